This is an optimization exercise on Yosys and OpenROAD, whose aim is small area, not a production implementation. At most, simulation tests tie the RTL to the original design; equivalence was not proved. Order is by start time. A run may have started before the one above it ended, and the first run may already hold edits. The series may have gaps, and a smaller design here may also do less where the tests do not look. No functional check of the RTL was part of runs 5 and 13. In runs 11 and 13 to 15 the design's own scripts or RTL, not TritonCTS, make the clock network. No driver is modelled on the clock port, so clock power and skew are understated where the tree is cut down; a real chip needs a root buffer or a tree. Power and IR drop assume default switching activity.

**flow/design.v**
```verilog
module AppAlarmClockForFPGA (
	clk,
	pushBtn,
	switches,
	led,
	buzzer,
	ps,
	seg0, seg1,
	seg2, seg3,
	seg4, seg5
);
input [9:0] switches;
input [1:0] pushBtn;
input clk;
output [9:0] led;
output reg buzzer;
output [3:0] ps;
output reg [7:0] seg0;
output reg [7:0] seg1;
output reg [7:0] seg2;
output reg [7:0] seg3;
output [6:0] seg4;
output [7:0] seg5;
localparam [9:0] SEC_CYCLES = 10'd1000;
localparam [9:0] HALF_SEC   = 10'd500;
localparam [5:0] HOLD       = 6'd40;
reg [8:0] cnt;
reg [1:0] currentState;
reg [5:0] counter_pressed, counter_not_pressed;
reg button_state;
reg alarmflag;
reg timerFlag;
reg buzzerFlag;
reg [5:0] led_flash;
reg [2:0] led_mode;
assign led = {led_flash, 1'b0, led_mode};
assign ps = {2'b00, currentState};
reg [9:0] count;
reg [7:0] hours;
reg [7:0] seconds;
reg [7:0] minutes;
reg [7:0] alarm_hours;
reg [7:0] alarm_minutes;
reg [7:0] timer_hours;
reg [7:0] timer_minutes;
reg [7:0] timer_seconds;
reg [7:0] stopwatch_hours;
reg [7:0] stopwatch_minutes;
reg [7:0] stopwatch_seconds;
reg [7:0] display_hours;
reg [7:0] display_seconds;
reg [7:0] display_minutes;
reg switch_old;
always @ (posedge clk) begin
if(!pushBtn[1]) begin
	hours <= 0;
	minutes <= 0;
	seconds <= 0;
	alarm_hours <= 0;
	alarm_minutes <= 0;
	timer_hours <= 0;
	timer_minutes <= 0;
	timer_seconds <= 8'd2;
	stopwatch_hours <= 0;
	stopwatch_minutes <= 0;
	stopwatch_seconds <= 0;
	alarmflag <= 0;
	timerFlag <= 0;
	count <= 0;
	buzzer <= 0;
end
else begin
	if((switches[9] == 1'b0)) begin  
		if(count == (SEC_CYCLES - 1'b1)) begin
			count <= 0;  
			if(seconds == 6'd59) begin
				seconds <= 0;
				if(minutes == 6'd59) begin
					minutes <= 0;
					if(hours == 6'd23) begin
						hours <= 0;
					end
					else begin
						hours <= hours + 1;
					end
				end
				else begin
					minutes <= minutes + 1;
				end
			end
			else begin
				seconds <= seconds + 1;
			end
			if(timer_seconds == 6'd00 && (timer_minutes != 0 ||timer_hours != 0)) begin
				timer_seconds <= 6'd59;
				if(timer_minutes == 6'd00) begin
					timer_minutes <= 6'd59;
					if(timer_hours == 6'd00) begin
						timer_hours <= 0;
					end
					else begin
						timer_hours <= timer_hours - 1;
					end
				end
				else begin
					timer_minutes <= timer_minutes - 1;
				end
			end
			else begin
			if (timer_seconds != 0) begin
				timer_seconds <= timer_seconds - 1;
				end
			end
			if (currentState ==3 && switches[0] == 1) begin
				if(stopwatch_seconds == 6'd59) begin
					stopwatch_seconds <= 0;
					if(stopwatch_minutes == 6'd59) begin
						stopwatch_minutes <= 0;
						if(stopwatch_hours == 6'd23) begin
							stopwatch_hours <= 0;
						end
						else begin
							stopwatch_hours <= stopwatch_hours + 1;
						end
					end
					else begin
						stopwatch_minutes <= stopwatch_minutes + 1;
					end
				end
				else begin
					stopwatch_seconds <= stopwatch_seconds + 1;
				end
			end
		end
		else begin
			count <= count + 1;
			if(count > HALF_SEC) begin
				if ((buzzerFlag && alarmflag) || (buzzerFlag && timerFlag)) begin
					buzzer <= 1;
				end
				end
			else begin
				buzzer <= 0;
			end
		end
	end
    if(currentState == 0 && switch_old != pushBtn[0] && !pushBtn[0]) begin
        if(switches[9] == 1'b1)
            if(switches[0] == 0 && switches[1] == 1) begin
                if(hours == 6'd23) begin
						hours <= 0;
					end
					else begin
						hours <= hours + 1;
					end
            end
            else if(switches[0] == 1 && switches[1] == 0) begin
                if(minutes == 6'd59) begin
						minutes <= 0;
					end
					else begin
						minutes <= minutes + 1;
					end
            end
    end
    else if(currentState == 1 && switch_old != pushBtn[0] && !pushBtn[0]) begin
			if(switches[9] == 1'b1)
            if(switches[0] == 0 && switches[1] == 1) begin
                if(alarm_hours == 6'd23) begin
						alarm_hours <= 0;
					end
					else begin
						alarm_hours <= alarm_hours + 1;
						alarmflag <=1;
					end
            end
            else if(switches[0] == 1 && switches[1] == 0) begin
                if(alarm_minutes == 6'd59) begin
						alarm_minutes <= 0;
					end
					else begin
						alarm_minutes <= alarm_minutes + 1;
						alarmflag <=1;
					end
            end
    end
	 else if(currentState == 2 && switch_old != pushBtn[0] && !pushBtn[0]) begin
        if(switches[9] == 1'b1)
            if(switches[0] == 0 && switches[1] == 1) begin
                if(timer_hours == 6'd23) begin
						timer_hours <= 0;
					end
					else begin
						timer_hours <= timer_hours + 1;
						timerFlag <= 1;
					end
            end
            else if(switches[0] == 1 && switches[1] == 0) begin
                if(timer_minutes == 6'd59) begin
						timer_minutes <= 0;
					end
					else begin
						timer_minutes <= timer_minutes + 1;
						timerFlag <= 1;
					end
            end
    end
end
switch_old  <= pushBtn[0];
end
wire button_state_mid = (counter_pressed == HOLD) ? 1'b1 : button_state;
always @ (posedge clk)
begin
	if(!pushBtn[1])
		begin
		currentState <= 2'b0;
		counter_pressed <= 6'b0;
		counter_not_pressed <= 6'b0;
		button_state <= 1'b1;
		end
	else
		begin
		if(!pushBtn[0] & !button_state)
			counter_pressed <= counter_pressed + 1'b1;
		else
			counter_pressed <= 6'b0;
		if(counter_pressed == HOLD)
			begin
			if (switches[9] == 1'b0)
				currentState <= currentState + 1'b1;
			counter_pressed <= 6'b0;
			end
		if(pushBtn[0] & button_state_mid)
			counter_not_pressed <= counter_not_pressed + 1'b1;
		else
			counter_not_pressed <= 6'b0;
		if(counter_not_pressed == HOLD)
			begin
			counter_not_pressed <= 6'b0;
			button_state <= 1'b0;
			end
		else
			button_state <= button_state_mid;
		end
end
always @ (posedge clk) begin
	if(!pushBtn[1])
		cnt <= 0;
	else
		cnt <= cnt + 1;
	if((hours == alarm_hours) && (minutes == alarm_minutes) && (alarmflag == 1)
	|| (0 == timer_minutes) && (0 == timer_seconds) && (timerFlag == 1) && (0 == timer_hours))
	begin
		led_flash <= {6{cnt[8]}};
		buzzerFlag <= 1;
	end
	else begin
		led_flash <= 6'b000000;
		buzzerFlag <= 0;
	end
end
always @ (*) begin
	case(currentState)
		0: begin
			display_hours = hours;
			display_minutes = minutes;
			display_seconds = seconds;
			led_mode = 3'b000;
			end
		1: begin
			display_hours = alarm_hours;
			display_minutes = alarm_minutes;
			display_seconds = 0;
			led_mode = 3'b001;
			end
		2: begin
			display_hours = timer_hours;
			display_minutes = timer_minutes;
			display_seconds = timer_seconds;
			led_mode = 3'b011;
			end
		default: begin
			display_hours = stopwatch_hours;
			display_seconds = stopwatch_seconds;
			display_minutes = stopwatch_minutes;
			led_mode = 3'b111;
			end
	endcase
end
reg [7:0] seg5_full, seg4_full;
assign seg5 = seg5_full;
assign seg4 = seg4_full[6:0];
always @ (*) begin
  case(display_hours)
		0: {seg5_full,seg4_full} =  {8'b11_00_00_00,8'b11_00_00_00};
		1: {seg5_full,seg4_full} =  {8'b11_00_00_00,8'b11_11_10_01};
		2: {seg5_full,seg4_full} =  {8'b11_00_00_00,8'b10_10_01_00};
		3: {seg5_full,seg4_full} =  {8'b11_00_00_00,8'b10_11_00_00};
		4: {seg5_full,seg4_full} =  {8'b11_00_00_00,8'b10_01_10_01};
		5: {seg5_full,seg4_full} =  {8'b11_00_00_00,8'b10_01_00_10};
		6: {seg5_full,seg4_full} =  {8'b11_00_00_00,8'b10_00_00_10};
		7: {seg5_full,seg4_full} =  {8'b11_00_00_00,8'b11_11_10_00};
		8: {seg5_full,seg4_full} =  {8'b11_00_00_00,8'b10_00_00_00};
		9: {seg5_full,seg4_full} =  {8'b11_00_00_00,8'b10_01_00_00};
		10: {seg5_full,seg4_full} = {8'b11_11_10_01,8'b11_00_00_00};
		11: {seg5_full,seg4_full} = {8'b11_11_10_01,8'b11_11_10_01};
		12: {seg5_full,seg4_full} = {8'b11_11_10_01,8'b10_10_01_00};
		13: {seg5_full,seg4_full} = {8'b11_11_10_01,8'b10_11_00_00};
		14: {seg5_full,seg4_full} = {8'b11_11_10_01,8'b10_01_10_01};
		15: {seg5_full,seg4_full} = {8'b11_11_10_01,8'b10_01_00_10};
		16: {seg5_full,seg4_full} = {8'b11_11_10_01,8'b10_00_00_10};
		17: {seg5_full,seg4_full} = {8'b11_11_10_01,8'b11_11_10_00};
		18: {seg5_full,seg4_full} = {8'b11_11_10_01,8'b10_00_00_00};
		19: {seg5_full,seg4_full} = {8'b11_11_10_01,8'b10_01_00_00};
		20: {seg5_full,seg4_full} = {8'b10_10_01_00,8'b11_00_00_00};
		21: {seg5_full,seg4_full} = {8'b10_10_01_00,8'b11_11_10_01};
		22: {seg5_full,seg4_full} = {8'b10_10_01_00,8'b10_10_01_00};
		23: {seg5_full,seg4_full} = {8'b10_10_01_00,8'b10_11_00_00};
		24: {seg5_full,seg4_full} = {8'b10_10_01_00,8'b10_01_10_01};
		default: {seg5_full,seg4_full} = {8'b11_11_11_11,8'b11_11_11_11};
  endcase
  case(display_minutes)
		0: {seg3,seg2} =  {8'b11_00_00_00,8'b11_00_00_00};
		1: {seg3,seg2} =  {8'b11_00_00_00,8'b11_11_10_01};
		2: {seg3,seg2} =  {8'b11_00_00_00,8'b10_10_01_00};
		3: {seg3,seg2} =  {8'b11_00_00_00,8'b10_11_00_00};
		4: {seg3,seg2} =  {8'b11_00_00_00,8'b10_01_10_01};
		5: {seg3,seg2} =  {8'b11_00_00_00,8'b10_01_00_10};
		6: {seg3,seg2} =  {8'b11_00_00_00,8'b10_00_00_10};
		7: {seg3,seg2} =  {8'b11_00_00_00,8'b11_11_10_00};
		8: {seg3,seg2} =  {8'b11_00_00_00,8'b10_00_00_00};
		9: {seg3,seg2} =  {8'b11_00_00_00,8'b10_01_00_00};
		10: {seg3,seg2} = {8'b11_11_10_01,8'b11_00_00_00};
		11: {seg3,seg2} = {8'b11_11_10_01,8'b11_11_10_01};
		12: {seg3,seg2} = {8'b11_11_10_01,8'b10_10_01_00};
		13: {seg3,seg2} = {8'b11_11_10_01,8'b10_11_00_00};
		14: {seg3,seg2} = {8'b11_11_10_01,8'b10_01_10_01};
		15: {seg3,seg2} = {8'b11_11_10_01,8'b10_01_00_10};
		16: {seg3,seg2} = {8'b11_11_10_01,8'b10_00_00_10};
		17: {seg3,seg2} = {8'b11_11_10_01,8'b11_11_10_00};
		18: {seg3,seg2} = {8'b11_11_10_01,8'b10_00_00_00};
		19: {seg3,seg2} = {8'b11_11_10_01,8'b10_01_00_00};
		20: {seg3,seg2} = {8'b10_10_01_00,8'b11_00_00_00};
		21: {seg3,seg2} = {8'b10_10_01_00,8'b11_11_10_01};
		22: {seg3,seg2} = {8'b10_10_01_00,8'b10_10_01_00};
		23: {seg3,seg2} = {8'b10_10_01_00,8'b10_11_00_00};
		24: {seg3,seg2} = {8'b10_10_01_00,8'b10_01_10_01};
		25: {seg3,seg2} = {8'b10_10_01_00,8'b10_01_00_10};
		26: {seg3,seg2} = {8'b10_10_01_00,8'b10_00_00_10};
		27: {seg3,seg2} = {8'b10_10_01_00,8'b11_11_10_00};
		28: {seg3,seg2} = {8'b10_10_01_00,8'b10_00_00_00};
		29: {seg3,seg2} = {8'b10_10_01_00,8'b10_01_00_00};
		30: {seg3,seg2} = {8'b10_11_00_00,8'b11_00_00_00};
		31: {seg3,seg2} = {8'b10_11_00_00,8'b11_11_10_01};
		32: {seg3,seg2} = {8'b10_11_00_00,8'b10_10_01_00};
		33: {seg3,seg2} = {8'b10_11_00_00,8'b10_11_00_00};
		34: {seg3,seg2} = {8'b10_11_00_00,8'b10_01_10_01};
		35: {seg3,seg2} = {8'b10_11_00_00,8'b10_01_00_10};
		36: {seg3,seg2} = {8'b10_11_00_00,8'b10_00_00_10};
		37: {seg3,seg2} = {8'b10_11_00_00,8'b11_11_10_00};
		38: {seg3,seg2} = {8'b10_11_00_00,8'b10_00_00_00};
		39: {seg3,seg2} = {8'b10_11_00_00,8'b10_01_00_00};
		40: {seg3,seg2} = {8'b10_01_10_01,8'b11_00_00_00};
		41: {seg3,seg2} = {8'b10_01_10_01,8'b11_11_10_01};
		42: {seg3,seg2} = {8'b10_01_10_01,8'b10_10_01_00};
		43: {seg3,seg2} = {8'b10_01_10_01,8'b10_11_00_00};
		44: {seg3,seg2} = {8'b10_01_10_01,8'b10_01_10_01};
		45: {seg3,seg2} = {8'b10_01_10_01,8'b10_01_00_10};
		46: {seg3,seg2} = {8'b10_01_10_01,8'b10_00_00_10};
		47: {seg3,seg2} = {8'b10_01_10_01,8'b11_11_10_00};
		48: {seg3,seg2} = {8'b10_01_10_01,8'b10_00_00_00};
		49: {seg3,seg2} = {8'b10_01_10_01,8'b10_01_00_00};
		50: {seg3,seg2} = {8'b10_01_00_10,8'b11_00_00_00};
		51: {seg3,seg2} = {8'b10_01_00_10,8'b11_11_10_01};
		52: {seg3,seg2} = {8'b10_01_00_10,8'b10_10_01_00};
		53: {seg3,seg2} = {8'b10_01_00_10,8'b10_11_00_00};
		54: {seg3,seg2} = {8'b10_01_00_10,8'b10_01_10_01};
		55: {seg3,seg2} = {8'b10_01_00_10,8'b10_01_00_10};
		56: {seg3,seg2} = {8'b10_01_00_10,8'b10_00_00_10};
		57: {seg3,seg2} = {8'b10_01_00_10,8'b11_11_10_00};
		58: {seg3,seg2} = {8'b10_01_00_10,8'b10_00_00_00};
		59: {seg3,seg2} = {8'b10_01_00_10,8'b10_01_00_00};
		60: {seg3,seg2} = {8'b10_00_00_10,8'b11_00_00_00};
		default: {seg3,seg2} = {8'b11_11_11_11,8'b11_11_11_11};
  endcase
  case(display_seconds)
		0: {seg1,seg0} =  {8'b11_00_00_00,8'b11_00_00_00};
		1: {seg1,seg0} =  {8'b11_00_00_00,8'b11_11_10_01};
		2: {seg1,seg0} =  {8'b11_00_00_00,8'b10_10_01_00};
		3: {seg1,seg0} =  {8'b11_00_00_00,8'b10_11_00_00};
		4: {seg1,seg0} =  {8'b11_00_00_00,8'b10_01_10_01};
		5: {seg1,seg0} =  {8'b11_00_00_00,8'b10_01_00_10};
		6: {seg1,seg0} =  {8'b11_00_00_00,8'b10_00_00_10};
		7: {seg1,seg0} =  {8'b11_00_00_00,8'b11_11_10_00};
		8: {seg1,seg0} =  {8'b11_00_00_00,8'b10_00_00_00};
		9: {seg1,seg0} =  {8'b11_00_00_00,8'b10_01_00_00};
		10: {seg1,seg0} = {8'b11_11_10_01,8'b11_00_00_00};
		11: {seg1,seg0} = {8'b11_11_10_01,8'b11_11_10_01};
		12: {seg1,seg0} = {8'b11_11_10_01,8'b10_10_01_00};
		13: {seg1,seg0} = {8'b11_11_10_01,8'b10_11_00_00};
		14: {seg1,seg0} = {8'b11_11_10_01,8'b10_01_10_01};
		15: {seg1,seg0} = {8'b11_11_10_01,8'b10_01_00_10};
		16: {seg1,seg0} = {8'b11_11_10_01,8'b10_00_00_10};
		17: {seg1,seg0} = {8'b11_11_10_01,8'b11_11_10_00};
		18: {seg1,seg0} = {8'b11_11_10_01,8'b10_00_00_00};
		19: {seg1,seg0} = {8'b11_11_10_01,8'b10_01_00_00};
		20: {seg1,seg0} = {8'b10_10_01_00,8'b11_00_00_00};
		21: {seg1,seg0} = {8'b10_10_01_00,8'b11_11_10_01};
		22: {seg1,seg0} = {8'b10_10_01_00,8'b10_10_01_00};
		23: {seg1,seg0} = {8'b10_10_01_00,8'b10_11_00_00};
		24: {seg1,seg0} = {8'b10_10_01_00,8'b10_01_10_01};
		25: {seg1,seg0} = {8'b10_10_01_00,8'b10_01_00_10};
		26: {seg1,seg0} = {8'b10_10_01_00,8'b10_00_00_10};
		27: {seg1,seg0} = {8'b10_10_01_00,8'b11_11_10_00};
		28: {seg1,seg0} = {8'b10_10_01_00,8'b10_00_00_00};
		29: {seg1,seg0} = {8'b10_10_01_00,8'b10_01_00_00};
		30: {seg1,seg0} = {8'b10_11_00_00,8'b11_00_00_00};
		31: {seg1,seg0} = {8'b10_11_00_00,8'b11_11_10_01};
		32: {seg1,seg0} = {8'b10_11_00_00,8'b10_10_01_00};
		33: {seg1,seg0} = {8'b10_11_00_00,8'b10_11_00_00};
		34: {seg1,seg0} = {8'b10_11_00_00,8'b10_01_10_01};
		35: {seg1,seg0} = {8'b10_11_00_00,8'b10_01_00_10};
		36: {seg1,seg0} = {8'b10_11_00_00,8'b10_00_00_10};
		37: {seg1,seg0} = {8'b10_11_00_00,8'b11_11_10_00};
		38: {seg1,seg0} = {8'b10_11_00_00,8'b10_00_00_00};
		39: {seg1,seg0} = {8'b10_11_00_00,8'b10_01_00_00};
		40: {seg1,seg0} = {8'b10_01_10_01,8'b11_00_00_00};
		41: {seg1,seg0} = {8'b10_01_10_01,8'b11_11_10_01};
		42: {seg1,seg0} = {8'b10_01_10_01,8'b10_10_01_00};
		43: {seg1,seg0} = {8'b10_01_10_01,8'b10_11_00_00};
		44: {seg1,seg0} = {8'b10_01_10_01,8'b10_01_10_01};
		45: {seg1,seg0} = {8'b10_01_10_01,8'b10_01_00_10};
		46: {seg1,seg0} = {8'b10_01_10_01,8'b10_00_00_10};
		47: {seg1,seg0} = {8'b10_01_10_01,8'b11_11_10_00};
		48: {seg1,seg0} = {8'b10_01_10_01,8'b10_00_00_00};
		49: {seg1,seg0} = {8'b10_01_10_01,8'b10_01_00_00};
		50: {seg1,seg0} = {8'b10_01_00_10,8'b11_00_00_00};
		51: {seg1,seg0} = {8'b10_01_00_10,8'b11_11_10_01};
		52: {seg1,seg0} = {8'b10_01_00_10,8'b10_10_01_00};
		53: {seg1,seg0} = {8'b10_01_00_10,8'b10_11_00_00};
		54: {seg1,seg0} = {8'b10_01_00_10,8'b10_01_10_01};
		55: {seg1,seg0} = {8'b10_01_00_10,8'b10_01_00_10};
		56: {seg1,seg0} = {8'b10_01_00_10,8'b10_00_00_10};
		57: {seg1,seg0} = {8'b10_01_00_10,8'b11_11_10_00};
		58: {seg1,seg0} = {8'b10_01_00_10,8'b10_00_00_00};
		59: {seg1,seg0} = {8'b10_01_00_10,8'b10_01_00_00};
		60: {seg1,seg0} = {8'b10_00_00_10,8'b11_00_00_00};
		default: {seg1,seg0} = {8'b11_11_11_11,8'b11_11_11_11};
  endcase
end
endmodule
```
**flow/run.sh**
```bash
#!/bin/bash
# synth_recipe.tcl (not shown) runs the flow's synth.tcl, then flattens the netlist and writes it again
# the make line also repeats each setting of config.mk as NAME=value (left out here)
make -C /OpenROAD-flow-scripts/flow DESIGN_CONFIG=/design/flow/config.mk WORK_HOME=/design/flow/orfs CLKGATE_MAP_FILE= SYNTH_SCRIPT=/design/flow/synth_recipe.tcl finish
```
**flow/config.mk**
```make
export PLATFORM = sky130hd
export DESIGN_NAME = AppAlarmClockForFPGA
export DESIGN_NICKNAME = AppAlarmClockForFPGA
export VERILOG_FILES = /design/flow/design.v
export SDC_FILE = /design/flow/constraint.sdc
export NUM_CORES = 4
export LEC_CHECK = 0
export CAP_MARGIN = 20
export CORE_MARGIN = 2
export CORE_UTILIZATION = 40
export SLEW_MARGIN = 20
```
**flow/constraint.sdc**
```tcl
create_clock -name core_clock -period 10.0 [get_ports {clk}]
set_input_delay 2.0000 -clock core_clock [delete_from_list [all_inputs] [get_ports {clk}]]
set_output_delay 2.0000 -clock core_clock [all_outputs]
set_load 0.01 [all_outputs]
```
==> impl_results.md, run 1 <==
* Clock Tree Root: clkbuf_16
* Gates resized, CTS repair at 0
* Crit path kind: flip-flop to primary output
* Ys Warns at 1
* Clock Path Buffers at 2
* Hold Crit Class: flip-flop to flip-flop
* Post-CTS Hold Buffers at 0
* Area growth syn-to-layout at 14.07%
* Initial antenna violation count at 0
* Worst hold start: cnt[0]$_SDFF_PN0_
* Worst skew pair latency at 0.42 ns
* Commonest cells in the netlist: 158 x nor2_1, 128 x dfxtp_1, 122 x nand2_1, 73 x o21ai_0, 69 x a21oi_1
* Clock Skew at 0.01051 ns
* Pin count of the biggest net entering global routing at 41
* ANT cells at 0
* Row count at 55
* Final hold violation count at 0
* Most used DFF post-synth: dfxtp_1
* # IOs at 75
* GR Util All Layers at 20.23%
* Setup TNS at 0 ns
* Worst-case vdd ir drop at 0.1009 mV
* FMAX at 0.1499 GHz
* MaxCap Viol Count at 0
* Tmin final at 6.673 ns
* Final #Nets at 1317
* Reg-to-Reg Start: currentState[1]$_SDFFE_PN0P_
* Level count of the clock H-tree at 4
* Max incr delay on CP at 0.72 ns
* Slew @ Worst Pin at 1.009 ns
* Routed Antenna Nets at 0
* Slew Viols, Final at 0
* DRT Pass-1 Iters at 8
* DRT iter0 DRCs at 619
* EDFF count, synth at 0
* Share of cells above drive strength 1 at 5.617%
* Yosys reg bits at 128
* Via count at 8880
* CP Max Fanout at 26
* Leakage at 3.924 nW
* First-pass GRT wire length at 40720 um
* Total Power at 0.001156 W
* # Post-CTS Setup Buffers at 0
* Cell Chain, Critical Path: inv_1, ha_1, buf_4, a221oi_1, nor2_2, clkinv_1, xnor2_1, a31oi_1, a21oi_1, o211a_1, clkdlybuf4s50_1
* Placer Congestion at 0.8728
* Die width at 156.7 um
* Synthesized cell area at 9326 sq um
* Largest register FFs at 10
* Grt total ovfl at 0
* Slowest stage cell, crit path: clkinv_1
* Sequential area share after synthesis at 27.48%
* CTS Buf Count at 17
* Area leader, netlist: dfxtp_1
* Outcome: complete, no violations
* Fin crit share at 66.73%
* Routed length per instance at 15.52 um
* Die span in y at 156.7 um
* Routed wire length at 24470 um
* Post-Place Worst Slack at 3.875 ns
* Min Hold Slack at 0.4477 ns
* Syn Area/Cell at 7.540 sq um
* Core area at 22780 sq um
* Fin util at 46.71%
* DP Wirelength at 17140 um
* P per Cell Area at 108.7 nW/um^2
* CTS tree: yes
* Initial Utilization at 40.94%
* Number of global-route vias before repair at 8050
* Port bufs at 59
* Asr flop ratio synth at 0%
* Mapped Cells at 1237
* DRC Markers at 0
* Setup WS post-layout at 3.327 ns
* Ranking of synthesized cells by area: dfxtp_1 27%, ha_1 7.0%, nor2_1 6.4%
* Sink Count at 128
* Count leader, synth: nor2_1
* Unrepaired setup endpoints after global routing: no
* Most flops, register: count
* Clock transition at path regs at 0.06 ns
* Vias per cell at 5.631
* Crit path DAT at 4.67 ns
* Data required, critical path at 8.00 ns
* Largest registers: count x10, cnt x9
* Setup violators final at 0
* Number of distinct library cells after synthesis at 81
* Synth top area share at 27.48%
* Die ar. at 24550 sq um
* CP endpoint kind: primary output
* Setup crit start kind: flip-flop
* Crit path launch: currentState[0]$_SDFFE_PN0P_
* Worst relative slew slack at 30.80%
==> power breakdown <==
group          switching, W  leakage, nW   total, W  internal [W]
combinational     0.0000212         2.62  0.0000319     0.0000107
clock              0.000235        0.272   0.000609      0.000373
sequential       0.00000286         1.03   0.000516      0.000513
==> kinds of logic (layout without fill, tap and decap cells) <==
group | count (synthesis) | in the layout | synth area share [%]
XOR/XNOR | 107 | 107 | 10.05
AND/OR/NAND/NOR | 505 | 505 | 26.38
buffers and inverters | 133 | 154 | 6.118
other | 2 | 8 | 0.08052
adder cells (fa/ha/maj) | 53 | 53 | 7.083
flip-flops | 128 | 128 | 27.48
multiplexers | 26 | 26 | 2.884
AO/OA/AOI/OAI | 283 | 283 | 19.94
==> per-stage QoR <==
step,area [sq um],cells
6_report,10640,1577
5_1_grt,10640,1577
4_1_cts,10640,1577
3_5_place_dp,10060,1546
3_3_place_gp,10060,1546
2_1_floorplan,9349,1243
==> critical path: cells and delay by family, from the launching register on <==
| family | cells | cell delay (ns) |
|---|---|---|
| AND/OR/NAND/NOR | 1 | 0.68 |
| adder cells (fa/ha/maj) | 1 | 0.15 |
| flip-flops | 1 | 0.35 |
| AO/OA/AOI/OAI | 4 | 0.76 |
| buffers and inverters | 4 | 1.65 |
| XOR/XNOR | 1 | 0.64 |
==> final cells by class <==
type	instances	area [sq um]
Tap cell	313	391.6
Clock inverter	12	135.1
Clock buffer	19	442.9
Inverter	49	183.9
Sequential cell	128	2562
Timing Repair Buffer	74	703.2
Fill cell	2250	12140
Multi-Input combinational cell	982	6220
==> cells in the final DEF, fill, tap and decap left out, types with 15 or more instances in the layout <==
cell,netlist,final
clkdlybuf4s50_1,0,59
nor2_1,158,158
or3_1,18,18
and3_1,17,17
dfxtp_1,128,128
buf_4,17,15
inv_1,46,46
a22oi_1,15,15
clkbuf_16,0,17
nand4_1,32,32
nand2_1,122,122
o21ai_0,73,73
a21oi_1,69,69
nor3_1,27,27
xnor2_1,64,64
ha_1,52,52
nand3_1,51,51
mux2i_1,19,18
xor2_1,43,43
==> metal layers <==
metal / vias to the layer above / track usage, % / share of wire (%)
li1: 4449 / - / -
met2: 237 / 32.93 / 46
met3: 28 / 3.129 / 4.3
met1: 4166 / 27.70 / 48
met4: 0 / 5.767 / 1.5
met5: - / 0 / 0
==> worst paths after layout <==
kind                                       to  slack [ns]  depth (start not counted)
setup / recovery                      seg0[3]        3.33                         11
hold / removal              cnt[0]$_SDFF_PN0_        0.45                          1
setup reg to reg  timer_minutes[6]$_SDFF_PN0_        6.96                          7
hold reg to reg             cnt[0]$_SDFF_PN0_        0.45                          1
==> run 2: changes to the inputs <==
==> flow/design.v (replaced) <==
module AppAlarmClockForFPGA (
	clk,
	pushBtn,
	switches,
	led,
	buzzer,
	ps,
	seg0, seg1,
	seg2, seg3,
	seg4, seg5
);
input [9:0] switches;
input [1:0] pushBtn;
input clk;
output [9:0] led;
output reg buzzer;
output [3:0] ps;
output [7:0] seg0;
output [7:0] seg1;
output [7:0] seg2;
output [7:0] seg3;
output [6:0] seg4;
output [7:0] seg5;
function [3:0] bcd_inc(input [3:0] d);
	bcd_inc = {(d[0] & d[1] & d[2]) | (d[3] & ~d[0]),
	           d[2] ^ (d[0] & d[1]),
	           d[1] ^ (d[0] & ~d[3]),
	           ~d[0]};
endfunction
function [3:0] bcd_dec(input [3:0] d);
	bcd_dec = {(d[3] & d[0]) | ~(d[0] | d[1] | d[2] | d[3]),
	           d[2] ^ (~d[0] & ~d[1] & (d[2] | d[3])),
	           d[1] ^ (~d[0] & (d[1] | d[2] | d[3])),
	           ~d[0]};
endfunction
function [6:0] ms_inc(input [6:0] v);
	ms_inc = {(v[0] & v[3]) ? {v[5], v[4], ~v[6]} : v[6:4], bcd_inc(v[3:0])};
endfunction
function [6:0] ms_dec(input [6:0] v);
	ms_dec = {(v[3:0] == 4'd0) ? {~v[4], v[6], v[5]} : v[6:4], bcd_dec(v[3:0])};
endfunction
function [5:0] h_inc(input [5:0] v);
	if (v[5] & v[1] & v[0])
		h_inc = 6'd0;
	else
		h_inc = {(v[0] & v[3]) ? {v[4], ~v[4]} : v[5:4], bcd_inc(v[3:0])};
endfunction
function [5:0] h_dec(input [5:0] v);
	h_dec = {(v[3:0] == 4'd0) ? {1'b0, v[5]} : v[5:4], bcd_dec(v[3:0])};
endfunction
function ms_is59(input [6:0] v);
	ms_is59 = v[6] & ~v[5] & v[3] & v[0];
endfunction
function h_is23(input [5:0] v);
	h_is23 = v[5] & v[1] & v[0];
endfunction
function ms_is0(input [6:0] v);
	ms_is0 = ~(v[6] | v[4] | v[3] | v[2] | v[1] | v[0]);
endfunction
function h_is0(input [5:0] v);
	h_is0 = ~(v[5] | v[4] | v[3] | v[2] | v[1] | v[0]);
endfunction
function [6:0] seg_bcd(input [3:0] d);
	reg A, B, C, D;
	begin
		A = d[3]; B = d[2]; C = d[1]; D = d[0];
		seg_bcd[0] = ~(A | C | (B & D) | (~B & ~D));
		seg_bcd[1] = ~(~B | (~C & ~D) | (C & D));
		seg_bcd[2] = ~(B | ~C | D);
		seg_bcd[3] = ~(A | (~B & ~D) | (~B & C) | (C & ~D) | (B & ~C & D));
		seg_bcd[4] = ~((~B & ~D) | (C & ~D));
		seg_bcd[5] = ~(A | (~C & ~D) | (B & ~C) | (B & ~D));
		seg_bcd[6] = ~(A | (~B & C) | (B & ~C) | (C & ~D));
	end
endfunction
function [6:0] seg_jt(input [2:0] j);
	seg_jt = {~j[1] & ~j[2], j[0], j[2] | (j[0] & ~j[1]), j[0] ^ j[1],
	          j[1] & ~j[2], j[2] & ~j[1], j[0] ^ j[1]};
endfunction
function [6:0] seg_ht(input [1:0] b);
	seg_ht = {~b[1], b[0] | b[1], b[0], b[0], b[1], 1'b0, b[0]};
endfunction
wire rst = ~pushBtn[1];
wire sw9 = switches[9];
reg [9:0] count;           
reg [8:0] cnt;             
reg [1:0] currentState;
reg [5:0] btn_cnt;
reg button_state;
reg alarmflag, timerFlag, buzzerFlag;
reg led_flash;
reg switch_old;
reg [5:0] hours, alarm_hours, timer_hours, stopwatch_hours;
reg [6:0] minutes, alarm_minutes, timer_minutes, stopwatch_minutes;
reg [6:0] seconds, timer_seconds, stopwatch_seconds;
wire tick = ~sw9 & (&count[9:4]) & count[1];
always @(posedge clk) begin
	if (rst)
		count <= 10'd11;
	else if (~sw9)
		count <= tick ? 10'd11 : count + 1'b1;
end
always @(posedge clk) begin
	if (rst)
		buzzer <= 1'b0;
	else if (~sw9 & ~tick) begin
		if (count[9]) begin
			if (buzzerFlag & (alarmflag | timerFlag))
				buzzer <= 1'b1;
		end
		else
			buzzer <= 1'b0;
	end
end
reg [5:0] disp_h;
reg [6:0] disp_m, disp_s;
always @(*) begin
	case (currentState)
		2'd0: begin disp_h = hours;           disp_m = minutes;           disp_s = seconds; end
		2'd1: begin disp_h = alarm_hours;     disp_m = alarm_minutes;     disp_s = 7'd0; end
		2'd2: begin disp_h = timer_hours;     disp_m = timer_minutes;     disp_s = timer_seconds; end
		default: begin disp_h = stopwatch_hours; disp_m = stopwatch_minutes; disp_s = stopwatch_seconds; end
	endcase
end
wire [5:0] disp_h_inc = h_inc(disp_h);
wire [6:0] disp_m_inc = ms_inc(disp_m);
wire [6:0] disp_s_inc = ms_inc(disp_s);
assign seg0 = {1'b1, seg_bcd(disp_s[3:0])};
assign seg1 = {1'b1, seg_jt(disp_s[6:4])};
assign seg2 = {1'b1, seg_bcd(disp_m[3:0])};
assign seg3 = {1'b1, seg_jt(disp_m[6:4])};
assign seg4 = seg_bcd(disp_h[3:0]);
assign seg5 = {1'b1, seg_ht(disp_h[5:4])};
assign ps = {2'b00, currentState};
assign led = {{6{led_flash}}, 1'b0, currentState[1] & currentState[0],
              currentState[1], currentState[1] | currentState[0]};
wire press = switch_old & ~pushBtn[0];
wire set_h = sw9 & press & ~switches[0] & switches[1];
wire set_m = sw9 & press & switches[0] & ~switches[1];
wire mode0 = currentState == 2'd0;
wire mode1 = currentState == 2'd1;
wire mode2 = currentState == 2'd2;
wire mode3 = currentState == 2'd3;
always @(posedge clk)
	switch_old <= pushBtn[0];
wire s59 = ms_is59(seconds);
wire m59 = ms_is59(minutes);
wire clk_s_en = tick;
wire clk_m_en = (tick & s59) | (set_m & mode0);
wire clk_h_en = (tick & s59 & m59) | (set_h & mode0);
always @(posedge clk) begin
	if (rst) begin
		hours <= 6'd0;
		minutes <= 7'd0;
		seconds <= 7'd0;
	end
	else begin
		if (clk_s_en) seconds <= ms_inc(seconds);
		if (clk_m_en) minutes <= ms_inc(minutes);
		if (clk_h_en) hours <= h_inc(hours);
	end
end
always @(posedge clk) begin
	if (rst) begin
		alarm_hours <= 6'd0;
		alarm_minutes <= 7'd0;
		alarmflag <= 1'b0;
	end
	else begin
		if (set_h & mode1) alarm_hours <= disp_h_inc;
		if (set_m & mode1) alarm_minutes <= disp_m_inc;
		if (mode1 & ((set_h & ~h_is23(disp_h)) | (set_m & ~ms_is59(disp_m))))
			alarmflag <= 1'b1;
	end
end
wire ts0 = ms_is0(timer_seconds);
wire tm0 = ms_is0(timer_minutes);
wire th0 = h_is0(timer_hours);
wire timer_zero = ts0 & tm0 & th0;
wire t_dec = tick & ~timer_zero;
always @(posedge clk) begin
	if (rst) begin
		timer_hours <= 6'd0;
		timer_minutes <= 7'd0;
		timer_seconds <= 7'd2;
		timerFlag <= 1'b0;
	end
	else begin
		if (t_dec) timer_seconds <= ms_dec(timer_seconds);
		if (t_dec & ts0) timer_minutes <= ms_dec(timer_minutes);
		else if (set_m & mode2) timer_minutes <= disp_m_inc;
		if (t_dec & ts0 & tm0) timer_hours <= h_dec(timer_hours);
		else if (set_h & mode2) timer_hours <= disp_h_inc;
		if (mode2 & ((set_h & ~h_is23(disp_h)) | (set_m & ~ms_is59(disp_m))))
			timerFlag <= 1'b1;
	end
end
wire sw_s_en = tick & mode3 & switches[0];
wire sw_m_en = sw_s_en & ms_is59(disp_s);
wire sw_h_en = sw_m_en & ms_is59(disp_m);
always @(posedge clk) begin
	if (rst) begin
		stopwatch_hours <= 6'd0;
		stopwatch_minutes <= 7'd0;
		stopwatch_seconds <= 7'd0;
	end
	else begin
		if (sw_s_en) stopwatch_seconds <= disp_s_inc;
		if (sw_m_en) stopwatch_minutes <= disp_m_inc;
		if (sw_h_en) stopwatch_hours <= disp_h_inc;
	end
end
wire btn_hit = btn_cnt[5] & btn_cnt[3];    
always @(posedge clk) begin
	if (rst) begin
		currentState <= 2'd0;
		btn_cnt <= 6'd0;
		button_state <= 1'b1;
	end
	else if (btn_hit) begin
		btn_cnt <= {5'd0, pushBtn[0] & ~button_state};
		button_state <= ~button_state;
		if (~button_state & ~sw9)
			currentState <= currentState + 1'b1;
	end
	else begin
		btn_cnt <= (pushBtn[0] == button_state) ? btn_cnt + 1'b1 : 6'd0;
	end
end
wire going_off = ((hours == alarm_hours) & (minutes == alarm_minutes) & alarmflag)
               | (timer_zero & timerFlag);
always @(posedge clk) begin
	if (rst)
		cnt <= 9'd0;
	else
		cnt <= cnt + 1'b1;
	led_flash <= going_off & cnt[8];
	buzzerFlag <= going_off;
end
endmodule
==> run 2 against run 1 <==
Compared with the run above: critical path depth down 3; via count decreased by 41%; core utilization is 0.82 points lower; global-route usage is 1.5 points lower; clock power decreased by 41%; sequential share of layout area rose by 7.0 points; register-to-register slack got worse by 0.32 ns; final cell count is 41% lower; die area is 34% lower; worst hold slack gained 0.012 ns.
==> impl_results.md, run 2 <==
* Outcome: complete, no violations
* Syn Area/Cell at 8.473 sq um (+12%)
* Setup violators final at 0 (unchanged)
* Die ar. at 16230 sq um (-34%)
* Final #Nets at 770 (-42%)
* Number of global-route vias before repair at 4892 (-39%)
* Post-Place Worst Slack at 5.020 ns (+1.145 ns)
* Worst relative slew slack at 33.73% (+2.9 points)
* Largest registers: count x10, cnt x9
* Synth top area share at 35.16% (+7.7 points)
* Crit path DAT at 3.38 ns (-1.29 ns)
* MaxCap Viol Count at 0 (unchanged)
* Die width at 127.4 um (-19%)
* Most used DFF post-synth: dfxtp_1
* Routed length per instance at 16.29 um (+5.0%)
* Min Hold Slack at 0.4597 ns (+0.01193 ns)
* Switching power at 0.0001866 W (-28%)
* Seq pwr share at 52.7% (+8.1 points)
* Clock Path Buffers at 2 (unchanged)
* Area growth syn-to-layout at 13.23%
* Clock Skew at 0.007942 ns (-0.002564 ns)
* Clock Tree Root: clkbuf_16
* Number of distinct library cells after synthesis at 81 (unchanged)
* P per Cell Area at 118.9 nW/um^2 (+9.4%)
* Port bufs at 58 (-1.7%)
* Asr flop ratio synth at 0% (unchanged)
* Final non-filler cell total at 933 (-41%)
* Commonest cells in the netlist: 107 x dfxtp_1, 73 x nor2_1, 66 x nand2_1, 48 x a21oi_1
* Level count of the clock H-tree at 3 (-1)
* Area leader, netlist: dfxtp_1
* Core area at 15030 sq um (-34%)
* Fin util at 45.88% (-0.82 points)
* Share of cells above drive strength 1 at 8.188% (+2.6 points)
* Largest register FFs at 10 (unchanged)
* Sequential area share after synthesis at 35.16% (+7.7 points)
* CTS Buf Count at 9 (-8)
* CP endpoint kind: primary output
* Initial Utilization at 40.52% (-0.42 points)
* EDFF count, synth at 0 (unchanged)
* Worst reg-to-reg setup slack at 6.64 ns (-0.32 ns)
* Post-CTS Hold Buffers at 0 (unchanged)
* Most flops, register: count
* Worst-case vdd ir drop at 0.08221 mV (-18%)
* Slew @ Worst Pin at 0.9941 ns (-0.01506 ns)
* Count leader, synth: dfxtp_1
* Pin count of the biggest net entering global routing at 55 (+34%)
* Sink Count at 107 (-16%)
* Logic pwr share at 3.5% (+0.7 points)
* Final hold violation count at 0 (unchanged)
* Data required, critical path at 8.00 ns (about the same)
* Worst skew pair latency at 0.36 ns (-0.06 ns)
* Via count at 5238 (-41%)
* Clock transition at path regs at 0.07 ns (about the same)
* Mapped Cells at 719 (-42%)
* Ys Warns at 1 (unchanged)
* Die span in y at 127.4 um (-19%)
* Net Sw Frac at 22.74% (+0.29 points)
* Number of fill cells at 1455 (-35%)
* CTS tree: yes
* P_int at 0.0006338 W (-29%)
* Leading cell types in the layout, fill and taps excluded: 107 x dfxtp_1, 73 x nor2_1, 66 x nand2_1
* Grt total ovfl at 0 (unchanged)
* Placed insts at 918 (-41%)
* Leakage at 2.594 nW (-34%)
* Yosys reg bits at 107 (-16%)
* GR Util All Layers at 18.72% (-1.5 points)
* Tmin final at 5.381 ns (-1.292 ns)
* Setup TNS at 0 ns (unchanged)
* Setup crit start kind: flip-flop
* Row count at 45 (-18%)
* Synthesized cell area at 6092 sq um (-35%)
* First-pass GRT wire length at 24520 um (-40%)
* Hold Crit Class: flip-flop to flip-flop
* Most common cell after layout, fill and taps aside: dfxtp_1
* # Post-CTS Setup Buffers at 0 (unchanged)
* # IOs at 75 (unchanged)
* DRC Markers at 0 (unchanged)
* Vias per cell at 5.614 (-0.30%)
* Routed Antenna Nets at 0 (unchanged)
* Clk pwr share at 43.8% (-8.8 points)
* Placer Congestion at 0.8207 (-6.0%)
* Initial antenna violation count at 0 (unchanged)
* Routed wire length at 15200 um (-38%)
* Setup WS post-layout at 4.619 ns (+1.292 ns)
* Slew Viols, Final at 0 (unchanged)
* DP Wirelength at 10690 um (-38%)
* DRT iter0 DRCs at 380 (-39%)
* Unrepaired setup endpoints after global routing: no
* FMAX at 0.1859 GHz (+24%)
* DRT Pass-1 Iters at 6 (-2)
* Ranking of synthesized cells by area: dfxtp_1 35%, nor2_1 4.5%, mux2i_1 4.1%
* CP Max Fanout at 17 (-35%)
* Fin crit share at 53.81% (-13 points)
* Crit path kind: flip-flop to primary output
* ANT cells at 0 (unchanged)
* Gates resized, CTS repair at 0 (unchanged)
==> run 2: cell count changes in the layout (fill, tap and decap cells not counted), moves of 17 or more <==
cell	delta
nand3_1	-31
dfxtp_1	-21
inv_1	-21
o21ai_0	-49
ha_1	-36
nor2_1	-85
nor3_1	-17
xnor2_1	-41
nand2_1	-56
xor2_1	-28
nand4_1	-26
a21oi_1	-21
==> run 2: area by class of cell <==
cell class                      instances  area (sq um)  area share, %
Tap cell                              188         235.2          3.410
Timing Repair Buffer                   63         618.1          8.961
Sequential cell                       107          2142          31.05
Clock buffer                           10         229.0          3.319
Inverter                               32         122.6          1.778
Clock inverter                          5         62.56         0.9069
Multi-Input combinational cell        528          3488          50.57
==> run 2: power groups by stage <==
stage | Combinational [W] | Clock (W) | Sequential (W)
2_1_floorplan | 0.0000223 | 0 | 0.000442
3_3_place_gp | 0.0000276 | 0 | 0.000442
3_5_place_dp | 0.0000285 | 0 | 0.000443
4_1_cts | 0.0000285 | 0.000368 | 0.000432
5_1_grt | 0.0000318 | 0.000383 | 0.000433
6_report | 0.0000284 | 0.000359 | 0.000433
==> run 2: kinds of logic (layout without fill, tap and decap cells) <==
kind of cell / after synthesis / in the layout / share of synthesized area [%]
compound gates: 168 / 168 / 19.04
buf+inv: 91 / 110 / 8.010
other cells: 2 / 9 / 0.1233
xor+xnor: 38 / 38 / 5.463
mux: 32 / 32 / 5.689
fa+ha+maj: 18 / 18 / 3.615
flops: 107 / 107 / 35.16
simple gates: 263 / 263 / 22.90
==> run 2: metrics by stage <==
stage	instance area, sq um	power, W
floorplan	6118	0.0004639
global placement	6606	0.0004698
detailed placement	6606	0.0004710
CTS	6898	0.0008288
global route	6898	0.0008483
finish	6898	0.0008204
==> run 2: layer usage <==
metal	track usage, %	vias to the layer above	part of all wire (%)
met5	0	-	0
met3	3.476	21	4.9
met1	24.14	2452	47
met2	31.46	172	47
met4	6.464	0	1.4
li1	-	2593	-
==> run 2: worst paths after layout <==
kind	from	to	depth (start not counted)
min	cnt[0]$_SDFF_PN0_	cnt[0]$_SDFF_PN0_	1
max reg2reg	currentState[1]$_SDFFE_PN0P_	stopwatch_hours[2]$_SDFFE_PN0P_	11
min reg2reg	cnt[0]$_SDFF_PN0_	cnt[0]$_SDFF_PN0_	1
max	currentState[1]$_SDFFE_PN0P_	seg4[6]	8
==> run 2: critical path, cell delays in order, from the launching register on <==
cell             delay, ns
dfxtp_1               0.36
inv_1                 0.09
ha_1                  0.64
a22oi_2               0.12
a22oi_1               0.80
nand2_1               0.21
nand2_1               0.11
and3_1                0.15
clkdlybuf4s50_1       0.53
==> run 3: changes to the inputs <==
==> flow/flow/run.sh (new file) <==
#!/bin/bash
# Layout flow: the standard ORFS flow with three changes
#  - synthesis maps the logic with an area-oriented ABC script (flow/abc_area.script)
#    and without the adder-cell extraction; registers are mapped exactly as in the
#    standard synthesis, which runs first and whose netlist is compared register by register
#  - port buffers are the smallest buffer (buf_1)
#  - CTS without dummy loads
# Each tool's output goes to a log file in the work folder.
set -euo pipefail
WORK=$(pwd)

# standard synthesis, kept for reference (register names and cells)
bash standard.sh SCRIPTS_DIR=$FLOW_HOME/scripts synth > std_synth.log 2>&1
mkdir -p std
cp orfs/results/$FLOW_PLATFORM/AppAlarmClockForFPGA/base/1_2_yosys.v std/1_2_yosys.v
rm -rf orfs

# ORFS scripts with the area ABC script
rm -rf orfs_scripts
cp -r "$FLOW_HOME/scripts" orfs_scripts
cp flow/abc_area.script orfs_scripts/abc_area.script

bash standard.sh SCRIPTS_DIR=$WORK/orfs_scripts ABC_AREA=1 ADDER_MAP_FILE= synth > synth.log 2>&1

python3 flow/regs.py std/1_2_yosys.v orfs/results/$FLOW_PLATFORM/AppAlarmClockForFPGA/base/1_2_yosys.v > regs_check.log 2>&1

export BUFFER_PORTS_ARGS="-buffer_cell sky130_fd_sc_hd__buf_1"
export CTS_ARGS="-sink_clustering_enable -repair_clock_nets -dont_use_dummy_load"
bash standard.sh > layout.log 2>&1
==> flow/flow/abc_area.script (new file) <==
strash
&get -n
&deepsyn -T 30
&put
amap
==> flow/flow/regs.py (new file) <==
# Compare the flip-flops (instance name -> cell type) of two Yosys netlists; exit 1 on a difference.
import re, sys

def regs(path):
    text = open(path).read()
    out = {}
    for m in re.finditer(r'^\s*(sky130_fd_sc_hd__(?:df|edf|sdf|dl)\w*)\s+(\S+)\s*\(', text, re.M):
        out[m.group(2)] = re.sub(r'_\d+$', '', m.group(1))
    return out

a, b = regs(sys.argv[1]), regs(sys.argv[2])
print(f"standard: {len(a)} registers, this flow: {len(b)} registers")
bad = 0
for k in sorted(set(a) | set(b)):
    if a.get(k) != b.get(k):
        print(f"differs: {k}: {a.get(k)} vs {b.get(k)}")
        bad += 1
print("registers match" if bad == 0 else f"{bad} differences")
sys.exit(1 if bad else 0)
==> flow/standard.sh (new file) <==
#!/bin/bash
# synth_recipe.tcl (not shown) runs the flow's synth.tcl, then flattens the netlist and writes it again
# the make line also repeats each setting of config.mk as NAME=value (left out here)
make -C /OpenROAD-flow-scripts/flow DESIGN_CONFIG=/design/flow/config.mk WORK_HOME=/design/flow/orfs CLKGATE_MAP_FILE= SYNTH_SCRIPT=/design/flow/synth_recipe.tcl "${@:-finish}"
removed: flow/run.sh
==> run 3 against run 2 <==
Compared with the run above: still clean on timing, DRC and antenna; sequential power barely moved; die area is 18% lower; count of clock-buffer cells in the layout shrank 1; setup slack better by 0.28 ns; clock power shrank 16%; routed wire length decreased by 14%; global-route usage increased by 1.2 points; critical path type unchanged.
==> impl_results.md, run 3 <==
* Synthesized cell area at 4945 sq um (-19%)
* Logic pwr share at 4.2% (+0.7 points)
* Switching power at 0.0001684 W (-9.7%)
* Vias per cell at 5.460 (-2.7%)
* Worst skew pair latency at 0.35 ns (about the same)
* Initial Utilization at 41.00% (+0.47 points)
* Die span in y at 115.2 um (-9.6%)
* WHS Path Cells at 2 (+1)
* Final hold violation count at 0 (unchanged)
* # Post-CTS Setup Buffers at 0 (unchanged)
* Area growth syn-to-layout at 11.46%
* Hold Crit Endpoint: led_flash$_DFF_P_
* EDFF count, synth at 0 (unchanged)
* Ranking of synthesized cells by area: dfxtp_1 43%, clkinv_1 8.2%, nor2_1 7.8%
* Worst R2R Path Depth at 11 (unchanged)
* Clk pwr share at 39.2% (-4.6 points)
* Setup TNS at 0 ns (unchanged)
* Most flops, register: count
* Reg-to-Reg Start: count[4]$_SDFFE_PN0N_
* # IOs at 75 (unchanged)
* Setup violators final at 0 (unchanged)
* Yosys reg bits at 107 (unchanged)
* Cell Chain, Critical Path: clkinv_1, nand2_1, o22ai_1, a221oi_1, clkinv_1, nor2_1, nor3_1, nor2_1, a31o_1, buf_1
* Count leader, synth: clkinv_1
* Leakage at 1.908 nW (-26%)
* Core area at 12060 sq um (-20%)
* Sequential area share after synthesis at 43.32% (+8.2 points)
* Fin crit share at 50.97% (-2.8 points)
* Setup crit start kind: flip-flop
* Slew @ Worst Pin at 0.8540 ns (-0.1400 ns)
* ANT cells at 0 (unchanged)
* Initial antenna violation count at 0 (unchanged)
* Reg2reg end: timer_hours[4]$_SDFFE_PN0P_
* DRT iter0 DRCs at 277 (-27%)
* MaxCap Viol Count at 0 (unchanged)
* GR Util All Layers at 19.94% (+1.2 points)
* Max incr delay on CP at 0.54 ns (-0.26 ns)
* GR Util met2 at 35.33% (+3.9 points)
* Gates resized, CTS repair at 0 (unchanged)
* Grt total ovfl at 0 (unchanged)
* Number of distinct library cells after synthesis at 42 (-48%)
* Outcome: complete, no violations
* Routed Antenna Nets at 0 (unchanged)
* Crit path kind: flip-flop to primary output
* Slowest stage cell, crit path: a221oi_1
* CTS Buf Count at 9 (unchanged)
* Most common cell after layout, fill and taps aside: clkinv_1
* Syn Area/Cell at 7.690 sq um (-9.2%)
* Hold Crit Class: flip-flop to flip-flop
* Pin count of the biggest net entering global routing at 28 (-49%)
* CP Max Fanout at 14 (-3)
* Tmin final at 5.097 ns (-0.2833 ns)
* Unrepaired setup endpoints after global routing: no
* DP Wirelength at 9815 um (-8.2%)
* Clock transition at path regs at 0.07 ns (about the same)
* CP endpoint kind: primary output
* Final #Nets at 717 (-6.9%)
* Commonest cells in the netlist: 108 x clkinv_1, 107 x dfxtp_1, 103 x nor2_1, 47 x o22ai_1, 42 x o21ai_0
* Sink Count at 107 (unchanged)
* Asr flop ratio synth at 0% (unchanged)
* Clock Path Buffers at 2 (unchanged)
* Clock Skew at 0.01495 ns (+0.007010 ns)
* Mapped Cells at 643 (-11%)
* Slew Viols, Final at 0 (unchanged)
* Placer Congestion at 0.8818 (+7.4%)
* Clock Tree Root: clkbuf_16
* Worst hold start: cnt[8]$_SDFF_PN0_
* Number of global-route vias before repair at 4284 (-12%)
* Via count at 4750 (-9.3%)
* Net Sw Frac at 21.94% (-0.81 points)
* Grt met3 use at 5.535% (+2.1 points)
* Post-CTS Hold Buffers at 0 (unchanged)
* CTS tree: yes
* Ys Warns at 1 (unchanged)
* Largest register FFs at 10 (unchanged)
* Leading cell types in the layout, fill and taps excluded: 108 x clkinv_1, 107 x dfxtp_1, 103 x nor2_1
* Fin util at 45.70% (-0.19 points)
* Met1 usage at 23.94% (-0.21 points)
* Worst-case vdd ir drop at 0.1326 mV (+61%)
* Share of cells above drive strength 1 at 1.994% (-6.2 points)
* FMAX at 0.1962 GHz (+5.6%)
* Synth top area share at 43.32% (+8.2 points)
* P per Cell Area at 139.3 nW/um^2 (+17%)
* Number of fill cells at 1196 (-18%)
* Largest registers: count x10, cnt x9
* Row count at 40 (-11%)
* Level count of the clock H-tree at 3 (unchanged)
* Crit path DAT at 3.10 ns (-0.28 ns)
* Worst reg-to-reg setup slack at 6.79 ns (+0.15 ns)
* Seq pwr share at 56.6% (+3.9 points)
* Routed wire length at 13040 um (-14%)
* Die width at 115.2 um (-9.6%)
* Die ar. at 13270 sq um (-18%)
* First-pass GRT wire length at 20680 um (-16%)
* Most used DFF post-synth: dfxtp_1
* Data required, critical path at 8.00 ns (about the same)
* Area leader, netlist: dfxtp_1
* DRC Markers at 0 (unchanged)
* P_int at 0.0005993 W (-5.4%)
* Routed length per instance at 14.99 um (-8.0%)
* Worst relative slew slack at 43.06% (+9.3 points)
* DRT Pass-1 Iters at 7 (+1)
* Port bufs at 58 (unchanged)
* Top Usage Layer GRT: met2
run 3: changes by cell type after synthesis, moves of 18 or more:
| cell | delta |
|---|---|
| clkinv_1 | +107 |
| inv_1 | -25 |
| nor2_1 | +30 |
| mux2i_1 | -25 |
| nor3_1 | +19 |
| o21ai_0 | +18 |
| xnor2_1 | -23 |
| o22ai_1 | +44 |
| nand2_1 | -28 |
| a21oi_1 | -26 |
run 3: layout make-up:
class                   instances  area [sq um]  area share (%)
inverters                     108         405.4           7.355
repair buffers                 63         255.2           4.631
flip-flops and latches        107          2142           38.86
well taps                     168         210.2           3.814
clock buffers                   9         225.2           4.086
multi-input cells             415          2273           41.25
run 3: cells by family (layout without fill, tap and decap cells):
kind of cell / Yosys count / count (layout) / synth area share (%)
AND/OR/NAND/NOR: 216 / 216 / 19.26
buffers and inverters: 128 / 180 / 11.23
AO/OA/AOI/OAI: 190 / 190 / 26.04
other: 2 / 9 / 0.1519
flip-flops: 107 / 107 / 43.32
run 3: layer usage:
metal	vias up	part of all wire (%)
met4	0	1.2
met3	9	6.5
met5	-	0
met1	2190	44
met2	154	48
li1	2397	-
run 3: stage by stage:
| stage | total power, W | area (sq um) | setup slack (ns) | hold WS [ns] | std cells |
|---|---|---|---|---|---|
| detailed placement | 0.0004762 | 5286 | 4.942 | 0.4299 | 861 |
| finish | 0.0007677 | 5512 | 4.903 | 0.4420 | 870 |
| floorplan | 0.0004671 | 4971 | 5.062 | 0.4146 | 650 |
| global route | 0.0007969 | 5512 | 4.618 | 0.4744 | 870 |
| CTS | 0.0007761 | 5512 | 4.926 | 0.4432 | 870 |
| global placement | 0.0004752 | 5286 | 5.054 | 0.4290 | 861 |
run 3: worst max-delay path by stage:
| stage | slack, ns | cells after the start | to | from |
|---|---|---|---|---|
| finish | 4.90 | 10 | seg2[3] | currentState[1]$_SDFFE_PN0P_ |
| global route | 4.62 | 9 | seg4[6] | currentState[1]$_SDFFE_PN0P_ |
| CTS | 4.93 | 10 | seg2[3] | currentState[1]$_SDFFE_PN0P_ |
| detailed placement | 4.94 | 13 | timer_hours[4]$_SDFFE_PN0P_ | switches[9] |
| global placement | 5.05 | 13 | timer_hours[4]$_SDFFE_PN0P_ | switches[9] |
| floorplan | 5.06 | 9 | seg2[3] | currentState[1]$_SDFFE_PN0P_ |
run 3: power groups by stage:
| stage | clock network, W | logic, W | registers [W] |
|---|---|---|---|
| 5_1_grt | 0.000326 | 0.0000360 | 0.000435 |
| 4_1_cts | 0.000310 | 0.0000319 | 0.000435 |
| 3_3_place_gp | 0 | 0.0000311 | 0.000444 |
| 3_5_place_dp | 0 | 0.0000319 | 0.000444 |
| 2_1_floorplan | 0 | 0.0000239 | 0.000443 |
| 6_report | 0.000301 | 0.0000321 | 0.000435 |
run 3: critical path, delay by kind of cell, from the launching register on:
family | cells | cell delay, ns
buffers and inverters | 3 | 0.63
AND/OR/NAND/NOR | 4 | 0.87
AO/OA/AOI/OAI | 3 | 0.83
flip-flops | 1 | 0.42
==> run 4: changes to the inputs <==
--- a/flow/design.v
+++ b/flow/design.v
@@ -212,3 +212,4 @@
 end
-wire btn_hit = btn_cnt[5] & btn_cnt[3];    
+wire btn_hit = ~btn_cnt[5] & btn_cnt[3] & ~btn_cnt[2] & btn_cnt[1] & ~btn_cnt[0];
+wire [5:0] btn_next = {btn_cnt[4:0], ~(btn_cnt[5] ^ btn_cnt[4])};
 always @(posedge clk) begin
@@ -226,3 +227,3 @@
 	else begin
-		btn_cnt <= (pushBtn[0] == button_state) ? btn_cnt + 1'b1 : 6'd0;
+		btn_cnt <= (pushBtn[0] == button_state) ? btn_next : 6'd0;
 	end
--- a/flow/flow/run.sh
+++ b/flow/flow/run.sh
@@ -6,3 +6,3 @@
 #  - port buffers are the smallest buffer (buf_1)
-#  - CTS without dummy loads
+#  - CTS with clkbuf_8 buffers and without dummy loads
 # Each tool's output goes to a log file in the work folder.
@@ -27,3 +27,3 @@
 export BUFFER_PORTS_ARGS="-buffer_cell sky130_fd_sc_hd__buf_1"
-export CTS_ARGS="-sink_clustering_enable -repair_clock_nets -dont_use_dummy_load"
+export CTS_ARGS="-sink_clustering_enable -repair_clock_nets -dont_use_dummy_load -buf_list sky130_fd_sc_hd__clkbuf_8 -root_buf sky130_fd_sc_hd__clkbuf_8"
 bash standard.sh > layout.log 2>&1
==> flow/flow/abc_area.script (replaced) <==
strash
&get -n
&deepsyn -I 10 -J 50
&put
amap
--- a/flow/flow/regs.py
+++ b/flow/flow/regs.py
@@ -6,3 +6,3 @@
     out = {}
-    for m in re.finditer(r'^\s*(sky130_fd_sc_hd__(?:df|edf|sdf|dl)\w*)\s+(\S+)\s*\(', text, re.M):
+    for m in re.finditer(r'^\s*(sky130_fd_sc_hd__(?:s?e?df|dl[xr])\w*)\s+(\S+)\s*\(', text, re.M):
         out[m.group(2)] = re.sub(r'_\d+$', '', m.group(1))
==> run 4 against run 3 <==
Compared with the run above: still clean on timing, DRC and antenna; total power fell by 13%; die area shrank 0.86%; final cell count shrank 3.2%; combinational power is about 20% lower; sequential cell count unchanged; critical path depth shrank 1; synthesized cell count shrank 0.93%; first-iteration DRC count rose by 14%; routed wire length decreased by 1.2%; core utilization down 1.1 points; highest routed layer unchanged.
==> impl_results.md, run 4 <==
* Outcome: complete, no violations
* Worst setup endpoint: seg2[0]
* Fin crit share at 57.00% (+6.0 points)
* Net Sw Frac at 22.80% (+0.86 points)
* Multi-input logic area at 2232 sq um (-1.8%)
* Area leader, netlist: dfxtp_1
* Worst-case vdd ir drop at 0.08298 mV (-37%)
* Number of global-route vias before repair at 4355 (+1.7%)
* Clk pwr share at 31.6% (-7.6 points)
* Initial Utilization at 40.97% (about the same)
* # Post-CTS Setup Buffers at 0 (unchanged)
* Area growth syn-to-layout at 8.859%
* Die span in y at 114.7 um (-0.43%)
* Sequential area share after synthesis at 43.71% (+0.39 points)
* Clock transition at path regs at 0.10 ns (+0.03 ns)
* FF+latch area at 2142 sq um (unchanged)
* Worst relative slew slack at 53.58% (+11 points)
* CP Max Fanout at 13 (-1)
* Cell Chain, Critical Path: clkinv_1, nor2_2, clkinv_1, o221ai_1, nor2b_1, nor3_1, nor3b_1, nor2b_1, buf_1
* Clock Skew at 0.02530 ns (+0.01035 ns)
* CTS tree: yes
* Asr flop ratio synth at 0% (unchanged)
* Tmin final at 5.700 ns (+0.6030 ns)
* Seq pwr share at 64.6% (+8.0 points)
* Mapped Cells at 637 (-0.93%)
* Die ar. at 13150 sq um (-0.86%)
* ANT cells at 0 (unchanged)
* Logic pwr share at 3.8% (-0.4 points)
* Slew @ Worst Pin at 0.6955 ns (-0.1585 ns)
* Crit path DAT at 3.70 ns (+0.60 ns)
* Sink Count at 107 (unchanged)
* Slew Viols, Final at 0 (unchanged)
* Count leader, synth: nor2_1
* P_int at 0.0005184 W (-14%)
* Initial antenna violation count at 0 (unchanged)
* Setup TNS at 0 ns (unchanged)
* Number of fill cells at 1208 (+1.0%)
* Met2 routed WL at 6154 um (-2.6%)
* Placer Congestion at 0.9096 (+3.2%)
* Hold Crit Class: flip-flop to flip-flop
* Metal3 WL at 776 um (-8.4%)
* Number of distinct library cells after synthesis at 39 (-7.1%)
* Row count at 40 (unchanged)
* Setup violators final at 0 (unchanged)
* Ranking of synthesized cells by area: dfxtp_1 44%, nor2_1 9.0%, clkinv_1 8.3%
* GR Util All Layers at 20.30% (+0.36 points)
* Crit path launch: currentState[0]$_SDFFE_PN0P_
* Final #Nets at 710 (-0.98%)
* Gates resized, CTS repair at 0 (unchanged)
* Worst reg-to-reg setup slack at 6.03 ns (-0.76 ns)
* Syn Area/Cell at 7.694 sq um (about the same)
* DP Area at 5209 sq um (-1.5%)
* DP Wirelength at 9582 um (-2.4%)
* Clock Path Buffers at 2 (unchanged)
* Routed length per instance at 15.31 um (+2.1%)
* First-pass GRT wire length at 20960 um (+1.3%)
* Slowest stage cell, crit path: o221ai_1
* Top Layer Used: met4
* DRT Pass-1 Iters at 7 (unchanged)
* Grt total ovfl at 0 (unchanged)
* Most flops, register: count
* Synth top area share at 43.71% (+0.39 points)
* Total Power at 0.0006715 W (-13%)
* Most used DFF post-synth: dfxtp_1
* Setup crit start kind: flip-flop
* Reg2reg end: timer_hours[1]$_SDFFE_PN0P_
* Core area at 11960 sq um (-0.83%)
* Vias per cell at 5.602 (+2.6%)
* Final hold violation count at 0 (unchanged)
* Commonest cells in the netlist: 117 x nor2_1, 108 x clkinv_1, 107 x dfxtp_1, 44 x o22ai_1, 38 x nand2_1
* Reg-to-Reg Start: count[4]$_SDFFE_PN0N_
* Worst R2R Path Depth at 16 (+5)
* Design area at 5335 sq um (-3.2%)
* Crit path kind: flip-flop to primary output
* Largest register FFs at 10 (unchanged)
* EDFF count, synth at 0 (unchanged)
* Routed wire length at 12890 um (-1.2%)
* Synthesized cell area at 4901 sq um (-0.89%)
* Post-CTS Hold Buffers at 0 (unchanged)
* Leakage at 1.876 nW (-1.7%)
* Level count of the clock H-tree at 3 (unchanged)
* Unrepaired setup endpoints after global routing: no
* Data required, critical path at 8.00 ns (about the same)
* Leading cell types in the layout, fill and taps excluded: 116 x nor2_1, 108 x clkinv_1, 107 x dfxtp_1
* CP endpoint kind: primary output
* DRC Markers at 0 (unchanged)
* Ys Warns at 1 (unchanged)
* Yosys reg bits at 107 (unchanged)
* CTS Buf Count at 9 (unchanged)
* Via count at 4717 (-0.69%)
* Routed Antenna Nets at 0 (unchanged)
* Share of cells above drive strength 1 at 2.014% (+0.020 points)
* Max incr delay on CP at 0.61 ns (+0.07 ns)
* P per Cell Area at 125.9 nW/um^2 (-9.6%)
* Most common cell after layout, fill and taps aside: nor2_1
* MaxCap Viol Count at 0 (unchanged)
* # IOs at 75 (unchanged)
* Clock Tree Root: clkbuf_8
* Pin count of the biggest net entering global routing at 30 (+7.1%)
* FMAX at 0.1754 GHz (-11%)
* Wl on met1 at 5643 um (-1.4%)
* Switching power at 0.0001531 W (-9.1%)
* Die width at 114.7 um (-0.43%)
* Port bufs at 58 (unchanged)
* Worst skew pair latency at 0.39 ns (+0.04 ns)
* Largest registers: count x10, cnt x9
* DRT iter0 DRCs at 317 (+14%)
run 4: changes by cell type in the layout (fill, tap and decap cells not counted), moves of 4 or more:
cell	change
nor2b_1	+4
nor3_1	-9
o21ai_0	-10
o21a_1	-7
nor2_1	+13
clkbuf_8	+9
a211oi_1	+6
clkbuf_16	-9
nand3_1	-4
run 4: power by group through the flow:
stage / combinational (W) / sequential [W] / clock (W)
global route: 0.0000288 / 0.000434 / 0.000236
finish: 0.0000256 / 0.000434 / 0.000212
CTS: 0.0000254 / 0.000433 / 0.000219
detailed placement: 0.0000254 / 0.000443 / 0
floorplan: 0.0000191 / 0.000443 / 0
global placement: 0.0000249 / 0.000443 / 0
run 4: critical path, delay by kind of cell (launching register included):
kind	cells	cell delay, ns
AOI/OAI and AO/OA	1	0.61
and+or+nand+nor	5	1.43
buffers and inverters	3	0.87
DFF	1	0.42
run 4: how the worst min path moves through the flow:
stage	endpoint	cells after the start	startpoint	slack (ns)
after floorplan	btn_cnt[3]$_SDFF_PP0_	2	btn_cnt[2]$_SDFF_PP0_	0.40
after global placement	btn_cnt[1]$_SDFF_PP0_	2	btn_cnt[0]$_SDFF_PN0_	0.41
after detailed placement	btn_cnt[3]$_SDFF_PP0_	2	btn_cnt[2]$_SDFF_PP0_	0.41
after CTS	btn_cnt[3]$_SDFF_PP0_	2	btn_cnt[2]$_SDFF_PP0_	0.43
after global routing	btn_cnt[3]$_SDFF_PP0_	2	btn_cnt[2]$_SDFF_PP0_	0.45
final	btn_cnt[3]$_SDFF_PP0_	2	btn_cnt[2]$_SDFF_PP0_	0.43
run 4: logic make-up after synthesis:
group	after synthesis	share of synthesized area (%)
AOI/OAI and AO/OA	174	24.41
other	2	0.1532
and+or+nand+nor	226	20.40
DFF	107	43.71
buffers and inverters	128	11.34
run 4: metrics by stage:
stage	utilization (%)	worst slack, ns	hold slack, ns	cells
after floorplan	-	5.061	0.4030	644
after global placement	43.55	4.376	0.4096	833
after detailed placement	43.55	4.243	0.4146	833
after CTS	44.58	3.871	0.4301	842
after global routing	44.60	4.020	0.4456	842
final	44.60	4.300	0.4272	842
run 4: area by class of cell:
cell class                      count  area share, %
Timing Repair Buffer               62          4.644
Inverter                          108          7.598
Clock buffer                        9          2.322
Multi-Input combinational cell    409          41.84
Tap cell                          147          3.447
Sequential cell                   107          40.15
run 4: metal layers:
layer,GRT usage [%],vias to the layer above
li1,-,2357
met1,25.02,2190
met2,34.16,142
met3,5.241,28
met4,7.550,0
met5,0,-
==> run 5: changes to the inputs <==
--- a/flow/design.v
+++ b/flow/design.v
@@ -23,53 +23,48 @@
 output [7:0] seg5;
+localparam [3:0] O0 = 4'b0000;
+localparam [3:0] O2 = 4'b0010;
 function [3:0] bcd_inc(input [3:0] d);
-	bcd_inc = {(d[0] & d[1] & d[2]) | (d[3] & ~d[0]),
-	           d[2] ^ (d[0] & d[1]),
-	           d[1] ^ (d[0] & ~d[3]),
-	           ~d[0]};
+	bcd_inc = {((d[0] & d[1] & d[2]) | (~d[0] & d[3])), ((~d[0] & d[2]) | (d[0] & d[1] & ~d[2]) | (~d[1] & d[2])), ((~d[0] & d[1]) | (d[0] & ~d[1] & ~d[3])), ((~d[0]))};
 endfunction
 function [3:0] bcd_dec(input [3:0] d);
-	bcd_dec = {(d[3] & d[0]) | ~(d[0] | d[1] | d[2] | d[3]),
-	           d[2] ^ (~d[0] & ~d[1] & (d[2] | d[3])),
-	           d[1] ^ (~d[0] & (d[1] | d[2] | d[3])),
-	           ~d[0]};
+	bcd_dec = {((d[0] & d[3]) | (~d[0] & ~d[1] & ~d[2] & ~d[3])), ((d[0] & d[2]) | (~d[0] & d[3]) | (d[1] & d[2])), ((~d[0] & ~d[1] & d[2]) | (~d[0] & d[3]) | (d[0] & d[1])), ((~d[0]))};
+endfunction
+function [6:0] seg_bcd(input [3:0] d);
+	seg_bcd = {((~d[1] & ~d[2] & ~d[3]) | (d[0] & d[1] & d[2])), ((d[1] & ~d[2]) | (d[0] & ~d[2] & ~d[3]) | (d[0] & d[1])), ((~d[1] & d[2]) | (d[0])), ((~d[0] & ~d[1] & d[2]) | (d[0] & ~d[1] & ~d[2] & ~d[3]) | (d[0] & d[1] & d[2])), ((~d[0] & d[1] & ~d[2])), ((~d[0] & d[1] & d[2]) | (d[0] & ~d[1] & d[2])), ((d[0] & ~d[1] & ~d[2] & ~d[3]) | (~d[0] & ~d[1] & d[2]))};
+endfunction
+function [0:0] o_is9(input [3:0] d);
+	o_is9 = ((d[0] & d[3]));
+endfunction
+function [0:0] o_is0(input [3:0] d);
+	o_is0 = ((~d[0] & ~d[1] & ~d[2] & ~d[3]));
+endfunction
+function o_is3h(input [3:0] d);
+	o_is3h = ((d[0] & d[1]));
 endfunction
 function [6:0] ms_inc(input [6:0] v);
-	ms_inc = {(v[0] & v[3]) ? {v[5], v[4], ~v[6]} : v[6:4], bcd_inc(v[3:0])};
+	ms_inc = {o_is9(v[3:0]) ? {v[5], v[4], ~v[6]} : v[6:4], bcd_inc(v[3:0])};
 endfunction
 function [6:0] ms_dec(input [6:0] v);
-	ms_dec = {(v[3:0] == 4'd0) ? {~v[4], v[6], v[5]} : v[6:4], bcd_dec(v[3:0])};
+	ms_dec = {o_is0(v[3:0]) ? {~v[4], v[6], v[5]} : v[6:4], bcd_dec(v[3:0])};
 endfunction
 function [5:0] h_inc(input [5:0] v);
-	if (v[5] & v[1] & v[0])
-		h_inc = 6'd0;
+	if (v[5] & o_is3h(v[3:0]))
+		h_inc = {2'd0, O0};
 	else
-		h_inc = {(v[0] & v[3]) ? {v[4], ~v[4]} : v[5:4], bcd_inc(v[3:0])};
+		h_inc = {o_is9(v[3:0]) ? {v[4], ~v[4]} : v[5:4], bcd_inc(v[3:0])};
 endfunction
 function [5:0] h_dec(input [5:0] v);
-	h_dec = {(v[3:0] == 4'd0) ? {1'b0, v[5]} : v[5:4], bcd_dec(v[3:0])};
+	h_dec = {o_is0(v[3:0]) ? {1'b0, v[5]} : v[5:4], bcd_dec(v[3:0])};
 endfunction
 function ms_is59(input [6:0] v);
-	ms_is59 = v[6] & ~v[5] & v[3] & v[0];
+	ms_is59 = v[6] & ~v[5] & o_is9(v[3:0]);
 endfunction
 function h_is23(input [5:0] v);
-	h_is23 = v[5] & v[1] & v[0];
+	h_is23 = v[5] & o_is3h(v[3:0]);
 endfunction
 function ms_is0(input [6:0] v);
-	ms_is0 = ~(v[6] | v[4] | v[3] | v[2] | v[1] | v[0]);
+	ms_is0 = ~(v[6] | v[4]) & o_is0(v[3:0]);
 endfunction
 function h_is0(input [5:0] v);
-	h_is0 = ~(v[5] | v[4] | v[3] | v[2] | v[1] | v[0]);
-endfunction
-function [6:0] seg_bcd(input [3:0] d);
-	reg A, B, C, D;
-	begin
-		A = d[3]; B = d[2]; C = d[1]; D = d[0];
-		seg_bcd[0] = ~(A | C | (B & D) | (~B & ~D));
-		seg_bcd[1] = ~(~B | (~C & ~D) | (C & D));
-		seg_bcd[2] = ~(B | ~C | D);
-		seg_bcd[3] = ~(A | (~B & ~D) | (~B & C) | (C & ~D) | (B & ~C & D));
-		seg_bcd[4] = ~((~B & ~D) | (C & ~D));
-		seg_bcd[5] = ~(A | (~C & ~D) | (B & ~C) | (B & ~D));
-		seg_bcd[6] = ~(A | (~B & C) | (B & ~C) | (C & ~D));
-	end
+	h_is0 = ~(v[5] | v[4]) & o_is0(v[3:0]);
 endfunction
@@ -119,3 +114,3 @@
 		2'd0: begin disp_h = hours;           disp_m = minutes;           disp_s = seconds; end
-		2'd1: begin disp_h = alarm_hours;     disp_m = alarm_minutes;     disp_s = 7'd0; end
+		2'd1: begin disp_h = alarm_hours;     disp_m = alarm_minutes;     disp_s = {3'd0, O0}; end
 		2'd2: begin disp_h = timer_hours;     disp_m = timer_minutes;     disp_s = timer_seconds; end
@@ -152,5 +147,5 @@
 	if (rst) begin
-		hours <= 6'd0;
-		minutes <= 7'd0;
-		seconds <= 7'd0;
+		hours <= {2'd0, O0};
+		minutes <= {3'd0, O0};
+		seconds <= {3'd0, O0};
 	end
@@ -164,4 +159,4 @@
 	if (rst) begin
-		alarm_hours <= 6'd0;
-		alarm_minutes <= 7'd0;
+		alarm_hours <= {2'd0, O0};
+		alarm_minutes <= {3'd0, O0};
 		alarmflag <= 1'b0;
@@ -182,5 +177,5 @@
 	if (rst) begin
-		timer_hours <= 6'd0;
-		timer_minutes <= 7'd0;
-		timer_seconds <= 7'd2;
+		timer_hours <= {2'd0, O0};
+		timer_minutes <= {3'd0, O0};
+		timer_seconds <= {3'd0, O2};
 		timerFlag <= 1'b0;
@@ -202,5 +197,5 @@
 	if (rst) begin
-		stopwatch_hours <= 6'd0;
-		stopwatch_minutes <= 7'd0;
-		stopwatch_seconds <= 7'd0;
+		stopwatch_hours <= {2'd0, O0};
+		stopwatch_minutes <= {3'd0, O0};
+		stopwatch_seconds <= {3'd0, O0};
 	end
--- a/flow/config.mk
+++ b/flow/config.mk
@@ -9,3 +9,3 @@
 export CORE_MARGIN = 2
-export CORE_UTILIZATION = 40
+export CORE_UTILIZATION = 60
 export SLEW_MARGIN = 20
==> run 5 against run 4 <==
Compared with the run above: total power down 0.64%; register-to-register slack better by 0.62 ns; clock skew up 0.013 ns; via count up 1.2%; critical path depth up 3; non-clock buffer count up 1; combinational power down 6%; critical path type unchanged; routed wire length down 5.5%; core utilization up 23 points; setup slack better by 0.50 ns; highest routed layer unchanged; still clean.
==> impl_results.md, run 5 <==
* Most flops, register: count
* Ys Warns at 1 (unchanged)
* DRT iter0 DRCs at 302 (-4.7%)
* Core area at 7807 sq um (-35%)
* Fin util at 67.40% (+23 points)
* CP endpoint kind: primary output
* Clock Tree Root: clkbuf_8
* # Post-CTS Setup Buffers at 0 (unchanged)
* Final hold violation count at 0 (unchanged)
* Placer Congestion at 0.9463 (+4.0%)
* Placed insts at 792 (-4.9%)
* Slew @ Worst Pin at 0.7368 ns (+0.04130 ns)
* CP Max Fanout at 15 (+2)
* Yosys reg bits at 107 (unchanged)
* Routed length per instance at 15.21 um (-0.62%)
* # IOs at 75 (unchanged)
* DP Wirelength at 9013 um (-5.9%)
* Level count of the clock H-tree at 3 (unchanged)
* Buf+Inv Stages, Crit Path at 5 (+2)
* Crit path kind: flip-flop to primary output
* Slowest stage cell, crit path: o221ai_1
* Crit path DAT at 3.20 ns (-0.50 ns)
* Initial Utilization at 62.50% (+22 points)
* Setup crit start kind: flip-flop
* GR Util All Layers at 28.02% (+7.7 points)
* Via count at 4772 (+1.2%)
* Net Sw Frac at 22.36% (-0.44 points)
* Top delay family on crit path: compound AO/OA/AOI/OAI gates
* Grt total ovfl at 0 (unchanged)
* Post-CTS Hold Buffers at 0 (unchanged)
* Routed wire length at 12180 um (-5.5%)
* P_int at 0.0005180 W (about the same)
* Top Layer Used: met4
* Unrepaired setup endpoints after global routing: no
* FF+latch area at 2142 sq um (unchanged)
* Vias per cell at 5.958 (+6.3%)
* P per Cell Area at 126.8 nW/um^2 (+0.73%)
* Largest register FFs at 10 (unchanged)
* Sink Count at 107 (unchanged)
* Final #Nets at 714 (+0.56%)
* Commonest cells in the netlist: 111 x nor2_1, 107 x dfxtp_1, 106 x clkinv_1, 47 x o22ai_1, 43 x nand2_1
* Clock transition at path regs at 0.08 ns (-0.02 ns)
* Setup TNS at 0 ns (unchanged)
* Most common cell after layout, fill and taps aside: nor2_1
* Final non-filler cell total at 801 (-4.9%)
* Asr flop ratio synth at 0% (unchanged)
* Cell Chain, Critical Path: clkinv_1, nor2_1, buf_4, clkinv_1, o221ai_1, nor2_1, clkinv_1, nor2_1, a31oi_1, o32ai_1, nor2b_1, buf_1
* Outcome: complete, no violations
* Die ar. at 8870 sq um (-33%)
* DRC Markers at 0 (unchanged)
* Die width at 94.18 um (-18%)
* Synth top area share at 43.90% (+0.19 points)
* Worst relative slew slack at 50.88% (-2.7 points)
* Data required, critical path at 8.00 ns (about the same)
* Largest registers: count x10, cnt x9
* ANT cells at 0 (unchanged)
* Clk pwr share at 31.6% (about the same)
* Sequential area share after synthesis at 43.90% (+0.19 points)
* Die span in y at 94.18 um (-18%)
* Max incr delay on CP at 0.57 ns (-0.04 ns)
* Count leader, synth: nor2_1
* Clock Skew at 0.03855 ns (+0.01325 ns)
* Worst R2R Path Depth at 13 (-3)
* Mapped Cells at 640 (+0.47%)
* Number of global-route vias before repair at 4237 (-2.7%)
* Number of distinct library cells after synthesis at 37 (-5.1%)
* Most used DFF post-synth: dfxtp_1
* Design area at 5263 sq um (-1.4%)
* Initial antenna violation count at 0 (unchanged)
* Synthesized cell area at 4880 sq um (-0.43%)
* Seq pwr share at 64.8% (+0.2 points)
* Clock Path Buffers at 2 (unchanged)
* Wl on met1 at 5333 um (-5.5%)
* WHS Path Cells at 2 (unchanged)
* MaxCap Viol Count at 0 (unchanged)
* Crit path launch: currentState[0]$_SDFFE_PN0P_
* Hold Crit Class: flip-flop to flip-flop
* Ranking of synthesized cells by area: dfxtp_1 44%, nor2_1 8.5%, clkinv_1 8.2%
* Routed Antenna Nets at 0 (unchanged)
* Area growth syn-to-layout at 7.846%
* FMAX at 0.1923 GHz (+9.6%)
* Worst-case vdd ir drop at 0.06525 mV (-21%)
* Worst reg-to-reg setup slack at 6.65 ns (+0.62 ns)
* Logic pwr share at 3.6% (-0.2 points)
* Metal3 WL at 917 um (+18%)
* Share of cells above drive strength 1 at 2.003% (-0.012 points)
* Worst skew pair latency at 0.38 ns (about the same)
* Row count at 32 (-20%)
* Area leader, netlist: dfxtp_1
* Setup violators final at 0 (unchanged)
* Min Hold Slack at 0.4244 ns (-0.002779 ns)
* Worst hold start: btn_cnt[3]$_SDFF_PP0_
* EDFF count, synth at 0 (unchanged)
* Slew Viols, Final at 0 (unchanged)
* Fin crit share at 51.99% (-5.0 points)
* CTS Buf Count at 9 (unchanged)
* Switching power at 0.0001492 W (-2.5%)
* Syn Area/Cell at 7.625 sq um (-0.90%)
* Reg2reg end: timer_hours[2]$_SDFFE_PN0P_
* Leakage at 1.875 nW (about the same)
* DRT Pass-1 Iters at 5 (-2)
* Number of fill cells at 710 (-41%)
* Port bufs at 58 (unchanged)
* Tmin final at 5.199 ns (-0.5009 ns)
* DP Area at 5139 sq um (-1.3%)
* Pin count of the biggest net entering global routing at 35 (+17%)
* CTS tree: yes
* Reg-to-Reg Start: currentState[1]$_SDFFE_PN0P_
* Multi-input logic area at 2216 sq um (-0.73%)
* First-pass GRT wire length at 19640 um (-6.3%)
* Hold Crit Endpoint: btn_cnt[4]$_SDFF_PP0_
* Leading cell types in the layout, fill and taps excluded: 111 x nor2_1, 107 x dfxtp_1, 106 x clkinv_1
* Met2 routed WL at 5748 um (-6.6%)
* Gates resized, CTS repair at 0 (unchanged)
run 5: metrics by stage:
step	setup slack, ns	total power (W)
5_1_grt	4.562	0.0006879
2_1_floorplan	5.135	0.0004605
3_3_place_gp	5.196	0.0004655
6_report	4.801	0.0006672
4_1_cts	4.844	0.0006696
3_5_place_dp	5.183	0.0004662
run 5: power by group through the flow:
| stage | logic, W | registers (W) | clock network, W |
|---|---|---|---|
| after CTS | 0.0000238 | 0.000433 | 0.000213 |
| after detailed placement | 0.0000236 | 0.000443 | 0 |
| after global routing | 0.0000270 | 0.000433 | 0.000228 |
| after floorplan | 0.0000186 | 0.000442 | 0 |
| after global placement | 0.0000232 | 0.000442 | 0 |
| final | 0.0000240 | 0.000433 | 0.000211 |
run 5: worst max-delay path by stage:
stage / end / slack, ns / depth (start not counted)
after floorplan: seg2[0] / 5.14 / 9
after global placement: timer_hours[5]$_SDFFE_PN0P_ / 5.20 / 16
after detailed placement: timer_hours[5]$_SDFFE_PN0P_ / 5.18 / 16
after CTS: seg2[0] / 4.84 / 12
after global routing: seg2[0] / 4.56 / 11
final: seg2[0] / 4.80 / 12
run 5: layout make-up:
type / instances / area share (%)
clock buffers: 9 / 2.354
inverters: 106 / 7.561
well taps: 102 / 2.425
flip-flops and latches: 107 / 40.70
repair buffers: 63 / 4.850
multi-input cells: 414 / 42.11
run 5: worst min-delay path, cell delays in order (launching register included):
cell and delay [ns]:
dfxtp_1 0.30, clkinv_1 0.05, nor2_1 0.04
run 5: kinds of logic (layout without fill, tap and decap cells):
family | count (synthesis) | count (layout) | share of synthesized area, %
AOI/OAI and AO/OA | 173 | 173 | 23.79
and+or+nand+nor | 232 | 232 | 20.92
other | 2 | 9 | 0.1539
buffers and inverters | 126 | 178 | 11.23
DFF | 107 | 107 | 43.90
run 5: layer usage:
layer / up-vias / global-route usage (%)
li1: 2352 / -
met1: 2206 / 36.05
met2: 194 / 46.79
met3: 20 / 5.859
met4: 0 / 9.420
met5: - / 0
==> run 6: changes to the inputs <==
--- a/flow/design.v
+++ b/flow/design.v
@@ -43,2 +43,5 @@
 endfunction
+function [6:0] seg_h1(input [3:0] d);
+	seg_h1 = {((~d[1] & ~d[2] & ~d[3]) | (d[1] & d[3]) | (d[0] & d[1] & d[2])), ((d[0] & d[1]) | (d[0] & ~d[2] & ~d[3]) | (d[1] & ~d[2] & ~d[3]) | (d[2] & d[3])), ((d[0]) | (~d[1] & d[2] & ~d[3])), ~((d[1] & ~d[2] & ~d[3]) | (~d[0] & ~d[2]) | (d[0] & ~d[1] & d[2]) | (~d[0] & d[1]) | (~d[1] & d[3])), ((~d[0] & d[1] & ~d[2] & ~d[3]) | (~d[0] & d[2] & d[3])), ((~d[0] & d[1] & d[2]) | (d[0] & ~d[1] & d[2] & ~d[3])), ~((~d[0] & ~d[2]) | (d[0] & d[2]) | (d[1] & ~d[3]) | (~d[1] & d[3]))};
+endfunction
 function [6:0] ms_inc(input [6:0] v);
@@ -49,10 +52,13 @@
 endfunction
-function [5:0] h_inc(input [5:0] v);
-	if (v[5] & o_is3h(v[3:0]))
-		h_inc = {2'd0, O0};
+function h_o9(input [3:0] o);
+	h_o9 = o[3] & ~o[2] & ~o[1] & o[0];
+endfunction
+function [4:0] h_inc(input [4:0] v);
+	if (v[3] & v[2] & v[0])
+		h_inc = 5'd0;
 	else
-		h_inc = {o_is9(v[3:0]) ? {v[4], ~v[4]} : v[5:4], bcd_inc(v[3:0])};
-endfunction
-function [5:0] h_dec(input [5:0] v);
-	h_dec = {o_is0(v[3:0]) ? {1'b0, v[5]} : v[5:4], bcd_dec(v[3:0])};
+		h_inc = {v[4] ^ h_o9(v[3:0]), (h_o9(v[3:0]) & ~v[4]) ? 4'd0 : v[3:0] + 4'd1};
+endfunction
+function [4:0] h_dec(input [4:0] v);
+	h_dec = {v[4] ^ (v[3:0] == 4'd0) ^ (v[3:0] == 4'd10), (v[3:0] == 4'd0) ? 4'd9 : v[3:0] - 4'd1};
 endfunction
@@ -61,4 +67,4 @@
 endfunction
-function h_is23(input [5:0] v);
-	h_is23 = v[5] & o_is3h(v[3:0]);
+function h_is23(input [4:0] v);
+	h_is23 = v[3] & v[2] & v[0];
 endfunction
@@ -67,4 +73,4 @@
 endfunction
-function h_is0(input [5:0] v);
-	h_is0 = ~(v[5] | v[4]) & o_is0(v[3:0]);
+function h_is0(input [4:0] v);
+	h_is0 = ~v[4] & ~(v[3] | v[2] | v[1] | v[0]);
 endfunction
@@ -87,3 +93,3 @@
 reg switch_old;
-reg [5:0] hours, alarm_hours, timer_hours, stopwatch_hours;
+reg [4:0] hours, alarm_hours, timer_hours, stopwatch_hours;
 reg [6:0] minutes, alarm_minutes, timer_minutes, stopwatch_minutes;
@@ -109,3 +115,3 @@
 end
-reg [5:0] disp_h;
+reg [4:0] disp_h;
 reg [6:0] disp_m, disp_s;
@@ -119,3 +125,3 @@
 end
-wire [5:0] disp_h_inc = h_inc(disp_h);
+wire [4:0] disp_h_inc = h_inc(disp_h);
 wire [6:0] disp_m_inc = ms_inc(disp_m);
@@ -126,4 +132,4 @@
 assign seg3 = {1'b1, seg_jt(disp_m[6:4])};
-assign seg4 = seg_bcd(disp_h[3:0]);
-assign seg5 = {1'b1, seg_ht(disp_h[5:4])};
+assign seg4 = seg_h1(disp_h[3:0]);
+assign seg5 = {1'b1, seg_ht({disp_h[3] & (disp_h[2] | disp_h[1]), disp_h[4]})};
 assign ps = {2'b00, currentState};
@@ -147,3 +153,3 @@
 	if (rst) begin
-		hours <= {2'd0, O0};
+		hours <= 5'd0;
 		minutes <= {3'd0, O0};
@@ -159,3 +165,3 @@
 	if (rst) begin
-		alarm_hours <= {2'd0, O0};
+		alarm_hours <= 5'd0;
 		alarm_minutes <= {3'd0, O0};
@@ -177,3 +183,3 @@
 	if (rst) begin
-		timer_hours <= {2'd0, O0};
+		timer_hours <= 5'd0;
 		timer_minutes <= {3'd0, O0};
@@ -197,3 +203,3 @@
 	if (rst) begin
-		stopwatch_hours <= {2'd0, O0};
+		stopwatch_hours <= 5'd0;
 		stopwatch_minutes <= {3'd0, O0};
==> run 6 against run 5 <==
Compared with the run above: sequential cell count fell by 4; first-iteration DRC count rose by 35%; total power is 3.3% lower; largest cell class unchanged; largest power group unchanged.
==> impl_results.md, run 6 <==
* Outcome: complete, no violations
* Clock Tree Root: clkbuf_8
* Asr flop ratio synth at 0% (unchanged)
* Setup TNS at 0 ns (unchanged)
* Leading cell types in the layout, fill and taps excluded: 112 x clkinv_1, 105 x nor2_1, 103 x dfxtp_1
* # IOs at 75 (unchanged)
* Row count at 32 (unchanged)
* Routed Antenna Nets at 0 (unchanged)
* Largest register FFs at 10 (unchanged)
* Count leader, synth: clkinv_1
* Ranking of synthesized cells by area: dfxtp_1 43%, clkinv_1 8.8%, nor2_1 8.2%
* Via count at 4640 (-2.8%)
* Initial antenna violation count at 0 (unchanged)
* Adder and majority gate portion of the synthesized area at 0% (unchanged)
* MaxCap Viol Count at 0 (unchanged)
* Vias per cell at 5.873 (-1.4%)
* DRC Markers at 0 (unchanged)
* Placer Congestion at 0.9489 (+0.27%)
* Final non-filler cell total at 790 (-1.4%)
* Clock Skew at 0.03321 ns (-0.005340 ns)
* Port bufs at 58 (unchanged)
* Clock transition at path regs at 0.10 ns (+0.02 ns)
* Initial Utilization at 61.98% (-0.52 points)
* CP endpoint kind: primary output
* CTS Buf Count at 9 (unchanged)
* Simple-gate share of the synthesized area at 20.51% (-0.42 points)
* Synth top area share at 43.05% (-0.85 points)
* Mux cell area share after synthesis at 0% (unchanged)
* Final hold violation count at 0 (unchanged)
* Die width at 93.35 um (-0.89%)
* Leakage at 1.773 nW (-5.4%)
* # Post-CTS Setup Buffers at 0 (unchanged)
* Buf+Inv Stages, Crit Path at 5 (unchanged)
* Worst skew pair latency at 0.37 ns (about the same)
* EDFF count, synth at 0 (unchanged)
* Sink Count at 103 (-3.7%)
* DRT Pass-1 Iters at 5 (unchanged)
* Pin count of the biggest net entering global routing at 32 (-8.6%)
* ANT cells at 0 (unchanged)
* Setup crit start kind: flip-flop
* P per Cell Area at 125.1 nW/um^2 (-1.3%)
* Mapped Cells at 631 (-1.4%)
* Worst-case vdd ir drop at 0.08046 mV (+23%)
* Number of distinct library cells after synthesis at 39 (+5.4%)
* Grt total ovfl at 0 (unchanged)
* Number of global-route vias before repair at 4183 (-1.3%)
* Tmin final at 6.060 ns (+0.8603 ns)
* XOR/XNOR Fraction of Synth Area at 0% (unchanged)
* Hold Crit Class: flip-flop to flip-flop
* Data required, critical path at 8.00 ns (about the same)
* Total Power at 0.0006454 W (-3.3%)
* Cell mode on critical path: clkinv_1
* Largest registers: count x10, cnt x9
* Routed length per instance at 15.21 um (about the same)
* Die span in y at 93.35 um (-0.89%)
* Routed wire length at 12010 um (-1.4%)
* Core area at 7727 sq um (-1.0%)
* Crit path DAT at 4.06 ns (+0.86 ns)
* First-pass GRT wire length at 19510 um (-0.67%)
* Fin crit share at 60.60% (+8.6 points)
* Most common cell after layout, fill and taps aside: clkinv_1
* Ys Warns at 1 (unchanged)
* FMAX at 0.1650 GHz (-14%)
* Synthesized cell area at 4790 sq um (-1.8%)
* CTS tree: yes
* Cell Chain, Critical Path: clkinv_1, nor2_1, clkinv_1, o221ai_1, clkinv_1, nor2_1, clkinv_1, o311ai_0, nor2b_1, buf_1
* Slew @ Worst Pin at 0.7880 ns (+0.05122 ns)
* Top delay family on crit path: buffers and inverters
* Max incr delay on CP at 0.70 ns (+0.13 ns)
* Slew Viols, Final at 0 (unchanged)
* Number of fill cells at 695 (-2.1%)
* GR Util All Layers at 28.14% (+0.12 points)
* Placed insts at 781 (-1.4%)
* Final #Nets at 703 (-1.5%)
* DRT iter0 DRCs at 408 (+35%)
* Most flops, register: count
* Area leader, netlist: dfxtp_1
* Sequential area share after synthesis at 43.05% (-0.85 points)
* Combinational family with the most area after synthesis: compound AO/OA/AOI/OAI gates
* Unrepaired setup endpoints after global routing: no
* Yosys reg bits at 103 (-3.7%)
* Level count of the clock H-tree at 3 (unchanged)
* Setup violators final at 0 (unchanged)
* Gates resized, CTS repair at 0 (unchanged)
* Synth Area in Compound Gates at 24.37% (+0.58 points)
* Clock Path Buffers at 2 (unchanged)
* Commonest cells in the netlist: 112 x clkinv_1, 105 x nor2_1, 103 x dfxtp_1, 43 x o22ai_1, 42 x nand2_1
* Post-CTS Hold Buffers at 0 (unchanged)
* Worst relative slew slack at 47.47% (-3.4 points)
* Crit path kind: flip-flop to primary output
* Syn Area/Cell at 7.590 sq um (-0.45%)
* DP Wirelength at 8990 um (-0.25%)
* Slowest stage cell, crit path: o221ai_1
* CP Max Fanout at 14 (-1)
* Most used DFF post-synth: dfxtp_1
* Min Hold Slack at 0.4279 ns (+0.003525 ns)
* Die ar. at 8713 sq um (-1.8%)
* Share of cells above drive strength 1 at 1.744% (-0.26 points)
* Area growth syn-to-layout at 7.680%
-- run 6: cell count changes in the layout (fill, tap and decap cells not counted), sizes merged, moves of 3 or more --
cell and change:
clkinv +6, dfxtp -4, nor2 -6, nor3 -3
o21a +3, o22ai -4
-- run 6: metrics by stage --
step | cell area [sq um] | util [%] | setup WS [ns]
after floorplan | 4816 | - | 5.254
after global placement | 5034 | 65.14 | 4.503
after detailed placement | 5034 | 65.14 | 4.442
after CTS | 5157 | 66.74 | 4.024
after global routing | 5157 | 66.74 | 3.626
final | 5157 | 66.74 | 3.940
-- run 6: per-layer routing --
metal  wire length [um]  track usage (%)  part of all wire (%)
met2               5604            46.82                    47
met5                  0                0                     0
met4                242            7.966                   2.0
met3                903            6.769                   7.5
met1               5262            36.47                    44
-- run 6: kinds of logic (layout without fill, tap and decap cells) --
family / after synthesis / count (layout)
compound gates: 172 / 172
buf+inv: 132 / 182
flops: 103 / 103
other cells: 2 / 9
simple gates: 222 / 222
-- run 6: final timing paths --
kind              cells after the start                         start  slack, ns                     endpoint
hold reg to reg                       2         btn_cnt[3]$_SDFF_PP0_       0.43        btn_cnt[4]$_SDFF_PP0_
hold / removal                        2         btn_cnt[3]$_SDFF_PP0_       0.43        btn_cnt[4]$_SDFF_PP0_
setup reg to reg                     12  currentState[1]$_SDFFE_PN0P_       5.82  timer_hours[3]$_SDFFE_PN0P_
setup / recovery                     10  currentState[1]$_SDFFE_PN0P_       3.94                      seg4[2]
-- run 6: worst reg2reg max path, cell delays in order (launching register included) --
cell      delay (ns)
dfxtp_1         0.42
clkinv_1        0.17
nor2_1          0.60
clkinv_1        0.65
o221ai_1        0.71
clkinv_1        0.33
a221oi_1        0.41
nor3_1          0.11
nand3_1         0.12
o21ai_0         0.11
a21oi_1         0.18
o21ai_0         0.10
a311oi_1        0.19
-- run 6: cell type report --
| type | instances | area [sq um] | share of cell area [%] |
|---|---|---|---|
| repair buffers | 61 | 240.2 | 4.658 |
| clock buffers | 9 | 123.9 | 2.402 |
| multi-input cells | 403 | 2183 | 42.33 |
| inverters | 112 | 420.4 | 8.151 |
| well taps | 102 | 127.6 | 2.475 |
| flip-flops and latches | 103 | 2062 | 39.98 |
-- run 6: where the power goes --
group          switching, W  internal (W)  leakage, nW
Clock              0.000124     0.0000811       0.0647
Combinational     0.0000173    0.00000687        0.876
Sequential       0.00000270      0.000414        0.832
Total              0.000144      0.000502         1.77
==> run 7: changes to the inputs <==
==> flow/flow/abc_area.script (replaced) <==
strash
&get -n
&deepsyn -I 10 -J 50
&put
dch -f
amap
==> run 7 against run 6 <==
Compared with the run above: combinational power fell by 7%; final cell count fell by 1.3%; clock skew fell by 0.0022 ns; worst hold slack improved by 0.017 ns; critical path depth did not move; synthesized cell count fell by 1.7%; clock power barely moved; largest cell class unchanged; highest routed layer unchanged.
==> impl_results.md, run 7 <==
* Outcome: complete, no violations
* Ranking of synthesized cells by area: dfxtp_1 44%, clkinv_1 7.9%, nor2_1 7.2%
* Routed length per instance at 14.99 um (-1.4%)
* Clock Skew at 0.03103 ns (-0.002181 ns)
* CP endpoint kind: primary output
* Post-Place Worst Slack at 4.838 ns (+0.3969 ns)
* Final #Nets at 693 (-1.4%)
* Via count at 4580 (-1.3%)
* Crit path launch: currentState[0]$_SDFFE_PN0P_
* Area growth syn-to-layout at 7.932%
* Area leader, netlist: dfxtp_1
* Fin util at 66.44% (-0.30 points)
* Most common cell after layout, fill and taps aside: dfxtp_1
* Synthesized cell area at 4732 sq um (-1.2%)
* Grt total ovfl at 0 (unchanged)
* Pin count of the biggest net entering global routing at 31 (-3.1%)
* Synth top area share at 43.57% (+0.52 points)
* Worst relative slew slack at 39.27% (-8.2 points)
* Data required, critical path at 8.00 ns (about the same)
* Slew @ Worst Pin at 0.9110 ns (+0.1230 ns)
* Leakage at 1.724 nW (-2.7%)
* Placed insts at 771 (-1.3%)
* Vias per cell at 5.872 (about the same)
* Hold Crit Class: flip-flop to flip-flop
* Worst setup endpoint: seg2[5]
* Tmin final at 5.503 ns (-0.5566 ns)
* GR Util All Layers at 27.66% (-0.48 points)
* Crit path kind: flip-flop to primary output
* Placer Congestion at 0.8817 (-7.1%)
* DP Wirelength at 8694 um (-3.3%)
* Reg2reg end: timer_hours[1]$_SDFFE_PN0P_
* Clock Tree Root: clkbuf_8
* FF+latch area at 2062 sq um (unchanged)
* Largest register FFs at 10 (unchanged)
* CTS Buf Count at 9 (unchanged)
* Reg-to-Reg Start: currentState[0]$_SDFFE_PN0P_
* First-pass GRT wire length at 19180 um (-1.7%)
* Gates resized, CTS repair at 0 (unchanged)
* Setup TNS at 0 ns (unchanged)
* Yosys reg bits at 103 (unchanged)
* Share of cells above drive strength 1 at 1.917% (+0.17 points)
* Largest registers: count x10, cnt x9
* Row count at 32 (unchanged)
* Level count of the clock H-tree at 3 (unchanged)
* Crit path DAT at 3.50 ns (-0.56 ns)
* WHS Path Cells at 2 (unchanged)
* Total Power at 0.0006395 W (-0.92%)
* Worst R2R Path Depth at 10 (-2)
* Setup violators final at 0 (unchanged)
* Most flops, register: count
* DRC Markers at 0 (unchanged)
* Multi-input logic area at 2171 sq um (-0.57%)
* Initial antenna violation count at 0 (unchanged)
* Unrepaired setup endpoints after global routing: no
* Number of distinct library cells after synthesis at 39 (unchanged)
* Core area at 7687 sq um (-0.52%)
* # Post-CTS Setup Buffers at 0 (unchanged)
* Sink Count at 103 (unchanged)
* Clock Path Buffers at 2 (unchanged)
* DRT iter0 DRCs at 292 (-28%)
* CTS tree: yes
* Slew Viols, Final at 0 (unchanged)
* Worst skew pair latency at 0.36 ns (about the same)
* Final hold violation count at 0 (unchanged)
* Mapped Cells at 620 (-1.7%)
* CP Max Fanout at 18 (+4)
* Routed wire length at 11690 um (-2.7%)
* Sequential area share after synthesis at 43.57% (+0.52 points)
* MaxCap Viol Count at 0 (unchanged)
* Clock transition at path regs at 0.10 ns (about the same)
* Post-CTS Hold Buffers at 0 (unchanged)
* Worst-case vdd ir drop at 0.07262 mV (-9.7%)
* DRT Pass-1 Iters at 5 (unchanged)
* Ys Warns at 1 (unchanged)
* Count leader, synth: dfxtp_1
* Syn Area/Cell at 7.632 sq um (+0.55%)
* Routed Antenna Nets at 0 (unchanged)
* Die span in y at 92.81 um (-0.58%)
* Asr flop ratio synth at 0% (unchanged)
* Worst reg-to-reg setup slack at 6.14 ns (+0.32 ns)
* Initial Utilization at 61.56% (-0.43 points)
* Port bufs at 58 (unchanged)
* Commonest cells in the netlist: 103 x dfxtp_1, 100 x clkinv_1, 91 x nor2_1, 54 x o22ai_1, 52 x nand2_1
* ANT cells at 0 (unchanged)
* Leading cell types in the layout, fill and taps excluded: 103 x dfxtp_1, 100 x clkinv_1, 91 x nor2_1
* Die ar. at 8613 sq um (-1.2%)
* Final non-filler cell total at 780 (-1.3%)
* FMAX at 0.1817 GHz (+10%)
* Fin crit share at 55.03% (-5.6 points)
* Setup crit start kind: flip-flop
* Number of fill cells at 699 (+0.58%)
* P per Cell Area at 125.2 nW/um^2 (about the same)
* Die width at 92.81 um (-0.58%)
* Setup WS post-layout at 4.497 ns (+0.5566 ns)
* EDFF count, synth at 0 (unchanged)
* Number of global-route vias before repair at 4142 (-0.98%)
* Most used DFF post-synth: dfxtp_1
* # IOs at 75 (unchanged)
[run 7: area by class of cell]
cell class	count	area share [%]
multi-input cells	404	42.50
flip-flops and latches	103	40.37
inverters	100	7.349
repair buffers	62	4.851
well taps	102	2.499
clock buffers	9	2.425
[run 7: cells by family after synthesis]
family	synth area share (%)
AOI/OAI and AO/OA	24.09
DFF	43.57
other	0.1587
buffers and inverters	11.11
and+or+nand+nor	21.07
[run 7: worst min-delay path by stage]
stage | from | to | slack [ns]
after floorplan | btn_cnt[1]$_SDFF_PP0_ | btn_cnt[2]$_SDFF_PP0_ | 0.40
after global placement | btn_cnt[1]$_SDFF_PP0_ | btn_cnt[2]$_SDFF_PP0_ | 0.42
after detailed placement | btn_cnt[1]$_SDFF_PP0_ | btn_cnt[2]$_SDFF_PP0_ | 0.43
after CTS | btn_cnt[1]$_SDFF_PP0_ | btn_cnt[2]$_SDFF_PP0_ | 0.45
after global routing | btn_cnt[1]$_SDFF_PP0_ | btn_cnt[2]$_SDFF_PP0_ | 0.46
final | btn_cnt[1]$_SDFF_PP0_ | btn_cnt[2]$_SDFF_PP0_ | 0.45
[run 7: where the power goes]
group | switching (W) | internal (W)
clock network | 0.000121 | 0.0000811
registers | 0.00000184 | 0.000413
logic | 0.0000164 | 0.00000603
total | 0.000139 | 0.000500
[run 7: layer usage]
layer / global-route usage, % / wire (um)
met5: 0 / 0
met4: 8.824 / 198
met3: 4.963 / 743
met2: 46.50 / 5499
met1: 36.10 / 5249
[run 7: critical path, cell delays in order, from the launching register on]
cell and delay, ns:
dfxtp_1 0.38, nand2_1 0.21, clkinv_1 0.56, a221oi_1 0.62, clkinv_1 0.22, nor2_1 0.22
clkinv_1 0.16, o21ai_0 0.14, or2_0 0.35, a21oi_1 0.13, buf_1 0.14
[run 7: stage by stage]
stage	hold slack (ns)	cell area [sq um]
global route	0.4612	5107
floorplan	0.4038	4758
detailed placement	0.4338	4984
global placement	0.4185	4984
CTS	0.4500	5107
finish	0.4453	5107
==> run 8: changes to the inputs <==
==> flow/flow/run.sh (replaced) <==
#!/bin/bash
# Layout flow: the standard ORFS flow with these changes
#  - synthesis: ORFS's synthesis script run with each area-oriented ABC script in
#    flow/abc_*.script (and without the adder-cell extraction); the netlist with the
#    smallest cell area is kept. Registers are mapped before ABC, exactly as in the
#    standard synthesis, which runs first and whose netlist is compared register by register.
#  - port buffers are the smallest buffer (buf_1)
#  - global placement keeps none of its timing-driven buffering (GPL_KEEP_OVERFLOW=0)
#  - CTS with clkbuf_8 buffers and without dummy loads
# Each tool's output goes to a log file in the work folder.
set -euo pipefail
WORK=$(pwd)
RES=results/$FLOW_PLATFORM/AppAlarmClockForFPGA/base

# standard synthesis, kept for reference (register names and cells)
bash standard.sh SCRIPTS_DIR=$FLOW_HOME/scripts synth > std_synth.log 2>&1
mkdir -p std
cp orfs/$RES/1_2_yosys.v std/1_2_yosys.v
rm -rf orfs

# synthesis candidates, in parallel
for s in flow/abc_*.script; do
  n=$(basename $s .script)
  rm -rf scripts_$n orfs_$n
  cp -r "$FLOW_HOME/scripts" scripts_$n
  cp $s scripts_$n/abc_area.script
  bash standard.sh SCRIPTS_DIR=$WORK/scripts_$n WORK_HOME=$WORK/orfs_$n ABC_AREA=1 ADDER_MAP_FILE= synth > synth_$n.log 2>&1 &
done
wait
best=$(python3 flow/pick.py orfs_abc_* 2> pick.log)
echo "picked $best" >> pick.log
mv orfs_$best orfs

python3 flow/regs.py std/1_2_yosys.v orfs/$RES/1_2_yosys.v > regs_check.log 2>&1

export BUFFER_PORTS_ARGS="-buffer_cell sky130_fd_sc_hd__buf_1"
export GPL_KEEP_OVERFLOW=0
export CTS_ARGS="-sink_clustering_enable -repair_clock_nets -dont_use_dummy_load -buf_list sky130_fd_sc_hd__clkbuf_8 -root_buf sky130_fd_sc_hd__clkbuf_8"
bash standard.sh > layout.log 2>&1
==> flow/flow/abc_a.script (new file) <==
strash
&get -n
&deepsyn -I 10 -J 50
&put
dch -f
amap
==> flow/flow/abc_b.script (new file) <==
strash
&get -n
&deepsyn -I 10 -J 50
&put
amap
==> flow/flow/abc_c.script (new file) <==
strash
&get -n
&deepsyn -I 4 -J 200
&put
dch -f
amap
==> flow/flow/abc_d.script (new file) <==
strash
dc2
dch -f
amap
strash
&get -n
&deepsyn -I 10 -J 50
&put
dch -f
amap
==> flow/flow/pick.py (new file) <==
# Print the name of the synthesis candidate (folder orfs_NAME) with the smallest cell area.
import re, sys, glob
best = None
for d in sorted(sys.argv[1:]):
    f = glob.glob(d + "/reports/*/AppAlarmClockForFPGA/base/synth_stat.txt")
    if not f:
        continue
    m = re.search(r"Chip area for module .*?: ([\d.]+)", open(f[0]).read())
    if not m:
        continue
    a = float(m.group(1))
    print(f"{d}: {a}", file=sys.stderr)
    if best is None or a < best[0]:
        best = (a, d)
print(best[1][len("orfs_"):])
removed: flow/flow/abc_area.script
==> run 8 against run 7 <==
Compared with the run above: die area did not move; final cell count fell by 0.51%; still clean on timing, DRC and antenna; sequential share of layout area rose by 0.19 points.
==> impl_results.md, run 8 <==
* Slew Viols, Final at 0 (unchanged)
* Wl on met1 at 5211 um (-0.72%)
* Met2 routed WL at 5445 um (-0.98%)
* Unrepaired setup endpoints after global routing: no
* Fin crit share at 57.11% (+2.1 points)
* Leading cell types in the layout, fill and taps excluded: 103 x dfxtp_1, 99 x clkinv_1, 89 x nor2_1
* Placed insts at 767 (-0.52%)
* P per Cell Area at 126.7 nW/um^2 (+1.2%)
* Leakage at 1.711 nW (-0.78%)
* Die span in y at 92.81 um (unchanged)
* Core area at 7687 sq um (unchanged)
* Final #Nets at 689 (-0.58%)
* Number of global-route vias before repair at 4108 (-0.82%)
* Grt total ovfl at 0 (unchanged)
* Yosys reg bits at 103 (unchanged)
* Worst hold start: btn_cnt[1]$_SDFF_PP0_
* Gates resized, CTS repair at 0 (unchanged)
* Synth top area share at 43.57% (unchanged)
* Vias per cell at 5.884 (+0.21%)
* Share of cells above drive strength 1 at 1.929% (+0.011 points)
* Routed wire length at 11770 um (+0.71%)
* Worst relative slew slack at 37.61% (-1.7 points)
* Routed length per instance at 15.17 um (+1.2%)
* Ranking of synthesized cells by area: dfxtp_1 44%, clkinv_1 7.9%, nor2_1 7.2%
* FMAX at 0.1751 GHz (-3.6%)
* Post-CTS Hold Buffers at 0 (unchanged)
* EDFF count, synth at 0 (unchanged)
* Number of fill cells at 726 (+3.9%)
* Routed Antenna Nets at 0 (unchanged)
* Area leader, netlist: dfxtp_1
* # IOs at 75 (unchanged)
* Die width at 92.81 um (unchanged)
* Initial antenna violation count at 0 (unchanged)
* Count leader, synth: dfxtp_1
* Via count at 4566 (-0.31%)
* Metal3 WL at 837 um (+13%)
* Worst skew pair latency at 0.38 ns (+0.02 ns)
* Crit path kind: flip-flop to primary output
* Setup TNS at 0 ns (unchanged)
* Worst-case vdd ir drop at 0.09683 mV (+33%)
* Crit path launch: currentState[1]$_SDFFE_PN0P_
* CTS tree: yes
* DP Wirelength at 8687 um (about the same)
* Slew @ Worst Pin at 0.9358 ns (+0.02485 ns)
* Clock transition at path regs at 0.12 ns (+0.02 ns)
* Ys Warns at 1 (unchanged)
* Syn Area/Cell at 7.632 sq um (unchanged)
* Commonest cells in the netlist: 103 x dfxtp_1, 100 x clkinv_1, 91 x nor2_1, 54 x o22ai_1, 52 x nand2_1
* Placer Congestion at 0.8746 (-0.81%)
* Area growth syn-to-layout at 7.430%
* DRC Markers at 0 (unchanged)
* Die ar. at 8613 sq um (unchanged)
* CP Max Fanout at 14 (-4)
* Clock Skew at 0.04248 ns (+0.01145 ns)
* Final non-filler cell total at 776 (-0.51%)
* Pin count of the biggest net entering global routing at 40 (+29%)
* Setup violators final at 0 (unchanged)
* CTS Buf Count at 9 (unchanged)
* Setup crit start kind: flip-flop
* Synthesized cell area at 4732 sq um (unchanged)
* # Post-CTS Setup Buffers at 0 (unchanged)
* Clock Tree Root: clkbuf_8
* CP endpoint kind: primary output
* Clock Path Buffers at 2 (unchanged)
* Top Layer Used: met4
* DRT iter0 DRCs at 376 (+29%)
* Most common cell after layout, fill and taps aside: dfxtp_1
* Outcome: complete, no violations
* Level count of the clock H-tree at 3 (unchanged)
* Final hold violation count at 0 (unchanged)
* DRT Pass-1 Iters at 7 (+2)
* Row count at 32 (unchanged)
* Tmin final at 5.711 ns (+0.2076 ns)
* Largest registers: count x10, cnt x9
* Most flops, register: count
* Reg-to-Reg Start: currentState[1]$_SDFFE_PN0P_
* MaxCap Viol Count at 0 (unchanged)
* Largest register FFs at 10 (unchanged)
* Number of distinct library cells after synthesis at 39 (unchanged)
* Crit path DAT at 3.71 ns (+0.21 ns)
* Multi-input logic area at 2176 sq um (+0.23%)
* First-pass GRT wire length at 19260 um (+0.43%)
* Sequential area share after synthesis at 43.57% (unchanged)
* Hold Crit Class: flip-flop to flip-flop
* Initial Utilization at 61.56% (unchanged)
* Sink Count at 103 (unchanged)
* Port bufs at 58 (unchanged)
* FF+latch area at 2062 sq um (unchanged)
* ANT cells at 0 (unchanged)
* Mapped Cells at 620 (unchanged)
* Most used DFF post-synth: dfxtp_1
* GR Util All Layers at 28.07% (+0.41 points)
* Total Power at 0.0006441 W (+0.72%)
* Asr flop ratio synth at 0% (unchanged)
* Data required, critical path at 8.00 ns (about the same)
-- run 8: cell counts after synthesis --
No cell type changed its count.
-- run 8: metal layers --
metal,track usage [%],vias to the layer above
li1,-,2285
met1,36.15,2091
met2,46.38,165
met3,6.184,25
met4,10.05,0
met5,0,-
-- run 8: cell families (layout without fill, tap and decap cells) --
family	after synthesis	after routing	share of synthesized area, %
buffers and inverters	120	167	11.11
and+or+nand+nor	224	224	21.07
AOI/OAI and AO/OA	171	171	24.09
other	2	9	0.1587
DFF	103	103	43.57
-- run 8: worst paths after layout --
check	end	slack, ns	cells past startpoint
max	seg2[5]	4.29	12
min	btn_cnt[2]$_SDFF_PP0_	0.45	2
max reg2reg	timer_hours[1]$_SDFFE_PN0P_	5.95	13
min reg2reg	btn_cnt[2]$_SDFF_PP0_	0.45	2
-- run 8: through the flow --
stage               utilization (%)  area [sq um]  setup WS, ns  hold slack (ns)
CTS                           66.13          5084         4.380           0.4554
detailed placement            64.52          4960         4.818           0.4379
finish                        66.13          5084         4.289           0.4481
global route                  66.13          5084         4.014           0.4779
global placement              64.44          4954         4.261           0.4191
floorplan                         -          4758         5.328           0.4038
-- run 8: area by class of cell --
cell class / count / share of cell area [%]
multi-input combinational: 404 / 42.80
sequential: 103 / 40.56
inverter: 100 / 7.384
timing repair buffer: 58 / 4.307
tap: 102 / 2.510
clock buffer: 9 / 2.437
-- run 8: worst max-delay path, stage by stage (launching register included) --
cell and delay, ns:
dfxtp_1 0.46, clkinv_1 0.16, nor2_2 0.65, clkinv_1 0.58, o22ai_1 0.25, a221oi_1 0.11, clkinv_1 0.15, nor2_1 0.08
clkinv_1 0.08, o21ai_0 0.10, or2_0 0.36, a21oi_1 0.19, buf_1 0.16
-- run 8: report_power, final --
group	leakage, nW	internal, W	switching (W)
sequential	0.832	0.000413	0.00000179
combinational	0.814	0.00000559	0.0000164
clock	0.0647	0.0000812	0.000126
total	1.71	0.000500	0.000144
==> run 9: changes to the inputs <==
--- a/flow/flow/run.sh
+++ b/flow/flow/run.sh
@@ -8,3 +8,4 @@
 #  - global placement keeps none of its timing-driven buffering (GPL_KEEP_OVERFLOW=0)
-#  - CTS with clkbuf_8 buffers and without dummy loads
+#  - CTS with clkbuf_8 buffers and without dummy loads; a leaf buffer whose flip-flop
+#    clock pins would see more than 110 ps of slew becomes a clkbuf_16 (flow/clock_fix.tcl)
 # Each tool's output goes to a log file in the work folder.
@@ -37,2 +38,3 @@
 export GPL_KEEP_OVERFLOW=0
+export POST_CTS_TCL=$WORK/flow/clock_fix.tcl
 export CTS_ARGS="-sink_clustering_enable -repair_clock_nets -dont_use_dummy_load -buf_list sky130_fd_sc_hd__clkbuf_8 -root_buf sky130_fd_sc_hd__clkbuf_8"
==> flow/flow/clock_fix.tcl (new file) <==
estimate_parasitics -placement
set m16 [[ord::get_db] findMaster sky130_fd_sc_hd__clkbuf_16]
set changed 0
foreach inst [[ord::get_db_block] getInsts] {
  if { [[$inst getMaster] getName] ne "sky130_fd_sc_hd__clkbuf_8" } { continue }
  set onet [[$inst findITerm X] getNet]
  if { $onet eq "NULL" } { continue }
  set worst 0
  foreach it [$onet getITerms] {
    if { ![$it isInputSignal] } { continue }
    if { ![string match "sky130_fd_sc_hd__df*" [[[$it getInst] getMaster] getName]] } { continue }
    set p [get_pins -quiet "[[$it getInst] getName]/[[$it getMTerm] getName]"]
    if { [llength $p] != 1 } { continue }
    set s [get_property $p slew_max]
    if { $s > $worst } { set worst $s }
  }
  if { $worst > 0.110 } {
    $inst swapMaster $m16
    incr changed
    puts "clock_fix: [$inst getName] -> clkbuf_16 (clock pin slew $worst ns)"
  }
}
if { $changed } {
  detailed_placement
  check_placement -verbose
  estimate_parasitics -placement
}
--- a/flow/config.mk
+++ b/flow/config.mk
@@ -9,3 +9,3 @@
 export CORE_MARGIN = 2
-export CORE_UTILIZATION = 60
+export CORE_UTILIZATION = 75
 export SLEW_MARGIN = 20
==> run 9 against run 8 <==
Compared with the run above: first-iteration DRC count grew 83%; still clean on timing, DRC and antenna; synthesized cell count stayed put; count of clock-buffer cells in the layout is the same; global-route usage increased by 6.7 points; final area decreased by 0.44%; sequential power hardly changed; sequential share of layout area rose by 0.18 points; critical path depth is the same.
==> impl_results.md, run 9 <==
* Leading cell types in the layout, fill and taps excluded: 103 x dfxtp_1, 99 x clkinv_1, 89 x nor2_1
* Yosys reg bits at 103 (unchanged)
* DRC Markers at 0 (unchanged)
* Tmin final at 5.714 ns (+0.003280 ns)
* Synth top area share at 43.57% (unchanged)
* FMAX at 0.1750 GHz (about the same)
* Setup crit start kind: flip-flop
* Sequential area share after synthesis at 43.57% (unchanged)
* Number of fill cells at 398 (-45%)
* Simple-gate share of the synthesized area at 21.07% (unchanged)
* Worst-case vdd ir drop at 0.1324 mV (+37%)
* Final hold violation count at 0 (unchanged)
* Grt total ovfl at 0 (unchanged)
* Final #Nets at 689 (unchanged)
* Port bufs at 58 (unchanged)
* Initial Utilization at 78.53% (+17 points)
* Area leader, netlist: dfxtp_1
* Syn Area/Cell at 7.632 sq um (unchanged)
* Largest registers: count x10, cnt x9
* Number of distinct library cells after synthesis at 39 (unchanged)
* Worst skew pair latency at 0.36 ns (-0.02 ns)
* Ranking of synthesized cells by area: dfxtp_1 44%, clkinv_1 7.9%, nor2_1 7.2%
* Unrepaired setup endpoints after global routing: no
* DRT Pass-1 Iters at 5 (-2)
* Hold Crit Class: flip-flop to flip-flop
* DP Area at 4923 sq um (-0.73%)
* Asr flop ratio synth at 0% (unchanged)
* Cell Chain, Critical Path: clkinv_1, nor2_2, clkinv_1, o22ai_1, a221oi_1, clkinv_1, nor2_1, clkinv_1, o21ai_0, or2_0, a21oi_1, buf_1
* P per Cell Area at 128.7 nW/um^2 (+1.6%)
* Slew Viols, Final at 0 (unchanged)
* Setup TNS at 0 ns (unchanged)
* Leakage at 1.716 nW (+0.30%)
* Slew @ Worst Pin at 0.9507 ns (+0.01486 ns)
* First-pass GRT wire length at 19800 um (+2.8%)
* DRT iter0 DRCs at 689 (+83%)
* ANT cells at 0 (unchanged)
* Crit path kind: flip-flop to primary output
* Row count at 28 (-13%)
* Setup WS post-layout at 4.286 ns (-0.003280 ns)
* FF+latch area at 2062 sq um (unchanged)
* Mapped Cells at 620 (unchanged)
* Post-Place Worst Slack at 4.378 ns (-0.4398 ns)
* CP endpoint kind: primary output
* Commonest cells in the netlist: 103 x dfxtp_1, 100 x clkinv_1, 91 x nor2_1, 54 x o22ai_1, 52 x nand2_1
* Die ar. at 6961 sq um (-19%)
* Via count at 4806 (+5.3%)
* Share of cells above drive strength 1 at 1.929% (unchanged)
* Setup violators final at 0 (unchanged)
* # IOs at 75 (unchanged)
* Total Power at 0.0006513 W (+1.1%)
* Cell mode on critical path: clkinv_1
* Placer Congestion at 0.9582 (+9.6%)
* DP Wirelength at 8476 um (-2.4%)
* GR Util All Layers at 34.73% (+6.7 points)
* Mux cell area share after synthesis at 0% (unchanged)
* Worst R2R Path Depth at 13 (unchanged)
* Largest register FFs at 10 (unchanged)
* Die span in y at 83.43 um (-10%)
* Area growth syn-to-layout at 6.954%
* Ys Warns at 1 (unchanged)
* Pin count of the biggest net entering global routing at 40 (unchanged)
* Clock transition at path regs at 0.08 ns (-0.04 ns)
* Synth Area in Compound Gates at 24.09% (unchanged)
* Combinational family with the most area after synthesis: compound AO/OA/AOI/OAI gates
* Count leader, synth: dfxtp_1
* Adder and majority gate portion of the synthesized area at 0% (unchanged)
* MaxCap Viol Count at 0 (unchanged)
* Initial antenna violation count at 0 (unchanged)
* WHS Path Cells at 2 (unchanged)
* Data required, critical path at 8.00 ns (about the same)
* XOR/XNOR Fraction of Synth Area at 0% (unchanged)
* Outcome: complete, no violations
* Fin crit share at 57.14% (about the same)
* Most used DFF post-synth: dfxtp_1
* Sink Count at 103 (unchanged)
* Synthesized cell area at 4732 sq um (unchanged)
* Number of global-route vias before repair at 4326 (+5.3%)
* Fin util at 83.99% (+18 points)
* Worst relative slew slack at 36.62% (-0.99 points)
* Max incr delay on CP at 0.63 ns (-0.02 ns)
* Crit path DAT at 3.71 ns (about the same)
* Routed length per instance at 16.13 um (+6.3%)
* Die width at 83.43 um (-10%)
* EDFF count, synth at 0 (unchanged)
* Routed Antenna Nets at 0 (unchanged)
* CTS tree: yes
* Most common cell after layout, fill and taps aside: dfxtp_1
* Design area at 5061 sq um (-0.44%)
* CP Max Fanout at 14 (unchanged)
* Vias per cell at 6.417 (+9.1%)
* Multi-input logic area at 2176 sq um (unchanged)
* Clock Skew at 0.01268 ns (-0.02980 ns)
* Core area at 6026 sq um (-22%)
* Routed wire length at 12080 um (+2.6%)
* Most flops, register: count
* Slowest stage cell, crit path: nor2_2
## run 9: changes by cell type in the layout (fill, tap and decap cells not counted)
cell,previous run,this run
clkbuf_8,9,8
clkbuf_16,0,1
## run 9: worst paths after layout
| path | from | to | slack (ns) |
|---|---|---|---|
| max | currentState[1]$_SDFFE_PN0P_ | seg2[5] | 4.29 |
| min | btn_cnt[1]$_SDFF_PP0_ | btn_cnt[2]$_SDFF_PP0_ | 0.44 |
| max reg2reg | currentState[1]$_SDFFE_PN0P_ | timer_hours[1]$_SDFFE_PN0P_ | 5.98 |
| min reg2reg | btn_cnt[1]$_SDFF_PP0_ | btn_cnt[2]$_SDFF_PP0_ | 0.44 |
## run 9: worst max-delay path, delay by kind of cell, from the launching register on
kind            cells  cell delay, ns
simple gates        3            1.08
flops               1            0.45
buf+inv             5            1.14
compound gates      4            0.66
## run 9: cell type report
cell class / count / share of cell area, %
repair buffers: 58 / 4.326
inverters: 100 / 7.417
clock buffers: 9 / 2.670
flip-flops and latches: 103 / 40.74
multi-input cells: 404 / 42.99
well taps: 75 / 1.854
## run 9: cells by family (layout without fill, tap and decap cells)
logic type	count (synthesis)	after routing
flip-flops	103	103
other	2	9
buffers and inverters	120	167
AND/OR/NAND/NOR	224	224
AO/OA/AOI/OAI	171	171
## run 9: through the flow
step / hold WS, ns / std cells
finish: 0.4402 / 749
global route: 0.4685 / 749
detailed placement: 0.4285 / 740
global placement: 0.4151 / 740
floorplan: 0.4038 / 627
## run 9: where the power goes
part           switching (W)  internal [W]   total, W  leakage (nW)
clock               0.000124     0.0000896   0.000214        0.0698
combinational      0.0000170    0.00000559  0.0000226         0.814
sequential        0.00000197      0.000413   0.000415         0.832
total               0.000143      0.000508   0.000651          1.72
## run 9: metal layers
| layer | vias up | part of all wire (%) | GRT usage, % |
|---|---|---|---|
| met5 | - | 0 | 0 |
| met4 | 0 | 2.3 | 11.29 |
| met3 | 36 | 9.6 | 8.648 |
| met2 | 293 | 48 | 60.12 |
| met1 | 2201 | 40 | 42.48 |
| li1 | 2276 | - | - |
==> run 10: changes to the inputs <==
--- a/flow/config.mk
+++ b/flow/config.mk
@@ -9,3 +9,3 @@
 export CORE_MARGIN = 2
-export CORE_UTILIZATION = 75
+export CORE_UTILIZATION = 60
 export SLEW_MARGIN = 20
==> run 10 against run 9 <==
Compared with the run above: first-iteration DRC count decreased by 44%; worst hold slack improved by 0.0021 ns; critical path depth unchanged; clock skew increased by 0.0057 ns; count of clock-buffer cells in the layout unchanged; final area increased by 0.67%; non-clock buffer count unchanged; clock power about the same; still clean on timing, DRC and antenna; die area increased by 24%; core utilization decreased by 18 points; sequential power about the same; fmax increased by 1.5%; highest routed layer unchanged.
==> impl_results.md, run 10 <==
* Number of fill cells at 726 (+82%)
* P_int at 0.0005083 W (about the same)
* Outcome: complete, no violations
* Share of cells above drive strength 1 at 1.929% (unchanged)
* CP Max Fanout at 14 (unchanged)
* Seq pwr share at 63.5% (-0.2 points)
* Placer Congestion at 0.8746 (-8.7%)
* Mapped Cells at 620 (unchanged)
* Syn Area/Cell at 7.632 sq um (unchanged)
* EDFF count, synth at 0 (unchanged)
* Row count at 32 (+14%)
* DRT iter0 DRCs at 388 (-44%)
* CP endpoint kind: primary output
* Slew Viols, Final at 0 (unchanged)
* Die span in y at 92.81 um (+11%)
* Initial Utilization at 61.56% (-17 points)
* Largest register FFs at 10 (unchanged)
* Worst R2R Path Depth at 13 (unchanged)
* Sink Count at 103 (unchanged)
* Fin crit share at 56.27% (-0.87 points)
* WHS Path Cells at 2 (unchanged)
* Vias per cell at 5.938 (-7.5%)
* DRC Markers at 0 (unchanged)
* Placed insts at 767 (+3.6%)
* Final hold violation count at 0 (unchanged)
* Min Hold Slack at 0.4424 ns (+0.002138 ns)
* Initial antenna violation count at 0 (unchanged)
* Reg-to-Reg Start: currentState[1]$_SDFFE_PN0P_
* Synthesized cell area at 4732 sq um (unchanged)
* Die width at 92.81 um (+11%)
* Routed length per instance at 15.26 um (-5.4%)
* Grt total ovfl at 0 (unchanged)
* Setup TNS at 0 ns (unchanged)
* Final non-filler cell total at 776 (+3.6%)
* Worst relative slew slack at 37.19% (+0.57 points)
* FMAX at 0.1777 GHz (+1.5%)
* Hold Crit Endpoint: btn_cnt[2]$_SDFF_PP0_
* Pin count of the biggest net entering global routing at 40 (unchanged)
* Final #Nets at 689 (unchanged)
* Tmin final at 5.627 ns (-0.08710 ns)
* Net Sw Frac at 22.17% (+0.19 points)
* Routed Antenna Nets at 0 (unchanged)
* # IOs at 75 (unchanged)
* GR Util All Layers at 28.07% (-6.7 points)
* Synth top area share at 43.57% (unchanged)
* Slew @ Worst Pin at 0.9421 ns (-0.008578 ns)
* Most used DFF post-synth: dfxtp_1
* Die ar. at 8613 sq um (+24%)
* Worst hold start: btn_cnt[1]$_SDFF_PP0_
* Setup violators final at 0 (unchanged)
* Clock transition at path regs at 0.08 ns (about the same)
* Crit path kind: flip-flop to primary output
* Worst skew pair latency at 0.36 ns (about the same)
* Unrepaired setup endpoints after global routing: no
* Leading cell types in the layout, fill and taps excluded: 103 x dfxtp_1, 99 x clkinv_1, 89 x nor2_1
* Core area at 7687 sq um (+28%)
* Crit path DAT at 3.63 ns (-0.08 ns)
* DP Wirelength at 8687 um (+2.5%)
* Area leader, netlist: dfxtp_1
* DRT Pass-1 Iters at 6 (+1)
* Ranking of synthesized cells by area: dfxtp_1 44%, clkinv_1 7.9%, nor2_1 7.2%
* Leakage at 1.716 nW (unchanged)
* Reg2reg end: timer_hours[1]$_SDFFE_PN0P_
* MaxCap Viol Count at 0 (unchanged)
* CTS tree: yes
* Count leader, synth: dfxtp_1
* Number of distinct library cells after synthesis at 39 (unchanged)
* Largest registers: count x10, cnt x9
* Ys Warns at 1 (unchanged)
* Commonest cells in the netlist: 103 x dfxtp_1, 100 x clkinv_1, 91 x nor2_1, 54 x o22ai_1, 52 x nand2_1
* Clock Skew at 0.01835 ns (+0.005671 ns)
* Sequential area share after synthesis at 43.57% (unchanged)
* Via count at 4608 (-4.1%)
* Routed wire length at 11840 um (-2.0%)
* Hold Crit Class: flip-flop to flip-flop
* Area growth syn-to-layout at 7.668%
* Most flops, register: count
* First-pass GRT wire length at 19260 um (-2.7%)
* Switching power at 0.0001448 W (+1.1%)
* Number of global-route vias before repair at 4106 (-5.1%)
* Asr flop ratio synth at 0% (unchanged)
* ANT cells at 0 (unchanged)
* Worst-case vdd ir drop at 0.09701 mV (-27%)
* P per Cell Area at 128.2 nW/um^2 (-0.39%)
* Clk pwr share at 33.1% (+0.3 points)
* Worst reg-to-reg setup slack at 6.01 ns (+0.03 ns)
* Setup crit start kind: flip-flop
* Yosys reg bits at 103 (unchanged)
* Logic pwr share at 3.4% (about the same)
* Most common cell after layout, fill and taps aside: dfxtp_1
* Data required, critical path at 8.00 ns (about the same)
* Port bufs at 58 (unchanged)
[run 10: cell counts after synthesis]
Identical to the previous run, type by type.
[run 10: power by group through the flow]
stage / Sequential, W / Clock (W) / Combinational (W)
2_1_floorplan: 0.000424 / 0 / 0.0000171
3_3_place_gp: 0.000424 / 0 / 0.0000213
3_5_place_dp: 0.000424 / 0 / 0.0000219
5_1_grt: 0.000415 / 0.000235 / 0.0000251
6_report: 0.000415 / 0.000216 / 0.0000220
[run 10: metrics by stage]
stage / worst slack, ns / util, % / cell area [sq um] / power [W]
after floorplan: 5.328 / - / 4758 / 0.0004411
after global placement: 4.261 / 64.44 / 4954 / 0.0004456
after detailed placement: 4.818 / 64.52 / 4960 / 0.0004463
after global routing: 4.057 / 66.28 / 5095 / 0.0006758
final: 4.373 / 66.28 / 5095 / 0.0006531
[run 10: layer usage]
layer	global-route usage, %	share of wire (%)
met1	36.15	44
met2	46.38	46
met3	6.184	7.4
met4	10.05	2.5
met5	0	0
[run 10: critical path, cell delays in order (launching register included)]
cell and delay, ns:
dfxtp_1 0.44, clkinv_1 0.15, nor2_2 0.62, clkinv_1 0.57
o22ai_1 0.25, a221oi_1 0.11, clkinv_1 0.15, nor2_1 0.08
clkinv_1 0.08, o21ai_0 0.10, or2_0 0.35, a21oi_1 0.19
buf_1 0.16
[run 10: cell type report]
| class | instances | area [sq um] | share of cell area (%) |
|---|---|---|---|
| timing repair buffer | 58 | 219.0 | 4.298 |
| clock buffer | 9 | 135.1 | 2.652 |
| sequential | 103 | 2062 | 40.47 |
| multi-input combinational | 404 | 2176 | 42.71 |
| tap | 102 | 127.6 | 2.505 |
| inverter | 100 | 375.4 | 7.367 |
[run 10: logic make-up after synthesis]
group	share of synthesized area [%]
buffers and inverters	11.11
DFF	43.57
other	0.1587
AOI/OAI and AO/OA	24.09
and+or+nand+nor	21.07
[run 10: worst max path at each step]
stage          slack, ns  cells past startpoint                    startpoint                            end
2_1_floorplan       5.33                      7  currentState[1]$_SDFFE_PN0P_                        seg4[2]
3_5_place_dp        4.82                     12  currentState[1]$_SDFFE_PN0P_                        seg2[5]
5_1_grt             4.06                     12  currentState[1]$_SDFFE_PN0P_                        seg2[5]
6_report            4.37                     12  currentState[1]$_SDFFE_PN0P_                        seg2[5]
3_3_place_gp        4.26                      5                    pushBtn[1]  alarm_minutes[0]$_SDFFE_PN0P_
==> run 11: changes to the inputs <==
--- a/flow/flow/run.sh
+++ b/flow/flow/run.sh
@@ -8,4 +8,7 @@
 #  - global placement keeps none of its timing-driven buffering (GPL_KEEP_OVERFLOW=0)
-#  - CTS with clkbuf_8 buffers and without dummy loads; a leaf buffer whose flip-flop
-#    clock pins would see more than 110 ps of slew becomes a clkbuf_16 (flow/clock_fix.tcl)
+#  - clock tree: the clock port drives 4 clkbuf_16 buffers, each at the centre of a group of
+#    flip-flops (flow/clock_tree.tcl); if that would give a flip-flop clock pin more than
+#    115 ps of slew, TritonCTS runs instead, with clkbuf_8 buffers and without dummy loads,
+#    and a leaf buffer whose flip-flop clock pins would see more than 110 ps of slew becomes
+#    a clkbuf_16 (flow/clock_fix.tcl)
 # Each tool's output goes to a log file in the work folder.
@@ -39,2 +42,4 @@
 export POST_CTS_TCL=$WORK/flow/clock_fix.tcl
+export PRE_CTS_TCL=$WORK/flow/clock_tree.tcl
+export CLK_LEAVES=4
 export CTS_ARGS="-sink_clustering_enable -repair_clock_nets -dont_use_dummy_load -buf_list sky130_fd_sc_hd__clkbuf_8 -root_buf sky130_fd_sc_hd__clkbuf_8"
==> flow/flow/clock_tree.tcl (new file) <==
rename clock_tree_synthesis orfs_clock_tree_synthesis
proc clock_tree_synthesis { args } {
  set k $::env(CLK_LEAVES)
  set block [ord::get_db_block]
  set master [[ord::get_db] findMaster sky130_fd_sc_hd__clkbuf_16]
  set clk_src [lindex [get_property [lindex [all_clocks] 0] sources] 0]
  set clk_net [$block findNet [get_full_name $clk_src]]
  set sinks {}
  foreach it [$clk_net getITerms] {
    if { [$it isInputSignal] } { lappend sinks $it }
  }
  set pts {}
  foreach it $sinks {
    set box [[$it getInst] getBBox]
    lappend pts [list [expr {([$box xMin] + [$box xMax]) / 2.0}] [expr {([$box yMin] + [$box yMax]) / 2.0}]]
  }
  set n [llength $pts]
  # k-means (Manhattan distance), seeded with points spread along the x order
  set order [lsort -real -index 0 $pts]
  set cent {}
  for { set c 0 } { $c < $k } { incr c } {
    lappend cent [lindex $order [expr {int(($c + 0.5) * $n / $k)}]]
  }
  set assign {}
  for { set iter 0 } { $iter < 100 } { incr iter } {
    set assign {}
    foreach p $pts {
      set best 0
      set bd 1e30
      for { set c 0 } { $c < $k } { incr c } {
        set q [lindex $cent $c]
        set d [expr {abs([lindex $p 0] - [lindex $q 0]) + abs([lindex $p 1] - [lindex $q 1])}]
        if { $d < $bd } { set bd $d; set best $c }
      }
      lappend assign $best
    }
    set newc {}
    for { set c 0 } { $c < $k } { incr c } {
      set sx 0.0; set sy 0.0; set m 0
      foreach p $pts a $assign {
        if { $a == $c } { set sx [expr {$sx + [lindex $p 0]}]; set sy [expr {$sy + [lindex $p 1]}]; incr m }
      }
      if { $m > 0 } { lappend newc [list [expr {$sx / $m}] [expr {$sy / $m}]] } else { lappend newc [lindex $cent $c] }
    }
    set cent $newc
  }
  set bufs {}
  set nets {}
  for { set c 0 } { $c < $k } { incr c } {
    set inst [odb::dbInst_create $block $master "clkbuf_leaf_$c"]
    set net [odb::dbNet_create $block "clknet_leaf_$c"]
    $net setSigType CLOCK
    [$inst findITerm A] connect $clk_net
    [$inst findITerm X] connect $net
    set q [lindex $cent $c]
    $inst setLocation [expr {int([lindex $q 0])}] [expr {int([lindex $q 1])}]
    $inst setPlacementStatus PLACED
    lappend bufs $inst
    lappend nets $net
    set m 0
    foreach it $sinks a $assign {
      if { $a == $c } { $it disconnect; $it connect $net; incr m }
    }
    puts "clock_tree: clkbuf_leaf_$c drives $m clock pins"
  }
  set_propagated_clock [all_clocks]
  estimate_parasitics -placement
  set worst 0
  foreach it $sinks {
    set p [get_pins -quiet "[[$it getInst] getName]/[[$it getMTerm] getName]"]
    if { [llength $p] != 1 } { set worst 1; continue }
    set s [get_property $p slew_max]
    if { $s > $worst } { set worst $s }
  }
  puts "clock_tree: worst estimated clock pin slew $worst ns"
  if { $worst > 0.115 } {
    puts "clock_tree: too slow, using TritonCTS instead"
    foreach it $sinks { $it disconnect; $it connect $clk_net }
    foreach inst $bufs { odb::dbInst_destroy $inst }
    foreach net $nets { odb::dbNet_destroy $net }
    orfs_clock_tree_synthesis {*}$args
  }
}
==> run 11 against run 10 <==
Compared with the run above: synthesized cell count unchanged; first-iteration DRC count down 7.0%; die area is the same; routed wire length decreased by 1.7%; combinational power about the same; still clean; sequential cell count unchanged; clock skew is 0.0093 ns higher; critical path depth did not move.
==> impl_results.md, run 11 <==
* Outcome: complete, no violations
* Placed insts at 767 (unchanged)
* Unrepaired setup endpoints after global routing: no
* Vias per cell at 5.916 (-0.38%)
* Worst R2R Path Depth at 13 (unchanged)
* Core area at 7687 sq um (unchanged)
* Initial Utilization at 61.56% (unchanged)
* DRC Markers at 0 (unchanged)
* Area leader, netlist: dfxtp_1
* Reg2reg end: timer_hours[1]$_SDFFE_PN0P_
* Worst setup endpoint: seg2[5]
* Crit path DAT at 3.51 ns (-0.12 ns)
* Final non-filler cell total at 771 (-0.64%)
* Synthesized cell area at 4732 sq um (unchanged)
* Most common cell after layout, fill and taps aside: dfxtp_1
* Slew Viols, Final at 0 (unchanged)
* Grt total ovfl at 0 (unchanged)
* FMAX at 0.1815 GHz (+2.1%)
* Setup crit start kind: flip-flop
* Most flops, register: count
* Die span in y at 92.81 um (unchanged)
* Share of cells above drive strength 1 at 1.196% (-0.73 points)
* Fin crit share at 55.11% (-1.2 points)
* Mapped Cells at 620 (unchanged)
* DP Area at 4960 sq um (unchanged)
* Syn Area/Cell at 7.632 sq um (unchanged)
* Largest registers: count x10, cnt x9
* Routed Antenna Nets at 0 (unchanged)
* Initial antenna violation count at 0 (unchanged)
* Data required, critical path at 8.00 ns (about the same)
* Setup TNS at 0 ns (unchanged)
* Setup violators final at 0 (unchanged)
* Number of distinct library cells after synthesis at 39 (unchanged)
* Min Hold Slack at 0.4473 ns (+0.004961 ns)
* Ranking of synthesized cells by area: dfxtp_1 44%, clkinv_1 7.9%, nor2_1 7.2%
* Final hold violation count at 0 (unchanged)
* Placer Congestion at 0.8746 (unchanged)
* Pin count of the biggest net entering global routing at 40 (unchanged)
* Tmin final at 5.511 ns (-0.1159 ns)
* Routed length per instance at 15.09 um (-1.1%)
* DRT iter0 DRCs at 361 (-7.0%)
* Count leader, synth: dfxtp_1
* MaxCap Viol Count at 0 (unchanged)
* GR Util All Layers at 26.49% (-1.6 points)
* CP endpoint kind: primary output
* CP Max Fanout at 14 (unchanged)
* Port bufs at 58 (unchanged)
* Yosys reg bits at 103 (unchanged)
* Hold Crit Class: flip-flop to flip-flop
* Design area at 5060 sq um (-0.69%)
* Asr flop ratio synth at 0% (unchanged)
* Total Power at 0.0006119 W (-6.3%)
* Crit path launch: currentState[1]$_SDFFE_PN0P_
* ANT cells at 0 (unchanged)
* EDFF count, synth at 0 (unchanged)
* Worst-case vdd ir drop at 0.1155 mV (+19%)
* # IOs at 75 (unchanged)
* Final #Nets at 684 (-0.73%)
* Synth top area share at 43.57% (unchanged)
* DP Wirelength at 8687 um (unchanged)
* Clock transition at path regs at 0.10 ns (+0.02 ns)
* Leading cell types in the layout, fill and taps excluded: 103 x dfxtp_1, 99 x clkinv_1, 89 x nor2_1
* Area growth syn-to-layout at 6.928%
* Crit path kind: flip-flop to primary output
* Routed wire length at 11640 um (-1.7%)
* Slew @ Worst Pin at 0.9209 ns (-0.02124 ns)
* Die width at 92.81 um (unchanged)
* Reg-to-Reg Start: currentState[1]$_SDFFE_PN0P_
* Row count at 32 (unchanged)
* Sequential area share after synthesis at 43.57% (unchanged)
* DRT Pass-1 Iters at 5 (-1)
* Number of global-route vias before repair at 4070 (-0.88%)
* Commonest cells in the netlist: 103 x dfxtp_1, 100 x clkinv_1, 91 x nor2_1, 54 x o22ai_1, 52 x nand2_1
* Worst reg-to-reg setup slack at 5.96 ns (-0.05 ns)
* Clock Skew at 0.02769 ns (+0.009338 ns)
* Leakage at 1.696 nW (-1.2%)
* Most used DFF post-synth: dfxtp_1
* First-pass GRT wire length at 18940 um (-1.7%)
* Largest register FFs at 10 (unchanged)
* Via count at 4561 (-1.0%)
* Worst relative slew slack at 38.61% (+1.4 points)
* Worst skew pair latency at 0.17 ns (-0.19 ns)
* Ys Warns at 1 (unchanged)
* Die ar. at 8613 sq um (unchanged)
* P per Cell Area at 120.9 nW/um^2 (-5.7%)
==> run 11: cell count changes in the layout (fill, tap and decap cells not counted), sizes merged <==
cell,delta
clkbuf,-5
==> run 11: worst min-delay path by stage <==
stage                                      from                     to  slack [ns]  depth (start not counted)
after floorplan           btn_cnt[1]$_SDFF_PP0_  btn_cnt[2]$_SDFF_PP0_        0.40                          2
after global placement    btn_cnt[1]$_SDFF_PP0_  btn_cnt[2]$_SDFF_PP0_        0.42                          2
after detailed placement  btn_cnt[1]$_SDFF_PP0_  btn_cnt[2]$_SDFF_PP0_        0.44                          2
after global routing          cnt[8]$_SDFF_PN0_      cnt[8]$_SDFF_PN0_        0.48                          1
final                     btn_cnt[1]$_SDFF_PP0_  btn_cnt[2]$_SDFF_PP0_        0.45                          2
==> run 11: layout make-up <==
type / instances / area (sq um)
fillers: 725 / 2628
multi-input cells: 404 / 2176
flip-flops and latches: 103 / 2062
inverters: 100 / 375.4
repair buffers: 58 / 219.0
well taps: 102 / 127.6
plain buffers: 4 / 100.1
==> run 11: cell families (layout without fill, tap and decap cells) <==
group,count (synthesis),count (layout),share of synthesized area (%)
other,2,9,0.1587
and+or+nand+nor,224,224,21.07
AOI/OAI and AO/OA,171,171,24.09
DFF,103,103,43.57
buffers and inverters,120,162,11.11
==> run 11: where the power goes <==
group          internal (W)  switching (W)  total (W)
combinational    0.00000559      0.0000165  0.0000221
clock             0.0000737       0.000101   0.000175
sequential         0.000413     0.00000181   0.000415
==> run 11: worst max-delay path: stages, from the launching register on <==
cell,delay [ns]
dfxtp_1,0.45
clkinv_1,0.16
nor2_2,0.64
clkinv_1,0.61
o22ai_1,0.26
a221oi_1,0.11
clkinv_1,0.15
nor2_1,0.08
clkinv_1,0.08
o21ai_0,0.11
or2_0,0.36
a21oi_1,0.19
buf_1,0.16
==> run 11: per-layer routing <==
layer | up-vias | track usage (%) | wire, um
li1 | 2270 | - | -
met1 | 2100 | 35.75 | 5130
met2 | 163 | 45.29 | 5429
met3 | 28 | 2.278 | 712
met4 | 0 | 7.843 | 365
met5 | - | 0 | 0
==> run 11: stage by stage <==
step                      utilization, %  setup slack, ns
after detailed placement           64.52            4.818
after global routing               65.82            4.240
after global placement             64.44            4.261
after floorplan                        -            5.328
final                              65.82            4.489
==> run 12: changes to the inputs <==
--- a/flow/flow/run.sh
+++ b/flow/flow/run.sh
@@ -7,2 +7,3 @@
 #  - port buffers are the smallest buffer (buf_1)
+#  - tie cells are not split per load (SKIP_REPAIR_TIE_FANOUT=1)
 #  - global placement keeps none of its timing-driven buffering (GPL_KEEP_OVERFLOW=0)
@@ -44,2 +45,3 @@
 export CLK_LEAVES=4
+export SKIP_REPAIR_TIE_FANOUT=1
 export CTS_ARGS="-sink_clustering_enable -repair_clock_nets -dont_use_dummy_load -buf_list sky130_fd_sc_hd__clkbuf_8 -root_buf sky130_fd_sc_hd__clkbuf_8"
==> run 12 against run 11 <==
Compared with the run above: synthesized cell count did not move; critical path type unchanged; largest power group unchanged; total power is 4.5% higher; routed wire length rose by 0.37%; final area about the same; core utilization about the same; critical path depth unchanged; combinational power hardly changed; global-route usage increased by 1.0 points; worst hold slack got worse by 0.0036 ns; first-iteration DRC count shrank 11%.
==> impl_results.md, run 12 <==
* Metal3 WL at 700 um (-1.7%)
* DP Wirelength at 8684 um (about the same)
* Port bufs at 58 (unchanged)
* Unrepaired setup endpoints after global routing: no
* Die width at 92.81 um (unchanged)
* # IOs at 75 (unchanged)
* DRT Pass-1 Iters at 5 (unchanged)
* Leakage at 1.688 nW (-0.45%)
* Worst hold start: btn_cnt[1]$_SDFF_PP0_
* Switching power at 0.0001395 W (+17%)
* DP Area at 4935 sq um (-0.50%)
* Syn Area/Cell at 7.632 sq um (unchanged)
* Synth top area share at 43.57% (unchanged)
* Worst-case vdd ir drop at 0.09240 mV (-20%)
* FF+latch area at 2062 sq um (unchanged)
* EDFF count, synth at 0 (unchanged)
* Leading cell types in the layout, fill and taps excluded: 103 x dfxtp_1, 99 x clkinv_1, 89 x nor2_1
* ANT cells at 0 (unchanged)
* Most common cell after layout, fill and taps aside: dfxtp_1
* GR Util All Layers at 27.51% (+1.0 points)
* CP Max Fanout at 14 (unchanged)
* Clock Skew at 0.04125 ns (+0.01356 ns)
* Number of global-route vias before repair at 4220 (+3.7%)
* DRC Markers at 0 (unchanged)
* Count leader, synth: dfxtp_1
* Largest register FFs at 10 (unchanged)
* Routed Antenna Nets at 0 (unchanged)
* Top Layer Used: met4
* Asr flop ratio synth at 0% (unchanged)
* Yosys reg bits at 103 (unchanged)
* Core area at 7687 sq um (unchanged)
* Fin util at 65.80% (about the same)
* Synthesized cell area at 4732 sq um (unchanged)
* Grt total ovfl at 0 (unchanged)
* Setup violators final at 0 (unchanged)
* Design area at 5059 sq um (about the same)
* Logic pwr share at 3.5% (about the same)
* Pin count of the biggest net entering global routing at 40 (unchanged)
* Die span in y at 92.81 um (unchanged)
* Fin crit share at 57.07% (+2.0 points)
* Worst R2R Path Depth at 13 (unchanged)
* Reg-to-Reg Start: currentState[1]$_SDFFE_PN0P_
* Routed wire length at 11680 um (+0.37%)
* Area growth syn-to-layout at 6.901% (about the same)
* Setup TNS at 0 ns (unchanged)
* CP endpoint kind: primary output
* DRT iter0 DRCs at 321 (-11%)
* Crit path kind: flip-flop to primary output
* Slew Viols, Final at 0 (unchanged)
* Final non-filler cell total at 769 (-0.26%)
* Mapped Cells at 620 (unchanged)
* Outcome: complete, no violations
* Worst skew pair latency at 0.37 ns (+0.20 ns)
* Data required, critical path at 8.00 ns (about the same)
* Number of distinct library cells after synthesis at 39 (unchanged)
* Commonest cells in the netlist: 103 x dfxtp_1, 100 x clkinv_1, 91 x nor2_1, 54 x o22ai_1, 52 x nand2_1
* Multi-input logic area at 2150 sq um (-1.2%)
* Initial Utilization at 61.56% (unchanged)
* WHS Path Cells at 2 (unchanged)
* Placer Congestion at 0.9022 (+3.2%)
* Clock transition at path regs at 0.11 ns (about the same)
* Wl on met1 at 5253 um (+2.4%)
* Sink Count at 103
* Area leader, netlist: dfxtp_1
* CTS tree: yes
* Seq pwr share at 64.9% (-2.9 points)
* Final hold violation count at 0 (unchanged)
* Die ar. at 8613 sq um (unchanged)
* Crit path DAT at 3.71 ns (+0.20 ns)
* Slew @ Worst Pin at 0.9424 ns (+0.02156 ns)
* Clk pwr share at 31.6% (+3.0 points)
* Most used DFF post-synth: dfxtp_1
* Worst relative slew slack at 36.59% (-2.0 points)
* Setup crit start kind: flip-flop
* MaxCap Viol Count at 0 (unchanged)
* Initial antenna violation count at 0 (unchanged)
* Final #Nets at 682 (-0.29%)
* Tmin final at 5.707 ns (+0.1965 ns)
* P per Cell Area at 126.4 nW/um^2 (+4.5%)
* P_int at 0.0004997 W (+1.5%)
* Placed insts at 760 (-0.91%)
* Vias per cell at 6.057 (+2.4%)
* Met2 routed WL at 5437 um (+0.15%)
* Ys Warns at 1 (unchanged)
* Post-Place Worst Slack at 4.719 ns (-0.09922 ns)
* FMAX at 0.1752 GHz (-3.4%)
* Sequential area share after synthesis at 43.57% (unchanged)
* Routed length per instance at 15.19 um (+0.63%)
* Hold Crit Class: flip-flop to flip-flop
* First-pass GRT wire length at 19120 um (+0.95%)
* Number of fill cells at 694 (-4.3%)
* Most flops, register: count
* Worst reg-to-reg setup slack at 5.99 ns (+0.03 ns)
* Setup WS post-layout at 4.293 ns (-0.1965 ns)
* Ranking of synthesized cells by area: dfxtp_1 44%, clkinv_1 7.9%, nor2_1 7.2%
* Via count at 4658 (+2.1%)
* Net Sw Frac at 21.83% (+2.3 points)
* Share of cells above drive strength 1 at 1.949% (+0.75 points)
* Row count at 32 (unchanged)
* Largest registers: count x10, cnt x9
* Crit path launch: currentState[1]$_SDFFE_PN0P_
[run 12: cell counts after synthesis]
Identical to the previous run, type by type.
[run 12: power groups by stage]
stage               sequential [W]  clock, W  combinational (W)
detailed placement        0.000424         0          0.0000221
floorplan                 0.000424         0          0.0000171
finish                    0.000415  0.000202          0.0000222
global route              0.000415  0.000217          0.0000249
global placement          0.000424         0          0.0000214
[run 12: critical path: stages, from the launching register on]
cell	delay, ns
dfxtp_1	0.46
clkinv_1	0.17
nor2_2	0.63
clkinv_1	0.60
o22ai_1	0.26
a221oi_1	0.11
clkinv_1	0.14
nor2_1	0.07
clkinv_1	0.08
o21ai_0	0.10
or2_0	0.35
a21oi_1	0.19
buf_1	0.16
[run 12: area by class of cell, without the clock buffers]
class / instances / share of cell area, %
multi-input cells: 397 / 42.49
flip-flops and latches: 103 / 40.76
inverters: 100 / 7.445
repair buffers: 58 / 4.328
well taps: 102 / 2.523
[run 12: final timing paths]
path	endpoint
setup reg to reg	timer_hours[3]$_SDFFE_PN0P_
hold reg to reg	btn_cnt[2]$_SDFF_PP0_
setup / recovery	seg2[5]
hold / removal	btn_cnt[2]$_SDFF_PP0_
[run 12: logic make-up after synthesis]
family / share of synthesized area (%)
and+or+nand+nor: 21.07
DFF: 43.57
AOI/OAI and AO/OA: 24.09
buffers and inverters: 11.11
other: 0.1587
[run 12: layer usage]
metal	track usage [%]	up-vias
met2	46.26	171
met3	3.662	27
met4	11.15	0
li1	-	2290
met1	35.72	2170
met5	0	-
[run 12: per-stage QoR]
stage / hold WS [ns] / power, W
2_1_floorplan: 0.4038 / 0.0004411
3_3_place_gp: 0.4154 / 0.0004456
3_5_place_dp: 0.4311 / 0.0004465
5_1_grt: 0.4699 / 0.0006576
6_report: 0.4437 / 0.0006393
==> run 13: changes to the inputs <==
--- a/flow/design.v
+++ b/flow/design.v
@@ -191,5 +191,5 @@
 		if (t_dec & ts0) timer_minutes <= ms_dec(timer_minutes);
-		else if (set_m & mode2) timer_minutes <= disp_m_inc;
+		else if (set_m & mode2) timer_minutes <= ms_inc(timer_minutes);
 		if (t_dec & ts0 & tm0) timer_hours <= h_dec(timer_hours);
-		else if (set_h & mode2) timer_hours <= disp_h_inc;
+		else if (set_h & mode2) timer_hours <= h_inc(timer_hours);
 		if (mode2 & ((set_h & ~h_is23(disp_h)) | (set_m & ~ms_is59(disp_m))))
--- a/flow/flow/run.sh
+++ b/flow/flow/run.sh
@@ -7,3 +7,2 @@
 #  - port buffers are the smallest buffer (buf_1)
-#  - tie cells are not split per load (SKIP_REPAIR_TIE_FANOUT=1)
 #  - global placement keeps none of its timing-driven buffering (GPL_KEEP_OVERFLOW=0)
@@ -45,3 +44,2 @@
 export CLK_LEAVES=4
-export SKIP_REPAIR_TIE_FANOUT=1
 export CTS_ARGS="-sink_clustering_enable -repair_clock_nets -dont_use_dummy_load -buf_list sky130_fd_sc_hd__clkbuf_8 -root_buf sky130_fd_sc_hd__clkbuf_8"
==> run 13 against run 12 <==
Compared with the run above: area after synthesis rose by 1.8%; fmax fell by 3.7%; register-to-register slack got worse by 0.03 ns; synthesized cell count rose by 4.2%; largest cell class unchanged; first-iteration DRC count rose by 7.8%; final cell count rose by 3.6%; combinational power fell by 3%.
==> impl_results.md, run 13 <==
* FMAX at 0.1687 GHz (-3.7%)
* Max incr delay on CP at 0.66 ns (+0.03 ns)
* Top Layer Used: met4
* MaxCap Viol Count at 0 (unchanged)
* GR Util All Layers at 26.29% (-1.2 points)
* Metal3 WL at 720 um (+2.9%)
* Hold Crit Class: flip-flop to flip-flop
* Ys Warns at 1 (unchanged)
* CP Max Fanout at 14 (unchanged)
* Die span in y at 93.60 um (+0.86%)
* Worst relative slew slack at 35.35% (-1.2 points)
* Port bufs at 58 (unchanged)
* Leading cell types in the layout, fill and taps excluded: 106 x nor2_1, 103 x dfxtp_1, 101 x clkinv_1
* Die ar. at 8761 sq um (+1.7%)
* Outcome: complete, no violations
* Slowest stage cell, crit path: nor2_2
* Unrepaired setup endpoints after global routing: no
* Ranking of synthesized cells by area: dfxtp_1 43%, nor2_1 8.4%, clkinv_1 7.9%
* DRC Markers at 0 (unchanged)
* Share of cells above drive strength 1 at 1.151% (-0.80 points)
* ANT cells at 0 (unchanged)
* First-pass GRT wire length at 19120 um (unchanged)
* Die width at 93.60 um (+0.86%)
* Grt total ovfl at 0 (unchanged)
* Cell Chain, Critical Path: clkinv_1, nor2_2, clkinv_1, nor2_1, a21oi_1, o221ai_1, clkinv_1, nor2_1, nor2_1, a311oi_1, clkinv_1, buf_1
* Most common cell after layout, fill and taps aside: nor2_1
* Placer Congestion at 0.8930 (-1.0%)
* Number of fill cells at 715 (+3.0%)
* Vias per cell at 5.922 (-2.2%)
* Asr flop ratio synth at 0% (unchanged)
* Clock transition at path regs at 0.11 ns (about the same)
* Initial Utilization at 62.02% (+0.46 points)
* CP endpoint kind: primary output
* Largest register FFs at 10 (unchanged)
* Slew Viols, Final at 0 (unchanged)
* Met2 routed WL at 5399 um (-0.70%)
* Leakage at 1.744 nW (+3.3%)
* Worst-case vdd ir drop at 0.1159 mV (+25%)
* Most used DFF post-synth: dfxtp_1
* Number of distinct library cells after synthesis at 36 (-7.7%)
* Fin crit share at 59.27% (+2.2 points)
* Area growth syn-to-layout at 6.831% (about the same)
* Fin util at 66.25% (+0.45 points)
* Largest registers: count x10, cnt x9
* Crit path DAT at 3.93 ns (+0.22 ns)
* Synthesized cell area at 4817 sq um (+1.8%)
* Routed length per instance at 14.69 um (-3.3%)
* Cell mode on critical path: clkinv_1
* Commonest cells in the netlist: 108 x nor2_1, 103 x dfxtp_1, 102 x clkinv_1, 48 x nand2_1, 40 x o22ai_1
* Via count at 4720 (+1.3%)
* Routed Antenna Nets at 0 (unchanged)
* Number of global-route vias before repair at 4188 (-0.76%)
* EDFF count, synth at 0 (unchanged)
* Pin count of the biggest net entering global routing at 44 (+10%)
* Core area at 7767 sq um (+1.0%)
* Data required, critical path at 8.00 ns (about the same)
* # IOs at 75 (unchanged)
* Sequential area share after synthesis at 42.81% (-0.77 points)
* Setup TNS at 0 ns (unchanged)
* Synth top area share at 42.81% (-0.77 points)
* Yosys reg bits at 103 (unchanged)
* DP Wirelength at 8621 um (-0.73%)
* Final #Nets at 710 (+4.1%)
* Area leader, netlist: dfxtp_1
* Initial antenna violation count at 0 (unchanged)
* Tmin final at 5.927 ns (+0.2195 ns)
* Most flops, register: count
* P per Cell Area at 119.7 nW/um^2 (-5.3%)
* Wl on met1 at 5421 um (+3.2%)
* Row count at 32 (unchanged)
* Setup violators final at 0 (unchanged)
* Routed wire length at 11710 um (+0.24%)
* Syn Area/Cell at 7.457 sq um (-2.3%)
* Crit path kind: flip-flop to primary output
* DRT iter0 DRCs at 346 (+7.8%)
* DRT Pass-1 Iters at 5 (unchanged)
* Mapped Cells at 646 (+4.2%)
* Worst skew pair latency at 0.17 ns (-0.20 ns)
* Setup crit start kind: flip-flop
* Slew @ Worst Pin at 0.9697 ns (+0.02725 ns)
* Clock Skew at 0.03209 ns (-0.009159 ns)
* Final hold violation count at 0 (unchanged)
* Count leader, synth: nor2_1
run 13: power by group:
group	internal [W]	switching, W
combinational	0.00000528	0.0000163
clock	0.0000738	0.000105
sequential	0.000414	0.00000207
total	0.000493	0.000123
run 13: worst paths after layout:
path	start	to	slack [ns]	depth (start not counted)
worst min-delay path	btn_cnt[1]$_SDFF_PP0_	btn_cnt[2]$_SDFF_PP0_	0.41	2
worst max-delay path	currentState[1]$_SDFFE_PN0P_	seg4[5]	4.07	12
worst max register to register	currentState[0]$_SDFFE_PN0P_	stopwatch_hours[2]$_SDFFE_PN0P_	5.96	9
worst min register to register	btn_cnt[1]$_SDFF_PP0_	btn_cnt[2]$_SDFF_PP0_	0.41	2
run 13: metal layers:
metal,vias up,global-route usage (%)
met4,0,3.744
met5,-,0
met2,175,46.46
met1,2156,36.36
li1,2366,-
met3,23,1.612
run 13: logic make-up after synthesis:
family,synth area share [%]
other,0.1559
AOI/OAI and AO/OA,23.22
and+or+nand+nor,22.75
buffers and inverters,11.06
DFF,42.81
run 13: per-stage QoR:
stage / instances / hold slack, ns / area [sq um] / setup WS [ns] / power [W]
after global routing: 797 / 0.4367 / 5146 / 3.775 / 0.0006338
final: 797 / 0.4146 / 5146 / 4.073 / 0.0006161
after global placement: 793 / 0.4133 / 5039 / 3.128 / 0.0004456
after floorplan: 653 / 0.4041 / 4843 / 5.164 / 0.0004411
after detailed placement: 793 / 0.4189 / 5046 / 4.433 / 0.0004464
run 13: worst max-delay path: cells and delay by family (launching register included):
family,cells,cell delay [ns]
DFF,1,0.45
buffers and inverters,5,1.35
AOI/OAI and AO/OA,3,0.67
and+or+nand+nor,4,1.31
run 13: area by class of cell:
type                    count  area (sq um)  share of cell area (%)
plain buffers               4         100.1                   1.945
inverters                 102         384.1                   7.464
multi-input cells         428          2253                   43.79
flip-flops and latches    103          2062                   40.07
well taps                 102         127.6                   2.480
repair buffers             58         219.0                   4.255
==> run 14: changes to the inputs <==
--- a/flow/design.v
+++ b/flow/design.v
@@ -85,3 +85,2 @@
 wire sw9 = switches[9];
-reg [9:0] count;           
 reg [8:0] cnt;             
@@ -96,8 +95,19 @@
 reg [6:0] seconds, timer_seconds, stopwatch_seconds;
-wire tick = ~sw9 & (&count[9:4]) & count[1];
-always @(posedge clk) begin
-	if (rst)
-		count <= 10'd11;
-	else if (~sw9)
-		count <= tick ? 10'd11 : count + 1'b1;
+reg pre_phase;
+reg [8:0] pre_cnt;
+wire pre_end = &pre_cnt;
+wire tick = ~sw9 & pre_end & pre_phase;
+always @(posedge clk) begin
+	if (rst) begin
+		pre_phase <= 1'b0;
+		pre_cnt <= 9'd11;
+	end
+	else if (~sw9) begin
+		if (pre_end) begin
+			pre_phase <= ~pre_phase;
+			pre_cnt <= pre_phase ? 9'd11 : 9'd13;
+		end
+		else
+			pre_cnt <= pre_cnt + 1'b1;
+	end
 end
@@ -107,3 +117,3 @@
 	else if (~sw9 & ~tick) begin
-		if (count[9]) begin
+		if (pre_phase) begin
 			if (buzzerFlag & (alarmflag | timerFlag))
@@ -191,5 +201,5 @@
 		if (t_dec & ts0) timer_minutes <= ms_dec(timer_minutes);
-		else if (set_m & mode2) timer_minutes <= ms_inc(timer_minutes);
+		else if (set_m & mode2) timer_minutes <= disp_m_inc;
 		if (t_dec & ts0 & tm0) timer_hours <= h_dec(timer_hours);
-		else if (set_h & mode2) timer_hours <= h_inc(timer_hours);
+		else if (set_h & mode2) timer_hours <= disp_h_inc;
 		if (mode2 & ((set_h & ~h_is23(disp_h)) | (set_m & ~ms_is59(disp_m))))
==> run 14 against run 13 <==
Compared with the run above: core utilization decreased by 0.53 points; die area shrank 1.9%; clock power about the same; global-route usage increased by 0.32 points; area after synthesis is 2.0% lower; final area decreased by 1.8%; sequential share of layout area increased by 0.74 points; critical path type unchanged.
==> impl_results.md, run 14 <==
* Setup TNS at 0 ns (unchanged)
* Fin util at 65.72% (-0.53 points)
* Initial antenna violation count at 0 (unchanged)
* Final non-filler cell total at 771 (-3.3%)
* Share of cells above drive strength 1 at 1.345% (+0.19 points)
* EDFF count, synth at 0 (unchanged)
* Adder and majority gate portion of the synthesized area at 0% (unchanged)
* Mapped Cells at 620 (-4.0%)
* Syn Area/Cell at 7.614 sq um (+2.1%)
* Asr flop ratio synth at 0% (unchanged)
* Vias per cell at 5.851 (-1.2%)
* Setup violators final at 0 (unchanged)
* DRT Pass-1 Iters at 7 (+2)
* Final hold violation count at 0 (unchanged)
* Die ar. at 8593 sq um (-1.9%)
* Slew @ Worst Pin at 0.8382 ns (-0.1315 ns)
* MaxCap Viol Count at 0 (unchanged)
* Slew Viols, Final at 0 (unchanged)
* Tmin final at 5.472 ns (-0.4550 ns)
* Synth top area share at 43.68% (+0.87 points)
* DP Wirelength at 8463 um (-1.8%)
* Crit path DAT at 3.47 ns (-0.46 ns)
* Pin count of the biggest net entering global routing at 45 (+2.3%)
* Design area at 5052 sq um (-1.8%)
* Outcome: complete, no violations
* Most used DFF post-synth: dfxtp_1
* Via count at 4511 (-4.4%)
* Setup crit start kind: flip-flop
* Number of fill cells at 711 (-0.56%)
* First-pass GRT wire length at 19040 um (-0.43%)
* Worst skew pair latency at 0.17 ns (about the same)
* Ys Warns at 1 (unchanged)
* GR Util All Layers at 26.60% (+0.32 points)
* Routed Antenna Nets at 0 (unchanged)
* Port bufs at 58 (unchanged)
* Mux cell area share after synthesis at 0% (unchanged)
* DRT iter0 DRCs at 311 (-10%)
* Worst relative slew slack at 44.06% (+8.7 points)
* Data required, critical path at 8.00 ns (about the same)
* CP endpoint kind: primary output
* # IOs at 75 (unchanged)
* Crit path kind: flip-flop to primary output
* Leading cell types in the layout, fill and taps excluded: 103 x dfxtp_1, 98 x clkinv_1, 95 x nor2_1
* Die span in y at 92.70 um (-0.96%)
* Worst-case vdd ir drop at 0.1225 mV (+5.7%)
* Clock Skew at 0.01944 ns (-0.01265 ns)
* Clock transition at path regs at 0.11 ns (about the same)
* DRC Markers at 0 (unchanged)
* Largest registers: cnt x9, pre_cnt x9
* Total Power at 0.0006139 W (-0.35%)
* Yosys reg bits at 103 (unchanged)
* ANT cells at 0 (unchanged)
* Count leader, synth: dfxtp_1
* Routed wire length at 11370 um (-2.9%)
* Combinational family with the most area after synthesis: compound AO/OA/AOI/OAI gates
* Fin crit share at 54.72% (-4.6 points)
* Leakage at 1.718 nW (-1.5%)
* CP Max Fanout at 16 (+2)
* Commonest cells in the netlist: 103 x dfxtp_1, 99 x clkinv_1, 98 x nor2_1, 54 x o22ai_1, 43 x nand2_1
* Final #Nets at 684 (-3.7%)
* Number of global-route vias before repair at 4085 (-2.5%)
* P per Cell Area at 121.5 nW/um^2 (+1.5%)
* Ranking of synthesized cells by area: dfxtp_1 44%, clkinv_1 7.9%, nor2_1 7.8%
* Hold Crit Class: flip-flop to flip-flop
* Area growth syn-to-layout at 7.024%
* Unrepaired setup endpoints after global routing: no
* Sequential area share after synthesis at 43.68% (+0.87 points)
* XOR/XNOR Fraction of Synth Area at 0% (unchanged)
* Initial Utilization at 61.41% (-0.61 points)
* Placed insts at 767 (-3.3%)
* FMAX at 0.1828 GHz (+8.3%)
* DP Area at 4952 sq um (-1.9%)
* Area leader, netlist: dfxtp_1
* Synth Area in Compound Gates at 23.27% (+0.050 points)
* Simple-gate share of the synthesized area at 21.84% (-0.91 points)
* Row count at 32 (unchanged)
* Number of distinct library cells after synthesis at 38 (+5.6%)
* Routed length per instance at 14.75 um (+0.42%)
* Grt total ovfl at 0 (unchanged)
* Die width at 92.70 um (-0.96%)
* Most common cell after layout, fill and taps aside: dfxtp_1
* Core area at 7687 sq um (-1.0%)
* Placer Congestion at 0.8880 (-0.56%)
* Synthesized cell area at 4721 sq um (-2.0%)
run 14: worst paths after layout:
check,slack (ns),depth (start not counted),start,endpoint
setup / recovery,4.53,11,currentState[1]$_SDFFE_PN0P_,seg2[5]
hold / removal,0.44,2,btn_cnt[1]$_SDFF_PP0_,btn_cnt[2]$_SDFF_PP0_
setup reg to reg,5.99,11,currentState[0]$_SDFFE_PN0P_,stopwatch_hours[1]$_SDFFE_PN0P_
hold reg to reg,0.44,2,btn_cnt[1]$_SDFF_PP0_,btn_cnt[2]$_SDFF_PP0_
run 14: cell type report:
class | instances | area [sq um] | area share, %
multi-input combinational | 405 | 2171 | 42.97
sequential | 103 | 2062 | 40.81
buffer | 4 | 100.1 | 1.981
tap | 102 | 127.6 | 2.526
timing repair buffer | 58 | 219.0 | 4.334
inverter | 99 | 372.9 | 7.380
run 14: metrics by stage:
stage | hold slack (ns) | worst slack [ns]
3_5_place_dp | 0.4252 | 4.551
5_1_grt | 0.4580 | 4.240
2_1_floorplan | 0.4038 | 5.209
3_3_place_gp | 0.4152 | 3.353
6_report | 0.4405 | 4.528
run 14: power by group:
part,internal [W],total (W),switching [W]
combinational,0.00000529,0.0000209,0.0000156
clock,0.0000738,0.000178,0.000104
sequential,0.000413,0.000415,0.00000193
total,0.000492,0.000614,0.000122
run 14: routing by layer:
layer  wire (um)  track usage (%)  vias up
met3         731            2.197       12
met2        5362            46.47      154
met5           0                0        -
li1            -                -     2291
met1        5103            36.73     2054
met4         176            4.534        0
run 14: logic make-up after synthesis:
logic type | count (synthesis)
buffers and inverters | 119
other | 2
AND/OR/NAND/NOR | 229
flip-flops | 103
AO/OA/AOI/OAI | 167
run 14: worst max-delay path, stage by stage, from the launching register on:
cell,delay (ns)
dfxtp_1,0.41
clkinv_1,0.18
nor2_2,0.67
clkinv_1,0.50
o221ai_1,0.50
nor2_1,0.12
clkinv_1,0.09
o21ai_0,0.11
nor2_1,0.23
clkinv_1,0.16
a21oi_1,0.17
buf_1,0.16
==> run 15: changes to the inputs <==
--- a/flow/flow/run.sh
+++ b/flow/flow/run.sh
@@ -7,2 +7,3 @@
 #  - port buffers are the smallest buffer (buf_1)
+#  - tie cells are not split per load (SKIP_REPAIR_TIE_FANOUT=1)
 #  - global placement keeps none of its timing-driven buffering (GPL_KEEP_OVERFLOW=0)
@@ -44,2 +45,3 @@
 export CLK_LEAVES=4
+export SKIP_REPAIR_TIE_FANOUT=1
 export CTS_ARGS="-sink_clustering_enable -repair_clock_nets -dont_use_dummy_load -buf_list sky130_fd_sc_hd__clkbuf_8 -root_buf sky130_fd_sc_hd__clkbuf_8"
==> run 15 against run 14 <==
Compared with the run above: routed wire length up 2.2%; worst hold slack worse by 0.0085 ns; synthesized cell count unchanged; first-iteration DRC count down 3.9%; via count up 1.3%; clock skew up 0.0024 ns; register-to-register slack better by 0.16 ns; combinational power up 2%; sequential share of layout area up 0.21 points; fmax up 0.12%; critical path type unchanged; critical endpoint unchanged; largest power group unchanged.
==> impl_results.md, run 15 <==
* Outcome: complete, no violations
* Share of cells above drive strength 1 at 1.360% (+0.014 points)
* Worst relative slew slack at 43.73% (-0.33 points)
* Worst R2R Path Depth at 11 (unchanged)
* Clock Skew at 0.02181 ns (+0.002369 ns)
* Core area at 7687 sq um (unchanged)
* Largest registers: cnt x9, pre_cnt x9
* Setup TNS at 0 ns (unchanged)
* Syn Area/Cell at 7.614 sq um (unchanged)
* Commonest cells in the netlist: 103 x dfxtp_1, 99 x clkinv_1, 98 x nor2_1, 54 x o22ai_1, 43 x nand2_1
* Via count at 4570 (+1.3%)
* Setup crit start kind: flip-flop
* Crit path DAT at 3.47 ns (about the same)
* Tmin final at 5.466 ns (-0.006320 ns)
* Slew Viols, Final at 0 (unchanged)
* MaxCap Viol Count at 0 (unchanged)
* Fin crit share at 54.66% (-0.063 points)
* Buf+Inv Stages, Crit Path at 5 (unchanged)
* Row count at 32 (unchanged)
* Worst skew pair latency at 0.17 ns (about the same)
* Die ar. at 8593 sq um (unchanged)
* Most used DFF post-synth: dfxtp_1
* Worst reg-to-reg setup slack at 6.15 ns (+0.16 ns)
* Routed length per instance at 15.22 um (+3.2%)
* Leakage at 1.695 nW (-1.3%)
* Yosys reg bits at 103 (unchanged)
* Logic pwr share at 3.5% (about the same)
* Pin count of the biggest net entering global routing at 45 (unchanged)
* Seq pwr share at 67.6% (about the same)
* Synthesized cell area at 4721 sq um (unchanged)
* FMAX at 0.1830 GHz (+0.12%)
* Routed Antenna Nets at 0 (unchanged)
* Min Hold Slack at 0.4320 ns (-0.008499 ns)
* CP Max Fanout at 16 (unchanged)
* Final hold violation count at 0 (unchanged)
* Reg2reg end: stopwatch_hours[1]$_SDFFE_PN0P_
* Die width at 92.70 um (unchanged)
* DP Wirelength at 8612 um (+1.8%)
* Grt total ovfl at 0 (unchanged)
* Asr flop ratio synth at 0% (unchanged)
* Number of global-route vias before repair at 4086 (+0.024%)
* Placed insts at 760 (-0.91%)
* Fin util at 65.38% (-0.34 points)
* P per Cell Area at 122.2 nW/um^2 (+0.55%)
* Area leader, netlist: dfxtp_1
* Data required, critical path at 8.00 ns (about the same)
* DRC Markers at 0 (unchanged)
* Crit path launch: currentState[1]$_SDFFE_PN0P_
* Critical Path Stages at 11 (unchanged)
* Ranking of synthesized cells by area: dfxtp_1 44%, clkinv_1 7.9%, nor2_1 7.8%
* Vias per cell at 5.982 (+2.2%)
* First-pass GRT wire length at 18960 um (-0.40%)
* Count leader, synth: dfxtp_1
* DRT Pass-1 Iters at 7 (unchanged)
* Clock transition at path regs at 0.09 ns (-0.02 ns)
* Worst-case vdd ir drop at 0.1529 mV (+25%)
* Final non-filler cell total at 764 (-0.91%)
* Initial Utilization at 61.41% (unchanged)
* EDFF count, synth at 0 (unchanged)
* Leading cell types in the layout, fill and taps excluded: 103 x dfxtp_1, 98 x clkinv_1, 95 x nor2_1
* Area growth syn-to-layout at 6.467%
* Clk pwr share at 28.9% (about the same)
* Slowest stage cell, crit path: nor2_2
* Sequential area share after synthesis at 43.68% (unchanged)
* Cell mode on critical path: clkinv_1
* Die span in y at 92.70 um (unchanged)
* Most common cell after layout, fill and taps aside: dfxtp_1
* Synth top area share at 43.68% (unchanged)
* Ys Warns at 1 (unchanged)
* Mapped Cells at 620 (unchanged)
* Number of distinct library cells after synthesis at 38 (unchanged)
* Initial antenna violation count at 0 (unchanged)
* Unrepaired setup endpoints after global routing: no
* Net Sw Frac at 19.84% (+0.021 points)
* Reg-to-Reg Start: currentState[0]$_SDFFE_PN0P_
* GR Util All Layers at 26.55% (-0.056 points)
* Max incr delay on CP at 0.68 ns (about the same)
* Switching power at 0.0001218 W (+0.13%)
* Port bufs at 58 (unchanged)
* Hold Crit Class: flip-flop to flip-flop
* Crit path kind: flip-flop to primary output
* Routed wire length at 11630 um (+2.2%)
* Cell Chain, Critical Path: clkinv_1, nor2_2, clkinv_1, o221ai_1, nor2_1, clkinv_1, o21ai_0, nor2_1, clkinv_1, a21oi_1, buf_1
* Slew @ Worst Pin at 0.8432 ns (+0.004944 ns)
* Top delay family on crit path: buffers and inverters
* DRT iter0 DRCs at 299 (-3.9%)
* Setup violators final at 0 (unchanged)
* # IOs at 75 (unchanged)
* CP endpoint kind: primary output
* Worst setup endpoint: seg2[5]
* Placer Congestion at 0.8808 (-0.81%)
* ANT cells at 0 (unchanged)
* Final #Nets at 677 (-1.0%)
* P_int at 0.0004922 W (about the same)
-- run 15: layer usage --
layer	up-vias	share of wire [%]	wire length, um	GRT usage, %
met4	0	1.3	149	4.289
li1	2265	-	-	-
met2	138	48	5587	47.32
met5	-	0	0	0
met1	2154	45	5242	36.47
met3	13	5.6	646	1.383
-- run 15: cells by family (layout without fill, tap and decap cells) --
kind of cell | count (synthesis) | after routing | synth area share, %
AO/OA/AOI/OAI | 167 | 167 | 23.27
buffers and inverters | 119 | 161 | 11.05
flip-flops | 103 | 103 | 43.68
other | 2 | 2 | 0.1591
AND/OR/NAND/NOR | 229 | 229 | 21.84
-- run 15: metrics by stage --
step	worst slack (ns)	cell area (sq um)	total power, W
2_1_floorplan	5.209	4721	0.0004401
3_3_place_gp	3.453	4916	0.0004447
3_5_place_dp	4.420	4923	0.0004454
5_1_grt	4.270	5026	0.0006298
6_report	4.534	5026	0.0006141
-- run 15: worst min-delay path by stage --
stage	to	from	slack (ns)	depth (start not counted)
after floorplan	btn_cnt[2]$_SDFF_PP0_	btn_cnt[1]$_SDFF_PP0_	0.40	2
after global placement	btn_cnt[2]$_SDFF_PP0_	btn_cnt[1]$_SDFF_PP0_	0.41	2
after detailed placement	btn_cnt[2]$_SDFF_PP0_	btn_cnt[1]$_SDFF_PP0_	0.42	2
after global routing	btn_cnt[2]$_SDFF_PP0_	btn_cnt[1]$_SDFF_PP0_	0.46	2
final	btn_cnt[2]$_SDFF_PP0_	btn_cnt[1]$_SDFF_PP0_	0.43	2
-- run 15: worst register-to-register path, cell delays in order (launching register included) --
cell and delay (ns):
dfxtp_1 0.45, clkinv_1 0.15, nor2_2 0.60, clkinv_1 0.51
nor3_1 0.57, nand2_1 0.17, nor3_1 0.28, nand2_1 0.32
nor2_1 0.24, clkinv_1 0.16, nand2_1 0.18, o22ai_1 0.10
-- run 15: layout make-up --
type,count,area [sq um]
Fill cell,684,2661
Multi-Input combinational cell,398,2145
Sequential cell,103,2062
Inverter,99,372.9
Timing Repair Buffer,58,219.0
Tap cell,102,127.6
Buffer,4,100.1
-- run 15: power by group through the flow --
| stage | clock (W) | combinational, W | sequential [W] |
|---|---|---|---|
| 3_3_place_gp | 0 | 0.0000203 | 0.000424 |
| 5_1_grt | 0.000191 | 0.0000236 | 0.000416 |
| 2_1_floorplan | 0 | 0.0000161 | 0.000424 |
| 6_report | 0.000178 | 0.0000213 | 0.000415 |
| 3_5_place_dp | 0 | 0.0000209 | 0.000424 |

## re-timing with driven ports
No port has a modelled driver above. Below, the same layouts with a new extraction and two added sets of constraints. Step 1 sets driving cells, clkbuf_16 on the clock port and buf_2 on the other inputs (assumed; they add their load-dependent delay and slew). Step 2 adds t to the input delays and takes it off the output delays; t is the mean of the earliest and latest rising clock arrival at the registers after step 1. Input paths then give back, and output paths get back, about the clock's delay inside the block. a / b / c = no drivers / after step 1 / after step 2; a / b = the first two.
run	shift t [ns]	slack for setup (ns)	latest minus earliest clock arrival (ns)	worst slew at a driven data input, ns
run 1	0.457	3.327 / 3.281 / 3.738	0.010 / 0.011	0.03
run 2	0.394	4.619 / 4.578 / 4.972	0.008 / 0.008	0.03
run 3	0.384	4.903 / 4.864 / 4.927	0.015 / 0.015	0.03
run 4	0.411	4.300 / 4.265 / 4.183	0.026 / 0.025	0.03
run 5	0.389	4.801 / 4.768 / 5.081	0.039 / 0.039	0.04
run 6	0.395	3.940 / 3.901 / 4.296	0.034 / 0.034	0.03
run 7	0.382	4.497 / 4.465 / 4.805	0.031 / 0.031	0.03
run 8	0.392	4.289 / 4.256 / 4.648	0.043 / 0.043	0.03
run 9	0.391	4.286 / 4.253 / 4.644	0.013 / 0.013	0.03
run 10	0.388	4.373 / 4.339 / 4.727	0.018 / 0.018	0.03
run 11	0.238	4.489 / 4.409 / 4.647	0.029 / 0.030	0.03
run 12	0.386	4.293 / 4.257 / 4.560	0.041 / 0.042	0.04
run 13	0.234	4.073 / 3.997 / 4.231	0.032 / 0.032	0.04
run 14	0.238	4.528 / 4.449 / 4.492	0.019 / 0.020	0.03
run 15	0.245	4.534 / 4.451 / 4.560	0.022 / 0.022	0.03
After both steps every run listed still meets setup and hold. The setup slack of run 4, which loses most, moves by -0.035 ns with the drivers and by -0.117 ns with both steps.
